Background: an optimization exercise with open tools, aiming at small area. Do not read the settings as production practice.
In this exercise RTL edits were held to simulation tests only and were not proved equivalent to the original.
The runs stand in the order in which they began. Some may have run side by side, so a run need not build on the results above it, and the first need not be the original design.
Some runs may be left out. An edit can pass the tests and still lose a function that they never use.

$ cat flow/constraint.sdc
create_clock -name core_clock -period 8.0 [get_ports {clk}]
set_input_delay 1.6000 -clock core_clock [delete_from_list [all_inputs] [get_ports {clk}]]
set_output_delay 1.6000 -clock core_clock [all_outputs]
set_load 0.01 [all_outputs]
$ cat flow/design.v
`timescale 1ns / 1ps
module fir(input clk,input rst,input wire signed [15:0] x,output reg signed [31:0] y);
	parameter word_width = 16;
	parameter order = 55;
	reg signed [word_width-1:0] delay_pipeline[order:0];
	wire signed [word_width-1:0]  h[order:0];
	assign h[0] = 0;
	assign h[1] = 0;
	assign h[2] = 0;
	assign h[3] = 0;
	assign h[4] = 0;
	assign h[5] = 0;
	assign h[6] = 2956;  
	assign h[7] = 0;
	assign h[8] = -12358;  
	assign h[9] = 0;
	assign h[10] = 24967;  
	assign h[11] = 0;
	assign h[12] = -32768;  
	assign h[13] = 0;
	assign h[14] = 30525;  
	assign h[15] = 0;
	assign h[16] = -19613;  
	assign h[17] = 0;
	assign h[18] = 5890; 
	assign h[19] = 0;
	assign h[20] = 4820;  
	assign h[21] = 0;
	assign h[22] = -9700;  
	assign h[23] = 0;
	assign h[24] = 9177;  
	assign h[25] = 0;
	assign h[26] = -5513; 
	assign h[27] = 0;
	assign h[28] = 1204;  
	assign h[29] = 0;
	assign h[30] = 2009;  
	assign h[31] = 0;
	assign h[32] = -3421;  
	assign h[33] = 0;
	assign h[34] = 3184;  
	assign h[35] = 0;
	assign h[36] = -1947;  
	assign h[37] = 0;
	assign h[38] = 468;  
	assign h[39] = 0;
	assign h[40] = 665;  
	assign h[41] = 0;
	assign h[42] = -1183;  
	assign h[43] = 0;
	assign h[44] = 1114;  
	assign h[45] = 0;
	assign h[46] = -683;  
	assign h[47] = 0;
	assign h[48] = 163;  
	assign h[49] = 0;
	assign h[50] = 234;  
	assign h[51] = 0;
	assign h[52] = -414;  
	assign h[53] = 0;
	assign h[54] = 389;  
	assign h[55] = 0;
	reg signed [31:0]  product[order:0];
	reg signed [31:0]  sum_buf;	
	reg signed [15:0] data_in_buf;
	always @(posedge clk or negedge rst) begin
		if (!rst) begin
			data_in_buf <= 0;
		end
		else begin
			data_in_buf <= x;
		end
	end
	always @(posedge clk or negedge rst) begin
		if (!rst) begin
			delay_pipeline[0] <= 0 ;
			delay_pipeline[1] <= 0 ;
			delay_pipeline[2] <= 0 ;
			delay_pipeline[3] <= 0 ;
			delay_pipeline[4] <= 0 ;
			delay_pipeline[5] <= 0 ;
			delay_pipeline[6] <= 0 ;
			delay_pipeline[7] <= 0 ;
			delay_pipeline[8] <= 0 ;
			delay_pipeline[9] <= 0 ;
			delay_pipeline[10] <= 0 ;
			delay_pipeline[11] <= 0 ;
			delay_pipeline[12] <= 0 ;
			delay_pipeline[13] <= 0 ;
			delay_pipeline[14] <= 0 ;
			delay_pipeline[15] <= 0 ;
			delay_pipeline[16] <= 0 ;
			delay_pipeline[17] <= 0 ;
			delay_pipeline[18] <= 0 ;
			delay_pipeline[19] <= 0 ;
			delay_pipeline[20] <= 0 ;
			delay_pipeline[21] <= 0 ;
			delay_pipeline[22] <= 0 ;
			delay_pipeline[23] <= 0 ;
			delay_pipeline[24] <= 0 ;
			delay_pipeline[25] <= 0 ;
			delay_pipeline[26] <= 0 ;
			delay_pipeline[27] <= 0 ;
			delay_pipeline[28] <= 0 ;
			delay_pipeline[29] <= 0 ;
			delay_pipeline[30] <= 0 ;
			delay_pipeline[31] <= 0 ;
			delay_pipeline[32] <= 0 ;
			delay_pipeline[33] <= 0 ;
			delay_pipeline[34] <= 0 ;
			delay_pipeline[35] <= 0 ;
			delay_pipeline[36] <= 0 ;
			delay_pipeline[37] <= 0 ;
			delay_pipeline[38] <= 0 ;
			delay_pipeline[39] <= 0 ;
			delay_pipeline[40] <= 0 ;
			delay_pipeline[41] <= 0 ;
			delay_pipeline[42] <= 0 ;
			delay_pipeline[43] <= 0 ;
			delay_pipeline[44] <= 0 ;
			delay_pipeline[45] <= 0 ;
			delay_pipeline[46] <= 0 ;
			delay_pipeline[47] <= 0 ;
			delay_pipeline[48] <= 0 ;
			delay_pipeline[49] <= 0 ;
			delay_pipeline[50] <= 0 ;
			delay_pipeline[51] <= 0 ;
			delay_pipeline[52] <= 0 ;
			delay_pipeline[53] <= 0 ;
			delay_pipeline[54] <= 0 ;
			delay_pipeline[55] <= 0 ;
		end 
		else begin
			delay_pipeline[0] <= data_in_buf ;
			delay_pipeline[1] <= delay_pipeline[0] ;
			delay_pipeline[2] <= delay_pipeline[1] ;
			delay_pipeline[3] <= delay_pipeline[2] ;
			delay_pipeline[4] <= delay_pipeline[3] ;
			delay_pipeline[5] <= delay_pipeline[4] ;
			delay_pipeline[6] <= delay_pipeline[5] ;
			delay_pipeline[7] <= delay_pipeline[6] ;
			delay_pipeline[8] <= delay_pipeline[7] ;
			delay_pipeline[9] <= delay_pipeline[8] ;
			delay_pipeline[10] <= delay_pipeline[9] ;
			delay_pipeline[11] <= delay_pipeline[10] ;
			delay_pipeline[12] <= delay_pipeline[11] ;
			delay_pipeline[13] <= delay_pipeline[12] ;
			delay_pipeline[14] <= delay_pipeline[13] ;
			delay_pipeline[15] <= delay_pipeline[14] ;
			delay_pipeline[16] <= delay_pipeline[15] ;
			delay_pipeline[17] <= delay_pipeline[16] ;
			delay_pipeline[18] <= delay_pipeline[17] ;
			delay_pipeline[19] <= delay_pipeline[18] ;
			delay_pipeline[20] <= delay_pipeline[19] ;
			delay_pipeline[21] <= delay_pipeline[20] ;
			delay_pipeline[22] <= delay_pipeline[21] ;
			delay_pipeline[23] <= delay_pipeline[22] ;
			delay_pipeline[24] <= delay_pipeline[23] ;
			delay_pipeline[25] <= delay_pipeline[24] ;
			delay_pipeline[26] <= delay_pipeline[25] ;
			delay_pipeline[27] <= delay_pipeline[26] ;
			delay_pipeline[28] <= delay_pipeline[27] ;
			delay_pipeline[29] <= delay_pipeline[28] ;
			delay_pipeline[30] <= delay_pipeline[29] ;
			delay_pipeline[31] <= delay_pipeline[30] ;
			delay_pipeline[32] <= delay_pipeline[31] ;
			delay_pipeline[33] <= delay_pipeline[32] ;
			delay_pipeline[34] <= delay_pipeline[33] ;
			delay_pipeline[35] <= delay_pipeline[34] ;
			delay_pipeline[36] <= delay_pipeline[35] ;
			delay_pipeline[37] <= delay_pipeline[36] ;
			delay_pipeline[38] <= delay_pipeline[37] ;
			delay_pipeline[39] <= delay_pipeline[38] ;
			delay_pipeline[40] <= delay_pipeline[39] ;
			delay_pipeline[41] <= delay_pipeline[40] ;
			delay_pipeline[42] <= delay_pipeline[41] ;
			delay_pipeline[43] <= delay_pipeline[42] ;
			delay_pipeline[44] <= delay_pipeline[43] ;
			delay_pipeline[45] <= delay_pipeline[44] ;
			delay_pipeline[46] <= delay_pipeline[45] ;
			delay_pipeline[47] <= delay_pipeline[46] ;
			delay_pipeline[48] <= delay_pipeline[47] ;
			delay_pipeline[49] <= delay_pipeline[48] ;
			delay_pipeline[50] <= delay_pipeline[49] ;
			delay_pipeline[51] <= delay_pipeline[50] ;
			delay_pipeline[52] <= delay_pipeline[51] ;
			delay_pipeline[53] <= delay_pipeline[52] ;
			delay_pipeline[54] <= delay_pipeline[53] ;
			delay_pipeline[55] <= delay_pipeline[54] ;
		end
	end
always @(posedge clk or negedge rst) begin
		if (!rst) begin
			product[0] <= 0;
			product[1] <= 0;
			product[2] <= 0;
			product[3] <= 0;
			product[4] <= 0;
			product[5] <= 0;
			product[6] <= 0;
			product[7] <= 0;
			product[8] <= 0;
			product[9] <= 0;
			product[10] <= 0;
			product[11] <= 0;
			product[12] <= 0;
			product[13] <= 0;
			product[14] <= 0;
			product[15] <= 0;
			product[16] <= 0;
			product[17] <= 0;
			product[18] <= 0;
			product[19] <= 0;
			product[20] <= 0;
			product[21] <= 0;
			product[22] <= 0;
			product[23] <= 0;
			product[24] <= 0;
			product[25] <= 0;
			product[26] <= 0;
			product[27] <= 0;
			product[28] <= 0;
			product[29] <= 0;
			product[30] <= 0;
			product[31] <= 0;
			product[32] <= 0;
			product[33] <= 0;
			product[34] <= 0;
			product[35] <= 0;
			product[36] <= 0;
			product[37] <= 0;
			product[38] <= 0;
			product[39] <= 0;
			product[40] <= 0;
			product[41] <= 0;
			product[42] <= 0;
			product[43] <= 0;
			product[44] <= 0;
			product[45] <= 0;
			product[46] <= 0;
			product[47] <= 0;
			product[48] <= 0;
			product[49] <= 0;
			product[50] <= 0;
			product[51] <= 0;
			product[52] <= 0;
			product[53] <= 0;
			product[54] <= 0;
			product[55] <= 0;
		end
		else begin
			product[0] <= h[0] * delay_pipeline[0];
			product[1] <= h[1] * delay_pipeline[1];
			product[2] <= h[2] * delay_pipeline[2];
			product[3] <= h[3] * delay_pipeline[3];
			product[4] <= h[4] * delay_pipeline[4];
			product[5] <= h[5] * delay_pipeline[5];
			product[6] <= h[6] * delay_pipeline[6];
			product[7] <= h[7] * delay_pipeline[7];
			product[8] <= h[8] * delay_pipeline[8];
			product[9] <= h[9] * delay_pipeline[9];
			product[10] <= h[10] * delay_pipeline[10];
			product[11] <= h[11] * delay_pipeline[11];
			product[12] <= h[12] * delay_pipeline[12];
			product[13] <= h[13] * delay_pipeline[13];
			product[14] <= h[14] * delay_pipeline[14];
			product[15] <= h[15] * delay_pipeline[15];
			product[16] <= h[16] * delay_pipeline[16];
			product[17] <= h[17] * delay_pipeline[17];
			product[18] <= h[18] * delay_pipeline[18];
			product[19] <= h[19] * delay_pipeline[19];
			product[20] <= h[20] * delay_pipeline[20];
			product[21] <= h[21] * delay_pipeline[21];
			product[22] <= h[22] * delay_pipeline[22];
			product[23] <= h[23] * delay_pipeline[23];
			product[24] <= h[24] * delay_pipeline[24];
			product[25] <= h[25] * delay_pipeline[25];
			product[26] <= h[26] * delay_pipeline[26];
			product[27] <= h[27] * delay_pipeline[27];
			product[28] <= h[28] * delay_pipeline[28];
			product[29] <= h[29] * delay_pipeline[29];
			product[30] <= h[30] * delay_pipeline[30];
			product[31] <= h[31] * delay_pipeline[31];
			product[32] <= h[32] * delay_pipeline[32];
			product[33] <= h[33] * delay_pipeline[33];
			product[34] <= h[34] * delay_pipeline[34];
			product[35] <= h[35] * delay_pipeline[35];
			product[36] <= h[36] * delay_pipeline[36];
			product[37] <= h[37] * delay_pipeline[37];
			product[38] <= h[38] * delay_pipeline[38];
			product[39] <= h[39] * delay_pipeline[39];
			product[40] <= h[40] * delay_pipeline[40];
			product[41] <= h[41] * delay_pipeline[41];
			product[42] <= h[42] * delay_pipeline[42];
			product[43] <= h[43] * delay_pipeline[43];
			product[44] <= h[44] * delay_pipeline[44];
			product[45] <= h[45] * delay_pipeline[45];
			product[46] <= h[46] * delay_pipeline[46];
			product[47] <= h[47] * delay_pipeline[47];
			product[48] <= h[48] * delay_pipeline[48];
			product[49] <= h[49] * delay_pipeline[49];
			product[50] <= h[50] * delay_pipeline[50];
			product[51] <= h[51] * delay_pipeline[51];
			product[52] <= h[52] * delay_pipeline[52];
			product[53] <= h[53] * delay_pipeline[53];
			product[54] <= h[54] * delay_pipeline[54];
			product[55] <= h[55] * delay_pipeline[55];
		end
	end
	always @(posedge clk or negedge rst) begin
		if (!rst) begin
			sum_buf <= 0;
		end
		else begin
			sum_buf <= product[0] + product[1]+ product[2]+ product[3]+ product[4]
			+ product[5]+ product[6]+ product[7]+ product[8]+ product[9]+ product[10]
			+ product[11]+ product[12]+ product[13]+ product[14]+ product[15]+ product[16]
			+ product[17]+ product[18]+ product[19]+ product[20]+ product[21]+ product[22]
			+ product[23]+ product[24]+ product[25]+ product[26]+ product[27]+ product[28]
			+ product[29]+ product[30]+ product[31]+ product[32]+ product[33]+ product[34]
			+ product[35]+ product[36]+ product[37]+ product[38]+ product[39]+ product[40]
			+ product[41]+ product[42]+ product[43]+ product[44]+ product[45]+ product[46]
			+ product[47]+ product[48]+ product[49]+ product[50] + product[51] + product[52]
			+ product[53] + product[54]+product[55];
		end
	end
	always @(*) begin
		if (!rst) begin
			y = 0;
		end
		else begin
			y = sum_buf;
		end
	end
endmodule
$ cat flow/run.sh
#!/bin/bash
# synth_recipe.tcl (not shown) runs the flow's synth.tcl, then flattens the netlist and writes it again
# the make line also repeats each setting of config.mk as NAME=value (left out here)
make -C /OpenROAD-flow-scripts/flow DESIGN_CONFIG=/design/flow/config.mk WORK_HOME=/design/flow/orfs CLKGATE_MAP_FILE= SYNTH_SCRIPT=/design/flow/synth_recipe.tcl finish
$ cat flow/config.mk
export PLATFORM = sky130hd
export DESIGN_NAME = fir
export DESIGN_NICKNAME = fir
export VERILOG_FILES = /design/flow/design.v
export SDC_FILE = /design/flow/constraint.sdc
export NUM_CORES = 4
export LEC_CHECK = 0
export CAP_MARGIN = 20
export CORE_MARGIN = 2
export CORE_UTILIZATION = 40
export SLEW_MARGIN = 20
==> results of run 1 <==
-- layer usage --
metal | part of all wire | routed length, um | vias to the layer above
li1 | - | - | 39400
met1 | 0.45 | 152000 | 42600
met2 | 0.47 | 159000 | 1281
met3 | 0.053 | 18100 | 423
met4 | 0.035 | 12100 | 8
met5 | 0.00016 | 53 | -
-- synth_stat cells (19+ instances only) --
cell      number
a31oi_1       36
o21ai_0      201
inv_1       3257
mux2i_1       34
xnor2_1      496
a211oi_1      61
or3_1         49
a21o_1       116
o21bai_1      39
o31ai_1       31
nor2b_1       59
nand3_1      103
and3_1        67
nand2b_1      66
a21oi_1      363
or2_2         38
ha_1        2386
a31o_2        19
nor3_1       148
o21a_1        67
a211o_1       26
dfrtp_1     1562
fa_1        2092
nand4_1       21
nor2_1       358
o211ai_1      42
xor2_1       160
and2_1        72
nand2_1      224
-- kinds of logic after synthesis --
logic type	count (synthesis)	synth area share
muxes	52	0.00379
adders and majority gates	4478	0.500
DFF	1562	0.273
AOI/OAI and AO/OA	1172	0.0540
buffers and inverters	3279	0.0859
and+or+nand+nor	1259	0.0431
xor gates and xnor gates	656	0.0401
-- metrics by stage --
| stage | std cells | utilization |
|---|---|---|
| after floorplan | 12500 | - |
| after global placement | 17300 | 0.421 |
| after detailed placement | 17300 | 0.421 |
| after CTS | 17600 | 0.439 |
| after global routing | 17600 | 0.439 |
| final | 17600 | 0.439 |
-- worst max-delay path by stage --
stage	depth (start not counted)	end	start	slack (ns)
floorplan	22	sum_buf[28]$_DFF_PN0_	delay_pipeline[53][3]$_DFF_PN0_	1.51
global placement	22	sum_buf[28]$_DFF_PN0_	delay_pipeline[53][3]$_DFF_PN0_	0.85
detailed placement	22	sum_buf[28]$_DFF_PN0_	delay_pipeline[53][3]$_DFF_PN0_	0.90
CTS	22	sum_buf[28]$_DFF_PN0_	delay_pipeline[53][3]$_DFF_PN0_	0.84
global route	22	sum_buf[28]$_DFF_PN0_	delay_pipeline[53][3]$_DFF_PN0_	0.46
finish	22	sum_buf[28]$_DFF_PN0_	delay_pipeline[53][3]$_DFF_PN0_	0.80
-- flip-flops by register name, indices dropped and copies added, names as in the netlist --
signal	flops
data_in_buf	16
delay_pipeline	880
product	634
sum_buf	32
-- cell type report --
cell class	instances	area (um^2)	share of cell area
well taps	4751	5940	0.0380
clock inverters	91	1270	0.00811
multi-input cells	7617	91900	0.587
diodes	13	32.5	0.000208
clock buffers	245	5210	0.0333
repair buffers	81	811	0.00518
flip-flops and latches	1562	39100	0.250
inverters	3257	12200	0.0781
-- critical path: cells and delay by family, from the launching register on --
family | cells | cell delay, ns
compound gates | 6 | 1.68
xor+xnor | 1 | 0.16
fa+ha+maj | 9 | 4.29
buf+inv | 4 | 0.21
flops | 1 | 0.41
simple gates | 2 | 0.32
==> flow_summary.json, run 1 <==
{
  "outcome": "timing/DRC/antenna clean",
  "dr_total_vias": 83700,
  "final_hold_viol_count": 0,
  "first_pass_iters": 8,
  "cts_tree": "yes",
  "htreeDepth": 4,
  "timing.rr.end": "sum_buf[28]$_DFF_PN0_",
  "die_area_um2": 363000,
  "viasPerCell": 4.75,
  "final_common_cell": "inv_1",
  "synth_top_area_frac": 0.292,
  "max_stage_delay_ns": 0.55,
  "cp.required_ns": 8.78,
  "skew_ns": 0.0707,
  "wl_per_cell_um": 19.4,
  "antenna_left": 0,
  "track_usage": 0.196,
  "cts_buffers": 185,
  "pre_cts_slack_ns": 0.898,
  "tns_ns": 0,
  "fin_nets": 17200,
  "synth_area_um2": 143000,
  "r2r_start": "delay_pipeline[53][3]$_DFF_PN0_",
  "pin_count": 50,
  "ys_async_sr_fraction": 1.00,
  "place.gp.congestion": 0.924,
  "post_cts_buffers": 0,
  "syn_area_per_cell_um2": 11.5,
  "final_cell_mix": "inv_1 (3257), ha_1 (2386), fa_1 (2092), dfrtp_1 (1562), xnor2_1 (496)",
  "synth_area_leader_cell": "fa_1",
  "grt_pass1_wl_um": 537000,
  "seq_area_frac_synth": 0.273,
  "clock_latency_ns": 0.90,
  "top_usage_layer": "met2",
  "clk_pin_slew_ns": 0.06,
  "die_w_um": 603,
  "worst_slack_ns": 0.803,
  "endpoint_kind": "flip-flop",
  "fin_crit_sh": 0.900,
  "wirelength_um": 342000,
  "drive_above_1_share": 0.0347,
  "syn_to_final_growth_pct": 9.20,
  "holdPathStages": 0,
  "slew_viol_final": 0,
  "fin_crit_ns": 7.20,
  "dpl_cell_area_um2": 150000,
  "worstHoldStart": "delay_pipeline[21][2]$_DFF_PN0_",
  "cp.arrival_ns": 7.98,
  "maxCapViolCount": 0,
  "drc_errors": 0,
  "core_area_um2": 356000,
  "grt_start_max_net_pins": 181,
  "cts_resized": 0,
  "yosysWarnings": 3,
  "portBuffers": 49,
  "r2r_cells": 22,
  "chipHeight_um": 603,
  "grt-ovfl-total": 0,
  "synth_ff_type": "dfrtp_1",
  "crit_chain": "fa_1, inv_1, fa_1, fa_1, fa_1, inv_1, fa_1, fa_1, inv_1, fa_1, inv_1, ha_1, fa_1, a21o_1, a211oi_1, o211ai_1, nand3_1, o211ai_1, a31o_2, a311oi_1, nor2_1, xor2_1",
  "slowest_stage": "fa_1",
  "crit_top_cell": "fa_1",
  "tightest_slew_ns": 1.04,
  "crit_fanout": 3,
  "cts_hold_buf": 0,
  "criticalPathCategory": "reg -> reg",
  "hold_class": "reg -> reg",
  "use_met3": 0.0335,
  "max_freq_mhz": 139,
  "ys_types": 87,
  "fillers": 33500,
  "start_util": 0.402,
  "root_buffer": "clkbuf_16",
  "antenna_found_initial": 41,
  "clk_path_buf_depth": 4,
  "syn-num-nets": 17000,
  "syn_inst": 12500,
  "holdPathEnd": "delay_pipeline[22][2]$_DFF_PN0_",
  "drt-initial-drc-count": 4690,
  "rsz0062_at_grt": "false",
  "grtUsageMet1": 0.268,
  "design_area_um2": 157000,
  "setup_viol": 0,
  "cts_num_sinks": 1562,
  "yosys-top-cells-area": "fa_1 (29%), dfrtp_1 (27%), ha_1 (21%), inv_1 (8.5%), xnor2_1 (3.0%)",
  "synth_edf_count": 0,
  "ff2ff_setup_slack_ns": 0.80,
  "slew_headroom": 0.306,
  "rows": 219,
  "crit_path_start_kind": "flip-flop",
  "dp.final_hpwl_um": 290000,
  "grt_pass1_vias": 89500,
  "holdWs_ns": 0.295,
  "use_met2": 0.317,
  "ys_ff_latch": 1562
}
Power of run 1 is not shown: default switching activity piles up to over one toggle a cycle in this logic, so the estimate is an artifact.
--- run 2: outline of the changes from run 1 ---
flow/design.v: 335 -> 2404 lines; modules unchanged: 0
  fir: edited, 334 -> 2395 lines, shown in part
  fa_cell: new, 4 lines
  ha_cell: new, 4 lines
==> module fir as of run 2, first 88 of 2395 lines <==
module fir(input clk, input rst, input wire signed [15:0] x, output reg signed [31:0] y);
	reg [15:0] d1, d2, d3, d4, d5, d6, d7, d8, d9, d10, d11, d12, d13, d14, d15, d16, d17, d18, d19, d20, d21, d22, d23, d24, d25, d26, d27, d28, d29, d30, d31, d32, d33, d34, d35, d36, d37, d38, d39, d40, d41, d42, d43, d44, d45, d46, d47, d48, d49, d50, d51, d52, d53, d54, d55, d56, d57;
	always @(posedge clk or negedge rst) begin
		if (!rst) begin
			d1 <= 16'd0;
			d2 <= 16'd0;
			d3 <= 16'd0;
			d4 <= 16'd0;
			d5 <= 16'd0;
			d6 <= 16'd0;
			d7 <= 16'd0;
			d8 <= 16'd0;
			d9 <= 16'd0;
			d10 <= 16'd0;
			d11 <= 16'd0;
			d12 <= 16'd0;
			d13 <= 16'd0;
			d14 <= 16'd0;
			d15 <= 16'd0;
			d16 <= 16'd0;
			d17 <= 16'd0;
			d18 <= 16'd0;
			d19 <= 16'd0;
			d20 <= 16'd0;
			d21 <= 16'd0;
			d22 <= 16'd0;
			d23 <= 16'd0;
			d24 <= 16'd0;
			d25 <= 16'd0;
			d26 <= 16'd0;
			d27 <= 16'd0;
			d28 <= 16'd0;
			d29 <= 16'd0;
			d30 <= 16'd0;
			d31 <= 16'd0;
			d32 <= 16'd0;
			d33 <= 16'd0;
			d34 <= 16'd0;
			d35 <= 16'd0;
			d36 <= 16'd0;
			d37 <= 16'd0;
			d38 <= 16'd0;
			d39 <= 16'd0;
			d40 <= 16'd0;
			d41 <= 16'd0;
			d42 <= 16'd0;
			d43 <= 16'd0;
			d44 <= 16'd0;
			d45 <= 16'd0;
			d46 <= 16'd0;
			d47 <= 16'd0;
			d48 <= 16'd0;
			d49 <= 16'd0;
			d50 <= 16'd0;
			d51 <= 16'd0;
			d52 <= 16'd0;
			d53 <= 16'd0;
			d54 <= 16'd0;
			d55 <= 16'd0;
			d56 <= 16'd0;
			d57 <= 16'd0;
		end else begin
			d1 <= x;
			d2 <= d1;
			d3 <= d2;
			d4 <= d3;
			d5 <= d4;
			d6 <= d5;
			d7 <= d6;
			d8 <= d7;
			d9 <= d8;
			d10 <= d9;
			d11 <= d10;
			d12 <= d11;
			d13 <= d12;
			d14 <= d13;
			d15 <= d14;
			d16 <= d15;
			d17 <= d16;
			d18 <= d17;
			d19 <= d18;
			d20 <= d19;
			d21 <= d20;
			d22 <= d21;
			d23 <= d22;
			d24 <= d23;
			d25 <= d24;
			d26 <= d25;
==> module fa_cell as of run 2 <==
module fa_cell(input a, input b, input c, output s, output co);
	assign s = a ^ b ^ c;
	assign co = (a & b) | (a & c) | (b & c);
endmodule
==> module ha_cell as of run 2 <==
module ha_cell(input a, input b, output s, output co);
	assign s = a ^ b;
	assign co = a & b;
endmodule
--- a/flow/config.mk
+++ b/flow/config.mk
@@ -9,3 +9,5 @@
 export CORE_MARGIN = 2
 export CORE_UTILIZATION = 40
 export SLEW_MARGIN = 20
+export SYNTH_HIERARCHICAL = 1
+export SYNTH_MINIMUM_KEEP_SIZE = 0
==> run 2 against run 1 <==
- routed wire length fell by 17%
- global-route usage rose by 17 points
- via count fell by 60%
- final cell count fell by 66%
- utilization rose by 3.8 points
- clock skew fell by 0.0035 ns
- worst setup slack got worse by 0.71 ns
- area after synthesis fell by 56%
- count of clock-buffer cells in the layout fell by 105
- hold slack barely moved
- cell area fell by 52%
- critical path type unchanged
==> flow_summary.json, run 2 <==
{
  "synth_area_um2": 63500,
  "ys_ff_latch": 962,
  "timing.rr.end": "qa[24]$_DFF_PN0_",
  "portBuffers": 49,
  "final_util": 0.478,
  "syn-num-nets": 5090,
  "ff2ff_setup_slack_ns": 0.1,
  "synth_ff_type": "dfrtp_1",
  "syn_area_per_cell_um2": 20.0,
  "final_cell_mix": "fa_1 (1862), dfrtp_1 (953), buf_4 (508), inv_1 (179), clkbuf_16 (107)",
  "max_freq_mhz": 127,
  "final_common_cell": "fa_1",
  "r2r_cells": 18,
  "slew_viol_final": 0,
  "yosysWarnings": 7,
  "ys_async_sr_fraction": 1.00,
  "holdPathEnd": "d23[7]$_DFF_PN0_",
  "core_area_um2": 158000,
  "drc_errors": 0,
  "slowest_stage": "fa_2",
  "worstHoldStart": "d22[7]$_DFF_PN0_",
  "crit_fanout": 4,
  "viasPerCell": 5.51,
  "crit_top_cell": "fa_1",
  "tns_ns": 0,
  "synth_area_leader_cell": "fa_1",
  "hold_class": "reg -> reg",
  "design_area_um2": 75500,
  "start_util": 0.402,
  "crit_chain": "fa_1, fa_2, buf_4, fa_1, fa_1, fa_1, fa_1, fa_1, fa_1, fa_2, buf_12, fa_1, inv_1, fa_1, fa_1, fa_1, fa_1, fa_1",
  "clk_path_buf_depth": 3,
  "grt_pass1_wl_um": 376000,
  "grt-ovfl-total": 0,
  "crit_path_start_kind": "flip-flop",
  "rsz0062_at_grt": "false",
  "maxCapViolCount": 0,
  "cts_num_sinks": 962,
  "max_stage_delay_ns": 0.67,
  "slew_headroom": 0.300,
  "top_regs": "qa x32, qb x18",
  "seq_area_frac_synth": 0.379,
  "fin_crit_sh": 0.988,
  "outcome": "timing/DRC/antenna clean",
  "syn_inst": 3170,
  "dp.final_hpwl_um": 246000,
  "ys_types": 40,
  "dpl_cell_area_um2": 71600,
  "antenna_left": 0,
  "holdWs_ns": 0.294,
  "die_w_um": 402,
  "syn_to_final_growth_pct": 18.9,
  "wirelength_um": 283000,
  "grt_start_max_net_pins": 195,
  "largest_reg_flops": 32,
  "root_buffer": "clkbuf_16",
  "clk_pin_slew_ns": 0.06,
  "criticalPathCategory": "reg -> reg",
  "track_usage": 0.366,
  "wl_per_cell_um": 46.6,
  "setup_viol": 0,
  "fin_nets": 5821,
  "die_area_um2": 162000,
  "tightest_slew_ns": 1.05,
  "final_hold_viol_count": 0,
  "drt-initial-drc-count": 4167,
  "synth_top_area_frac": 0.590,
  "fin_crit_ns": 7.90,
  "pin_count": 50,
  "max_flop_register": "qa",
  "yosysMostFrequentCell": "fa_1",
  "skew_ns": 0.0671,
  "holdPathStages": 0,
  "drive_above_1_share": 0.197,
  "cp.arrival_ns": 8.51,
  "endpoint_kind": "flip-flop",
  "post_cts_buffers": 0,
  "grt_pass1_vias": 38600,
  "r2r_start": "d45[5]$_DFF_PN0_",
  "cts_hold_buf": 0,
  "synth_edf_count": 0,
  "htreeDepth": 3,
  "cp.required_ns": 8.60,
  "place.gp.congestion": 1.08,
  "chipHeight_um": 402,
  "dr_total_vias": 33400,
  "cts_tree": "yes",
  "yosys-top-cells-area": "fa_1 (59%), dfrtp_1 (38%), inv_1 (1.1%), ha_1 (0.65%), xnor2_1 (0.28%)",
  "rows": 146,
  "cts_buffers": 107,
  "clock_latency_ns": 0.79,
  "first_pass_iters": 5,
  "antenna_found_initial": 21,
  "synthTopCellsByCount": "fa_1 (1869), dfrtp_1 (962), inv_1 (179), ha_1 (33), xnor2_1 (20)"
}
run 2: cells by family after synthesis:
group,Yosys count,share of synthesized area
adders and majority gates,1902,0.596
DFF,962,0.379
xor gates and xnor gates,27,0.00373
AOI/OAI and AO/OA,46,0.00554
buffers and inverters,179,0.0106
muxes,1,0.000158
and+or+nand+nor,53,0.00459
run 2: worst max path at each step:
stage                      startpoint                to  slack (ns)
floorplan           d19[10]$_DFF_PN0_  qa[24]$_DFF_PN0_        0.77
global placement      d9[4]$_DFF_PN0_  qa[24]$_DFF_PN0_       -0.20
detailed placement    d9[4]$_DFF_PN0_  qa[24]$_DFF_PN0_       -0.18
CTS                  d11[0]$_DFF_PN0_  qa[24]$_DFF_PN0_        0.03
global route         d45[5]$_DFF_PN0_  qa[24]$_DFF_PN0_       0.002
finish               d45[5]$_DFF_PN0_  qa[24]$_DFF_PN0_         0.1
run 2: per-module statistics from Yosys (local to each module, per instance):
module / cell area (um^2) / copies in the design / flip-flops and latches / cells inside
fa_cell: 20.0 / 1868 / 0 / 1
fir: 26100 / 1 / 962 / 1302
run 2: cell type report:
class,instances,area [um^2]
antenna,7,17.5
clock buffer,140,2990
clock inverter,60,762
fill,13300,82500
inverter,179,672
multi-input combinational,2029,38700
sequential,962,24100
tap,2072,2590
timing repair buffer,622,5610
run 2: layer usage:
metal / vias to the layer above / wire length [um] / GRT usage
met4: 10 / 21800 / 0.221
li1: 11100 / - / -
met5: - / 69 / 0
met1: 19400 / 108000 / 0.492
met2: 2228 / 125000 / 0.537
met3: 662 / 27800 / 0.101
run 2: critical path: cells and delay by family, from the launching register on:
kind                     cells  cell delay [ns]
flip-flops                   1             0.55
buffers and inverters        3             0.36
adder cells (fa/ha/maj)     15             6.82
run 2: stage by stage:
stage	worst slack (ns)	cells
2_1_floorplan	0.767	3170
3_3_place_gp	-0.200	5862
3_5_place_dp	-0.175	5862
4_1_cts	0.0277	6062
5_1_grt	0.00194	6064
6_report	0.0966	6071
run 2: what timing repair did:
action,CTS,global route
resized for setup,5,11
endpoints found under the hold margin,0,0
endpoints found under the setup margin,2,3
Power of run 2 is left out for the same reason.
## Run 3: large edit since run 2, in outline
flow/design.v: 2404 -> 2771 lines; modules unchanged: 2
  fir: edited, 2395 -> 2762 lines, shown in part
==> module fir, changes in run 3, first 66 of 5116 lines <==
@@ -1,2395 +1,2762 @@
 module fir(input clk, input rst, input wire signed [15:0] x, output reg signed [31:0] y);
-	reg [15:0] d1, d2, d3, d4, d5, d6, d7, d8, d9, d10, d11, d12, d13, d14, d15, d16, d17, d18, d19, d20, d21, d22, d23, d24, d25, d26, d27, d28, d29, d30, d31, d32, d33, d34, d35, d36, d37, d38, d39, d40, d41, d42, d43, d44, d45, d46, d47, d48, d49, d50, d51, d52, d53, d54, d55, d56, d57;
+	reg [15:0] d1, d2, d3, d4, d5, d6, d7, d8, d9, d10, d11, d12, d13, d14, d15, d16, d17, d18, d19, d20, d21, d22, d23, d24, d25, d26, d27, d28, d29, d30, d31, d32, d33, d34, d35, d36, d37, d38, d39, d40, d41, d42, d43, d44, d45, d46, d47, d48, d49, d50, d51, d52, d53, d54, d55, d56;
+	reg [31:0] r0, r1;
+	always @(posedge clk) begin
+		d1 <= x;
+		d2 <= d1;
+		d3 <= d2;
+		d4 <= d3;
+		d5 <= d4;
+		d6 <= d5;
+		d7 <= d6;
+		d8 <= d7;
+		d9 <= d8;
+		d10 <= d9;
+		d11 <= d10;
+		d12 <= d11;
+		d13 <= d12;
+		d14 <= d13;
+		d15 <= d14;
+		d16 <= d15;
+		d17 <= d16;
+		d18 <= d17;
+		d19 <= d18;
+		d20 <= d19;
+		d21 <= d20;
+		d22 <= d21;
+		d23 <= d22;
+		d24 <= d23;
+		d25 <= d24;
+		d26 <= d25;
+		d27 <= d26;
+		d28 <= d27;
+		d29 <= d28;
+		d30 <= d29;
+		d31 <= d30;
+		d32 <= d31;
+		d33 <= d32;
+		d34 <= d33;
+		d35 <= d34;
+		d36 <= d35;
+		d37 <= d36;
+		d38 <= d37;
+		d39 <= d38;
+		d40 <= d39;
+		d41 <= d40;
+		d42 <= d41;
+		d43 <= d42;
+		d44 <= d43;
+		d45 <= d44;
+		d46 <= d45;
+		d47 <= d46;
+		d48 <= d47;
+		d49 <= d48;
+		d50 <= d49;
+		d51 <= d50;
+		d52 <= d51;
+		d53 <= d52;
+		d54 <= d53;
+		d55 <= d54;
+		d56 <= d55;
+	end
+	reg [5:0] vc;
+	wire [5:0] vc_n = (vc == 6'd63) ? vc : vc + 6'd1;
+	reg vm8, vm11, vm12, vm15, vm16, vm18, vm21, vm23, vm25, vm27, vm29, vm30, vm33, vm34, vm37, vm38, vm41, vm43, vm45, vm46, vm48, vm50, vm53, vm55, vm56;
==> run 3 against run 2 <==
- register-to-register slack better by 0.28 ns
- count of clock-buffer cells in the layout is 17 lower
- global-route usage is 11 points lower
- still clean
- sequential share of layout area is 1.1 points higher
- final cell count is 1.7% higher
- via count is 9.2% lower
- area after synthesis is 7.6% lower
==> flow_summary.json, run 3 <==
{
  "core_area_um2": 146000,
  "synth_top_family_by_area": "adder cells",
  "grt-ovfl-total": 0,
  "crit_path_start_kind": "flip-flop",
  "wl_per_cell_um": 30.5,
  "post_cts_buffers": 0,
  "cts_buffers": 101,
  "tightest_slew_ns": 1.00,
  "ys_ff_latch": 1043,
  "yosysMostFrequentCell": "fa_1",
  "fin_nets": 5816,
  "synth_fa_ha_area_frac": 0.533,
  "start_util": 0.403,
  "worstHoldStart": "d4[10]$_DFF_P_",
  "drt-initial-drc-count": 2644,
  "fillers": 13000,
  "tns_ns": 0,
  "root_buffer": "clkbuf_16",
  "seq_area_frac_synth": 0.369,
  "antenna_left": 0,
  "final_common_cell": "fa_1",
  "crit_top_cell": "fa_1",
  "endpoint_kind": "flip-flop",
  "yosys-mux-area-fraction": 0.000512,
  "synth-xor-area-share": 0.00478,
  "rows": 140,
  "synthTopCellsByCount": "fa_1 (1452), dfxtp_1 (896), inv_1 (609), nand2_1 (395), ha_1 (175)",
  "top_usage_layer": "met2",
  "pin_count": 50,
  "syn_to_final_growth_pct": 11.8,
  "max_freq_mhz": 131,
  "instances_no_fill": 6174,
  "max_stage_delay_ns": 0.87,
  "skew_ns": 0.0470,
  "yosysWarnings": 7,
  "synth_compound_area_frac": 0.0143,
  "criticalPathCategory": "reg -> reg",
  "use_met2": 0.426,
  "use_met3": 0.0433,
  "r2r_start": "vm29$_DFF_PN0_",
  "slew_viol_final": 0,
  "syn_area_per_cell_um2": 14.7,
  "viasPerCell": 4.92,
  "wirelength_um": 188000,
  "track_usage": 0.260,
  "antenna_found_initial": 4,
  "syn_inst": 3991,
  "multiInputGateArea_um2": 34500,
  "dp.final_hpwl_um": 169000,
  "synth_top_area_frac": 0.496,
  "die_area_um2": 150000,
  "die_w_um": 387,
  "drive_above_1_share": 0.0731,
  "outcome": "timing/DRC/antenna clean",
  "portBuffers": 49,
  "cts_resized": 0,
  "final_cell_mix": "fa_1 (1452), dfxtp_1 (896), inv_1 (609), nand2_1 (395), ha_1 (175)",
  "first_pass_iters": 7,
  "maxCapViolCount": 0,
  "cp.arrival_ns": 8.21,
  "cts_tree": "yes",
  "final_hold_viol_count": 0,
  "chipHeight_um": 387,
  "crit_chain": "nand2_1, inv_1, ha_1, inv_1, fa_1, fa_1, fa_1, fa_1, fa_1, fa_1, fa_1, fa_1, fa_1, fa_1, fa_1, fa_1, fa_1, inv_1",
  "hold_class": "reg -> reg",
  "yosys-top-cells-area": "fa_1 (50%), dfxtp_1 (31%), dfrtp_1 (4.9%), inv_1 (3.9%), ha_1 (3.7%)",
  "ys_types": 63,
  "fin_crit_ns": 7.62,
  "ff_latch_area_um2": 21700,
  "diodes": 0,
  "cp.required_ns": 8.59,
  "synthSimpleGateAreaFrac": 0.0363,
  "synth_edf_count": 0,
  "critPathLaunch": "vm29$_DFF_PN0_",
  "grt_start_max_net_pins": 56,
  "htreeDepth": 3,
  "grt_pass1_vias": 34800,
  "setup_viol": 0,
  "grt_pass1_wl_um": 265000,
  "crit_fanout": 16,
  "top_regs": "q0 x32, r0 x32, q1 x28",
  "place.gp.congestion": 1.01,
  "dp_cells": 5985,
  "clock_latency_ns": 0.74,
  "cpLargestDelayFamily": "adder cells",
  "cts_hold_buf": 0,
  "slew_headroom": 0.334,
  "cts_num_sinks": 1043,
  "synth_area_leader_cell": "fa_1",
  "grtUsageMet1": 0.351,
  "drc_errors": 0,
  "ys_async_sr_fraction": 0.141,
  "fin_crit_sh": 0.952,
  "clk_path_buf_depth": 3,
  "worst-path-buf-inv": 3,
  "dr_total_vias": 30300,
  "syn-num-nets": 5636,
  "slowest_stage": "dfrtp_1",
  "synth_area_um2": 58700,
  "rsz0062_at_grt": "false",
  "synth_ff_type": "dfxtp_1",
  "clk_pin_slew_ns": 0.08
}
## run 3: per-stage QoR
stage | hold WS, ns | utilization | cell area [um^2] | worst slack [ns]
2_1_floorplan | 0.310 | - | 58700 | 1.27
6_report | 0.307 | 0.451 | 65600 | 0.380
4_1_cts | 0.311 | 0.451 | 65600 | 0.358
3_3_place_gp | 0.310 | 0.425 | 61900 | 0.439
5_1_grt | 0.312 | 0.451 | 65600 | 0.215
3_5_place_dp | 0.312 | 0.425 | 61900 | 0.395
## run 3: path summary, 6_finish.rpt
check | end | slack [ns] | cells after the start
hold / removal | d5[10]$_DFF_P_ | 0.31 | 0
min in group asynchronous | q1[27]$_DFF_PN0_ | 0.82 | 1
max in group asynchronous | r0[24]$_DFF_PN0_ | 5.86 | 2
hold reg to reg | d5[10]$_DFF_P_ | 0.31 | 0
setup reg to reg | q0[19]$_DFF_PN0_ | 0.38 | 18
setup / recovery | q0[19]$_DFF_PN0_ | 0.38 | 18
## run 3: Yosys stat by module, one instance, submodules excluded
| module | copies in the design | flip-flops and latches |
|---|---|---|
| fa_cell | 1452 | 0 |
| fir | 1 | 1043 |
| ha_cell | 52 | 0 |
## run 3: logic make-up after synthesis
family | count (synthesis)
muxes | 3
buffers and inverters | 656
adders and majority gates | 1627
AOI/OAI and AO/OA | 120
DFF | 1043
and+or+nand+nor | 510
xor gates and xnor gates | 32
## run 3: worst reg2reg max path: stages, from the launching register on
cell and delay, ns:
dfrtp_1 0.87, nand2_1 0.38, inv_1 0.22, ha_1 0.17, inv_1 0.05, fa_1 0.37, fa_1 0.40, fa_1 0.47
fa_1 0.43, fa_1 0.42, fa_1 0.40, fa_1 0.52, fa_1 0.46, fa_1 0.41, fa_1 0.43, fa_1 0.45
fa_1 0.47, fa_1 0.53, inv_1 0.04
## run 3: final cells by class
cell class | count | share of cell area
inverters | 609 | 0.0348
well taps | 1917 | 0.0366
flip-flops and latches | 1043 | 0.330
multi-input cells | 2292 | 0.526
clock buffers | 123 | 0.0424
repair buffers | 124 | 0.0161
clock inverters | 66 | 0.0137
## run 3: metal layers
metal  vias up  part of all wire
li1      12300                 -
met1     16700              0.42
met2      1074              0.49
met3       264             0.058
met4         2             0.040
met5         -          0.000069
Power of run 3 is left out for the same reason.
==> run 4: changes to the inputs <==
--- a/flow/config.mk
+++ b/flow/config.mk
@@ -8,6 +8,8 @@
 export CAP_MARGIN = 20
 export CORE_MARGIN = 2
 export CORE_UTILIZATION = 40
+export CTS_BUF_LIST = sky130_fd_sc_hd__clkbuf_4 sky130_fd_sc_hd__clkbuf_8
+export GPL_TIMING_DRIVEN = 0
 export SLEW_MARGIN = 20
 export SYNTH_HIERARCHICAL = 1
 export SYNTH_MINIMUM_KEEP_SIZE = 0
==> run 4 against run 3 <==
- still clean on timing, DRC and antenna
- fmax down 3.7%
- via count increased by 0.58%
- first-iteration DRC count is 5.2% lower
- routed wire length down 3.0%
- register-to-register slack worse by 0.29 ns
==> flow_summary.json, run 4 <==
{
  "use_met3": 0.0540,
  "worst_slack_ns": 0.0907,
  "synth_area_um2": 58700,
  "outcome": "timing/DRC/antenna clean",
  "synth_top_area_frac": 0.496,
  "synth_edf_count": 0,
  "setup_viol": 0,
  "drt-initial-drc-count": 2507,
  "grt_pass1_wl_um": 259000,
  "pin_count": 50,
  "yosysMostFrequentCell": "fa_1",
  "dp.final_hpwl_um": 164000,
  "fin_crit_ns": 7.91,
  "cp.required_ns": 8.71,
  "top_usage_layer": "met2",
  "ff_latch_area_um2": 21700,
  "clk_path_buf_depth": 3,
  "slew_headroom": 0.453,
  "maxCapViolCount": 0,
  "rsz0062_at_grt": "false",
  "fin_nets": 5845,
  "fin_crit_sh": 0.989,
  "criticalPathCategory": "reg -> reg",
  "syn_inst": 3991,
  "cp.arrival_ns": 8.61,
  "grt-ovfl-total": 0,
  "viasPerCell": 4.88,
  "grt_start_max_net_pins": 80,
  "antenna_left": 0,
  "place.gp.congestion": 0.997,
  "holdPathStages": 0,
  "slew_viol_final": 0,
  "final_common_cell": "fa_1",
  "worstHoldStart": "d10[8]$_DFF_P_",
  "core_area_um2": 146000,
  "use_met2": 0.408,
  "max_freq_mhz": 126,
  "hold_class": "reg -> reg",
  "crit_path_start_kind": "flip-flop",
  "grtUsageMet1": 0.338,
  "syn-num-nets": 5636,
  "wl_per_cell_um": 29.2,
  "cts_tree": "yes",
  "final_cell_mix": "fa_1 (1452), dfxtp_1 (896), inv_1 (609), nand2_1 (388), clkbuf_8 (206)",
  "portBuffers": 49,
  "ff2ff_setup_slack_ns": 0.09,
  "syn_to_final_growth_pct": 11.3,
  "final_hold_viol_count": 0,
  "dpl_cell_area_um2": 61600,
  "root_buffer": "clkbuf_8",
  "grt_pass1_vias": 35200,
  "yosysWarnings": 7,
  "track_usage": 0.253,
  "skew_ns": 0.0783,
  "drive_above_1_share": 0.0864,
  "cts_num_sinks": 1043,
  "cts_hold_buf": 0,
  "timing.rr.end": "r0[23]$_DFF_PN1_",
  "tns_ns": 0,
  "yosys-top-cells-area": "fa_1 (50%), dfxtp_1 (31%), dfrtp_1 (4.9%), inv_1 (3.9%), ha_1 (3.7%)",
  "crit_fanout": 10,
  "top_regs": "q0 x32, r0 x32, q1 x28",
  "tightest_slew_ns": 0.820,
  "start_util": 0.403,
  "holdPathEnd": "d11[8]$_DFF_P_",
  "ys_ff_latch": 1043,
  "dr_total_vias": 30500,
  "first_pass_iters": 6,
  "endpoint_kind": "flip-flop",
  "clock_latency_ns": 0.88,
  "r2r_start": "vm18$_DFF_PN0_",
  "r2r_cells": 17,
  "seq_area_frac_synth": 0.369,
  "ys_types": 63,
  "ys_async_sr_fraction": 0.141,
  "rows": 140,
  "design_area_um2": 65300,
  "clk_pin_slew_ns": 0.08,
  "htreeDepth": 4,
  "wirelength_um": 182000,
  "chipHeight_um": 387,
  "pre_cts_slack_ns": -0.210,
  "drc_errors": 0,
  "synthTopCellsByCount": "fa_1 (1452), dfxtp_1 (896), inv_1 (609), nand2_1 (395), ha_1 (175)",
  "antenna_found_initial": 6,
  "fillers": 13100,
  "synth_ff_type": "dfxtp_1",
  "syn_area_per_cell_um2": 14.7,
  "cts_buffers": 162,
  "synth_area_leader_cell": "fa_1",
  "die_w_um": 387,
  "multiInputGateArea_um2": 34600,
  "die_area_um2": 150000
}
==> run 4: cell counts after synthesis <==
No cell type changed its count.
==> run 4: logic make-up after synthesis <==
| group | after synthesis | synth area share |
|---|---|---|
| xor gates and xnor gates | 32 | 0.00478 |
| buffers and inverters | 656 | 0.0421 |
| adders and majority gates | 1627 | 0.533 |
| and+or+nand+nor | 510 | 0.0363 |
| muxes | 3 | 0.000512 |
| DFF | 1043 | 0.369 |
| AOI/OAI and AO/OA | 120 | 0.0143 |
==> run 4: how the worst max path moves through the flow <==
stage,from,depth (start not counted),endpoint,slack [ns]
detailed placement,vm46$_DFF_PN0_,18,r1[17]$_DFF_PN1_,-0.21
CTS,vm12$_DFF_PN0_,16,r0[23]$_DFF_PN1_,0.005
global placement,rst,1,r1[25]$_DFF_PN0_,-1.57
floorplan,vm43$_DFF_PN0_,17,q0[19]$_DFF_PN0_,1.27
finish,vm18$_DFF_PN0_,17,r0[23]$_DFF_PN1_,0.09
global route,vm18$_DFF_PN0_,19,r1[17]$_DFF_PN1_,0.001
==> run 4: critical path: stages, from the launching register on <==
cell,delay [ns]
dfrtp_1,0.33
clkbuf_1,0.57
clkbuf_2,0.41
nand2_1,0.39
fa_1,0.55
fa_1,0.38
fa_1,0.52
fa_1,0.52
inv_1,0.04
ha_1,0.42
fa_1,0.49
fa_1,0.53
fa_1,0.43
fa_1,0.40
fa_1,0.44
fa_1,0.46
ha_1,0.22
fa_1,0.66
==> run 4: per-layer routing <==
metal | share of wire | up-vias
met1 | 0.41 | 16800
met4 | 0.041 | 0
li1 | - | 12300
met2 | 0.48 | 1150
met3 | 0.071 | 235
met5 | 0 | -
==> run 4: per-module statistics from Yosys (local to each module, per instance) <==
module,flops+latches,times used
fa_cell,0,1452
fir,1043,1
ha_cell,0,52
==> run 4: timing repair <==
item / 4_1_cts / 5_1_grt
buffers inserted: 0 / 0
endpoints found under the setup margin: 6 / 19
gates resized for setup: 7 / 26
==> run 4: cell type report <==
type / count / area share
flip-flops and latches: 1043 / 0.332
inverters: 609 / 0.0350
diodes: 5 / 0.000192
clock buffers: 250 / 0.0485
clock inverters: 41 / 0.00742
multi-input cells: 2292 / 0.529
repair buffers: 50 / 0.00801
plain buffers: 42 / 0.00284
well taps: 1917 / 0.0368
==> run 4: metrics by stage <==
step / hold WS [ns] / instances / util
final: 0.294 / 6249 / 0.448
after global placement: 0.310 / 5957 / 0.423
after detailed placement: 0.312 / 5958 / 0.423
after floorplan: 0.310 / 3991 / -
after global routing: 0.307 / 6247 / 0.448
after CTS: 0.302 / 6249 / 0.448
Power of run 4 is left out for the same reason.
--- run 5: outline of the changes from run 4 ---
flow/design.v: 2771 -> 2237 lines; modules unchanged: 2
  fir: edited, 2762 -> 2228 lines, shown in part
==> module fir, changes in run 5, first 61 of 4932 lines <==
@@ -1,6 +1,37 @@
 module fir(input clk, input rst, input wire signed [15:0] x, output reg signed [31:0] y);
 	reg [15:0] d1, d2, d3, d4, d5, d6, d7, d8, d9, d10, d11, d12, d13, d14, d15, d16, d17, d18, d19, d20, d21, d22, d23, d24, d25, d26, d27, d28, d29, d30, d31, d32, d33, d34, d35, d36, d37, d38, d39, d40, d41, d42, d43, d44, d45, d46, d47, d48, d49, d50, d51, d52, d53, d54, d55, d56;
-	reg [31:0] r0, r1;
+	reg [5:0] vc;
+	always @(posedge clk or negedge rst) begin
+		if (!rst) vc <= 6'd0;
+		else if (vc != 6'd63) vc <= vc + 6'd1;
+	end
+	wire vz = (vc == 6'd0);
+	wire vnz = ~vz;
+	wire vg9 = (vc >= 6'd8);
+	wire vg11 = (vc >= 6'd10);
+	wire vg12 = (vc >= 6'd11);
+	wire vg15 = (vc >= 6'd14);
+	wire vg17 = (vc >= 6'd16);
+	wire vg19 = (vc >= 6'd18);
+	wire vg21 = (vc >= 6'd20);
+	wire vg23 = (vc >= 6'd22);
+	wire vg24 = (vc >= 6'd23);
+	wire vg27 = (vc >= 6'd26);
+	wire vg28 = (vc >= 6'd27);
+	wire vg30 = (vc >= 6'd29);
+	wire vg33 = (vc >= 6'd32);
+	wire vg34 = (vc >= 6'd33);
+	wire vg37 = (vc >= 6'd36);
+	wire vg38 = (vc >= 6'd37);
+	wire vg41 = (vc >= 6'd40);
+	wire vg42 = (vc >= 6'd41);
+	wire vg45 = (vc >= 6'd44);
+	wire vg46 = (vc >= 6'd45);
+	wire vg48 = (vc >= 6'd47);
+	wire vg50 = (vc >= 6'd49);
+	wire vg53 = (vc >= 6'd52);
+	wire vg55 = (vc >= 6'd54);
+	wire vg56 = (vc >= 6'd55);
 	always @(posedge clk) begin
 		d1 <= x;
 		d2 <= d1;
@@ -10,2753 +41,2188 @@
 		d6 <= d5;
 		d7 <= d6;
 		d8 <= d7;
-		d9 <= d8;
+		d9 <= ~(d8 & {16{vg9}});
 		d10 <= d9;
-		d11 <= d10;
-		d12 <= d11;
+		d11 <= ~(d10 | {16{~vg11}});
+		d12 <= ~(d11 & {16{vg12}});
 		d13 <= d12;
 		d14 <= d13;
-		d15 <= d14;
+		d15 <= ~(d14 | {16{~vg15}});
 		d16 <= d15;
-		d17 <= d16;
+		d17 <= ~(d16 & {16{vg17}});
 		d18 <= d17;
-		d19 <= d18;
+		d19 <= ~(d18 | {16{~vg19}});
 		d20 <= d19;
--- a/flow/config.mk
+++ b/flow/config.mk
@@ -7,8 +7,9 @@
 export LEC_CHECK = 0
 export CAP_MARGIN = 20
 export CORE_MARGIN = 2
-export CORE_UTILIZATION = 40
-export CTS_BUF_LIST = sky130_fd_sc_hd__clkbuf_4 sky130_fd_sc_hd__clkbuf_8
+export CORE_UTILIZATION = 70
+export CTS_CLUSTER_DIAMETER = 120
+export CTS_CLUSTER_SIZE = 24
 export GPL_TIMING_DRIVEN = 0
 export SLEW_MARGIN = 20
 export SYNTH_HIERARCHICAL = 1
==> run 5 against run 4 <==
- highest routed layer unchanged
- sequential share of layout area up 1.6 points
- clock skew down 0.024 ns
- fmax up 11%
- register-to-register slack better by 0.80 ns
- synthesized cell count down 4.5%
- die area down 44%
- hold slack better by 0.024 ns
- non-clock buffer count up 18
- via count up 3.8%
- final cell count down 20%
- utilization up 30 points
- largest cell class unchanged
- global-route usage up 21 points
==> flow_summary.json, run 5 <==
{
  "cts_resized": 0,
  "crit_path_start_kind": "flip-flop",
  "multiInputGateArea_um2": 34600,
  "cp.arrival_ns": 7.60,
  "grtUsageMet1": 0.627,
  "core_area_um2": 80700,
  "syn_inst": 3810,
  "syn_area_per_cell_um2": 15.0,
  "outcome": "timing/DRC/antenna clean",
  "tightest_slew_ns": 1.19,
  "r2r_cells": 15,
  "cp.required_ns": 8.49,
  "holdPathStages": 0,
  "synth-xor-area-share": 0.00490,
  "drc_errors": 0,
  "place.gp.congestion": 1.05,
  "dr_total_vias": 31700,
  "hold_class": "reg -> reg",
  "top_regs": "q0 x32, r0 x32, q1 x27",
  "drt-initial-drc-count": 3753,
  "ys_types": 56,
  "wirelength_um": 185000,
  "viasPerCell": 6.34,
  "cts_hold_buf": 0,
  "max_stage_delay_ns": 0.90,
  "setup_viol": 0,
  "fin_crit_ns": 7.11,
  "yosysMostFrequentCell": "fa_1",
  "chipHeight_um": 290,
  "grt-ovfl-total": 0,
  "die_w_um": 290,
  "rsz0062_at_grt": "false",
  "skew_ns": 0.0541,
  "pin_count": 50,
  "synth_compound_area_frac": 0.0128,
  "syn-num-nets": 5444,
  "crit_top_cell": "fa_1",
  "final_common_cell": "fa_1",
  "tns_ns": 0,
  "maxCapViolCount": 0,
  "seq_area_frac_synth": 0.368,
  "slowest_stage": "dfxtp_1",
  "first_pass_iters": 6,
  "grt_pass1_vias": 36600,
  "grt_pass1_wl_um": 264000,
  "cts_num_sinks": 1017,
  "final_hold_viol_count": 0,
  "final_util": 0.750,
  "root_buffer": "clkbuf_16",
  "antenna_left": 0,
  "clk_pin_slew_ns": 0.09,
  "drive_above_1_share": 0.0389,
  "slew_viol_final": 0,
  "post_cts_buffers": 0,
  "fillers": 4732,
  "cp_num_cells": 15,
  "cpLargestDelayFamily": "adder cells",
  "antenna_found_initial": 4,
  "rows": 104,
  "synthSimpleGateAreaFrac": 0.0420,
  "portBuffers": 49,
  "track_usage": 0.465,
  "start_util": 0.709,
  "synth_top_area_frac": 0.508,
  "htreeDepth": 2,
  "synth_ff_type": "dfxtp_1",
  "use_met3": 0.154,
  "slew_headroom": 0.204,
  "yosysWarnings": 7,
  "syn_to_final_growth_pct": 5.78,
  "top_usage_layer": "met2",
  "worst-path-buf-inv": 2,
  "fin_crit_sh": 0.888,
  "synth_fa_ha_area_frac": 0.544,
  "fin_nets": 5545,
  "criticalPathCategory": "reg -> reg",
  "final_cell_mix": "fa_1 (1451), dfxtp_1 (896), inv_1 (369), nand2_1 (301), nor2_1 (257)",
  "dp.final_hpwl_um": 161000,
  "synth_edf_count": 0,
  "clock_latency_ns": 0.66,
  "crit_fanout": 4,
  "synthTopCellsByCount": "fa_1 (1451), dfxtp_1 (896), inv_1 (369), nand2_1 (301), nor2_1 (257)",
  "cts_buffers": 49,
  "crit_chain": "fa_1, fa_1, fa_1, fa_1, fa_1, fa_1, fa_1, fa_1, inv_1, fa_1, fa_1, fa_1, inv_1, fa_1, nor2_1",
  "yosys-mux-area-fraction": 0.000197,
  "max_freq_mhz": 141,
  "endpoint_kind": "flip-flop",
  "grt_start_max_net_pins": 70,
  "yosys-top-cells-area": "fa_1 (51%), dfxtp_1 (31%), ha_1 (3.6%), dfstp_2 (3.4%), inv_1 (2.4%)",
  "ys_async_sr_fraction": 0.119,
  "synth_area_um2": 57200,
  "synth_top_family_by_area": "adder cells",
  "die_area_um2": 84000,
  "use_met2": 0.693,
  "clk_path_buf_depth": 3,
  "cts_tree": "yes",
  "wl_per_cell_um": 37.1,
  "synth_area_leader_cell": "fa_1",
  "ys_ff_latch": 1017,
  "ff_latch_area_um2": 21100
}
-- run 5: changes by cell type after synthesis, sizes merged, moves of 15 or more --
cell	before	now
inv	609	369
dfstp	31	73
and2	47	2
nand2	395	301
dfrtp	116	48
nor2	26	257
clkbuf	42	57
-- run 5: through the flow --
step                      cells  instance area (um^2)  hold WS, ns  setup WS [ns]
final                      4998                 60500        0.317          0.894
after global routing       4997                 60500        0.320          0.753
after CTS                  4997                 60500        0.313          0.948
after detailed placement   4920                 59100        0.312          0.944
after global placement     4919                 59000        0.310          0.802
after floorplan            3810                 57200        0.310           1.62
-- run 5: worst paths after layout --
kind / from / endpoint / slack [ns]
min: d5[1]$_DFF_P_ / d6[1]$_DFF_P_ / 0.32
max in group asynchronous: rst / r0[28]$_DFF_PN1_ / 6.24
max reg2reg: d24[9]$_DFF_P_ / r0[15]$_DFF_PN0_ / 0.89
min reg2reg: d5[1]$_DFF_P_ / d6[1]$_DFF_P_ / 0.32
max: d24[9]$_DFF_P_ / r0[15]$_DFF_PN0_ / 0.89
min in group asynchronous: rst / q0[10]$_DFF_PN0_ / 0.89
-- run 5: per-module statistics from Yosys, one instance, submodules excluded --
module   copies in the design  cell area, um^2  flip-flops and latches  cells inside
fa_cell                  1450             20.0                       0             1
ha_cell                   135             12.5                       0             1
fir                         1            26500                    1017          2225
-- run 5: final cells by class --
cell class,count,share of cell area
Timing Repair Buffer,50,0.00858
Tap cell,1060,0.0219
Multi-Input combinational cell,2364,0.571
Clock inverter,6,0.00136
Antenna cell,1,0.0000414
Buffer,60,0.00376
Inverter,369,0.0229
Clock buffer,71,0.0220
Sequential cell,1017,0.348
-- run 5: worst register-to-register path, cell delays in order, from the launching register on --
cell and delay (ns):
dfxtp_1 0.90, fa_1 0.56, fa_1 0.54, fa_1 0.45
fa_1 0.55, fa_1 0.46, fa_1 0.41, fa_1 0.42
fa_1 0.50, inv_1 0.05, fa_1 0.41, fa_1 0.42
fa_1 0.50, inv_1 0.07, fa_1 0.63, nor2_1 0.08
-- run 5: cell families (layout without fill, tap and decap cells) --
logic type	after synthesis	count (layout)
fa+ha+maj	1616	1616
flops	1017	1017
simple gates	606	606
buf+inv	429	556
compound gates	109	109
xor+xnor	32	32
mux	1	1
other cells	0	1
-- run 5: routing by layer --
| metal | up-vias | wire length (um) |
|---|---|---|
| li1 | 11700 | - |
| met2 | 2245 | 83200 |
| met1 | 17200 | 66400 |
| met5 | - | 0 |
| met4 | 0 | 12100 |
| met3 | 556 | 23700 |
Power of run 5 is left out for the same reason.
==> run 6: changes to the inputs <==
--- a/flow/config.mk
+++ b/flow/config.mk
@@ -7,10 +7,9 @@
 export LEC_CHECK = 0
 export CAP_MARGIN = 20
 export CORE_MARGIN = 2
-export CORE_UTILIZATION = 70
+export CORE_UTILIZATION = 60
 export CTS_CLUSTER_DIAMETER = 120
 export CTS_CLUSTER_SIZE = 24
-export GPL_TIMING_DRIVEN = 0
 export SLEW_MARGIN = 20
 export SYNTH_HIERARCHICAL = 1
 export SYNTH_MINIMUM_KEEP_SIZE = 0
==> run 6 against run 5 <==
- still clean
- die area rose by 16%
- cell area rose by 0.58%
- register-to-register slack improved by 0.20 ns
- first-iteration DRC count fell by 24%
- synthesized cell count did not move
- global-route usage fell by 6.2 points
- sequential share of layout area fell by 0.20 points
- critical path depth rose by 1
- sequential cell count did not move
- hold slack improved by 0.0061 ns
- routed wire length rose by 1.0%
==> flow_summary.json, run 6 <==
{
  "syn_to_final_growth_pct": 6.40,
  "first_pass_iters": 8,
  "die_area_um2": 97800,
  "grt-ovfl-total": 0,
  "holdPathStages": 0,
  "viasPerCell": 5.84,
  "drt-initial-drc-count": 2855,
  "synth_area_um2": 57200,
  "cts_resized": 0,
  "grt_start_max_net_pins": 53,
  "dp.final_hpwl_um": 164000,
  "wirelength_um": 187000,
  "fin_crit_ns": 6.91,
  "antenna_left": 0,
  "top_regs": "q0 x32, r0 x32, q1 x27",
  "rsz0062_at_grt": "false",
  "cts_hold_buf": 0,
  "clk_pin_slew_ns": 0.11,
  "cts_buffers": 50,
  "tns_ns": 0,
  "use_met3": 0.102,
  "slew_headroom": 0.210,
  "core_area_um2": 94700,
  "setup_viol": 0,
  "wl_per_cell_um": 36.1,
  "die_w_um": 313,
  "criticalPathCategory": "reg -> reg",
  "chipHeight_um": 313,
  "cp.arrival_ns": 7.49,
  "yosysWarnings": 7,
  "track_usage": 0.403,
  "syn_inst": 3810,
  "place.gp.congestion": 1.03,
  "tightest_slew_ns": 1.18,
  "post_cts_buffers": 0,
  "endpoint_kind": "flip-flop",
  "grtUsageMet1": 0.561,
  "crit_fanout": 6,
  "yosys-top-cells-area": "fa_1 (51%), dfxtp_1 (31%), ha_1 (3.6%), dfstp_2 (3.4%), inv_1 (2.4%)",
  "synth_edf_count": 0,
  "crit_path_start_kind": "flip-flop",
  "grt_pass1_vias": 35000,
  "outcome": "timing/DRC/antenna clean",
  "final_cell_mix": "fa_1 (1451), dfxtp_1 (896), inv_1 (369), nand2_1 (301), nor2_1 (255)",
  "root_buffer": "clkbuf_16",
  "drc_errors": 0,
  "dr_total_vias": 30300,
  "seq_area_frac_synth": 0.368,
  "fin_crit_sh": 0.863,
  "max_freq_mhz": 145,
  "slew_viol_final": 0,
  "max_stage_delay_ns": 0.72,
  "cts_num_sinks": 1017,
  "slowest_stage": "dfxtp_1",
  "clock_latency_ns": 0.68,
  "maxCapViolCount": 0,
  "syn-num-nets": 5444,
  "antenna_found_initial": 6,
  "hold_class": "reg -> reg",
  "portBuffers": 49,
  "syn_area_per_cell_um2": 15.0,
  "synthTopCellsByCount": "fa_1 (1451), dfxtp_1 (896), inv_1 (369), nand2_1 (301), nor2_1 (257)",
  "clk_path_buf_depth": 3,
  "grt_pass1_wl_um": 265000,
  "cp.required_ns": 8.58,
  "synth_top_area_frac": 0.508,
  "htreeDepth": 2,
  "start_util": 0.604,
  "use_met2": 0.625,
  "ff2ff_setup_slack_ns": 1.09,
  "r2r_cells": 16,
  "synth_ff_type": "dfxtp_1",
  "yosysMostFrequentCell": "fa_1",
  "final_hold_viol_count": 0,
  "ys_ff_latch": 1017,
  "skew_ns": 0.0326,
  "top_usage_layer": "met2",
  "fin_nets": 5515,
  "cts_tree": "yes",
  "rows": 113,
  "final_common_cell": "fa_1",
  "ys_types": 56,
  "synth_area_leader_cell": "fa_1",
  "drive_above_1_share": 0.0468,
  "pin_count": 50,
  "crit_chain": "fa_1, fa_1, fa_1, fa_1, inv_1, fa_1, fa_1, fa_1, fa_1, fa_1, fa_1, fa_1, inv_1, fa_1, fa_1, nand2_1",
  "ys_async_sr_fraction": 0.119,
  "crit_top_cell": "fa_1"
}
run 6: worst paths after layout:
kind	to	start
max in group asynchronous	r1[25]$_DFF_PN0_	rst
max reg2reg	q0[16]$_DFF_PN1_	d11[6]$_DFF_P_
min	d3[11]$_DFF_P_	d2[11]$_DFF_P_
min reg2reg	d3[11]$_DFF_P_	d2[11]$_DFF_P_
min in group asynchronous	r0[6]$_DFF_PN0_	rst
max	q0[16]$_DFF_PN1_	d11[6]$_DFF_P_
run 6: stage by stage:
stage / std cells / setup slack [ns] / area [um^2] / util / hold slack (ns)
2_1_floorplan: 3810 / 1.62 / 57200 / - / 0.310
3_3_place_gp: 5093 / 1.03 / 59300 / 0.626 / 0.310
3_5_place_dp: 5094 / 1.11 / 59300 / 0.626 / 0.312
4_1_cts: 5179 / 1.08 / 60900 / 0.642 / 0.325
5_1_grt: 5179 / 0.938 / 60900 / 0.642 / 0.320
6_report: 5180 / 1.09 / 60900 / 0.643 / 0.323
run 6: layout make-up:
cell class | instances | area [um^2]
Multi-Input combinational cell | 2364 | 34600
Fill cell | 6790 | 33900
Sequential cell | 1017 | 21100
Tap cell | 1265 | 1580
Inverter | 369 | 1390
Clock buffer | 76 | 1350
Timing Repair Buffer | 79 | 733
Clock inverter | 9 | 174
Antenna cell | 1 | 2.50
run 6: Yosys stat by module, one instance, submodules excluded:
module,times used,flip-flops and latches
fa_cell,1450,0
ha_cell,135,0
fir,1,1017
run 6: cell families (layout without fill, tap and decap cells):
kind of cell / Yosys count / in the layout / share of synthesized area
multiplexers: 1 / 1 / 0.000197
buffers and inverters: 429 / 533 / 0.0282
other: 0 / 1 / 0
adder cells (fa/ha/maj): 1616 / 1616 / 0.544
flip-flops: 1017 / 1017 / 0.368
AO/OA/AOI/OAI: 109 / 109 / 0.0128
AND/OR/NAND/NOR: 606 / 606 / 0.0420
XOR/XNOR: 32 / 32 / 0.00490
run 6: critical path, delay by kind of cell, from the launching register on:
kind / cells / cell delay, ns
and+or+nand+nor: 1 / 0.05
adders and majority gates: 13 / 5.91
buffers and inverters: 2 / 0.11
DFF: 1 / 0.72
run 6: layer usage:
layer | vias to the layer above | wire (um)
met5 | - | 16
met4 | 2 | 8540
met3 | 343 | 17000
met2 | 1469 | 87900
met1 | 16800 | 73800
li1 | 11600 | -
Power of run 6 is left out for the same reason.
## Run 7: large edit since run 6, in outline
flow/design.v: 2237 -> 2232 lines; modules unchanged: 2
  fir: edited, 2228 -> 2223 lines, shown in part
==> module fir, changes in run 7, first 71 of 4336 lines <==
@@ -7,30 +7,30 @@
 	end
 	wire vz = (vc == 6'd0);
 	wire vnz = ~vz;
-	wire vg9 = (vc >= 6'd8);
+	wire vg8 = (vc >= 6'd7);
 	wire vg11 = (vc >= 6'd10);
 	wire vg12 = (vc >= 6'd11);
 	wire vg15 = (vc >= 6'd14);
-	wire vg17 = (vc >= 6'd16);
-	wire vg19 = (vc >= 6'd18);
-	wire vg21 = (vc >= 6'd20);
+	wire vg16 = (vc >= 6'd15);
+	wire vg18 = (vc >= 6'd17);
+	wire vg20 = (vc >= 6'd19);
 	wire vg23 = (vc >= 6'd22);
 	wire vg24 = (vc >= 6'd23);
-	wire vg27 = (vc >= 6'd26);
+	wire vg26 = (vc >= 6'd25);
 	wire vg28 = (vc >= 6'd27);
-	wire vg30 = (vc >= 6'd29);
-	wire vg33 = (vc >= 6'd32);
+	wire vg31 = (vc >= 6'd30);
+	wire vg32 = (vc >= 6'd31);
 	wire vg34 = (vc >= 6'd33);
 	wire vg37 = (vc >= 6'd36);
 	wire vg38 = (vc >= 6'd37);
-	wire vg41 = (vc >= 6'd40);
+	wire vg40 = (vc >= 6'd39);
 	wire vg42 = (vc >= 6'd41);
-	wire vg45 = (vc >= 6'd44);
-	wire vg46 = (vc >= 6'd45);
-	wire vg48 = (vc >= 6'd47);
+	wire vg44 = (vc >= 6'd43);
+	wire vg47 = (vc >= 6'd46);
+	wire vg49 = (vc >= 6'd48);
 	wire vg50 = (vc >= 6'd49);
-	wire vg53 = (vc >= 6'd52);
-	wire vg55 = (vc >= 6'd54);
+	wire vg52 = (vc >= 6'd51);
+	wire vg54 = (vc >= 6'd53);
 	wire vg56 = (vc >= 6'd55);
 	always @(posedge clk) begin
 		d1 <= x;
@@ -40,289 +40,287 @@
 		d5 <= d4;
 		d6 <= d5;
 		d7 <= d6;
-		d8 <= d7;
-		d9 <= ~(d8 & {16{vg9}});
+		d8 <= ~(d7 & {16{vg8}});
+		d9 <= d8;
 		d10 <= d9;
 		d11 <= ~(d10 | {16{~vg11}});
 		d12 <= ~(d11 & {16{vg12}});
 		d13 <= d12;
 		d14 <= d13;
 		d15 <= ~(d14 | {16{~vg15}});
-		d16 <= d15;
-		d17 <= ~(d16 & {16{vg17}});
-		d18 <= d17;
-		d19 <= ~(d18 | {16{~vg19}});
-		d20 <= d19;
-		d21 <= ~(d20 & {16{vg21}});
+		d16 <= ~(d15 & {16{vg16}});
+		d17 <= d16;
+		d18 <= ~(d17 | {16{~vg18}});
+		d19 <= d18;
+		d20 <= ~(d19 & {16{vg20}});
+		d21 <= d20;
 		d22 <= d21;
--- a/flow/config.mk
+++ b/flow/config.mk
@@ -7,7 +7,7 @@
 export LEC_CHECK = 0
 export CAP_MARGIN = 20
 export CORE_MARGIN = 2
-export CORE_UTILIZATION = 60
+export CORE_UTILIZATION = 70
 export CTS_CLUSTER_DIAMETER = 120
 export CTS_CLUSTER_SIZE = 24
 export SLEW_MARGIN = 20
==> run 7 against run 6 <==
- utilization up 11 points
- critical path depth up 5
- worst setup slack worse by 0.85 ns
- cell area down 2.6%
==> flow_summary.json, run 7 <==
{
  "tightest_slew_ns": 1.13,
  "setup_viol": 0,
  "antenna_left": 0,
  "core_area_um2": 78900,
  "grt_start_max_net_pins": 53,
  "ys_types": 48,
  "dp.final_hpwl_um": 168000,
  "place.gp.congestion": 1.17,
  "hold_class": "reg -> reg",
  "syn_inst": 3675,
  "die_w_um": 286,
  "tns_ns": 0,
  "cp.arrival_ns": 8.33,
  "wirelength_um": 196000,
  "max_freq_mhz": 129,
  "endpoint_kind": "flip-flop",
  "final_common_cell": "fa_1",
  "yosysWarnings": 7,
  "cts_resized": 0,
  "htreeDepth": 2,
  "syn_to_final_growth_pct": 6.60,
  "cts_num_sinks": 992,
  "maxCapViolCount": 0,
  "crit_fanout": 5,
  "synth_area_leader_cell": "fa_1",
  "grt_pass1_vias": 36200,
  "wl_per_cell_um": 40.2,
  "dr_total_vias": 31700,
  "yosys-top-cells-area": "fa_1 (52%), dfxtp_1 (32%), ha_1 (3.4%), dfrtp_1 (3.0%), inv_1 (2.5%)",
  "fin_crit_sh": 0.970,
  "drc_errors": 0,
  "final_cell_mix": "fa_1 (1435), dfxtp_1 (896), inv_1 (371), nand2_1 (270), nor2_1 (252)",
  "fin_crit_ns": 7.76,
  "portBuffers": 49,
  "skew_ns": 0.0446,
  "outcome": "timing/DRC/antenna clean",
  "clock_latency_ns": 0.68,
  "cp.required_ns": 8.57,
  "syn-num-nets": 5278,
  "fillers": 4653,
  "drt-initial-drc-count": 4022,
  "ys_ff_latch": 992,
  "clk_pin_slew_ns": 0.11,
  "slew_headroom": 0.244,
  "synth_edf_count": 0,
  "root_buffer": "clkbuf_16",
  "syn_area_per_cell_um2": 15.1,
  "rows": 103,
  "final_hold_viol_count": 0,
  "start_util": 0.705,
  "cts_tree": "yes",
  "first_pass_iters": 5,
  "chipHeight_um": 286,
  "yosysMostFrequentCell": "fa_1",
  "top_regs": "r0 x32, y x32, r1 x26",
  "cts_hold_buf": 0,
  "pin_count": 50,
  "seq_area_frac_synth": 0.366,
  "antenna_found_initial": 12,
  "synth_top_area_frac": 0.517,
  "fin_nets": 5406,
  "cts_buffers": 49,
  "drive_above_1_share": 0.0496,
  "clk_path_buf_depth": 3,
  "post_cts_buffers": 0,
  "synthTopCellsByCount": "fa_1 (1435), dfxtp_1 (896), inv_1 (371), nand2_1 (272), nor2_1 (254)",
  "viasPerCell": 6.49,
  "criticalPathCategory": "reg -> reg",
  "crit_path_start_kind": "flip-flop",
  "track_usage": 0.514,
  "die_area_um2": 81700,
  "rsz0062_at_grt": "false",
  "slew_viol_final": 0,
  "synth_area_um2": 55600,
  "ys_async_sr_fraction": 0.0968,
  "grt_pass1_wl_um": 277000,
  "grt-ovfl-total": 0,
  "synth_ff_type": "dfxtp_1"
}
run 7: final timing paths:
path / startpoint / end / slack (ns) / cells after the start
worst min-delay path: d1[8]$_DFF_P_ / d2[8]$_DFF_P_ / 0.32 / 0
min in group asynchronous: rst / y[9]$_DFF_PN0_ / 0.96 / 1
worst max register to register: d11[8]$_DFF_P_ / y[30]$_DFF_PN0_ / 0.24 / 21
worst min register to register: d1[8]$_DFF_P_ / d2[8]$_DFF_P_ / 0.32 / 0
worst max-delay path: d11[8]$_DFF_P_ / y[30]$_DFF_PN0_ / 0.24 / 21
max in group asynchronous: rst / r0[13]$_DFF_PN0_ / 5.61 / 2
run 7: layer usage:
metal  global-route usage  vias to the layer above  wire length (um)
met1                0.617                    16800             62100
met4                0.416                        6             21700
met2                0.740                     2705             85200
li1                     -                    11300                 -
met3                0.206                      935             27400
met5              0.00756                        -                70
run 7: layout make-up:
class,count,area (um^2),share of cell area
repair buffers,123,1040,0.0176
clock buffers,69,1310,0.0221
inverters,371,1390,0.0235
flip-flops and latches,992,20400,0.344
diodes,7,17.5,0.000296
multi-input cells,2266,33700,0.568
well taps,1050,1310,0.0222
clock inverters,9,131,0.00222
run 7: worst max-delay path: stages (launching register included):
cell and delay [ns]:
dfxtp_1 0.66, inv_1 0.10, ha_1 0.24, fa_1 0.41, fa_1 0.42, fa_1 0.57, fa_1 0.48, fa_1 0.52
fa_1 0.44, fa_1 0.44, fa_1 0.41, inv_1 0.07, fa_1 0.42, fa_1 0.49, inv_1 0.04, ha_1 0.32
a21o_1 0.19, a21o_1 0.22, a21oi_1 0.39, a211oi_2 0.18, o21ai_0 0.31, nor3b_2 0.32
run 7: Yosys stat by module, one instance, submodules excluded:
module,cell area [um^2],copies in the design
ha_cell,12.5,125
fir,25300,1
fa_cell,20.0,1434
run 7: cells by family (layout without fill, tap and decap cells):
| kind of cell | Yosys count | count (layout) | synth area share |
|---|---|---|---|
| AOI/OAI and AO/OA | 78 | 78 | 0.00929 |
| xor gates and xnor gates | 20 | 20 | 0.00315 |
| adders and majority gates | 1585 | 1585 | 0.550 |
| buffers and inverters | 417 | 572 | 0.0286 |
| DFF | 992 | 992 | 0.366 |
| muxes | 2 | 2 | 0.000450 |
| other | 0 | 7 | 0 |
| and+or+nand+nor | 581 | 581 | 0.0417 |
run 7: stage by stage:
step / cell area [um^2] / util / hold WS [ns] / instances / setup slack [ns]
after floorplan: 55600 / - / 0.310 / 3675 / 1.28
after global placement: 57800 / 0.733 / 0.309 / 4802 / 0.487
after detailed placement: 57800 / 0.733 / 0.312 / 4802 / 0.460
after CTS: 59200 / 0.751 / 0.321 / 4880 / 0.361
after global routing: 59300 / 0.751 / 0.321 / 4882 / 0.00947
final: 59300 / 0.752 / 0.317 / 4887 / 0.241
Power of run 7 is left out for the same reason.
==> run 8: too many edits to list; what changed since run 7 <==
flow/design.v: 2232 -> 2192 lines; modules unchanged: 2
  fir: edited, 2223 -> 2183 lines, shown in part
==> module fir, changes in run 8, first 70 of 4301 lines <==
@@ -8,27 +8,27 @@
 	wire vz = (vc == 6'd0);
 	wire vnz = ~vz;
 	wire vg8 = (vc >= 6'd7);
-	wire vg11 = (vc >= 6'd10);
+	wire vg10 = (vc >= 6'd9);
 	wire vg12 = (vc >= 6'd11);
-	wire vg15 = (vc >= 6'd14);
+	wire vg14 = (vc >= 6'd13);
 	wire vg16 = (vc >= 6'd15);
 	wire vg18 = (vc >= 6'd17);
 	wire vg20 = (vc >= 6'd19);
-	wire vg23 = (vc >= 6'd22);
+	wire vg22 = (vc >= 6'd21);
 	wire vg24 = (vc >= 6'd23);
-	wire vg26 = (vc >= 6'd25);
+	wire vg27 = (vc >= 6'd26);
 	wire vg28 = (vc >= 6'd27);
-	wire vg31 = (vc >= 6'd30);
+	wire vg30 = (vc >= 6'd29);
 	wire vg32 = (vc >= 6'd31);
 	wire vg34 = (vc >= 6'd33);
-	wire vg37 = (vc >= 6'd36);
+	wire vg36 = (vc >= 6'd35);
 	wire vg38 = (vc >= 6'd37);
 	wire vg40 = (vc >= 6'd39);
-	wire vg42 = (vc >= 6'd41);
-	wire vg44 = (vc >= 6'd43);
-	wire vg47 = (vc >= 6'd46);
+	wire vg43 = (vc >= 6'd42);
+	wire vg45 = (vc >= 6'd44);
+	wire vg46 = (vc >= 6'd45);
 	wire vg49 = (vc >= 6'd48);
-	wire vg50 = (vc >= 6'd49);
+	wire vg51 = (vc >= 6'd50);
 	wire vg52 = (vc >= 6'd51);
 	wire vg54 = (vc >= 6'd53);
 	wire vg56 = (vc >= 6'd55);
@@ -42,48 +42,48 @@
 		d7 <= d6;
 		d8 <= ~(d7 & {16{vg8}});
 		d9 <= d8;
-		d10 <= d9;
-		d11 <= ~(d10 | {16{~vg11}});
+		d10 <= ~(d9 | {16{~vg10}});
+		d11 <= d10;
 		d12 <= ~(d11 & {16{vg12}});
 		d13 <= d12;
-		d14 <= d13;
-		d15 <= ~(d14 | {16{~vg15}});
+		d14 <= ~(d13 | {16{~vg14}});
+		d15 <= d14;
 		d16 <= ~(d15 & {16{vg16}});
 		d17 <= d16;
 		d18 <= ~(d17 | {16{~vg18}});
 		d19 <= d18;
 		d20 <= ~(d19 & {16{vg20}});
 		d21 <= d20;
-		d22 <= d21;
-		d23 <= ~(d22 | {16{~vg23}});
+		d22 <= ~(d21 | {16{~vg22}});
+		d23 <= d22;
 		d24 <= ~(d23 & {16{vg24}});
 		d25 <= d24;
-		d26 <= ~(d25 | {16{~vg26}});
-		d27 <= d26;
+		d26 <= d25;
+		d27 <= ~(d26 | {16{~vg27}});
 		d28 <= ~(d27 & {16{vg28}});
 		d29 <= d28;
==> run 8 against run 7 <==
- still clean
- routed wire length is 7.9% higher
- fmax shrank 1.4%
- final cell count increased by 1.5%
- critical path depth is 1 lower
- global-route usage is 1.9 points higher
- utilization is 0.24 points higher
- worst setup slack worse by 0.11 ns
- count of clock-buffer cells in the layout decreased by 2
- cell area is 1.8% higher
- die area increased by 1.2%
- sequential cell count did not move
- area after synthesis increased by 1.3%
- critical path type unchanged
==> flow_summary.json, run 8 <==
{
  "antenna_found_initial": 15,
  "endpoint_kind": "flip-flop",
  "clk_pin_slew_ns": 0.12,
  "grt_pass1_vias": 37300,
  "ys_types": 58,
  "antenna_left": 0,
  "fin_crit_sh": 0.984,
  "synth_area_um2": 56300,
  "crit_chain": "inv_1, ha_1, fa_1, fa_1, fa_1, fa_1, fa_1, ha_1, fa_1, fa_1, fa_1, fa_1, fa_1, ha_1, and2_1, nand2_1, nor4_1, o311ai_1, nand3_1, nor3b_1",
  "max_stage_delay_ns": 0.65,
  "timing.rr.end": "y[31]$_DFF_PN0_",
  "yosysMostFrequentCell": "fa_1",
  "dp_cells": 4875,
  "drive_above_1_share": 0.0571,
  "start_util": 0.704,
  "die_area_um2": 82700,
  "syn-num-nets": 5340,
  "top_regs": "r0 x32, y x32, r1 x26",
  "synthTopCellsByCount": "fa_1 (1458), dfxtp_1 (896), inv_1 (299), nor2_1 (267), nand2_1 (263)",
  "ys_async_sr_fraction": 0.0968,
  "wl_per_cell_um": 42.7,
  "drc_errors": 0,
  "syn_area_per_cell_um2": 15.2,
  "core_area_um2": 80000,
  "first_pass_iters": 8,
  "r2r_cells": 20,
  "hold_class": "reg -> reg",
  "maxCapViolCount": 0,
  "grt-ovfl-total": 0,
  "wirelength_um": 212000,
  "setup_viol": 0,
  "syn_inst": 3706,
  "rsz0062_at_grt": "false",
  "chipHeight_um": 288,
  "portBuffers": 49,
  "synth_edf_count": 0,
  "yosysWarnings": 7,
  "synth_area_leader_cell": "fa_1",
  "r2r_start": "d49[1]$_DFF_P_",
  "dp.final_hpwl_um": 177000,
  "worstHoldStart": "d1[13]$_DFF_P_",
  "synth_top_area_frac": 0.518,
  "slew_headroom": 0.184,
  "cpLargestDelayFamily": "adder cells",
  "criticalPathCategory": "reg -> reg",
  "tns_ns": 0,
  "holdPathStages": 0,
  "skew_ns": 0.0404,
  "crit_top_cell": "fa_1",
  "slowest_stage": "fa_1",
  "htreeDepth": 2,
  "tightest_slew_ns": 1.22,
  "holdPathEnd": "d2[13]$_DFF_P_",
  "dr_total_vias": 33200,
  "outcome": "timing/DRC/antenna clean",
  "post_cts_buffers": 0,
  "cts_resized": 0,
  "fin_crit_ns": 7.87,
  "final_common_cell": "fa_1",
  "cts_tree": "yes",
  "fin_nets": 5501,
  "crit_path_start_kind": "flip-flop",
  "drt-initial-drc-count": 4414,
  "syn_to_final_growth_pct": 7.15,
  "final_cell_mix": "fa_1 (1458), dfxtp_1 (896), inv_1 (299), nor2_1 (264), nand2_1 (263)",
  "ff2ff_setup_slack_ns": 0.13,
  "crit_fanout": 6,
  "cts_buffers": 50,
  "clock_latency_ns": 0.68,
  "place.gp.congestion": 1.16,
  "synth_ff_type": "dfxtp_1",
  "slew_viol_final": 0,
  "ys_ff_latch": 992,
  "cp.arrival_ns": 8.45,
  "final_hold_viol_count": 0,
  "cts_num_sinks": 992,
  "pre_cts_slack_ns": 0.278,
  "seq_area_frac_synth": 0.362,
  "grt_pass1_wl_um": 288000,
  "root_buffer": "clkbuf_16",
  "pin_count": 50,
  "track_usage": 0.533,
  "yosys-top-cells-area": "fa_1 (52%), dfxtp_1 (32%), ha_1 (3.5%), dfrtp_1 (3.0%), inv_1 (2.0%)",
  "grt_start_max_net_pins": 67,
  "clk_path_buf_depth": 3,
  "cp.required_ns": 8.58,
  "max_freq_mhz": 127,
  "worst-path-buf-inv": 1,
  "worst_slack_ns": 0.129,
  "viasPerCell": 6.70,
  "cts_hold_buf": 0,
  "die_w_um": 288,
  "cp_num_cells": 20,
  "rows": 104,
  "instances_no_fill": 4960
}
## run 8: cell count changes after synthesis, moves of 6 or more
cell and change:
a21o_1 +12, and2_1 -6, ha_1 +8, nand2_1 -9
clkbuf_1 +21, inv_1 -72, xor2_1 +6, a21oi_1 +20
nor2_1 +13, buf_2 -18, nor3_1 +10, fa_1 +23
## run 8: Yosys stat by module (local to each module, per instance)
module,area (um^2),times used,cells inside
ha_cell,12.5,124,1
fir,25600,1,2125
fa_cell,20.0,1457,1
## run 8: worst max-delay path by stage
stage,slack [ns],endpoint,from
after floorplan,0.91,r0[23]$_DFF_PN0_,d16[5]$_DFF_P_
after global placement,0.33,r0[23]$_DFF_PN0_,d10[13]$_DFF_P_
after detailed placement,0.28,y[31]$_DFF_PN0_,d49[1]$_DFF_P_
after CTS,0.19,y[31]$_DFF_PN0_,d49[1]$_DFF_P_
after global routing,0.06,y[30]$_DFF_PN0_,d49[1]$_DFF_P_
final,0.13,y[31]$_DFF_PN0_,d49[1]$_DFF_P_
## run 8: cell families after synthesis
logic type	synth area share
adder cells (fa/ha/maj)	0.553
flip-flops	0.362
AND/OR/NAND/NOR	0.0441
buffers and inverters	0.0233
AO/OA/AOI/OAI	0.0132
XOR/XNOR	0.00358
multiplexers	0.000556
## run 8: area by class of cell
type | count | area, um^2
clock inverter | 8 | 156
clock buffer | 67 | 1330
fill | 4456 | 19700
antenna | 10 | 25.0
timing repair buffer | 159 | 1310
inverter | 299 | 1120
tap | 1060 | 1330
multi-input combinational | 2365 | 34700
sequential | 992 | 20400
## run 8: layer usage
metal / GRT usage / part of all wire
met5: 0.00581 / 0.00061
met4: 0.378 / 0.095
met3: 0.221 / 0.14
met2: 0.779 / 0.43
met1: 0.647 / 0.33
## run 8: per-stage QoR
step | utilization | cell area (um^2) | hold slack [ns]
after floorplan | - | 56300 | 0.310
after global placement | 0.735 | 58800 | 0.310
after global routing | 0.754 | 60300 | 0.328
after detailed placement | 0.735 | 58800 | 0.312
final | 0.754 | 60300 | 0.323
after CTS | 0.754 | 60300 | 0.324
Power of run 8 is left out for the same reason.
==> run 9: changes to the inputs <==
==> flow/design.v: back to that of run 7 <==
--- a/flow/config.mk
+++ b/flow/config.mk
@@ -7,9 +7,11 @@
 export LEC_CHECK = 0
 export CAP_MARGIN = 20
 export CORE_MARGIN = 2
-export CORE_UTILIZATION = 70
+export CORE_UTILIZATION = 60
 export CTS_CLUSTER_DIAMETER = 120
 export CTS_CLUSTER_SIZE = 24
+export GPL_TIMING_DRIVEN = 0
+export SETUP_SLACK_MARGIN = 0.1
 export SLEW_MARGIN = 20
 export SYNTH_HIERARCHICAL = 1
 export SYNTH_MINIMUM_KEEP_SIZE = 0
==> run 9 against run 8 <==
- count of clock-buffer cells in the layout shrank 1
- via count down 9.5%
- sequential share of layout area rose by 0.66 points
- hold slack lost 0.044 ns
- sequential cell count is the same
- still clean
- worst setup slack better by 0.030 ns
- final cell count up 1.8%
- non-clock buffer count fell by 63
==> flow_summary.json, run 9 <==
{
  "outcome": "timing/DRC/antenna clean",
  "endpoint_kind": "flip-flop",
  "ff_latch_area_um2": 20400,
  "final_hold_viol_count": 0,
  "cp.required_ns": 8.57,
  "grt_start_max_net_pins": 52,
  "syn_inst": 3675,
  "synth_ff_type": "dfxtp_1",
  "die_w_um": 308,
  "multiInputGateArea_um2": 33700,
  "crit_fanout": 7,
  "ys_types": 48,
  "htreeDepth": 2,
  "yosysMostFrequentCell": "fa_1",
  "place.gp.congestion": 1.06,
  "maxCapViolCount": 0,
  "design_area_um2": 59200,
  "synth_top_area_frac": 0.517,
  "clock_latency_ns": 0.71,
  "portBuffers": 49,
  "cts_hold_buf": 0,
  "ys_ff_latch": 992,
  "crit_path_start_kind": "flip-flop",
  "synth_edf_count": 0,
  "dr_total_vias": 30100,
  "fin_crit_sh": 0.980,
  "final_cell_mix": "fa_1 (1428), dfxtp_1 (886), inv_1 (371), nand2_1 (272), nor2_1 (254)",
  "drt-initial-drc-count": 3559,
  "ff2ff_setup_slack_ns": 0.16,
  "antenna_left": 0,
  "r2r_start": "d18[0]$_DFF_P_",
  "timing.rr.end": "r0[15]$_DFF_PN0_",
  "die_area_um2": 95100,
  "slew_viol_final": 0,
  "cts_buffers": 49,
  "setup_viol": 0,
  "fin_crit_ns": 7.84,
  "chipHeight_um": 308,
  "holdWs_ns": 0.279,
  "r2r_cells": 14,
  "final_common_cell": "fa_1",
  "wirelength_um": 193000,
  "criticalPathCategory": "reg -> reg",
  "clk_path_buf_depth": 3,
  "root_buffer": "clkbuf_16",
  "pre_cts_slack_ns": -0.0296,
  "grt-ovfl-total": 0,
  "drive_above_1_share": 0.0379,
  "clk_pin_slew_ns": 0.09,
  "track_usage": 0.434,
  "skew_ns": 0.0828,
  "hold_class": "reg -> reg",
  "syn_to_final_growth_pct": 6.48,
  "viasPerCell": 5.96,
  "fillers": 6404,
  "rows": 111,
  "grt_pass1_vias": 34400,
  "cp.arrival_ns": 8.41,
  "critPathLaunch": "d18[0]$_DFF_P_",
  "drc_errors": 0,
  "cts_num_sinks": 992,
  "slew_headroom": 0.218,
  "post_cts_buffers": 0,
  "dp.final_hpwl_um": 170000,
  "synthTopCellsByCount": "fa_1 (1435), dfxtp_1 (896), inv_1 (371), nand2_1 (272), nor2_1 (254)",
  "yosys-top-cells-area": "fa_1 (52%), dfxtp_1 (32%), ha_1 (3.4%), dfrtp_1 (3.0%), inv_1 (2.5%)",
  "ys_async_sr_fraction": 0.0968,
  "cts_tree": "yes",
  "synth_area_um2": 55600,
  "tightest_slew_ns": 1.17,
  "cp-endpoint": "r0[15]$_DFF_PN0_",
  "pin_count": 50,
  "worst_slack_ns": 0.159,
  "syn_area_per_cell_um2": 15.1,
  "grt_pass1_wl_um": 269000,
  "dpl_cell_area_um2": 57700,
  "rsz0062_at_grt": "false",
  "antenna_found_initial": 13,
  "top_regs": "r0 x32, y x32, r1 x26",
  "synth_area_leader_cell": "fa_1",
  "start_util": 0.606,
  "yosysWarnings": 7,
  "core_area_um2": 91800,
  "syn-num-nets": 5278,
  "wl_per_cell_um": 38.2,
  "max_freq_mhz": 128,
  "fin_nets": 5379,
  "first_pass_iters": 7,
  "seq_area_frac_synth": 0.366
}
==> run 9: modules after synthesis (local to each module, per instance) <==
| module | cells inside | cell area [um^2] | copies in the design |
|---|---|---|---|
| fir | 2116 | 25300 | 1 |
| ha_cell | 1 | 12.5 | 125 |
| fa_cell | 1 | 20.0 | 1434 |
==> run 9: metal layers <==
metal / track usage / wire length [um] / vias to the layer above
li1: - / - / 11200
met1: 0.573 / 71100 / 16600
met2: 0.642 / 86200 / 1858
met3: 0.138 / 21800 / 474
met4: 0.245 / 13800 / 6
met5: 0 / 41 / -
==> run 9: worst min-delay path by stage <==
stage	start	endpoint	slack [ns]	depth (start not counted)
after floorplan	d9[0]$_DFF_P_	d10[0]$_DFF_P_	0.31	0
after global placement	d3[6]$_DFF_P_	d4[6]$_DFF_P_	0.31	0
after detailed placement	d9[5]$_DFF_P_	d10[5]$_DFF_P_	0.31	0
after CTS	d9[1]$_DFF_P_	d10[1]$_DFF_P_	0.27	0
after global routing	d13[1]$_DFF_P_	d14[1]$_DFF_P_	0.29	0
final	d13[1]$_DFF_P_	d14[1]$_DFF_P_	0.28	0
==> run 9: layout make-up <==
cell class                 instances  area share
multi-input combinational       2266       0.569
sequential                       992       0.344
tap                             1243      0.0263
inverter                         371      0.0235
clock buffer                      66      0.0223
timing repair buffer              50     0.00877
buffer                            46     0.00330
clock inverter                     8     0.00254
antenna                            6    0.000254
==> run 9: cell families (layout without fill, tap and decap cells) <==
group,after synthesis,count (layout),synth area share
compound gates,78,78,0.00929
xor+xnor,20,20,0.00315
fa+ha+maj,1585,1585,0.550
buf+inv,417,541,0.0286
flops,992,992,0.366
mux,2,2,0.000450
other cells,0,6,0
simple gates,581,581,0.0417
==> run 9: repair_timing <==
item / 4_1_cts / 5_1_grt
pin swaps: 0 / 0
endpoints found under the setup margin: 2 / 11
resized for setup: 5 / 13
==> run 9: stage by stage <==
stage / utilization / TNS [ns] / instances
after global placement: 0.628 / 0 / 4967
after global routing: 0.645 / 0 / 5042
after detailed placement: 0.628 / -0.0296 / 4968
after floorplan: - / 0 / 3675
final: 0.645 / 0 / 5048
after CTS: 0.645 / 0 / 5042
==> run 9: critical path, cell delays in order (launching register included) <==
cell and delay [ns]:
dfxtp_1 0.81, fa_1 0.57, fa_1 0.40, fa_1 0.47, fa_1 0.55, fa_1 0.45, fa_1 0.56, fa_1 0.60
fa_1 0.56, fa_1 0.58, fa_1 0.45, fa_1 0.42, fa_1 0.44, fa_2 0.73, nor2_1 0.10
Power of run 9 is left out for the same reason.
==> run 10: changes to the inputs <==
--- a/flow/design.v
+++ b/flow/design.v
@@ -94,16 +94,13 @@
 	reg [31:0] r0, r1;
 	wire [31:0] sa = {c3453, ~c3441, c3431, c3416, c3399, ~c3377, ~c3352, ~c3325, ~c3298, c3267, ~c3231, ~c3192, ~c3152, c3107, ~s3104, c3021, c2982, ~c2941, ~s2940, c2864, s2863, s2827, s2795, ~c2747, s2743, ~s2719, s2700, s2682, s2667, s2654, s2645, s2638};
 	wire [31:0] sb = {~s3457, s3452, ~s3440, s3430, s3415, s3398, ~s3376, ~s3351, ~s3324, ~s3297, s3266, ~s3230, ~s3191, ~s3151, s3106, s3065, s3020, s2981, 1'b0, ~s2902, 1'b0, 1'b0, 1'b0, s2770, ~s2746, s2721, 1'b0, 1'b0, 1'b0, 1'b0, 1'b0, 1'b0};
+	always @(posedge clk) begin
+		r0 <= {~(c2421 | vz), ~(c2409 & vnz), ~(c2392 & vnz), ~(c2367 | vz), ~(c2336 | vz), ~(c2296 & vnz), ~(c2242 & vnz), ~(c2188 & vnz), ~(c2126 | vz), ~(c2056 | vz), ~(c1974 | vz), ~(c1888 | vz), ~(c1797 & vnz), ~(c1703 | vz), ~(c1600 | vz), ~(c1500 & vnz), ~(s1499 | vz), ~(c1302 | vz), ~(s1301 | vz), ~(c1121 & vnz), ~(c1036 | vz), ~(s1035 & vnz), ~(s962 | vz), ~(s893 & vnz), ~(c789 & vnz), ~(c745 | vz), ~(s744 & vnz), ~(s703 & vnz), ~(s678 & vnz), ~(s657 | vz), ~(s641 | vz), ~(s629 & vnz)};
+		r1 <= {~(s2423 & vnz), ~(s2420 & vnz), ~(s2408 | vz), ~(s2391 & vnz), ~(s2366 & vnz), ~(s2335 & vnz), ~(s2295 | vz), ~(s2241 & vnz), ~(s2187 | vz), ~(s2125 & vnz), ~(s2055 & vnz), ~(s1973 & vnz), ~(s1887 & vnz), ~(s1796 | vz), ~(s1702 & vnz), ~(s1599 & vnz), 1'b0, ~(s1397 | vz), 1'b0, ~(s1203 | vz), ~(s1120 | vz), 1'b0, 1'b0, 1'b0, ~(s837 & vnz), ~(s788 | vz), 1'b0, ~(s707 | vz), ~(s681 | vz), ~(s659 & vnz), ~(s644 | vz), ~(s632 & vnz)};
+	end
 	always @(posedge clk or negedge rst) begin
-		if (!rst) begin
-			r0 <= 32'h670915b9;
-			r1 <= 32'hdd7b0085;
-			y <= 32'sd0;
-		end else begin
-			r0 <= {~(c2421 | vz), ~(c2409 & vnz), ~(c2392 & vnz), ~(c2367 | vz), ~(c2336 | vz), ~(c2296 & vnz), ~(c2242 & vnz), ~(c2188 & vnz), ~(c2126 | vz), ~(c2056 | vz), ~(c1974 | vz), ~(c1888 | vz), ~(c1797 & vnz), ~(c1703 | vz), ~(c1600 | vz), ~(c1500 & vnz), ~(s1499 | vz), ~(c1302 | vz), ~(s1301 | vz), ~(c1121 & vnz), ~(c1036 | vz), ~(s1035 & vnz), ~(s962 | vz), ~(s893 & vnz), ~(c789 & vnz), ~(c745 | vz), ~(s744 & vnz), ~(s703 & vnz), ~(s678 & vnz), ~(s657 | vz), ~(s641 | vz), ~(s629 & vnz)};
-			r1 <= {~(s2423 & vnz), ~(s2420 & vnz), ~(s2408 | vz), ~(s2391 & vnz), ~(s2366 & vnz), ~(s2335 & vnz), ~(s2295 | vz), ~(s2241 & vnz), ~(s2187 | vz), ~(s2125 & vnz), ~(s2055 & vnz), ~(s1973 & vnz), ~(s1887 & vnz), ~(s1796 | vz), ~(s1702 & vnz), ~(s1599 & vnz), 1'b0, ~(s1397 | vz), 1'b0, ~(s1203 | vz), ~(s1120 | vz), 1'b0, 1'b0, 1'b0, ~(s837 & vnz), ~(s788 | vz), 1'b0, ~(s707 | vz), ~(s681 | vz), ~(s659 & vnz), ~(s644 | vz), ~(s632 & vnz)};
-			y <= (sa + sb) & {32{vnz}};
-		end
+		if (!rst) y <= 32'sd0;
+		else y <= (sa + sb) & {32{vnz}};
 	end
 	wire s1, c2, s3, c4, s5, c6, s7, c8, s9, c10, s11, c12, s13, c14, s15, c16;
 	wire s17, c18, s19, c20, s21, c22, s23, c24, s25, c26, s27, c28, s29, c30, n31, s32;
==> run 10 against run 9 <==
- still clean
- critical path depth grew 3
- clock skew shrank 0.012 ns
- cell area shrank 0.50%
- first-iteration DRC count grew 6.0%
- fmax grew 0.44%
- synthesized cell count grew 0.73%
- final cell count shrank 0.93%
- global-route usage shrank 1.2 points
- non-clock buffer count grew 7
- critical endpoint is now r0[15]$_DFF_P_
- largest cell class unchanged
- highest routed layer unchanged
==> flow_summary.json, run 10 <==
{
  "hold_class": "reg -> reg",
  "cts_buffers": 49,
  "criticalPathCategory": "reg -> reg",
  "core_area_um2": 91700,
  "fin_crit_sh": 0.976,
  "die_area_um2": 94800,
  "synthTopCellsByCount": "fa_1 (1435), dfxtp_1 (954), inv_1 (370), nand2_1 (265), nor2_1 (252)",
  "pin_count": 50,
  "drc_errors": 0,
  "dr_wl_met3_um": 19800,
  "syn_inst": 3702,
  "htreeDepth": 2,
  "track_usage": 0.421,
  "syn_to_final_growth_pct": 6.27,
  "crit_top_cell": "fa_1",
  "design_area_um2": 58900,
  "worst-path-buf-inv": 1,
  "syn-num-nets": 5305,
  "dp.final_hpwl_um": 167000,
  "final_cell_mix": "fa_1 (1431), dfxtp_1 (945), inv_1 (370), nand2_1 (265), nor2_1 (252)",
  "cp.arrival_ns": 8.35,
  "cts_hold_buf": 0,
  "rsz0062_at_grt": "true",
  "slew_viol_final": 0,
  "wl_met2_um": 83200,
  "clk_path_buf_depth": 3,
  "drive_above_1_share": 0.0247,
  "endpoint_kind": "flip-flop",
  "wirelength_um": 187000,
  "setup_viol": 0,
  "cp.required_ns": 8.54,
  "dpl_cell_area_um2": 57500,
  "dr_total_vias": 29800,
  "cts_resized": 5,
  "clk_pin_slew_ns": 0.10,
  "fin_nets": 5405,
  "synth_area_leader_cell": "fa_1",
  "chipHeight_um": 308,
  "max_freq_mhz": 128,
  "post_cts_buffers": 0,
  "grt-ovfl-total": 0,
  "clock_latency_ns": 0.72,
  "grt_start_max_net_pins": 26,
  "cts_tree": "yes",
  "synth_ff_type": "dfxtp_1",
  "max_stage_delay_ns": 0.74,
  "antenna_found_initial": 14,
  "synth_area_um2": 55400,
  "fin_crit_ns": 7.81,
  "grt_pass1_wl_um": 262000,
  "yosysWarnings": 7,
  "ys_types": 55,
  "top_regs": "r0 x32, y x32, r1 x26",
  "yosys-top-cells-area": "fa_1 (52%), dfxtp_1 (34%), ha_1 (3.4%), inv_1 (2.5%), nand2_1 (1.8%)",
  "tns_ns": 0,
  "cts_num_sinks": 992,
  "crit_chain": "ha_1, fa_1, fa_1, fa_1, fa_1, fa_1, fa_1, fa_1, fa_1, fa_1, inv_1, fa_1, fa_1, fa_1, fa_1, fa_2, nor2_1",
  "slew_headroom": 0.230,
  "highest_layer": "met5",
  "final_common_cell": "fa_1",
  "die_w_um": 308,
  "yosysMostFrequentCell": "fa_1",
  "syn_area_per_cell_um2": 15.0,
  "ys_ff_latch": 992,
  "synth_edf_count": 0,
  "outcome": "timing/DRC/antenna clean",
  "grt_pass1_vias": 33300,
  "skew_ns": 0.0711,
  "viasPerCell": 5.96,
  "m1WireLength_um": 70300,
  "crit_path_start_kind": "flip-flop",
  "wl_per_cell_um": 37.4,
  "place.gp.congestion": 1.05,
  "start_util": 0.605,
  "synth_top_area_frac": 0.518,
  "antenna_left": 0,
  "cpLargestDelayFamily": "adder cells",
  "maxCapViolCount": 0,
  "portBuffers": 49,
  "tightest_slew_ns": 1.16,
  "rows": 111,
  "drt-initial-drc-count": 3774,
  "seq_area_frac_synth": 0.362,
  "ys_async_sr_fraction": 0.0383,
  "slowest_stage": "fa_1",
  "root_buffer": "clkbuf_16",
  "first_pass_iters": 7,
  "crit_fanout": 4,
  "fillers": 6565,
  "final_hold_viol_count": 0
}
-- run 10: cell types whose count changed after synthesis, moves of 5 or more --
cell,before,now
nor3_1,6,11
dfrtp_1,66,38
nand3_1,10,15
nand2_1,272,265
buf_2,18,3
dfxtp_1,896,954
clkbuf_1,26,50
dfstp_2,30,0
-- run 10: stage by stage --
| stage | util | setup WS, ns | instances | hold slack (ns) |
|---|---|---|---|---|
| 3_3_place_gp | 0.626 | 0.152 | 4937 | 0.310 |
| 3_5_place_dp | 0.627 | 0.0170 | 4940 | 0.312 |
| 6_report | 0.643 | 0.193 | 5001 | 0.314 |
| 5_1_grt | 0.643 | 0.00140 | 4999 | 0.325 |
| 4_1_cts | 0.642 | 0.124 | 5002 | 0.294 |
| 2_1_floorplan | - | 1.07 | 3702 | 0.310 |
-- run 10: per-module statistics from Yosys, one instance, submodules excluded --
module,flops+latches,times used
ha_cell,0,125
fa_cell,0,1434
fir,992,1
-- run 10: area by class of cell --
type,instances,area (um^2),share of cell area
buffer,50,191,0.00325
timing repair buffer,53,536,0.00909
clock inverter,8,161,0.00274
sequential,992,20100,0.340
inverter,370,1390,0.0236
antenna,2,5.00,0.0000849
clock buffer,54,1250,0.0213
tap,1186,1480,0.0252
multi-input combinational,2286,33800,0.574
-- run 10: path summary, 6_finish.rpt --
path | startpoint | to | slack (ns) | cells after the start
max | d34[4]$_DFF_P_ | r0[15]$_DFF_P_ | 0.19 | 17
min in group asynchronous | rst | y[13]$_DFF_PN0_ | 0.91 | 1
min reg2reg | d35[7]$_DFF_P_ | d36[7]$_DFF_P_ | 0.31 | 0
min | d35[7]$_DFF_P_ | d36[7]$_DFF_P_ | 0.31 | 0
max in group asynchronous | rst | y[5]$_DFF_PN0_ | 6.60 | 2
max reg2reg | d34[4]$_DFF_P_ | r0[15]$_DFF_P_ | 0.19 | 17
-- run 10: routing by layer --
metal	vias to the layer above	global-route usage
met1	16300	0.573
met3	417	0.113
li1	11300	-
met5	-	0
met4	6	0.240
met2	1756	0.622
-- run 10: kinds of logic (layout without fill, tap and decap cells) --
| kind of cell | after synthesis | count (layout) | synth area share |
|---|---|---|---|
| mux | 3 | 3 | 0.000542 |
| buf+inv | 424 | 535 | 0.0288 |
| compound gates | 85 | 85 | 0.0104 |
| fa+ha+maj | 1585 | 1585 | 0.552 |
| xor+xnor | 16 | 16 | 0.00253 |
| flops | 992 | 992 | 0.362 |
| simple gates | 597 | 597 | 0.0441 |
| other cells | 0 | 2 | 0 |
Power of run 10 is left out for the same reason.
==> run 11: changes to the inputs <==
--- a/flow/config.mk
+++ b/flow/config.mk
@@ -8,8 +8,8 @@
 export CAP_MARGIN = 20
 export CORE_MARGIN = 2
 export CORE_UTILIZATION = 60
-export CTS_CLUSTER_DIAMETER = 120
-export CTS_CLUSTER_SIZE = 24
+export CTS_CLUSTER_DIAMETER = 110
+export CTS_CLUSTER_SIZE = 28
 export GPL_TIMING_DRIVEN = 0
 export SETUP_SLACK_MARGIN = 0.1
 export SLEW_MARGIN = 20
==> run 11 against run 10 <==
- sequential cell count stayed put
- die area stayed put
- area after synthesis stayed put
- hold slack better by 0.012 ns
- register-to-register slack barely moved
- via count rose by 0.24%
- cell area hardly changed
- first-iteration DRC count is 16% lower
- worst setup slack better by 0.0023 ns
- sequential share of layout area barely moved
- non-clock buffer count is the same
- largest cell class unchanged
==> flow_summary.json, run 11 <==
{
  "synth_area_um2": 55400,
  "syn_to_final_growth_pct": 6.21,
  "dp_cells": 4940,
  "crit_path_start_kind": "flip-flop",
  "criticalPathCategory": "reg -> reg",
  "synthSimpleGateAreaFrac": 0.0441,
  "final_hold_viol_count": 0,
  "cp.arrival_ns": 8.36,
  "tightest_slew_ns": 1.21,
  "rows": 111,
  "syn-num-nets": 5305,
  "core_area_um2": 91700,
  "track_usage": 0.422,
  "r2r_start": "d18[9]$_DFF_P_",
  "max_freq_mhz": 128,
  "timing.rr.end": "r1[21]$_DFF_P_",
  "die_area_um2": 94800,
  "worstHoldStart": "d35[14]$_DFF_P_",
  "drc_errors": 0,
  "drt-initial-drc-count": 3185,
  "r2r_cells": 15,
  "cts_buffers": 45,
  "portBuffers": 49,
  "ys_async_sr_fraction": 0.0383,
  "clk_path_buf_depth": 3,
  "grt_start_max_net_pins": 30,
  "yosysWarnings": 7,
  "synth_top_family_by_area": "adder cells",
  "fin_nets": 5401,
  "crit_fanout": 5,
  "rsz0062_at_grt": "true",
  "final_common_cell": "fa_1",
  "dp.final_hpwl_um": 167000,
  "hold_class": "reg -> reg",
  "start_util": 0.605,
  "first_pass_iters": 5,
  "antenna_left": 0,
  "clock_latency_ns": 0.70,
  "crit_top_cell": "fa_1",
  "die_w_um": 308,
  "wl_per_cell_um": 37.5,
  "yosysMostFrequentCell": "fa_1",
  "synth_edf_count": 0,
  "dr_total_vias": 29900,
  "cts_tree": "yes",
  "maxCapViolCount": 0,
  "viasPerCell": 5.98,
  "synthTopCellsByCount": "fa_1 (1435), dfxtp_1 (954), inv_1 (370), nand2_1 (265), nor2_1 (252)",
  "slowest_stage": "dfxtp_1",
  "grt-ovfl-total": 0,
  "max_stage_delay_ns": 0.85,
  "cp.required_ns": 8.56,
  "grt_pass1_wl_um": 263000,
  "fin_crit_ns": 7.80,
  "cts_num_sinks": 992,
  "skew_ns": 0.0490,
  "ys_ff_latch": 992,
  "fin_crit_sh": 0.976,
  "syn_area_per_cell_um2": 15.0,
  "seq_area_frac_synth": 0.362,
  "yosys-mux-area-fraction": 0.000542,
  "root_buffer": "clkbuf_16",
  "synth-xor-area-share": 0.00253,
  "wirelength_um": 187000,
  "htreeDepth": 2,
  "synth_compound_area_frac": 0.0104,
  "post_cts_buffers": 0,
  "endpoint_kind": "flip-flop",
  "crit_chain": "fa_1, fa_1, fa_1, fa_1, fa_1, fa_1, fa_1, fa_1, fa_1, fa_1, fa_1, fa_1, inv_1, fa_1, nand2_1",
  "fillers": 6567,
  "tns_ns": 0,
  "syn_inst": 3702,
  "ff2ff_setup_slack_ns": 0.20,
  "critPathLaunch": "d18[9]$_DFF_P_",
  "chipHeight_um": 308,
  "synth_area_leader_cell": "fa_1",
  "top_regs": "r0 x32, y x32, r1 x26",
  "synth_ff_type": "dfxtp_1",
  "ff_latch_area_um2": 20100,
  "setup_viol": 0,
  "pin_count": 50,
  "antenna_found_initial": 15,
  "cts_hold_buf": 0,
  "grt_pass1_vias": 33300,
  "drive_above_1_share": 0.0247,
  "place.gp.congestion": 1.05,
  "ys_types": 55,
  "holdPathStages": 0,
  "clk_pin_slew_ns": 0.11,
  "outcome": "timing/DRC/antenna clean",
  "synth_fa_ha_area_frac": 0.552,
  "slew_headroom": 0.191,
  "yosys-top-cells-area": "fa_1 (52%), dfxtp_1 (34%), ha_1 (3.4%), inv_1 (2.5%), nand2_1 (1.8%)",
  "slew_viol_final": 0,
  "holdPathEnd": "d36[14]$_DFF_P_",
  "instances_no_fill": 4999,
  "final_cell_mix": "fa_1 (1430), dfxtp_1 (944), inv_1 (370), nand2_1 (265), nor2_1 (252)",
  "synth_top_area_frac": 0.518,
  "multiInputGateArea_um2": 33800
}
## run 11: cell counts after synthesis
Identical to the previous run, type by type.
## run 11: repair_timing
item                                    CTS  global route
gates resized for setup                   3            17
cloned                                    0             0
endpoints found under the setup margin    2            14
## run 11: critical path, delay by kind of cell, from the launching register on
family / cells / cell delay, ns
adders and majority gates: 13 / 6.65
buffers and inverters: 1 / 0.05
DFF: 1 / 0.85
and+or+nand+nor: 1 / 0.11
## run 11: final cells by class
cell class	count	share of cell area
diodes	2	0.0000850
clock buffers	48	0.0193
well taps	1186	0.0252
clock inverters	12	0.00410
repair buffers	53	0.00910
flip-flops and latches	992	0.341
plain buffers	50	0.00325
inverters	370	0.0236
multi-input cells	2286	0.575
## run 11: routing by layer
layer / share of wire / vias up / GRT usage
li1: - / 11300 / -
met1: 0.37 / 16300 / 0.574
met2: 0.45 / 1830 / 0.628
met3: 0.11 / 423 / 0.114
met4: 0.072 / 8 / 0.229
met5: 0.00020 / - / 0
## run 11: logic make-up after synthesis
group                    after synthesis
buffers and inverters                424
adder cells (fa/ha/maj)             1585
flip-flops                           992
AND/OR/NAND/NOR                      597
multiplexers                           3
AO/OA/AOI/OAI                         85
XOR/XNOR                              16
## run 11: per-module statistics from Yosys, one instance, submodules excluded
module   copies in the design  flip-flops and latches
fir                         1                     992
fa_cell                  1434                       0
ha_cell                   125                       0
## run 11: how the worst max path moves through the flow
stage | endpoint | slack, ns
3_5_place_dp | y[30]$_DFF_PN0_ | 0.02
2_1_floorplan | y[26]$_DFF_PN0_ | 1.07
5_1_grt | y[31]$_DFF_PN0_ | 0.06
4_1_cts | r0[15]$_DFF_P_ | 0.15
3_3_place_gp | y[30]$_DFF_PN0_ | 0.15
6_report | r1[21]$_DFF_P_ | 0.20
## run 11: stage by stage
stage	worst slack, ns	utilization	instance area (um^2)	hold slack [ns]
final	0.196	0.642	58900	0.327
after global placement	0.152	0.626	57400	0.310
after detailed placement	0.0170	0.627	57500	0.312
after global routing	0.0648	0.642	58900	0.330
after floorplan	1.07	-	55400	0.310
after CTS	0.145	0.642	58800	0.324
Power of run 11 is left out for the same reason.
==> run 12: changes to the inputs <==
--- a/flow/design.v
+++ b/flow/design.v
@@ -92,8 +92,8 @@
 		d56 <= ~(d55 & {16{vg56}});
 	end
 	reg [31:0] r0, r1;
-	wire [31:0] sa = {c3453, ~c3441, c3431, c3416, c3399, ~c3377, ~c3352, ~c3325, ~c3298, c3267, ~c3231, ~c3192, ~c3152, c3107, ~s3104, c3021, c2982, ~c2941, ~s2940, c2864, s2863, s2827, s2795, ~c2747, s2743, ~s2719, s2700, s2682, s2667, s2654, s2645, s2638};
-	wire [31:0] sb = {~s3457, s3452, ~s3440, s3430, s3415, s3398, ~s3376, ~s3351, ~s3324, ~s3297, s3266, ~s3230, ~s3191, ~s3151, s3106, s3065, s3020, s2981, 1'b0, ~s2902, 1'b0, 1'b0, 1'b0, s2770, ~s2746, s2721, 1'b0, 1'b0, 1'b0, 1'b0, 1'b0, 1'b0};
+	wire [31:0] sa = {~s3408, ~c3396, c3386, c3371, s3370, c3335, ~c3313, c3287, ~s3284, c3234, s3233, ~c3161, c3124, ~c3082, c3043, ~c3000, s2997, c2925, ~c2889, s2885, s2851, c2788, s2787, s2759, ~c2715, s2711, s2694, s2678, s2665, s2654, s2645, s2638};
+	wire [31:0] sb = {s3410, s3406, ~s3395, s3385, 1'b0, s3355, s3334, ~s3312, s3286, s3263, 1'b0, s3200, ~s3160, s3123, ~s3081, s3042, ~s2999, ~s2963, s2924, ~s2888, 1'b0, s2818, 1'b0, ~s2762, s2739, ~s2714, 1'b0, 1'b0, 1'b0, 1'b0, 1'b0, 1'b0};
 	always @(posedge clk) begin
 		r0 <= {~(c2421 | vz), ~(c2409 & vnz), ~(c2392 & vnz), ~(c2367 | vz), ~(c2336 | vz), ~(c2296 & vnz), ~(c2242 & vnz), ~(c2188 & vnz), ~(c2126 | vz), ~(c2056 | vz), ~(c1974 | vz), ~(c1888 | vz), ~(c1797 & vnz), ~(c1703 | vz), ~(c1600 | vz), ~(c1500 & vnz), ~(s1499 | vz), ~(c1302 | vz), ~(s1301 | vz), ~(c1121 & vnz), ~(c1036 | vz), ~(s1035 & vnz), ~(s962 | vz), ~(s893 & vnz), ~(c789 & vnz), ~(c745 | vz), ~(s744 & vnz), ~(s703 & vnz), ~(s678 & vnz), ~(s657 | vz), ~(s641 | vz), ~(s629 & vnz)};
 		r1 <= {~(s2423 & vnz), ~(s2420 & vnz), ~(s2408 | vz), ~(s2391 & vnz), ~(s2366 & vnz), ~(s2335 & vnz), ~(s2295 | vz), ~(s2241 & vnz), ~(s2187 | vz), ~(s2125 & vnz), ~(s2055 & vnz), ~(s1973 & vnz), ~(s1887 & vnz), ~(s1796 | vz), ~(s1702 & vnz), ~(s1599 & vnz), 1'b0, ~(s1397 | vz), 1'b0, ~(s1203 | vz), ~(s1120 | vz), 1'b0, 1'b0, 1'b0, ~(s837 & vnz), ~(s788 | vz), 1'b0, ~(s707 | vz), ~(s681 | vz), ~(s659 & vnz), ~(s644 | vz), ~(s632 & vnz)};
@@ -267,58 +267,55 @@
 	wire n2593, s2594, c2595, n2596, s2597, c2598, n2599, s2600, c2601, n2602, s2603, c2604, n2605, s2606, c2607, n2608;
 	wire s2609, c2610, n2611, s2612, c2613, n2614, s2615, c2616, n2617, s2618, c2619, n2620, s2621, c2622, n2623, s2624;
 	wire c2625, n2626, s2627, c2628, n2629, s2630, c2631, s2632, c2633, n2634, s2635, c2636, n2637, s2638, c2639, s2640;
-	wire c2641, s2642, c2643, n2644, s2645, c2646, s2647, c2648, s2649, c2650, s2651, c2652, n2653, s2654, c2655, n2656;
-	wire s2657, c2658, n2659, s2660, c2661, s2662, c2663, s2664, c2665, n2666, s2667, c2668, s2669, c2670, n2671, s2672;
-	wire c2673, n2674, s2675, c2676, s2677, c2678, s2679, c2680, n2681, s2682, c2683, n2684, s2685, c2686, s2687, c2688;
-	wire n2689, s2690, c2691, n2692, s2693, c2694, s2695, c2696, s2697, c2698, n2699, s2700, c2701, n2702, s2703, c2704;
-	wire s2705, c2706, s2707, c2708, s2709, c2710, s2711, c2712, s2713, c2714, n2715, s2716, c2717, n2718, s2719, c2720;
-	wire s2721, c2722, s2723, c2724, s2725, c2726, s2727, c2728, n2729, s2730, c2731, n2732, s2733, c2734, s2735, c2736;
-	wire s2737, c2738, s2739, c2740, s2741, c2742, s2743, c2744, n2745, s2746, c2747, s2748, c2749, s2750, c2751, s2752;
-	wire c2753, s2754, c2755, s2756, c2757, s2758, c2759, n2760, s2761, c2762, s2763, c2764, s2765, c2766, s2767, c2768;
-	wire n2769, s2770, c2771, s2772, c2773, n2774, s2775, c2776, s2777, c2778, s2779, c2780, s2781, c2782, s2783, c2784;
-	wire s2785, c2786, n2787, s2788, c2789, s2790, c2791, s2792, c2793, n2794, s2795, c2796, s2797, c2798, n2799, s2800;
-	wire c2801, s2802, c2803, s2804, c2805, s2806, c2807, s2808, c2809, s2810, c2811, s2812, c2813, s2814, c2815, s2816;
-	wire c2817, s2818, c2819, s2820, c2821, s2822, c2823, s2824, c2825, n2826, s2827, c2828, s2829, c2830, s2831, c2832;
-	wire s2833, c2834, s2835, c2836, n2837, s2838, c2839, s2840, c2841, s2842, c2843, s2844, c2845, s2846, c2847, s2848;
-	wire c2849, s2850, c2851, s2852, c2853, s2854, c2855, n2856, s2857, c2858, n2859, s2860, c2861, n2862, s2863, c2864;
-	wire s2865, c2866, s2867, c2868, s2869, c2870, s2871, c2872, s2873, c2874, s2875, c2876, n2877, s2878, c2879, s2880;
-	wire c2881, s2882, c2883, s2884, c2885, s2886, c2887, s2888, c2889, s2890, c2891, s2892, c2893, s2894, c2895, s2896;
-	wire c2897, n2898, s2899, c2900, n2901, s2902, c2903, s2904, c2905, s2906, c2907, s2908, c2909, s2910, c2911, s2912;
-	wire c2913, s2914, c2915, n2916, s2917, c2918, n2919, s2920, c2921, s2922, c2923, n2924, s2925, c2926, s2927, c2928;
-	wire s2929, c2930, s2931, c2932, s2933, c2934, s2935, c2936, s2937, c2938, n2939, s2940, c2941, s2942, c2943, s2944;
+	wire c2641, s2642, c2643, n2644, s2645, c2646, s2647, c2648, s2649, c2650, s2651, c2652, n2653, s2654, c2655, s2656;
+	wire c2657, s2658, c2659, s2660, c2661, s2662, c2663, n2664, s2665, c2666, s2667, c2668, s2669, c2670, s2671, c2672;
+	wire s2673, c2674, s2675, c2676, n2677, s2678, c2679, n2680, s2681, c2682, s2683, c2684, s2685, c2686, s2687, c2688;
+	wire s2689, c2690, s2691, c2692, n2693, s2694, c2695, n2696, s2697, c2698, s2699, c2700, s2701, c2702, s2703, c2704;
+	wire s2705, c2706, s2707, c2708, s2709, c2710, s2711, c2712, n2713, s2714, c2715, s2716, c2717, s2718, c2719, s2720;
+	wire c2721, n2722, s2723, c2724, n2725, s2726, c2727, s2728, c2729, s2730, c2731, s2732, c2733, s2734, c2735, s2736;
+	wire c2737, n2738, s2739, c2740, s2741, c2742, s2743, c2744, s2745, c2746, s2747, c2748, s2749, c2750, s2751, c2752;
+	wire s2753, c2754, s2755, c2756, s2757, c2758, s2759, c2760, n2761, s2762, c2763, s2764, c2765, s2766, c2767, s2768;
+	wire c2769, s2770, c2771, s2772, c2773, s2774, c2775, s2776, c2777, s2778, c2779, n2780, s2781, c2782, n2783, s2784;
+	wire c2785, n2786, s2787, c2788, s2789, c2790, s2791, c2792, s2793, c2794, s2795, c2796, s2797, c2798, s2799, c2800;
+	wire s2801, c2802, s2803, c2804, s2805, c2806, s2807, c2808, s2809, c2810, s2811, c2812, s2813, c2814, n2815, s2816;
+	wire c2817, s2818, c2819, s2820, c2821, s2822, c2823, s2824, c2825, s2826, c2827, s2828, c2829, s2830, c2831, s2832;
+	wire c2833, s2834, c2835, s2836, c2837, s2838, c2839, s2840, c2841, s2842, c2843, s2844, c2845, s2846, c2847, s2848;
+	wire c2849, n2850, s2851, c2852, s2853, c2854, s2855, c2856, s2857, c2858, s2859, c2860, s2861, c2862, s2863, c2864;
+	wire s2865, c2866, s2867, c2868, s2869, c2870, s2871, c2872, s2873, c2874, s2875, c2876, s2877, c2878, s2879, c2880;
+	wire s2881, c2882, s2883, c2884, s2885, c2886, n2887, s2888, c2889, s2890, c2891, s2892, c2893, s2894, c2895, s2896;
+	wire c2897, s2898, c2899, s2900, c2901, s2902, c2903, s2904, c2905, s2906, c2907, s2908, c2909, s2910, c2911, s2912;
+	wire c2913, s2914, c2915, s2916, c2917, s2918, c2919, n2920, s2921, c2922, n2923, s2924, c2925, s2926, c2927, s2928;
+	wire c2929, s2930, c2931, s2932, c2933, s2934, c2935, s2936, c2937, s2938, c2939, s2940, c2941, s2942, c2943, s2944;
 	wire c2945, s2946, c2947, s2948, c2949, s2950, c2951, s2952, c2953, s2954, c2955, s2956, c2957, s2958, c2959, s2960;
-	wire c2961, s2962, c2963, s2964, c2965, s2966, c2967, s2968, c2969, s2970, c2971, s2972, c2973, n2974, s2975, c2976;
-	wire n2977, s2978, c2979, n2980, s2981, c2982, s2983, c2984, s2985, c2986, s2987, c2988, s2989, c2990, s2991, c2992;
+	wire c2961, n2962, s2963, c2964, s2965, c2966, s2967, c2968, s2969, c2970, s2971, c2972, s2973, c2974, s2975, c2976;
+	wire s2977, c2978, s2979, c2980, s2981, c2982, s2983, c2984, s2985, c2986, s2987, c2988, s2989, c2990, s2991, c2992;
 	wire s2993, c2994, s2995, c2996, s2997, c2998, s2999, c3000, s3001, c3002, s3003, c3004, s3005, c3006, s3007, c3008;
-	wire s3009, c3010, s3011, c3012, n3013, s3014, c3015, n3016, s3017, c3018, n3019, s3020, c3021, s3022, c3023, s3024;
-	wire c3025, s3026, c3027, s3028, c3029, s3030, c3031, n3032, s3033, c3034, s3035, c3036, s3037, c3038, s3039, c3040;
-	wire s3041, c3042, s3043, c3044, s3045, c3046, s3047, c3048, s3049, c3050, s3051, c3052, s3053, c3054, s3055, c3056;
-	wire s3057, c3058, s3059, c3060, n3061, s3062, c3063, n3064, s3065, c3066, s3067, c3068, n3069, s3070, c3071, s3072;
-	wire c3073, s3074, c3075, s3076, c3077, s3078, c3079, s3080, c3081, s3082, c3083, s3084, c3085, s3086, c3087, s3088;
-	wire c3089, s3090, c3091, s3092, c3093, n3094, s3095, c3096, s3097, c3098, n3099, s3100, c3101, s3102, c3103, s3104;
-	wire c3105, s3106, c3107, s3108, c3109, n3110, s3111, c3112, s3113, c3114, n3115, s3116, c3117, s3118, c3119, s3120;
-	wire c3121, s3122, c3123, s3124, c3125, s3126, c3127, s3128, c3129, s3130, c3131, s3132, c3133, s3134, c3135, s3136;
-	wire c3137, n3138, s3139, c3140, s3141, c3142, s3143, c3144, s3145, c3146, n3147, s3148, c3149, n3150, s3151, c3152;
-	wire s3153, c3154, s3155, c3156, s3157, c3158, n3159, s3160, c3161, n3162, s3163, c3164, s3165, c3166, s3167, c3168;
-	wire s3169, c3170, s3171, c3172, s3173, c3174, s3175, c3176, s3177, c3178, s3179, c3180, s3181, c3182, s3183, c3184;
-	wire s3185, c3186, n3187, s3188, c3189, n3190, s3191, c3192, s3193, c3194, s3195, c3196, s3197, c3198, s3199, c3200;
-	wire s3201, c3202, s3203, c3204, s3205, c3206, s3207, c3208, s3209, c3210, s3211, c3212, s3213, c3214, s3215, c3216;
-	wire s3217, c3218, s3219, c3220, s3221, c3222, s3223, c3224, s3225, c3226, s3227, c3228, n3229, s3230, c3231, n3232;
-	wire s3233, c3234, n3235, s3236, c3237, s3238, c3239, s3240, c3241, s3242, c3243, s3244, c3245, s3246, c3247, s3248;
-	wire c3249, s3250, c3251, s3252, c3253, s3254, c3255, s3256, c3257, s3258, c3259, s3260, c3261, n3262, s3263, c3264;
-	wire n3265, s3266, c3267, s3268, c3269, s3270, c3271, s3272, c3273, n3274, s3275, c3276, s3277, c3278, s3279, c3280;
-	wire s3281, c3282, s3283, c3284, s3285, c3286, s3287, c3288, s3289, c3290, s3291, c3292, n3293, s3294, c3295, n3296;
-	wire s3297, c3298, n3299, s3300, c3301, s3302, c3303, s3304, c3305, s3306, c3307, n3308, s3309, c3310, s3311, c3312;
-	wire s3313, c3314, n3315, s3316, c3317, s3318, c3319, n3320, s3321, c3322, n3323, s3324, c3325, s3326, c3327, s3328;
-	wire c3329, s3330, c3331, s3332, c3333, s3334, c3335, s3336, c3337, s3338, c3339, s3340, c3341, n3342, s3343, c3344;
-	wire s3345, c3346, n3347, s3348, c3349, n3350, s3351, c3352, s3353, c3354, s3355, c3356, s3357, c3358, n3359, s3360;
-	wire c3361, s3362, c3363, n3364, s3365, c3366, n3367, s3368, c3369, s3370, c3371, n3372, s3373, c3374, n3375, s3376;
-	wire c3377, s3378, c3379, n3380, s3381, c3382, s3383, c3384, s3385, c3386, n3387, s3388, c3389, s3390, c3391, n3392;
-	wire s3393, c3394, s3395, c3396, n3397, s3398, c3399, s3400, c3401, s3402, c3403, s3404, c3405, n3406, s3407, c3408;
-	wire n3409, s3410, c3411, n3412, s3413, c3414, s3415, c3416, s3417, c3418, s3419, c3420, n3421, s3422, c3423, s3424;
-	wire c3425, n3426, s3427, c3428, n3429, s3430, c3431, n3432, s3433, c3434, s3435, c3436, n3437, s3438, c3439, s3440;
-	wire c3441, n3442, s3443, c3444, s3445, c3446, n3447, s3448, c3449, n3450, n3451, s3452, c3453, n3454, s3455, c3456;
-	wire s3457, c3458;
+	wire s3009, c3010, s3011, c3012, s3013, c3014, s3015, c3016, s3017, c3018, s3019, c3020, s3021, c3022, s3023, c3024;
+	wire s3025, c3026, s3027, c3028, s3029, c3030, s3031, c3032, s3033, c3034, s3035, c3036, s3037, c3038, s3039, c3040;
+	wire n3041, s3042, c3043, s3044, c3045, s3046, c3047, s3048, c3049, s3050, c3051, s3052, c3053, s3054, c3055, s3056;
+	wire c3057, s3058, c3059, s3060, c3061, s3062, c3063, s3064, c3065, s3066, c3067, s3068, c3069, s3070, c3071, s3072;
+	wire c3073, s3074, c3075, s3076, c3077, s3078, c3079, n3080, s3081, c3082, s3083, c3084, s3085, c3086, s3087, c3088;
+	wire s3089, c3090, s3091, c3092, s3093, c3094, s3095, c3096, s3097, c3098, s3099, c3100, s3101, c3102, s3103, c3104;
+	wire s3105, c3106, s3107, c3108, s3109, c3110, s3111, c3112, s3113, c3114, s3115, c3116, s3117, c3118, n3119, s3120;
+	wire c3121, n3122, s3123, c3124, s3125, c3126, s3127, c3128, s3129, c3130, s3131, c3132, s3133, c3134, s3135, c3136;
+	wire s3137, c3138, s3139, c3140, s3141, c3142, s3143, c3144, s3145, c3146, s3147, c3148, s3149, c3150, s3151, c3152;
+	wire s3153, c3154, s3155, c3156, s3157, c3158, n3159, s3160, c3161, s3162, c3163, s3164, c3165, s3166, c3167, s3168;
+	wire c3169, s3170, c3171, s3172, c3173, s3174, c3175, s3176, c3177, s3178, c3179, s3180, c3181, s3182, c3183, s3184;
+	wire c3185, s3186, c3187, s3188, c3189, s3190, c3191, s3192, c3193, s3194, c3195, n3196, s3197, c3198, n3199, s3200;
+	wire c3201, s3202, c3203, s3204, c3205, s3206, c3207, s3208, c3209, s3210, c3211, s3212, c3213, s3214, c3215, s3216;
+	wire c3217, s3218, c3219, s3220, c3221, s3222, c3223, s3224, c3225, s3226, c3227, s3228, c3229, s3230, c3231, n3232;
+	wire s3233, c3234, s3235, c3236, s3237, c3238, s3239, c3240, s3241, c3242, s3243, c3244, s3245, c3246, s3247, c3248;
+	wire s3249, c3250, s3251, c3252, s3253, c3254, s3255, c3256, s3257, c3258, n3259, s3260, c3261, n3262, s3263, c3264;
+	wire s3265, c3266, s3267, c3268, s3269, c3270, s3271, c3272, s3273, c3274, s3275, c3276, s3277, c3278, s3279, c3280;
+	wire s3281, c3282, n3283, s3284, c3285, s3286, c3287, s3288, c3289, s3290, c3291, s3292, c3293, s3294, c3295, s3296;
+	wire c3297, s3298, c3299, s3300, c3301, s3302, c3303, s3304, c3305, n3306, s3307, c3308, s3309, c3310, n3311, s3312;
+	wire c3313, s3314, c3315, s3316, c3317, s3318, c3319, s3320, c3321, s3322, c3323, s3324, c3325, s3326, c3327, s3328;
+	wire c3329, n3330, s3331, c3332, n3333, s3334, c3335, s3336, c3337, s3338, c3339, s3340, c3341, s3342, c3343, s3344;
+	wire c3345, s3346, c3347, n3348, s3349, c3350, n3351, s3352, c3353, n3354, s3355, c3356, s3357, c3358, s3359, c3360;
+	wire s3361, c3362, s3363, c3364, s3365, c3366, s3367, c3368, n3369, s3370, c3371, s3372, c3373, s3374, c3375, n3376;
+	wire s3377, c3378, s3379, c3380, n3381, s3382, c3383, n3384, s3385, c3386, s3387, c3388, n3389, s3390, c3391, s3392;
+	wire c3393, n3394, s3395, c3396, n3397, s3398, c3399, s3400, c3401, n3402, s3403, c3404, n3405, s3406, c3407, s3408;
+	wire c3409, s3410, c3411;
 	ha_cell u_s1 (.a(d34[0]), .b(d50[0]), .s(s1), .co(c2));
 	fa_cell u_s3 (.a(d34[1]), .b(d50[1]), .c(c2), .s(s3), .co(c4));
 	fa_cell u_s5 (.a(d34[2]), .b(d50[2]), .c(c4), .s(s5), .co(c6));
@@ -1770,454 +1767,407 @@
 	fa_cell u_s2651 (.a(s2459), .b(c2641), .c(s2647), .s(s2651), .co(c2652));
 	assign n2653 = ~s2649;
 	fa_cell u_s2654 (.a(n2653), .b(c2646), .c(s2651), .s(s2654), .co(c2655));
-	assign n2656 = ~d23[1];
-	fa_cell u_s2657 (.a(n2656), .b(d47[0]), .c(r0[3]), .s(s2657), .co(c2658));
-	assign n2659 = ~r1[3];
-	fa_cell u_s2660 (.a(n2659), .b(s2591), .c(c2648), .s(s2660), .co(c2661));
-	fa_cell u_s2662 (.a(s2657), .b(s2550), .c(c2650), .s(s2662), .co(c2663));
-	fa_cell u_s2664 (.a(s2461), .b(c2652), .c(s2660), .s(s2664), .co(c2665));
-	assign n2666 = ~s2662;
-	fa_cell u_s2667 (.a(n2666), .b(c2655), .c(s2664), .s(s2667), .co(c2668));
-	fa_cell u_s2669 (.a(d49[0]), .b(r1[4]), .c(d23[2]), .s(s2669), .co(c2670));
-	assign n2671 = ~r0[4];
-	fa_cell u_s2672 (.a(n2671), .b(s2459), .c(c2658), .s(s2672), .co(c2673));
-	assign n2674 = ~s2669;
-	fa_cell u_s2675 (.a(n2674), .b(s2594), .c(c2661), .s(s2675), .co(c2676));
-	fa_cell u_s2677 (.a(s2672), .b(s2553), .c(c2663), .s(s2677), .co(c2678));
-	fa_cell u_s2679 (.a(s2463), .b(c2665), .c(s2675), .s(s2679), .co(c2680));
-	assign n2681 = ~s2677;
-	fa_cell u_s2682 (.a(n2681), .b(c2668), .c(s2679), .s(s2682), .co(c2683));
-	assign n2684 = ~d23[3];
-	fa_cell u_s2685 (.a(n2684), .b(d49[1]), .c(d47[0]), .s(s2685), .co(c2686));
-	fa_cell u_s2687 (.a(r0[5]), .b(c2670), .c(s2685), .s(s2687), .co(c2688));
-	assign n2689 = ~d23[2];
-	fa_cell u_s2690 (.a(n2689), .b(s2461), .c(c2673), .s(s2690), .co(c2691));
-	assign n2692 = ~s2687;
-	fa_cell u_s2693 (.a(n2692), .b(s2597), .c(c2676), .s(s2693), .co(c2694));
-	fa_cell u_s2695 (.a(s2690), .b(s2556), .c(c2678), .s(s2695), .co(c2696));
-	fa_cell u_s2697 (.a(s2465), .b(c2680), .c(s2693), .s(s2697), .co(c2698));
-	assign n2699 = ~s2695;
-	fa_cell u_s2700 (.a(n2699), .b(c2683), .c(s2697), .s(s2700), .co(c2701));
-	assign n2702 = ~d23[4];
-	fa_cell u_s2703 (.a(n2702), .b(d49[2]), .c(d49[0]), .s(s2703), .co(c2704));
-	fa_cell u_s2705 (.a(r0[6]), .b(r1[6]), .c(s2459), .s(s2705), .co(c2706));
-	fa_cell u_s2707 (.a(n2590), .b(c2686), .c(s2703), .s(s2707), .co(c2708));
-	fa_cell u_s2709 (.a(s2705), .b(c2688), .c(s2707), .s(s2709), .co(c2710));
-	fa_cell u_s2711 (.a(s2463), .b(c2691), .c(c2557), .s(s2711), .co(c2712));
-	fa_cell u_s2713 (.a(s2467), .b(c2466), .c(s2558), .s(s2713), .co(c2714));
-	assign n2715 = ~s2709;
-	fa_cell u_s2716 (.a(n2715), .b(s2600), .c(c2694), .s(s2716), .co(c2717));
-	assign n2718 = ~s2713;
-	fa_cell u_s2719 (.a(s2711), .b(n2718), .c(c2696), .s(s2719), .co(c2720));
-	fa_cell u_s2721 (.a(c2698), .b(s2716), .c(c2701), .s(s2721), .co(c2722));
-	fa_cell u_s2723 (.a(d11[1]), .b(d37[0]), .c(d49[3]), .s(s2723), .co(c2724));
-	fa_cell u_s2725 (.a(d23[5]), .b(d47[0]), .c(r1[7]), .s(s2725), .co(c2726));
-	fa_cell u_s2727 (.a(d49[1]), .b(r0[7]), .c(d11[0]), .s(s2727), .co(c2728));
-	assign n2729 = ~s2603;
-	fa_cell u_s2730 (.a(n2729), .b(c2704), .c(s2723), .s(s2730), .co(c2731));
-	assign n2732 = ~s2725;
-	fa_cell u_s2733 (.a(n2732), .b(s2727), .c(c2706), .s(s2733), .co(c2734));
-	fa_cell u_s2735 (.a(s2461), .b(c2708), .c(s2730), .s(s2735), .co(c2736));
-	fa_cell u_s2737 (.a(s2733), .b(c2710), .c(s2735), .s(s2737), .co(c2738));
-	fa_cell u_s2739 (.a(c2601), .b(c2714), .c(c2717), .s(s2739), .co(c2740));
-	fa_cell u_s2741 (.a(s2465), .b(c2712), .c(s2737), .s(s2741), .co(c2742));
-	fa_cell u_s2743 (.a(s2469), .b(s2560), .c(s2739), .s(s2743), .co(c2744));
-	assign n2745 = ~c2722;
-	fa_cell u_s2746 (.a(s2741), .b(c2720), .c(n2745), .s(s2746), .co(c2747));
-	fa_cell u_s2748 (.a(d11[2]), .b(d37[1]), .c(d49[4]), .s(s2748), .co(c2749));
-	fa_cell u_s2750 (.a(d23[6]), .b(r0[8]), .c(s2459), .s(s2750), .co(c2751));
-	fa_cell u_s2752 (.a(s2548), .b(c2724), .c(c2728), .s(s2752), .co(c2753));
-	fa_cell u_s2754 (.a(c2726), .b(s2750), .c(s2606), .s(s2754), .co(c2755));
-	fa_cell u_s2756 (.a(s2748), .b(c2731), .c(s2752), .s(s2756), .co(c2757));
-	fa_cell u_s2758 (.a(c2734), .b(s2463), .c(c2736), .s(s2758), .co(c2759));
-	assign n2760 = ~s2754;
-	fa_cell u_s2761 (.a(n2760), .b(s2756), .c(s2467), .s(s2761), .co(c2762));
-	fa_cell u_s2763 (.a(c2466), .b(c2738), .c(s2758), .s(s2763), .co(c2764));
-	fa_cell u_s2765 (.a(s2761), .b(c2742), .c(s2763), .s(s2765), .co(c2766));
-	fa_cell u_s2767 (.a(s2473), .b(s2564), .c(c2740), .s(s2767), .co(c2768));
-	assign n2769 = ~s2765;
-	fa_cell u_s2770 (.a(n2769), .b(c2744), .c(s2767), .s(s2770), .co(c2771));
-	fa_cell u_s2772 (.a(d11[3]), .b(d37[2]), .c(d49[5]), .s(s2772), .co(c2773));
-	assign n2774 = ~c2749;
-	fa_cell u_s2775 (.a(d23[7]), .b(r0[9]), .c(n2774), .s(s2775), .co(c2776));
-	fa_cell u_s2777 (.a(s2772), .b(s2550), .c(c2753), .s(s2777), .co(c2778));
-	fa_cell u_s2779 (.a(c2751), .b(s2461), .c(s2775), .s(s2779), .co(c2780));
-	fa_cell u_s2781 (.a(s2609), .b(c2755), .c(s2779), .s(s2781), .co(c2782));
-	fa_cell u_s2783 (.a(c2757), .b(s2777), .c(s2465), .s(s2783), .co(c2784));
-	fa_cell u_s2785 (.a(c2759), .b(c2762), .c(s2469), .s(s2785), .co(c2786));
-	assign n2787 = ~s2781;
-	fa_cell u_s2788 (.a(n2787), .b(s2783), .c(c2764), .s(s2788), .co(c2789));
-	fa_cell u_s2790 (.a(s2785), .b(c2766), .c(s2788), .s(s2790), .co(c2791));
-	fa_cell u_s2792 (.a(s2477), .b(s2568), .c(c2768), .s(s2792), .co(c2793));
-	assign n2794 = ~s2790;
-	fa_cell u_s2795 (.a(n2794), .b(c2771), .c(s2792), .s(s2795), .co(c2796));
-	fa_cell u_s2797 (.a(d23[8]), .b(d47[0]), .c(d31[0]), .s(s2797), .co(c2798));
-	assign n2799 = ~d49[0];
-	fa_cell u_s2800 (.a(d37[3]), .b(d49[6]), .c(n2799), .s(s2800), .co(c2801));
-	fa_cell u_s2802 (.a(r0[10]), .b(d11[4]), .c(s2797), .s(s2802), .co(c2803));
-	fa_cell u_s2804 (.a(c2773), .b(s2800), .c(s2553), .s(s2804), .co(c2805));
-	fa_cell u_s2806 (.a(c2776), .b(s2802), .c(s2463), .s(s2806), .co(c2807));
-	fa_cell u_s2808 (.a(c2778), .b(s2467), .c(c2466), .s(s2808), .co(c2809));
-	fa_cell u_s2810 (.a(c2780), .b(s2479), .c(s2570), .s(s2810), .co(c2811));
-	fa_cell u_s2812 (.a(s2612), .b(s2806), .c(c2782), .s(s2812), .co(c2813));
-	fa_cell u_s2814 (.a(s2804), .b(c2784), .c(s2808), .s(s2814), .co(c2815));
-	fa_cell u_s2816 (.a(s2810), .b(c2476), .c(s2812), .s(s2816), .co(c2817));
-	fa_cell u_s2818 (.a(s2473), .b(c2786), .c(s2814), .s(s2818), .co(c2819));
-	fa_cell u_s2820 (.a(c2567), .b(c2478), .c(c2569), .s(s2820), .co(c2821));
-	fa_cell u_s2822 (.a(c2789), .b(s2818), .c(c2791), .s(s2822), .co(c2823));
-	fa_cell u_s2824 (.a(s2816), .b(s2820), .c(c2793), .s(s2824), .co(c2825));
-	assign n2826 = ~s2822;
-	fa_cell u_s2827 (.a(n2826), .b(c2796), .c(s2824), .s(s2827), .co(c2828));
-	fa_cell u_s2829 (.a(d23[9]), .b(d47[1]), .c(d31[1]), .s(s2829), .co(c2830));
-	fa_cell u_s2831 (.a(d37[4]), .b(d49[7]), .c(d11[4]), .s(s2831), .co(c2832));
-	fa_cell u_s2833 (.a(d49[1]), .b(r0[11]), .c(r1[11]), .s(s2833), .co(c2834));
-	fa_cell u_s2835 (.a(d11[5]), .b(s2615), .c(c2798), .s(s2835), .co(c2836));
-	assign n2837 = ~s2829;
-	fa_cell u_s2838 (.a(c2801), .b(n2837), .c(s2831), .s(s2838), .co(c2839));
-	fa_cell u_s2840 (.a(s2833), .b(c2803), .c(s2835), .s(s2840), .co(c2841));
-	fa_cell u_s2842 (.a(s2838), .b(s2556), .c(c2805), .s(s2842), .co(c2843));
-	fa_cell u_s2844 (.a(s2840), .b(c2613), .c(s2465), .s(s2844), .co(c2845));
-	fa_cell u_s2846 (.a(c2807), .b(c2811), .c(s2481), .s(s2846), .co(c2847));
-	fa_cell u_s2848 (.a(c2809), .b(s2469), .c(s2842), .s(s2848), .co(c2849));
-	fa_cell u_s2850 (.a(s2844), .b(s2572), .c(c2813), .s(s2850), .co(c2851));
-	fa_cell u_s2852 (.a(c2815), .b(s2848), .c(s2477), .s(s2852), .co(c2853));
-	fa_cell u_s2854 (.a(s2846), .b(c2817), .c(s2850), .s(s2854), .co(c2855));
-	assign n2856 = ~c2821;
-	fa_cell u_s2857 (.a(c2819), .b(n2856), .c(s2852), .s(s2857), .co(c2858));
-	assign n2859 = ~s2854;
-	fa_cell u_s2860 (.a(n2859), .b(c2823), .c(s2857), .s(s2860), .co(c2861));
-	assign n2862 = ~s2860;
-	fa_cell u_s2863 (.a(c2825), .b(n2862), .c(c2828), .s(s2863), .co(c2864));
-	fa_cell u_s2865 (.a(d23[10]), .b(d47[2]), .c(d11[0]), .s(s2865), .co(c2866));
-	fa_cell u_s2867 (.a(d37[5]), .b(d49[8]), .c(d11[5]), .s(s2867), .co(c2868));
-	fa_cell u_s2869 (.a(r0[12]), .b(r1[12]), .c(d11[6]), .s(s2869), .co(c2870));
-	fa_cell u_s2871 (.a(s2425), .b(c2830), .c(c2834), .s(s2871), .co(c2872));
-	fa_cell u_s2873 (.a(s2503), .b(c2832), .c(s2867), .s(s2873), .co(c2874));
-	fa_cell u_s2875 (.a(s2865), .b(s2869), .c(s2618), .s(s2875), .co(c2876));
-	assign n2877 = ~c2839;
-	fa_cell u_s2878 (.a(c2836), .b(s2871), .c(n2877), .s(s2878), .co(c2879));
-	fa_cell u_s2880 (.a(s2873), .b(s2479), .c(c2557), .s(s2880), .co(c2881));
-	fa_cell u_s2882 (.a(s2875), .b(c2841), .c(s2467), .s(s2882), .co(c2883));
-	fa_cell u_s2884 (.a(c2466), .b(s2878), .c(s2558), .s(s2884), .co(c2885));
-	fa_cell u_s2886 (.a(s2882), .b(c2845), .c(s2884), .s(s2886), .co(c2887));
-	fa_cell u_s2888 (.a(c2843), .b(s2880), .c(s2473), .s(s2888), .co(c2889));
-	fa_cell u_s2890 (.a(s2485), .b(s2576), .c(c2847), .s(s2890), .co(c2891));
-	fa_cell u_s2892 (.a(c2476), .b(c2849), .c(c2478), .s(s2892), .co(c2893));
-	fa_cell u_s2894 (.a(s2886), .b(c2851), .c(s2890), .s(s2894), .co(c2895));
-	fa_cell u_s2896 (.a(s2888), .b(c2853), .c(s2892), .s(s2896), .co(c2897));
-	assign n2898 = ~c2858;
-	fa_cell u_s2899 (.a(c2855), .b(s2894), .c(n2898), .s(s2899), .co(c2900));
-	assign n2901 = ~s2899;
-	fa_cell u_s2902 (.a(s2896), .b(c2861), .c(n2901), .s(s2902), .co(c2903));
-	fa_cell u_s2904 (.a(d11[7]), .b(d37[6]), .c(d49[9]), .s(s2904), .co(c2905));
-	fa_cell u_s2906 (.a(d23[11]), .b(d47[3]), .c(d11[1]), .s(s2906), .co(c2907));
-	fa_cell u_s2908 (.a(r0[13]), .b(d11[6]), .c(c2868), .s(s2908), .co(c2909));
-	fa_cell u_s2910 (.a(c2866), .b(c2870), .c(s2906), .s(s2910), .co(c2911));
-	fa_cell u_s2912 (.a(s2904), .b(s2506), .c(c2874), .s(s2912), .co(c2913));
-	fa_cell u_s2914 (.a(s2427), .b(c2872), .c(s2910), .s(s2914), .co(c2915));
-	assign n2916 = ~s2908;
-	fa_cell u_s2917 (.a(n2916), .b(s2621), .c(c2876), .s(s2917), .co(c2918));
-	assign n2919 = ~s2912;
-	fa_cell u_s2920 (.a(n2919), .b(c2879), .c(s2914), .s(s2920), .co(c2921));
-	fa_cell u_s2922 (.a(s2917), .b(c2883), .c(c2885), .s(s2922), .co(c2923));
-	assign n2924 = ~s2920;
-	fa_cell u_s2925 (.a(c2881), .b(n2924), .c(s2481), .s(s2925), .co(c2926));
-	fa_cell u_s2927 (.a(s2469), .b(s2560), .c(c2887), .s(s2927), .co(c2928));
-	fa_cell u_s2929 (.a(s2922), .b(s2489), .c(s2580), .s(s2929), .co(c2930));
-	fa_cell u_s2931 (.a(s2925), .b(s2477), .c(c2889), .s(s2931), .co(c2932));
-	fa_cell u_s2933 (.a(c2891), .b(s2927), .c(s2929), .s(s2933), .co(c2934));
-	fa_cell u_s2935 (.a(c2893), .b(s2931), .c(c2897), .s(s2935), .co(c2936));
-	fa_cell u_s2937 (.a(c2895), .b(s2933), .c(c2900), .s(s2937), .co(c2938));
-	assign n2939 = ~s2937;
-	fa_cell u_s2940 (.a(s2935), .b(n2939), .c(c2903), .s(s2940), .co(c2941));
-	fa_cell u_s2942 (.a(d23[12]), .b(d47[4]), .c(d11[8]), .s(s2942), .co(c2943));
-	fa_cell u_s2944 (.a(d37[7]), .b(d49[10]), .c(r0[14]), .s(s2944), .co(c2945));
-	fa_cell u_s2946 (.a(r1[14]), .b(c2905), .c(s2944), .s(s2946), .co(c2947));
-	fa_cell u_s2948 (.a(s2591), .b(c2907), .c(s2942), .s(s2948), .co(c2949));
-	fa_cell u_s2950 (.a(c2909), .b(s2946), .c(s2509), .s(s2950), .co(c2951));
-	fa_cell u_s2952 (.a(c2911), .b(s2948), .c(s2429), .s(s2952), .co(c2953));
-	fa_cell u_s2954 (.a(c2913), .b(s2479), .c(s2950), .s(s2954), .co(c2955));
-	fa_cell u_s2956 (.a(c2915), .b(s2491), .c(s2582), .s(s2956), .co(c2957));
-	fa_cell u_s2958 (.a(s2624), .b(c2918), .c(s2952), .s(s2958), .co(c2959));
-	fa_cell u_s2960 (.a(c2921), .b(s2956), .c(s2958), .s(s2960), .co(c2961));
-	fa_cell u_s2962 (.a(s2954), .b(s2485), .c(c2476), .s(s2962), .co(c2963));
-	fa_cell u_s2964 (.a(s2473), .b(c2488), .c(s2564), .s(s2964), .co(c2965));
-	fa_cell u_s2966 (.a(c2923), .b(c2579), .c(s2960), .s(s2966), .co(c2967));
-	fa_cell u_s2968 (.a(c2926), .b(c2478), .c(s2962), .s(s2968), .co(c2969));
-	fa_cell u_s2970 (.a(c2490), .b(c2581), .c(c2928), .s(s2970), .co(c2971));
-	fa_cell u_s2972 (.a(s2964), .b(s2966), .c(c2930), .s(s2972), .co(c2973));
-	assign n2974 = ~s2970;
-	fa_cell u_s2975 (.a(c2932), .b(s2968), .c(n2974), .s(s2975), .co(c2976));
-	assign n2977 = ~s2975;
-	fa_cell u_s2978 (.a(c2934), .b(s2972), .c(n2977), .s(s2978), .co(c2979));
-	assign n2980 = ~c2936;
-	fa_cell u_s2981 (.a(n2980), .b(s2978), .c(c2938), .s(s2981), .co(c2982));
-	fa_cell u_s2983 (.a(d11[9]), .b(d15[0]), .c(d37[8]), .s(s2983), .co(c2984));
-	fa_cell u_s2985 (.a(d23[13]), .b(d47[5]), .c(n2529), .s(s2985), .co(c2986));
-	fa_cell u_s2987 (.a(r0[15]), .b(d11[8]), .c(c2945), .s(s2987), .co(c2988));
-	fa_cell u_s2989 (.a(s2627), .b(c2943), .c(s2985), .s(s2989), .co(c2990));
-	fa_cell u_s2991 (.a(s2983), .b(c2947), .c(s2987), .s(s2991), .co(c2992));
-	fa_cell u_s2993 (.a(s2594), .b(c2949), .c(s2989), .s(s2993), .co(c2994));
-	fa_cell u_s2995 (.a(s2991), .b(s2512), .c(c2951), .s(s2995), .co(c2996));
-	fa_cell u_s2997 (.a(s2993), .b(c2625), .c(s2431), .s(s2997), .co(c2998));
-	fa_cell u_s2999 (.a(c2953), .b(c2957), .c(s2493), .s(s2999), .co(c3000));
-	fa_cell u_s3001 (.a(s2481), .b(c2955), .c(s2995), .s(s3001), .co(c3002));
-	fa_cell u_s3003 (.a(c2959), .b(s2997), .c(s2584), .s(s3003), .co(c3004));
-	fa_cell u_s3005 (.a(c2961), .b(s2999), .c(s3003), .s(s3005), .co(c3006));
-	fa_cell u_s3007 (.a(s3001), .b(s2489), .c(c2963), .s(s3007), .co(c3008));
-	fa_cell u_s3009 (.a(s2477), .b(s2568), .c(c2965), .s(s3009), .co(c3010));
-	fa_cell u_s3011 (.a(c2967), .b(s3005), .c(c2971), .s(s3011), .co(c3012));
-	assign n3013 = ~s3009;
-	fa_cell u_s3014 (.a(c2969), .b(s3007), .c(n3013), .s(s3014), .co(c3015));
-	assign n3016 = ~s3014;
-	fa_cell u_s3017 (.a(c2973), .b(s3011), .c(n3016), .s(s3017), .co(c3018));
-	assign n3019 = ~c2976;
-	fa_cell u_s3020 (.a(n3019), .b(s3017), .c(c2979), .s(s3020), .co(c3021));
-	fa_cell u_s3022 (.a(d15[1]), .b(d37[9]), .c(d49[12]), .s(s3022), .co(c3023));
-	fa_cell u_s3024 (.a(d23[14]), .b(d47[6]), .c(d11[10]), .s(s3024), .co(c3025));
-	fa_cell u_s3026 (.a(r0[16]), .b(r1[16]), .c(s2515), .s(s3026), .co(c3027));
-	fa_cell u_s3028 (.a(s2433), .b(c2986), .c(s3024), .s(s3028), .co(c3029));
-	fa_cell u_s3030 (.a(c2984), .b(s3022), .c(c2988), .s(s3030), .co(c3031));
-	assign n3032 = ~c2990;
-	fa_cell u_s3033 (.a(s3026), .b(s2630), .c(n3032), .s(s3033), .co(c3034));
-	fa_cell u_s3035 (.a(s3028), .b(s2597), .c(c2994), .s(s3035), .co(c3036));
-	fa_cell u_s3037 (.a(c2992), .b(s3030), .c(s2491), .s(s3037), .co(c3038));
-	fa_cell u_s3039 (.a(s2479), .b(c2432), .c(s2570), .s(s3039), .co(c3040));
-	fa_cell u_s3041 (.a(s3033), .b(c2513), .c(s3037), .s(s3041), .co(c3042));
-	fa_cell u_s3043 (.a(s3035), .b(c2998), .c(s3039), .s(s3043), .co(c3044));
-	fa_cell u_s3045 (.a(c2996), .b(s2485), .c(c2488), .s(s3045), .co(c3046));
-	fa_cell u_s3047 (.a(s2498), .b(c2476), .c(c2567), .s(s3047), .co(c3048));
-	fa_cell u_s3049 (.a(s3041), .b(c3002), .c(c2490), .s(s3049), .co(c3050));
-	fa_cell u_s3051 (.a(c3000), .b(s3043), .c(s2586), .s(s3051), .co(c3052));
-	fa_cell u_s3053 (.a(c3004), .b(c2478), .c(c2569), .s(s3053), .co(c3054));
-	fa_cell u_s3055 (.a(s3045), .b(c3008), .c(s3049), .s(s3055), .co(c3056));
-	fa_cell u_s3057 (.a(s3047), .b(c3006), .c(s3051), .s(s3057), .co(c3058));
-	fa_cell u_s3059 (.a(c3010), .b(s3053), .c(s3057), .s(s3059), .co(c3060));
-	assign n3061 = ~c3012;
-	fa_cell u_s3062 (.a(s3055), .b(n3061), .c(c3015), .s(s3062), .co(c3063));
-	assign n3064 = ~s3062;
-	fa_cell u_s3065 (.a(s3059), .b(n3064), .c(c3018), .s(s3065), .co(c3066));
-	fa_cell u_s3067 (.a(d15[2]), .b(d23[15]), .c(d37[10]), .s(s3067), .co(c3068));
-	assign n3069 = ~d47[7];
-	fa_cell u_s3070 (.a(n3069), .b(d49[13]), .c(r0[17]), .s(s3070), .co(c3071));
-	fa_cell u_s3072 (.a(r1[17]), .b(d11[10]), .c(n2623), .s(s3072), .co(c3073));
-	fa_cell u_s3074 (.a(c3023), .b(s3067), .c(s3070), .s(s3074), .co(c3075));
-	fa_cell u_s3076 (.a(c3025), .b(s2435), .c(c3029), .s(s3076), .co(c3077));
-	fa_cell u_s3078 (.a(s3072), .b(c3027), .c(s2518), .s(s3078), .co(c3079));
-	fa_cell u_s3080 (.a(s3074), .b(s2632), .c(c3031), .s(s3080), .co(c3081));
-	fa_cell u_s3082 (.a(s3078), .b(c3034), .c(s3080), .s(s3082), .co(c3083));
-	fa_cell u_s3084 (.a(s3076), .b(s2600), .c(c3036), .s(s3084), .co(c3085));
-	fa_cell u_s3086 (.a(c3038), .b(s2493), .c(s3082), .s(s3086), .co(c3087));
-	fa_cell u_s3088 (.a(c3040), .b(s2481), .c(s2572), .s(s3088), .co(c3089));
-	fa_cell u_s3090 (.a(s3084), .b(c3044), .c(s3088), .s(s3090), .co(c3091));
-	fa_cell u_s3092 (.a(c3042), .b(s2489), .c(s3086), .s(s3092), .co(c3093));
-	assign n3094 = ~c3046;
-	fa_cell u_s3095 (.a(n3094), .b(s2500), .c(s2588), .s(s3095), .co(c3096));
-	fa_cell u_s3097 (.a(c3048), .b(c3052), .c(s3090), .s(s3097), .co(c3098));
-	assign n3099 = ~c3054;
-	fa_cell u_s3100 (.a(c3050), .b(n3099), .c(s3092), .s(s3100), .co(c3101));
-	fa_cell u_s3102 (.a(s3095), .b(c3058), .c(s3097), .s(s3102), .co(c3103));
-	fa_cell u_s3104 (.a(c3056), .b(s3100), .c(c3063), .s(s3104), .co(c3105));
-	fa_cell u_s3106 (.a(c3060), .b(s3102), .c(c3066), .s(s3106), .co(c3107));
-	fa_cell u_s3108 (.a(d15[3]), .b(d37[11]), .c(d49[14]), .s(s3108), .co(c3109));
-	assign n3110 = ~d47[8];
-	fa_cell u_s3111 (.a(n3110), .b(r0[18]), .c(r1[18]), .s(s3111), .co(c3112));
-	fa_cell u_s3113 (.a(d11[11]), .b(c3068), .c(c3071), .s(s3113), .co(c3114));
-	assign n3115 = ~c3073;
-	fa_cell u_s3116 (.a(d11[12]), .b(s2603), .c(n3115), .s(s3116), .co(c3117));
-	fa_cell u_s3118 (.a(s3108), .b(s3111), .c(c3075), .s(s3118), .co(c3119));
-	fa_cell u_s3120 (.a(s3113), .b(s2521), .c(c3079), .s(s3120), .co(c3121));
-	fa_cell u_s3122 (.a(s2454), .b(s3116), .c(s2543), .s(s3122), .co(c3123));
-	fa_cell u_s3124 (.a(s2437), .b(c3077), .c(s2635), .s(s3124), .co(c3125));
-	fa_cell u_s3126 (.a(s3118), .b(s2491), .c(c3081), .s(s3126), .co(c3127));
-	fa_cell u_s3128 (.a(s3122), .b(c2601), .c(s3124), .s(s3128), .co(c3129));
-	fa_cell u_s3130 (.a(s3120), .b(c3083), .c(s3126), .s(s3130), .co(c3131));
-	fa_cell u_s3132 (.a(c3085), .b(s2485), .c(s2576), .s(s3132), .co(c3133));
-	fa_cell u_s3134 (.a(s2498), .b(c2488), .c(c3087), .s(s3134), .co(c3135));
-	fa_cell u_s3136 (.a(s3128), .b(c3089), .c(c2501), .s(s3136), .co(c3137));
-	assign n3138 = ~c2589;
-	fa_cell u_s3139 (.a(s3130), .b(c2490), .c(n3138), .s(s3139), .co(c3140));
-	fa_cell u_s3141 (.a(s3132), .b(c3091), .c(s3136), .s(s3141), .co(c3142));
-	fa_cell u_s3143 (.a(c3093), .b(s3134), .c(s3139), .s(s3143), .co(c3144));
-	fa_cell u_s3145 (.a(c3096), .b(c3098), .c(s3141), .s(s3145), .co(c3146));
-	assign n3147 = ~c3103;
-	fa_cell u_s3148 (.a(c3101), .b(s3143), .c(n3147), .s(s3148), .co(c3149));
-	assign n3150 = ~s3145;
-	fa_cell u_s3151 (.a(n3150), .b(c3105), .c(s3148), .s(s3151), .co(c3152));
-	fa_cell u_s3153 (.a(d11[13]), .b(d15[4]), .c(d37[12]), .s(s3153), .co(c3154));
-	fa_cell u_s3155 (.a(d47[9]), .b(d49[15]), .c(r1[19]), .s(s3155), .co(c3156));
-	fa_cell u_s3157 (.a(r0[19]), .b(d11[12]), .c(c3109), .s(s3157), .co(c3158));
-	assign n3159 = ~s3155;
-	fa_cell u_s3160 (.a(c3112), .b(s3153), .c(n3159), .s(s3160), .co(c3161));
-	assign n3162 = ~s2606;
-	fa_cell u_s3163 (.a(n3162), .b(c3114), .c(s3157), .s(s3163), .co(c3164));
-	fa_cell u_s3165 (.a(c3117), .b(s2457), .c(s2546), .s(s3165), .co(c3166));
-	fa_cell u_s3167 (.a(s3160), .b(c3119), .c(s3163), .s(s3167), .co(c3168));
-	fa_cell u_s3169 (.a(c2636), .b(c3123), .c(s2439), .s(s3169), .co(c3170));
-	fa_cell u_s3171 (.a(s2524), .b(c3121), .c(s3167), .s(s3171), .co(c3172));
-	fa_cell u_s3173 (.a(s3165), .b(c3125), .c(s3169), .s(s3173), .co(c3174));
-	fa_cell u_s3175 (.a(c3127), .b(s2493), .c(s3171), .s(s3175), .co(c3176));
-	fa_cell u_s3177 (.a(c3129), .b(s3173), .c(s2489), .s(s3177), .co(c3178));
-	fa_cell u_s3179 (.a(c3131), .b(s2500), .c(s3175), .s(s3179), .co(c3180));
-	fa_cell u_s3181 (.a(s2580), .b(c3133), .c(c3137), .s(s3181), .co(c3182));
-	fa_cell u_s3183 (.a(c3135), .b(c3140), .c(s3179), .s(s3183), .co(c3184));
-	fa_cell u_s3185 (.a(s3177), .b(c3142), .c(s3181), .s(s3185), .co(c3186));
-	assign n3187 = ~c3146;
-	fa_cell u_s3188 (.a(c3144), .b(s3183), .c(n3187), .s(s3188), .co(c3189));
-	assign n3190 = ~s3185;
-	fa_cell u_s3191 (.a(n3190), .b(c3149), .c(s3188), .s(s3191), .co(c3192));
-	fa_cell u_s3193 (.a(d15[5]), .b(d37[13]), .c(r1[20]), .s(s3193), .co(c3194));
-	fa_cell u_s3195 (.a(d47[10]), .b(r0[20]), .c(d11[14]), .s(s3195), .co(c3196));
-	fa_cell u_s3197 (.a(s2441), .b(c3156), .c(s3195), .s(s3197), .co(c3198));
-	fa_cell u_s3199 (.a(s2527), .b(c3154), .c(s3193), .s(s3199), .co(c3200));
-	fa_cell u_s3201 (.a(c3158), .b(c3161), .c(s2454), .s(s3201), .co(c3202));
-	fa_cell u_s3203 (.a(s3197), .b(c2458), .c(s2609), .s(s3203), .co(c3204));
-	fa_cell u_s3205 (.a(s3199), .b(c3164), .c(s3201), .s(s3205), .co(c3206));
-	fa_cell u_s3207 (.a(c2547), .b(s2491), .c(c2440), .s(s3207), .co(c3208));
-	fa_cell u_s3209 (.a(s2582), .b(c3166), .c(s3203), .s(s3209), .co(c3210));
-	fa_cell u_s3211 (.a(c2525), .b(c3168), .c(s3205), .s(s3211), .co(c3212));
-	fa_cell u_s3213 (.a(c3170), .b(s3207), .c(s3209), .s(s3213), .co(c3214));
-	fa_cell u_s3215 (.a(s2498), .b(c3172), .c(s3211), .s(s3215), .co(c3216));
-	fa_cell u_s3217 (.a(c2488), .b(c2579), .c(c3174), .s(s3217), .co(c3218));
-	fa_cell u_s3219 (.a(c2501), .b(c3176), .c(s3215), .s(s3219), .co(c3220));
-	fa_cell u_s3221 (.a(c2490), .b(s3213), .c(c2581), .s(s3221), .co(c3222));
-	fa_cell u_s3223 (.a(s3217), .b(c3178), .c(s3221), .s(s3223), .co(c3224));
-	fa_cell u_s3225 (.a(c3180), .b(s3219), .c(c3184), .s(s3225), .co(c3226));
-	fa_cell u_s3227 (.a(c3182), .b(s3223), .c(c3186), .s(s3227), .co(c3228));
-	assign n3229 = ~s3227;
-	fa_cell u_s3230 (.a(s3225), .b(n3229), .c(c3189), .s(s3230), .co(c3231));
-	assign n3232 = ~d11[15];
-	fa_cell u_s3233 (.a(n3232), .b(d15[6]), .c(d37[14]), .s(s3233), .co(c3234));
-	assign n3235 = ~d47[11];
-	fa_cell u_s3236 (.a(n3235), .b(r0[21]), .c(r1[21]), .s(s3236), .co(c3237));
-	fa_cell u_s3238 (.a(d11[14]), .b(c3194), .c(s3233), .s(s3238), .co(c3239));
-	fa_cell u_s3240 (.a(c3196), .b(s2443), .c(c3198), .s(s3240), .co(c3241));
-	fa_cell u_s3242 (.a(s3236), .b(s2530), .c(c3200), .s(s3242), .co(c3243));
-	fa_cell u_s3244 (.a(s3238), .b(s2457), .c(c3202), .s(s3244), .co(c3245));
-	fa_cell u_s3246 (.a(s3240), .b(s2612), .c(c3204), .s(s3246), .co(c3247));
-	fa_cell u_s3248 (.a(s3242), .b(c3206), .c(s3244), .s(s3248), .co(c3249));
-	fa_cell u_s3250 (.a(c3208), .b(s2493), .c(s2584), .s(s3250), .co(c3251));
-	fa_cell u_s3252 (.a(c3210), .b(s3246), .c(c3214), .s(s3252), .co(c3253));
-	fa_cell u_s3254 (.a(c3212), .b(s3248), .c(s2500), .s(s3254), .co(c3255));
-	fa_cell u_s3256 (.a(s3250), .b(c3218), .c(s3252), .s(s3256), .co(c3257));
-	fa_cell u_s3258 (.a(c3216), .b(s3254), .c(c3220), .s(s3258), .co(c3259));
-	fa_cell u_s3260 (.a(c3222), .b(s3256), .c(c3224), .s(s3260), .co(c3261));
-	assign n3262 = ~s3260;
-	fa_cell u_s3263 (.a(s3258), .b(n3262), .c(c3226), .s(s3263), .co(c3264));
-	assign n3265 = ~s3263;
-	ha_cell u_s3266 (.a(c3228), .b(n3265), .s(s3266), .co(c3267));
-	fa_cell u_s3268 (.a(d15[7]), .b(r0[22]), .c(r1[22]), .s(s3268), .co(c3269));
-	fa_cell u_s3270 (.a(d37[15]), .b(d47[12]), .c(s2615), .s(s3270), .co(c3271));
-	fa_cell u_s3272 (.a(c3234), .b(c3237), .c(s3268), .s(s3272), .co(c3273));
-	assign n3274 = ~s3270;
-	fa_cell u_s3275 (.a(n3274), .b(c3239), .c(s2454), .s(s3275), .co(c3276));
-	fa_cell u_s3277 (.a(s3272), .b(c2458), .c(s2533), .s(s3277), .co(c3278));
-	fa_cell u_s3279 (.a(s2445), .b(c3241), .c(c2613), .s(s3279), .co(c3280));
-	fa_cell u_s3281 (.a(c3243), .b(s3275), .c(s3277), .s(s3281), .co(c3282));
-	fa_cell u_s3283 (.a(c3245), .b(s3281), .c(c3249), .s(s3283), .co(c3284));
-	fa_cell u_s3285 (.a(c3247), .b(s3279), .c(s2498), .s(s3285), .co(c3286));
-	fa_cell u_s3287 (.a(s2586), .b(c3251), .c(s3285), .s(s3287), .co(c3288));
-	fa_cell u_s3289 (.a(c2501), .b(s3283), .c(c3255), .s(s3289), .co(c3290));
-	fa_cell u_s3291 (.a(c3253), .b(s3287), .c(c3257), .s(s3291), .co(c3292));
-	assign n3293 = ~s3291;
-	fa_cell u_s3294 (.a(s3289), .b(c3259), .c(n3293), .s(s3294), .co(c3295));
-	assign n3296 = ~c3261;
-	fa_cell u_s3297 (.a(n3296), .b(s3294), .c(c3264), .s(s3297), .co(c3298));
-	assign n3299 = ~d47[13];
-	fa_cell u_s3300 (.a(n3299), .b(r0[23]), .c(r1[23]), .s(s3300), .co(c3301));
-	fa_cell u_s3302 (.a(d15[8]), .b(c3271), .c(s2618), .s(s3302), .co(c3303));
-	fa_cell u_s3304 (.a(c3269), .b(s3300), .c(c3273), .s(s3304), .co(c3305));
-	fa_cell u_s3306 (.a(s2457), .b(c3276), .c(s3304), .s(s3306), .co(c3307));
-	assign n3308 = ~s2536;
-	fa_cell u_s3309 (.a(s3302), .b(s2447), .c(n3308), .s(s3309), .co(c3310));
-	fa_cell u_s3311 (.a(c3278), .b(s3306), .c(c3282), .s(s3311), .co(c3312));
-	fa_cell u_s3313 (.a(c3280), .b(s3309), .c(c3286), .s(s3313), .co(c3314));
-	assign n3315 = ~s2500;
-	fa_cell u_s3316 (.a(s3311), .b(c3284), .c(n3315), .s(s3316), .co(c3317));
-	fa_cell u_s3318 (.a(s2588), .b(c3288), .c(s3313), .s(s3318), .co(c3319));
-	assign n3320 = ~s3318;
-	fa_cell u_s3321 (.a(s3316), .b(c3290), .c(n3320), .s(s3321), .co(c3322));
-	assign n3323 = ~c3292;
-	fa_cell u_s3324 (.a(n3323), .b(s3321), .c(c3295), .s(s3324), .co(c3325));
-	fa_cell u_s3326 (.a(d47[14]), .b(d15[9]), .c(s2449), .s(s3326), .co(c3327));
-	fa_cell u_s3328 (.a(r0[24]), .b(r1[24]), .c(d15[8]), .s(s3328), .co(c3329));
-	fa_cell u_s3330 (.a(s2539), .b(c3301), .c(s3328), .s(s3330), .co(c3331));
-	fa_cell u_s3332 (.a(s3326), .b(s2454), .c(s2543), .s(s3332), .co(c3333));
-	fa_cell u_s3334 (.a(s3330), .b(c2458), .c(c3305), .s(s3334), .co(c3335));
-	fa_cell u_s3336 (.a(s2621), .b(c3303), .c(c2448), .s(s3336), .co(c3337));
-	fa_cell u_s3338 (.a(s3332), .b(s3336), .c(c3310), .s(s3338), .co(c3339));
-	fa_cell u_s3340 (.a(c2537), .b(c3307), .c(s3334), .s(s3340), .co(c3341));
-	assign n3342 = ~s3338;
-	fa_cell u_s3343 (.a(s3340), .b(c3312), .c(n3342), .s(s3343), .co(c3344));
-	fa_cell u_s3345 (.a(c2501), .b(c2589), .c(c3314), .s(s3345), .co(c3346));
-	assign n3347 = ~c3319;
-	fa_cell u_s3348 (.a(s3343), .b(c3317), .c(n3347), .s(s3348), .co(c3349));
-	assign n3350 = ~s3345;
-	fa_cell u_s3351 (.a(n3350), .b(s3348), .c(c3322), .s(s3351), .co(c3352));
-	fa_cell u_s3353 (.a(d15[10]), .b(d47[15]), .c(r0[25]), .s(s3353), .co(c3354));
-	fa_cell u_s3355 (.a(r1[25]), .b(d15[9]), .c(c3329), .s(s3355), .co(c3356));
-	fa_cell u_s3357 (.a(s3353), .b(s2541), .c(c3331), .s(s3357), .co(c3358));
-	assign n3359 = ~s3355;
-	fa_cell u_s3360 (.a(c3327), .b(s2452), .c(n3359), .s(s3360), .co(c3361));
-	fa_cell u_s3362 (.a(s2457), .b(s2546), .c(c3333), .s(s3362), .co(c3363));
-	assign n3364 = ~s3357;
-	fa_cell u_s3365 (.a(n3364), .b(s3360), .c(s2624), .s(s3365), .co(c3366));
-	assign n3367 = ~c3335;
-	fa_cell u_s3368 (.a(n3367), .b(c3337), .c(s3362), .s(s3368), .co(c3369));
-	fa_cell u_s3370 (.a(s3365), .b(s3368), .c(c3339), .s(s3370), .co(c3371));
-	assign n3372 = ~s3370;
-	fa_cell u_s3373 (.a(c3341), .b(n3372), .c(c3344), .s(s3373), .co(c3374));
-	assign n3375 = ~c3346;
-	fa_cell u_s3376 (.a(n3375), .b(s3373), .c(c3349), .s(s3376), .co(c3377));
-	fa_cell u_s3378 (.a(d15[11]), .b(r0[26]), .c(r1[26]), .s(s3378), .co(c3379));
-	assign n3380 = ~s2627;
-	fa_cell u_s3381 (.a(n3380), .b(c3354), .c(s3378), .s(s3381), .co(c3382));
-	fa_cell u_s3383 (.a(c3356), .b(s3381), .c(s2543), .s(s3383), .co(c3384));
-	fa_cell u_s3385 (.a(s2454), .b(c2458), .c(c2547), .s(s3385), .co(c3386));
-	assign n3387 = ~c3361;
-	fa_cell u_s3388 (.a(c3358), .b(n3387), .c(s3383), .s(s3388), .co(c3389));
-	fa_cell u_s3390 (.a(c2625), .b(s3385), .c(c3363), .s(s3390), .co(c3391));
-	assign n3392 = ~s3388;
-	fa_cell u_s3393 (.a(n3392), .b(c3366), .c(c3369), .s(s3393), .co(c3394));
-	fa_cell u_s3395 (.a(s3390), .b(s3393), .c(c3371), .s(s3395), .co(c3396));
-	assign n3397 = ~c3374;
-	ha_cell u_s3398 (.a(s3395), .b(n3397), .s(s3398), .co(c3399));
-	fa_cell u_s3400 (.a(d15[12]), .b(r0[27]), .c(r1[27]), .s(s3400), .co(c3401));
-	fa_cell u_s3402 (.a(c3379), .b(s3400), .c(s2630), .s(s3402), .co(c3403));
-	fa_cell u_s3404 (.a(c3382), .b(s2546), .c(s3402), .s(s3404), .co(c3405));
-	assign n3406 = ~c3384;
-	fa_cell u_s3407 (.a(s2457), .b(n3406), .c(c3386), .s(s3407), .co(c3408));
-	assign n3409 = ~s3407;
-	fa_cell u_s3410 (.a(s3404), .b(c3389), .c(n3409), .s(s3410), .co(c3411));
-	assign n3412 = ~s3410;
-	fa_cell u_s3413 (.a(c3391), .b(n3412), .c(c3394), .s(s3413), .co(c3414));
-	ha_cell u_s3415 (.a(s3413), .b(c3396), .s(s3415), .co(c3416));
-	fa_cell u_s3417 (.a(d15[13]), .b(r0[28]), .c(r1[28]), .s(s3417), .co(c3418));
-	fa_cell u_s3419 (.a(c3401), .b(s3417), .c(s2632), .s(s3419), .co(c3420));
-	assign n3421 = ~c2458;
-	fa_cell u_s3422 (.a(n3421), .b(c2547), .c(c3403), .s(s3422), .co(c3423));
-	fa_cell u_s3424 (.a(s3419), .b(c3405), .c(s3422), .s(s3424), .co(c3425));
-	assign n3426 = ~c3408;
-	fa_cell u_s3427 (.a(n3426), .b(s3424), .c(c3411), .s(s3427), .co(c3428));
-	assign n3429 = ~s3427;
-	ha_cell u_s3430 (.a(n3429), .b(c3414), .s(s3430), .co(c3431));
-	assign n3432 = ~d15[14];
-	fa_cell u_s3433 (.a(r0[29]), .b(r1[29]), .c(n3432), .s(s3433), .co(c3434));
-	fa_cell u_s3435 (.a(c3418), .b(s3433), .c(c3420), .s(s3435), .co(c3436));
-	assign n3437 = ~s2635;
-	fa_cell u_s3438 (.a(n3437), .b(c3423), .c(s3435), .s(s3438), .co(c3439));
-	fa_cell u_s3440 (.a(c3425), .b(s3438), .c(c3428), .s(s3440), .co(c3441));
-	assign n3442 = ~d15[15];
-	fa_cell u_s3443 (.a(n3442), .b(r0[30]), .c(r1[30]), .s(s3443), .co(c3444));
-	fa_cell u_s3445 (.a(d15[14]), .b(c3434), .c(s3443), .s(s3445), .co(c3446));
-	assign n3447 = ~c2636;
-	fa_cell u_s3448 (.a(s3445), .b(n3447), .c(c3436), .s(s3448), .co(c3449));
-	assign n3450 = ~c3439;
-	assign n3451 = ~s3448;
-	ha_cell u_s3452 (.a(n3450), .b(n3451), .s(s3452), .co(c3453));
-	assign n3454 = ~r1[31];
-	fa_cell u_s3455 (.a(r0[31]), .b(n3454), .c(c3444), .s(s3455), .co(c3456));
-	fa_cell u_s3457 (.a(c3446), .b(s3455), .c(c3449), .s(s3457), .co(c3458));
+	fa_cell u_s2656 (.a(d23[1]), .b(s2591), .c(c2648), .s(s2656), .co(c2657));
+	fa_cell u_s2658 (.a(d47[0]), .b(r0[3]), .c(r1[3]), .s(s2658), .co(c2659));
+	fa_cell u_s2660 (.a(s2658), .b(s2550), .c(c2650), .s(s2660), .co(c2661));
+	fa_cell u_s2662 (.a(s2461), .b(c2652), .c(s2656), .s(s2662), .co(c2663));
+	assign n2664 = ~s2660;
+	fa_cell u_s2665 (.a(n2664), .b(c2655), .c(s2662), .s(s2665), .co(c2666));
+	fa_cell u_s2667 (.a(d49[0]), .b(r1[4]), .c(d23[2]), .s(s2667), .co(c2668));
+	fa_cell u_s2669 (.a(r0[4]), .b(s2594), .c(c2657), .s(s2669), .co(c2670));
+	fa_cell u_s2671 (.a(s2459), .b(c2659), .c(s2667), .s(s2671), .co(c2672));
+	fa_cell u_s2673 (.a(s2671), .b(s2553), .c(c2661), .s(s2673), .co(c2674));
+	fa_cell u_s2675 (.a(s2463), .b(c2663), .c(s2669), .s(s2675), .co(c2676));
+	assign n2677 = ~s2673;
+	fa_cell u_s2678 (.a(n2677), .b(c2666), .c(s2675), .s(s2678), .co(c2679));
+	assign n2680 = ~d23[3];
+	fa_cell u_s2681 (.a(n2680), .b(d49[1]), .c(d47[0]), .s(s2681), .co(c2682));
+	fa_cell u_s2683 (.a(r0[5]), .b(c2668), .c(s2681), .s(s2683), .co(c2684));
+	fa_cell u_s2685 (.a(d23[2]), .b(s2597), .c(c2670), .s(s2685), .co(c2686));
+	fa_cell u_s2687 (.a(s2461), .b(c2672), .c(s2683), .s(s2687), .co(c2688));
+	fa_cell u_s2689 (.a(s2687), .b(s2556), .c(c2674), .s(s2689), .co(c2690));
+	fa_cell u_s2691 (.a(s2465), .b(c2676), .c(s2685), .s(s2691), .co(c2692));
+	assign n2693 = ~s2689;
+	fa_cell u_s2694 (.a(n2693), .b(c2679), .c(s2691), .s(s2694), .co(c2695));
+	assign n2696 = ~d23[4];
+	fa_cell u_s2697 (.a(n2696), .b(d49[2]), .c(d49[0]), .s(s2697), .co(c2698));
+	fa_cell u_s2699 (.a(r0[6]), .b(r1[6]), .c(s2459), .s(s2699), .co(c2700));
+	fa_cell u_s2701 (.a(d11[0]), .b(s2467), .c(c2466), .s(s2701), .co(c2702));
+	fa_cell u_s2703 (.a(c2682), .b(s2697), .c(s2699), .s(s2703), .co(c2704));
+	fa_cell u_s2705 (.a(c2684), .b(s2463), .c(s2703), .s(s2705), .co(c2706));
+	fa_cell u_s2707 (.a(c2688), .b(c2557), .c(s2705), .s(s2707), .co(c2708));
+	fa_cell u_s2709 (.a(s2558), .b(s2600), .c(c2686), .s(s2709), .co(c2710));
+	fa_cell u_s2711 (.a(s2701), .b(c2692), .c(s2709), .s(s2711), .co(c2712));
+	assign n2713 = ~c2695;
+	fa_cell u_s2714 (.a(c2690), .b(s2707), .c(n2713), .s(s2714), .co(c2715));
+	fa_cell u_s2716 (.a(d11[1]), .b(d37[0]), .c(d49[3]), .s(s2716), .co(c2717));
+	fa_cell u_s2718 (.a(d23[5]), .b(d47[0]), .c(r1[7]), .s(s2718), .co(c2719));
+	fa_cell u_s2720 (.a(d49[1]), .b(r0[7]), .c(d11[0]), .s(s2720), .co(c2721));
+	assign n2722 = ~s2603;
+	fa_cell u_s2723 (.a(n2722), .b(c2698), .c(s2716), .s(s2723), .co(c2724));
+	assign n2725 = ~s2718;
+	fa_cell u_s2726 (.a(n2725), .b(s2720), .c(c2700), .s(s2726), .co(c2727));
+	fa_cell u_s2728 (.a(s2461), .b(s2723), .c(c2704), .s(s2728), .co(c2729));
+	fa_cell u_s2730 (.a(s2726), .b(s2465), .c(c2706), .s(s2730), .co(c2731));
+	fa_cell u_s2732 (.a(c2601), .b(c2702), .c(c2710), .s(s2732), .co(c2733));
+	fa_cell u_s2734 (.a(s2728), .b(c2708), .c(s2730), .s(s2734), .co(c2735));
+	fa_cell u_s2736 (.a(s2469), .b(s2560), .c(c2712), .s(s2736), .co(c2737));
+	assign n2738 = ~s2734;
+	fa_cell u_s2739 (.a(s2732), .b(n2738), .c(s2736), .s(s2739), .co(c2740));
+	fa_cell u_s2741 (.a(d11[2]), .b(d37[1]), .c(d49[4]), .s(s2741), .co(c2742));
+	fa_cell u_s2743 (.a(d23[6]), .b(r0[8]), .c(s2459), .s(s2743), .co(c2744));
+	fa_cell u_s2745 (.a(s2548), .b(c2717), .c(c2721), .s(s2745), .co(c2746));
+	fa_cell u_s2747 (.a(c2719), .b(s2743), .c(s2606), .s(s2747), .co(c2748));
+	fa_cell u_s2749 (.a(s2741), .b(c2724), .c(s2745), .s(s2749), .co(c2750));
+	fa_cell u_s2751 (.a(c2727), .b(s2463), .c(s2749), .s(s2751), .co(c2752));
+	fa_cell u_s2753 (.a(s2747), .b(s2473), .c(s2564), .s(s2753), .co(c2754));
+	fa_cell u_s2755 (.a(s2467), .b(c2466), .c(c2729), .s(s2755), .co(c2756));
+	fa_cell u_s2757 (.a(s2751), .b(c2731), .c(s2755), .s(s2757), .co(c2758));
+	fa_cell u_s2759 (.a(c2733), .b(s2753), .c(c2737), .s(s2759), .co(c2760));
+	assign n2761 = ~c2740;
+	fa_cell u_s2762 (.a(c2735), .b(s2757), .c(n2761), .s(s2762), .co(c2763));
+	fa_cell u_s2764 (.a(d11[3]), .b(d37[2]), .c(d49[5]), .s(s2764), .co(c2765));
+	fa_cell u_s2766 (.a(d23[7]), .b(r0[9]), .c(c2744), .s(s2766), .co(c2767));
+	fa_cell u_s2768 (.a(c2742), .b(s2764), .c(s2550), .s(s2768), .co(c2769));
+	fa_cell u_s2770 (.a(s2461), .b(s2766), .c(s2609), .s(s2770), .co(c2771));
+	fa_cell u_s2772 (.a(c2746), .b(s2768), .c(c2750), .s(s2772), .co(c2773));
+	fa_cell u_s2774 (.a(c2748), .b(s2770), .c(s2477), .s(s2774), .co(c2775));
+	fa_cell u_s2776 (.a(s2465), .b(c2752), .c(s2772), .s(s2776), .co(c2777));
+	fa_cell u_s2778 (.a(c2756), .b(s2469), .c(s2776), .s(s2778), .co(c2779));
+	assign n2780 = ~c2758;
+	fa_cell u_s2781 (.a(n2780), .b(s2568), .c(c2754), .s(s2781), .co(c2782));
+	assign n2783 = ~s2778;
+	fa_cell u_s2784 (.a(n2783), .b(s2774), .c(s2781), .s(s2784), .co(c2785));
+	assign n2786 = ~c2763;
+	fa_cell u_s2787 (.a(c2760), .b(s2784), .c(n2786), .s(s2787), .co(c2788));
+	fa_cell u_s2789 (.a(d23[8]), .b(d47[0]), .c(d31[0]), .s(s2789), .co(c2790));
+	fa_cell u_s2791 (.a(d37[3]), .b(d49[6]), .c(c2765), .s(s2791), .co(c2792));
+	fa_cell u_s2793 (.a(d49[0]), .b(r0[10]), .c(d11[4]), .s(s2793), .co(c2794));
+	fa_cell u_s2795 (.a(s2789), .b(s2793), .c(c2767), .s(s2795), .co(c2796));
+	fa_cell u_s2797 (.a(s2791), .b(s2553), .c(c2769), .s(s2797), .co(c2798));
+	fa_cell u_s2799 (.a(s2463), .b(s2479), .c(s2570), .s(s2799), .co(c2800));
+	fa_cell u_s2801 (.a(s2467), .b(c2466), .c(s2797), .s(s2801), .co(c2802));
+	fa_cell u_s2803 (.a(s2795), .b(s2612), .c(c2771), .s(s2803), .co(c2804));
+	fa_cell u_s2805 (.a(c2773), .b(s2801), .c(c2777), .s(s2805), .co(c2806));
+	fa_cell u_s2807 (.a(s2799), .b(s2803), .c(c2476), .s(s2807), .co(c2808));
+	fa_cell u_s2809 (.a(s2473), .b(c2779), .c(s2805), .s(s2809), .co(c2810));
+	fa_cell u_s2811 (.a(c2567), .b(c2478), .c(c2569), .s(s2811), .co(c2812));
+	fa_cell u_s2813 (.a(s2807), .b(c2775), .c(c2782), .s(s2813), .co(c2814));
+	assign n2815 = ~s2809;
+	fa_cell u_s2816 (.a(n2815), .b(s2811), .c(c2785), .s(s2816), .co(c2817));
+	ha_cell u_s2818 (.a(s2813), .b(s2816), .s(s2818), .co(c2819));
+	fa_cell u_s2820 (.a(d23[9]), .b(d47[1]), .c(d31[1]), .s(s2820), .co(c2821));
+	fa_cell u_s2822 (.a(d37[4]), .b(d49[7]), .c(d11[4]), .s(s2822), .co(c2823));
+	fa_cell u_s2824 (.a(d49[1]), .b(r0[11]), .c(r1[11]), .s(s2824), .co(c2825));
+	fa_cell u_s2826 (.a(d11[5]), .b(s2615), .c(c2790), .s(s2826), .co(c2827));
+	fa_cell u_s2828 (.a(c2794), .b(s2820), .c(s2824), .s(s2828), .co(c2829));
+	fa_cell u_s2830 (.a(s2822), .b(c2792), .c(s2556), .s(s2830), .co(c2831));
+	fa_cell u_s2832 (.a(s2826), .b(s2828), .c(c2796), .s(s2832), .co(c2833));
+	fa_cell u_s2834 (.a(c2613), .b(s2465), .c(c2800), .s(s2834), .co(c2835));
+	fa_cell u_s2836 (.a(c2798), .b(s2469), .c(c2802), .s(s2836), .co(c2837));
+	fa_cell u_s2838 (.a(s2832), .b(c2804), .c(s2481), .s(s2838), .co(c2839));
+	fa_cell u_s2840 (.a(s2830), .b(s2836), .c(c2806), .s(s2840), .co(c2841));
+	fa_cell u_s2842 (.a(s2572), .b(s2834), .c(s2838), .s(s2842), .co(c2843));
+	fa_cell u_s2844 (.a(s2477), .b(c2810), .c(s2840), .s(s2844), .co(c2845));
+	fa_cell u_s2846 (.a(c2808), .b(s2842), .c(c2812), .s(s2846), .co(c2847));
+	fa_cell u_s2848 (.a(c2814), .b(s2846), .c(c2817), .s(s2848), .co(c2849));
+	assign n2850 = ~s2844;
+	fa_cell u_s2851 (.a(n2850), .b(c2819), .c(s2848), .s(s2851), .co(c2852));
+	fa_cell u_s2853 (.a(d23[10]), .b(d47[2]), .c(d11[0]), .s(s2853), .co(c2854));
+	fa_cell u_s2855 (.a(d37[5]), .b(d49[8]), .c(d11[5]), .s(s2855), .co(c2856));
+	fa_cell u_s2857 (.a(r0[12]), .b(r1[12]), .c(d11[6]), .s(s2857), .co(c2858));
+	fa_cell u_s2859 (.a(s2425), .b(c2821), .c(c2825), .s(s2859), .co(c2860));
+	fa_cell u_s2861 (.a(s2503), .b(c2823), .c(s2855), .s(s2861), .co(c2862));
+	fa_cell u_s2863 (.a(s2853), .b(s2857), .c(s2618), .s(s2863), .co(c2864));
+	fa_cell u_s2865 (.a(c2827), .b(c2829), .c(s2859), .s(s2865), .co(c2866));
+	fa_cell u_s2867 (.a(s2861), .b(s2479), .c(c2557), .s(s2867), .co(c2868));
+	fa_cell u_s2869 (.a(s2863), .b(s2865), .c(s2467), .s(s2869), .co(c2870));
+	fa_cell u_s2871 (.a(c2466), .b(s2558), .c(c2833), .s(s2871), .co(c2872));
+	fa_cell u_s2873 (.a(s2869), .b(s2485), .c(s2576), .s(s2873), .co(c2874));
+	fa_cell u_s2875 (.a(c2831), .b(s2867), .c(s2473), .s(s2875), .co(c2876));
+	fa_cell u_s2877 (.a(c2476), .b(c2837), .c(c2478), .s(s2877), .co(c2878));
+	fa_cell u_s2879 (.a(c2835), .b(s2871), .c(c2839), .s(s2879), .co(c2880));
+	fa_cell u_s2881 (.a(s2875), .b(c2841), .c(s2877), .s(s2881), .co(c2882));
+	fa_cell u_s2883 (.a(s2873), .b(c2843), .c(s2879), .s(s2883), .co(c2884));
+	fa_cell u_s2885 (.a(s2883), .b(c2847), .c(c2849), .s(s2885), .co(c2886));
+	assign n2887 = ~c2852;
+	fa_cell u_s2888 (.a(c2845), .b(s2881), .c(n2887), .s(s2888), .co(c2889));
+	fa_cell u_s2890 (.a(d11[7]), .b(d37[6]), .c(d49[9]), .s(s2890), .co(c2891));
+	fa_cell u_s2892 (.a(d23[11]), .b(d47[3]), .c(d11[1]), .s(s2892), .co(c2893));
+	fa_cell u_s2894 (.a(r0[13]), .b(d11[6]), .c(c2856), .s(s2894), .co(c2895));
+	fa_cell u_s2896 (.a(c2854), .b(c2858), .c(s2892), .s(s2896), .co(c2897));
+	fa_cell u_s2898 (.a(s2890), .b(s2506), .c(c2862), .s(s2898), .co(c2899));
+	fa_cell u_s2900 (.a(s2427), .b(c2860), .c(s2896), .s(s2900), .co(c2901));
+	fa_cell u_s2902 (.a(s2894), .b(s2898), .c(c2868), .s(s2902), .co(c2903));
+	fa_cell u_s2904 (.a(s2621), .b(c2864), .c(c2866), .s(s2904), .co(c2905));
+	fa_cell u_s2906 (.a(s2900), .b(s2904), .c(c2870), .s(s2906), .co(c2907));
+	fa_cell u_s2908 (.a(s2481), .b(s2902), .c(s2477), .s(s2908), .co(c2909));
+	fa_cell u_s2910 (.a(s2469), .b(s2560), .c(c2872), .s(s2910), .co(c2911));
+	fa_cell u_s2912 (.a(s2906), .b(s2489), .c(s2580), .s(s2912), .co(c2913));
+	fa_cell u_s2914 (.a(c2876), .b(c2878), .c(s2908), .s(s2914), .co(c2915));
+	fa_cell u_s2916 (.a(c2874), .b(s2910), .c(c2880), .s(s2916), .co(c2917));
+	fa_cell u_s2918 (.a(s2912), .b(c2884), .c(s2916), .s(s2918), .co(c2919));
+	assign n2920 = ~s2918;
+	fa_cell u_s2921 (.a(c2882), .b(s2914), .c(n2920), .s(s2921), .co(c2922));
+	assign n2923 = ~s2921;
+	ha_cell u_s2924 (.a(n2923), .b(c2886), .s(s2924), .co(c2925));
+	fa_cell u_s2926 (.a(d23[12]), .b(d47[4]), .c(d11[8]), .s(s2926), .co(c2927));
+	fa_cell u_s2928 (.a(d37[7]), .b(d49[10]), .c(r0[14]), .s(s2928), .co(c2929));
+	fa_cell u_s2930 (.a(r1[14]), .b(c2891), .c(s2928), .s(s2930), .co(c2931));
+	fa_cell u_s2932 (.a(s2591), .b(c2893), .c(s2926), .s(s2932), .co(c2933));
+	fa_cell u_s2934 (.a(c2895), .b(s2930), .c(s2509), .s(s2934), .co(c2935));
+	fa_cell u_s2936 (.a(c2897), .b(s2932), .c(s2429), .s(s2936), .co(c2937));
+	fa_cell u_s2938 (.a(c2899), .b(s2479), .c(s2934), .s(s2938), .co(c2939));
+	fa_cell u_s2940 (.a(c2901), .b(s2491), .c(s2582), .s(s2940), .co(c2941));
+	fa_cell u_s2942 (.a(s2624), .b(s2936), .c(c2905), .s(s2942), .co(c2943));
+	fa_cell u_s2944 (.a(s2940), .b(s2942), .c(s2473), .s(s2944), .co(c2945));
+	fa_cell u_s2946 (.a(s2938), .b(s2485), .c(c2476), .s(s2946), .co(c2947));
+	fa_cell u_s2948 (.a(c2907), .b(c2488), .c(s2564), .s(s2948), .co(c2949));
+	fa_cell u_s2950 (.a(c2903), .b(c2478), .c(s2946), .s(s2950), .co(c2951));
+	fa_cell u_s2952 (.a(c2579), .b(c2490), .c(c2581), .s(s2952), .co(c2953));
+	fa_cell u_s2954 (.a(c2911), .b(s2944), .c(s2948), .s(s2954), .co(c2955));
+	fa_cell u_s2956 (.a(c2909), .b(s2950), .c(c2915), .s(s2956), .co(c2957));
+	fa_cell u_s2958 (.a(c2913), .b(s2952), .c(c2917), .s(s2958), .co(c2959));
+	fa_cell u_s2960 (.a(s2954), .b(c2919), .c(s2958), .s(s2960), .co(c2961));
+	assign n2962 = ~s2960;
+	fa_cell u_s2963 (.a(s2956), .b(n2962), .c(c2922), .s(s2963), .co(c2964));
+	fa_cell u_s2965 (.a(d11[9]), .b(d15[0]), .c(d37[8]), .s(s2965), .co(c2966));
+	fa_cell u_s2967 (.a(d23[13]), .b(d47[5]), .c(s2627), .s(s2967), .co(c2968));
+	fa_cell u_s2969 (.a(d49[11]), .b(r0[15]), .c(d11[8]), .s(s2969), .co(c2970));
+	fa_cell u_s2971 (.a(c2927), .b(s2594), .c(s2967), .s(s2971), .co(c2972));
+	fa_cell u_s2973 (.a(c2929), .b(s2965), .c(s2969), .s(s2973), .co(c2974));
+	fa_cell u_s2975 (.a(c2931), .b(s2973), .c(s2512), .s(s2975), .co(c2976));
+	fa_cell u_s2977 (.a(c2933), .b(s2971), .c(c2625), .s(s2977), .co(c2978));
+	fa_cell u_s2979 (.a(s2431), .b(c2937), .c(c2941), .s(s2979), .co(c2980));
+	fa_cell u_s2981 (.a(c2935), .b(s2481), .c(c2939), .s(s2981), .co(c2982));
+	fa_cell u_s2983 (.a(s2977), .b(s2493), .c(s2584), .s(s2983), .co(c2984));
+	fa_cell u_s2985 (.a(s2975), .b(s2981), .c(s2489), .s(s2985), .co(c2986));
+	fa_cell u_s2987 (.a(c2943), .b(s2979), .c(s2983), .s(s2987), .co(c2988));
+	fa_cell u_s2989 (.a(s2477), .b(c2945), .c(s2568), .s(s2989), .co(c2990));
+	fa_cell u_s2991 (.a(c2947), .b(s2985), .c(c2951), .s(s2991), .co(c2992));
+	fa_cell u_s2993 (.a(c2949), .b(s2987), .c(c2953), .s(s2993), .co(c2994));
+	fa_cell u_s2995 (.a(c2955), .b(s2989), .c(s2993), .s(s2995), .co(c2996));
+	fa_cell u_s2997 (.a(c2959), .b(s2995), .c(c2961), .s(s2997), .co(c2998));
+	fa_cell u_s2999 (.a(s2991), .b(c2957), .c(c2964), .s(s2999), .co(c3000));
+	fa_cell u_s3001 (.a(d15[1]), .b(d37[9]), .c(d49[12]), .s(s3001), .co(c3002));
+	fa_cell u_s3003 (.a(d23[14]), .b(d47[6]), .c(d11[10]), .s(s3003), .co(c3004));
+	fa_cell u_s3005 (.a(r0[16]), .b(r1[16]), .c(s2515), .s(s3005), .co(c3006));
+	fa_cell u_s3007 (.a(s2433), .b(s3003), .c(c2968), .s(s3007), .co(c3008));
+	fa_cell u_s3009 (.a(c2966), .b(c2970), .c(s3001), .s(s3009), .co(c3010));
+	fa_cell u_s3011 (.a(s3005), .b(s2630), .c(c2974), .s(s3011), .co(c3012));
+	fa_cell u_s3013 (.a(s3009), .b(s3011), .c(s2491), .s(s3013), .co(c3014));
+	fa_cell u_s3015 (.a(s2597), .b(c2972), .c(s3007), .s(s3015), .co(c3016));
+	fa_cell u_s3017 (.a(s2479), .b(c2432), .c(s2570), .s(s3017), .co(c3018));
+	fa_cell u_s3019 (.a(c2513), .b(s3013), .c(c2976), .s(s3019), .co(c3020));
+	fa_cell u_s3021 (.a(s3015), .b(c2978), .c(s3017), .s(s3021), .co(c3022));
+	fa_cell u_s3023 (.a(s2498), .b(c2476), .c(c2980), .s(s3023), .co(c3024));
+	fa_cell u_s3025 (.a(s2485), .b(c2488), .c(c2982), .s(s3025), .co(c3026));
+	fa_cell u_s3027 (.a(c2567), .b(s3021), .c(s2586), .s(s3027), .co(c3028));
+	fa_cell u_s3029 (.a(c2984), .b(c2478), .c(c2569), .s(s3029), .co(c3030));
+	fa_cell u_s3031 (.a(s3019), .b(c2490), .c(s3025), .s(s3031), .co(c3032));
+	fa_cell u_s3033 (.a(s3023), .b(c2988), .c(s3027), .s(s3033), .co(c3034));
+	fa_cell u_s3035 (.a(c2986), .b(s3031), .c(c2992), .s(s3035), .co(c3036));
+	fa_cell u_s3037 (.a(c2990), .b(s3029), .c(s3033), .s(s3037), .co(c3038));
+	fa_cell u_s3039 (.a(c2994), .b(s3037), .c(c2996), .s(s3039), .co(c3040));
+	assign n3041 = ~s3035;
+	fa_cell u_s3042 (.a(n3041), .b(s3039), .c(c2998), .s(s3042), .co(c3043));
+	fa_cell u_s3044 (.a(d15[2]), .b(d23[15]), .c(d37[10]), .s(s3044), .co(c3045));
+	fa_cell u_s3046 (.a(d47[7]), .b(d11[11]), .c(c3004), .s(s3046), .co(c3047));
+	fa_cell u_s3048 (.a(d49[13]), .b(r0[17]), .c(r1[17]), .s(s3048), .co(c3049));
+	fa_cell u_s3050 (.a(d11[10]), .b(c3002), .c(s3044), .s(s3050), .co(c3051));
+	fa_cell u_s3052 (.a(s3048), .b(c3006), .c(s2518), .s(s3052), .co(c3053));
+	fa_cell u_s3054 (.a(s2435), .b(s3046), .c(c3008), .s(s3054), .co(c3055));
+	fa_cell u_s3056 (.a(c3010), .b(s3050), .c(s2632), .s(s3056), .co(c3057));
+	fa_cell u_s3058 (.a(s3052), .b(c3012), .c(s3056), .s(s3058), .co(c3059));
+	fa_cell u_s3060 (.a(s2600), .b(c3016), .c(s3054), .s(s3060), .co(c3061));
+	fa_cell u_s3062 (.a(c3014), .b(s2493), .c(s3058), .s(s3062), .co(c3063));
+	fa_cell u_s3064 (.a(c3018), .b(s2481), .c(s2572), .s(s3064), .co(c3065));
+	fa_cell u_s3066 (.a(s3060), .b(c3022), .c(s3064), .s(s3066), .co(c3067));
+	fa_cell u_s3068 (.a(c3020), .b(s3062), .c(s2489), .s(s3068), .co(c3069));
+	fa_cell u_s3070 (.a(s2500), .b(s2588), .c(c3024), .s(s3070), .co(c3071));
+	fa_cell u_s3072 (.a(c3026), .b(s3068), .c(c3032), .s(s3072), .co(c3073));
+	fa_cell u_s3074 (.a(c3028), .b(s3066), .c(c3030), .s(s3074), .co(c3075));
+	fa_cell u_s3076 (.a(s3070), .b(c3034), .c(s3074), .s(s3076), .co(c3077));
+	fa_cell u_s3078 (.a(c3038), .b(s3076), .c(c3040), .s(s3078), .co(c3079));
+	assign n3080 = ~s3078;
+	fa_cell u_s3081 (.a(s3072), .b(c3036), .c(n3080), .s(s3081), .co(c3082));
+	fa_cell u_s3083 (.a(d15[3]), .b(d37[11]), .c(d49[14]), .s(s3083), .co(c3084));
+	fa_cell u_s3085 (.a(d47[8]), .b(d11[12]), .c(s2603), .s(s3085), .co(c3086));
+	fa_cell u_s3087 (.a(r0[18]), .b(r1[18]), .c(d11[11]), .s(s3087), .co(c3088));
+	fa_cell u_s3089 (.a(c3045), .b(c3049), .c(s3083), .s(s3089), .co(c3090));
+	fa_cell u_s3091 (.a(s3087), .b(c3051), .c(s3089), .s(s3091), .co(c3092));
+	fa_cell u_s3093 (.a(c3047), .b(s3085), .c(s2454), .s(s3093), .co(c3094));
+	fa_cell u_s3095 (.a(s2543), .b(s2437), .c(s2635), .s(s3095), .co(c3096));
+	fa_cell u_s3097 (.a(s2521), .b(c3053), .c(s2491), .s(s3097), .co(c3098));
+	fa_cell u_s3099 (.a(s3093), .b(c2601), .c(c3055), .s(s3099), .co(c3100));
+	fa_cell u_s3101 (.a(s3091), .b(c3057), .c(s3097), .s(s3101), .co(c3102));
+	fa_cell u_s3103 (.a(s3095), .b(c3061), .c(s3099), .s(s3103), .co(c3104));
+	fa_cell u_s3105 (.a(c3059), .b(s2498), .c(c2488), .s(s3105), .co(c3106));
+	fa_cell u_s3107 (.a(s2485), .b(s2576), .c(c3065), .s(s3107), .co(c3108));
+	fa_cell u_s3109 (.a(s3101), .b(c3063), .c(c2490), .s(s3109), .co(c3110));
+	fa_cell u_s3111 (.a(s3103), .b(c2501), .c(c2589), .s(s3111), .co(c3112));
+	fa_cell u_s3113 (.a(s3105), .b(c3069), .c(s3109), .s(s3113), .co(c3114));
+	fa_cell u_s3115 (.a(c3067), .b(s3107), .c(c3071), .s(s3115), .co(c3116));
+	fa_cell u_s3117 (.a(s3111), .b(c3075), .c(s3115), .s(s3117), .co(c3118));
+	assign n3119 = ~c3077;
+	fa_cell u_s3120 (.a(s3113), .b(c3073), .c(n3119), .s(s3120), .co(c3121));
+	assign n3122 = ~s3120;
+	fa_cell u_s3123 (.a(s3117), .b(n3122), .c(c3079), .s(s3123), .co(c3124));
+	fa_cell u_s3125 (.a(d11[13]), .b(d15[4]), .c(d37[12]), .s(s3125), .co(c3126));
+	fa_cell u_s3127 (.a(d47[9]), .b(d49[15]), .c(r1[19]), .s(s3127), .co(c3128));
+	fa_cell u_s3129 (.a(r0[19]), .b(d11[12]), .c(c3084), .s(s3129), .co(c3130));
+	fa_cell u_s3131 (.a(c3088), .b(s3125), .c(c3090), .s(s3131), .co(c3132));
+	fa_cell u_s3133 (.a(s3127), .b(c3086), .c(s2606), .s(s3133), .co(c3134));
+	fa_cell u_s3135 (.a(s3129), .b(c3092), .c(s3131), .s(s3135), .co(c3136));
+	fa_cell u_s3137 (.a(s2457), .b(s2546), .c(s3133), .s(s3137), .co(c3138));
+	fa_cell u_s3139 (.a(c2636), .b(c3094), .c(s2439), .s(s3139), .co(c3140));
+	fa_cell u_s3141 (.a(s2524), .b(c3098), .c(s3135), .s(s3141), .co(c3142));
+	fa_cell u_s3143 (.a(s3137), .b(c3096), .c(c3100), .s(s3143), .co(c3144));
+	fa_cell u_s3145 (.a(s2493), .b(c3102), .c(s3141), .s(s3145), .co(c3146));
+	fa_cell u_s3147 (.a(s3139), .b(c3104), .c(s3143), .s(s3147), .co(c3148));
+	fa_cell u_s3149 (.a(s2489), .b(s2580), .c(c3108), .s(s3149), .co(c3150));
+	fa_cell u_s3151 (.a(c3106), .b(s2500), .c(s3145), .s(s3151), .co(c3152));
+	fa_cell u_s3153 (.a(s3147), .b(c3112), .c(s3149), .s(s3153), .co(c3154));
+	fa_cell u_s3155 (.a(c3110), .b(s3151), .c(c3114), .s(s3155), .co(c3156));
+	fa_cell u_s3157 (.a(c3116), .b(s3153), .c(c3118), .s(s3157), .co(c3158));
+	assign n3159 = ~s3157;
+	fa_cell u_s3160 (.a(s3155), .b(c3121), .c(n3159), .s(s3160), .co(c3161));
+	fa_cell u_s3162 (.a(d15[5]), .b(d37[13]), .c(r1[20]), .s(s3162), .co(c3163));
+	fa_cell u_s3164 (.a(d47[10]), .b(r0[20]), .c(d11[14]), .s(s3164), .co(c3165));
+	fa_cell u_s3166 (.a(s2441), .b(c3128), .c(s3164), .s(s3166), .co(c3167));
+	fa_cell u_s3168 (.a(s2527), .b(c3126), .c(s3162), .s(s3168), .co(c3169));
+	fa_cell u_s3170 (.a(c3130), .b(s2454), .c(s3168), .s(s3170), .co(c3171));
+	fa_cell u_s3172 (.a(s3166), .b(c2458), .c(s2609), .s(s3172), .co(c3173));
+	fa_cell u_s3174 (.a(c3134), .b(c2547), .c(s2491), .s(s3174), .co(c3175));
+	fa_cell u_s3176 (.a(c3132), .b(s3170), .c(c2525), .s(s3176), .co(c3177));
+	fa_cell u_s3178 (.a(c2440), .b(s2582), .c(c3138), .s(s3178), .co(c3179));
+	fa_cell u_s3180 (.a(s3172), .b(s3174), .c(c3140), .s(s3180), .co(c3181));
+	fa_cell u_s3182 (.a(c3136), .b(s3176), .c(s2498), .s(s3182), .co(c3183));
+	fa_cell u_s3184 (.a(s3178), .b(c2488), .c(c2579), .s(s3184), .co(c3185));
+	fa_cell u_s3186 (.a(c3142), .b(c2501), .c(s3182), .s(s3186), .co(c3187));
+	fa_cell u_s3188 (.a(c3144), .b(s3180), .c(c2490), .s(s3188), .co(c3189));
+	fa_cell u_s3190 (.a(c2581), .b(s3184), .c(c3148), .s(s3190), .co(c3191));
+	fa_cell u_s3192 (.a(c3146), .b(s3186), .c(c3152), .s(s3192), .co(c3193));
+	fa_cell u_s3194 (.a(s3188), .b(c3150), .c(s3190), .s(s3194), .co(c3195));
+	assign n3196 = ~s3192;
+	fa_cell u_s3197 (.a(n3196), .b(c3154), .c(s3194), .s(s3197), .co(c3198));
+	assign n3199 = ~c3156;
+	fa_cell u_s3200 (.a(n3199), .b(s3197), .c(c3158), .s(s3200), .co(c3201));
+	fa_cell u_s3202 (.a(d11[15]), .b(d47[11]), .c(c3165), .s(s3202), .co(c3203));
+	fa_cell u_s3204 (.a(d15[6]), .b(d37[14]), .c(r0[21]), .s(s3204), .co(c3205));
+	fa_cell u_s3206 (.a(r1[21]), .b(d11[14]), .c(c3163), .s(s3206), .co(c3207));
+	fa_cell u_s3208 (.a(s3204), .b(s2530), .c(c3169), .s(s3208), .co(c3209));
+	fa_cell u_s3210 (.a(s2443), .b(c3167), .c(s3202), .s(s3210), .co(c3211));
+	fa_cell u_s3212 (.a(s3206), .b(s2457), .c(c3171), .s(s3212), .co(c3213));
+	fa_cell u_s3214 (.a(s3208), .b(s3212), .c(c3177), .s(s3214), .co(c3215));
+	fa_cell u_s3216 (.a(s3210), .b(s2612), .c(c3173), .s(s3216), .co(c3217));
+	fa_cell u_s3218 (.a(c3175), .b(s2493), .c(s2584), .s(s3218), .co(c3219));
+	fa_cell u_s3220 (.a(c3179), .b(s3216), .c(c3181), .s(s3220), .co(c3221));
+	fa_cell u_s3222 (.a(s3214), .b(c3183), .c(s2500), .s(s3222), .co(c3223));
+	fa_cell u_s3224 (.a(s3218), .b(c3185), .c(s3220), .s(s3224), .co(c3225));
+	fa_cell u_s3226 (.a(c3189), .b(c3191), .c(s3224), .s(s3226), .co(c3227));
+	fa_cell u_s3228 (.a(c3187), .b(s3222), .c(c3193), .s(s3228), .co(c3229));
+	fa_cell u_s3230 (.a(c3195), .b(s3226), .c(c3198), .s(s3230), .co(c3231));
+	assign n3232 = ~s3228;
+	fa_cell u_s3233 (.a(n3232), .b(s3230), .c(c3201), .s(s3233), .co(c3234));
+	fa_cell u_s3235 (.a(d15[7]), .b(r0[22]), .c(r1[22]), .s(s3235), .co(c3236));
+	fa_cell u_s3237 (.a(d37[15]), .b(d47[12]), .c(s2615), .s(s3237), .co(c3238));
+	fa_cell u_s3239 (.a(c3205), .b(s3235), .c(c3207), .s(s3239), .co(c3240));
+	fa_cell u_s3241 (.a(c3203), .b(s3237), .c(s2445), .s(s3241), .co(c3242));
+	fa_cell u_s3243 (.a(s2454), .b(c2458), .c(s2533), .s(s3243), .co(c3244));
+	fa_cell u_s3245 (.a(c3209), .b(s3239), .c(s3243), .s(s3245), .co(c3246));
+	fa_cell u_s3247 (.a(c3211), .b(c2613), .c(s3241), .s(s3247), .co(c3248));
+	fa_cell u_s3249 (.a(c3213), .b(s3245), .c(c3215), .s(s3249), .co(c3250));
+	fa_cell u_s3251 (.a(c3217), .b(s3247), .c(s2498), .s(s3251), .co(c3252));
+	fa_cell u_s3253 (.a(s2586), .b(c3219), .c(s3251), .s(s3253), .co(c3254));
+	fa_cell u_s3255 (.a(c2501), .b(s3249), .c(c3223), .s(s3255), .co(c3256));
+	fa_cell u_s3257 (.a(c3221), .b(s3253), .c(c3225), .s(s3257), .co(c3258));
+	assign n3259 = ~s3255;
+	fa_cell u_s3260 (.a(n3259), .b(c3227), .c(s3257), .s(s3260), .co(c3261));
+	assign n3262 = ~c3229;
+	fa_cell u_s3263 (.a(n3262), .b(s3260), .c(c3231), .s(s3263), .co(c3264));
+	fa_cell u_s3265 (.a(d47[13]), .b(d15[8]), .c(c3238), .s(s3265), .co(c3266));
+	fa_cell u_s3267 (.a(r0[23]), .b(r1[23]), .c(c3236), .s(s3267), .co(c3268));
+	fa_cell u_s3269 (.a(s2618), .b(s3265), .c(s2447), .s(s3269), .co(c3270));
+	fa_cell u_s3271 (.a(s3267), .b(s2457), .c(c3240), .s(s3271), .co(c3272));
+	fa_cell u_s3273 (.a(c3242), .b(c3248), .c(s3269), .s(s3273), .co(c3274));
+	fa_cell u_s3275 (.a(s2536), .b(c3244), .c(s3271), .s(s3275), .co(c3276));
+	fa_cell u_s3277 (.a(c3246), .b(s3275), .c(c3250), .s(s3277), .co(c3278));
+	fa_cell u_s3279 (.a(s3273), .b(c3252), .c(s2500), .s(s3279), .co(c3280));
+	fa_cell u_s3281 (.a(s2588), .b(c3254), .c(s3279), .s(s3281), .co(c3282));
+	assign n3283 = ~c3258;
+	fa_cell u_s3284 (.a(s3277), .b(c3256), .c(n3283), .s(s3284), .co(c3285));
+	fa_cell u_s3286 (.a(s3281), .b(c3261), .c(c3264), .s(s3286), .co(c3287));
+	fa_cell u_s3288 (.a(d47[14]), .b(d15[9]), .c(s2449), .s(s3288), .co(c3289));
+	fa_cell u_s3290 (.a(r0[24]), .b(r1[24]), .c(d15[8]), .s(s3290), .co(c3291));
+	fa_cell u_s3292 (.a(s2539), .b(s3290), .c(c3268), .s(s3292), .co(c3293));
+	fa_cell u_s3294 (.a(s3288), .b(s2454), .c(s2543), .s(s3294), .co(c3295));
+	fa_cell u_s3296 (.a(c2458), .b(s3292), .c(c2537), .s(s3296), .co(c3297));
+	fa_cell u_s3298 (.a(c3266), .b(s2621), .c(c2448), .s(s3298), .co(c3299));
+	fa_cell u_s3300 (.a(s3294), .b(c3270), .c(s3298), .s(s3300), .co(c3301));
+	fa_cell u_s3302 (.a(c3272), .b(s3296), .c(c3276), .s(s3302), .co(c3303));
+	fa_cell u_s3304 (.a(c3274), .b(s3300), .c(c2501), .s(s3304), .co(c3305));
+	assign n3306 = ~s3302;
+	fa_cell u_s3307 (.a(n3306), .b(c2589), .c(c3280), .s(s3307), .co(c3308));
+	fa_cell u_s3309 (.a(s3304), .b(s3307), .c(c3282), .s(s3309), .co(c3310));
+	assign n3311 = ~s3309;
+	fa_cell u_s3312 (.a(c3278), .b(n3311), .c(c3285), .s(s3312), .co(c3313));
+	fa_cell u_s3314 (.a(d15[10]), .b(d47[15]), .c(r0[25]), .s(s3314), .co(c3315));
+	fa_cell u_s3316 (.a(r1[25]), .b(d15[9]), .c(c3291), .s(s3316), .co(c3317));
+	fa_cell u_s3318 (.a(s3314), .b(s2541), .c(s3316), .s(s3318), .co(c3319));
+	fa_cell u_s3320 (.a(c3289), .b(s2452), .c(s2457), .s(s3320), .co(c3321));
+	fa_cell u_s3322 (.a(c3293), .b(s3318), .c(c3297), .s(s3322), .co(c3323));
+	fa_cell u_s3324 (.a(s2546), .b(c3295), .c(s2624), .s(s3324), .co(c3325));
+	fa_cell u_s3326 (.a(s3320), .b(c3299), .c(s3324), .s(s3326), .co(c3327));
+	fa_cell u_s3328 (.a(c3301), .b(s3326), .c(c3305), .s(s3328), .co(c3329));
+	assign n3330 = ~c3308;
+	fa_cell u_s3331 (.a(s3322), .b(c3303), .c(n3330), .s(s3331), .co(c3332));
+	assign n3333 = ~s3331;
+	fa_cell u_s3334 (.a(s3328), .b(c3310), .c(n3333), .s(s3334), .co(c3335));
+	fa_cell u_s3336 (.a(d15[11]), .b(r0[26]), .c(r1[26]), .s(s3336), .co(c3337));
+	fa_cell u_s3338 (.a(s2627), .b(s2454), .c(c2458), .s(s3338), .co(c3339));
+	fa_cell u_s3340 (.a(c3315), .b(s3336), .c(c3317), .s(s3340), .co(c3341));
+	fa_cell u_s3342 (.a(s2543), .b(c3319), .c(s3340), .s(s3342), .co(c3343));
+	fa_cell u_s3344 (.a(c2547), .b(c2625), .c(c3321), .s(s3344), .co(c3345));
+	fa_cell u_s3346 (.a(s3338), .b(c3325), .c(s3344), .s(s3346), .co(c3347));
+	assign n3348 = ~c3327;
+	fa_cell u_s3349 (.a(s3342), .b(c3323), .c(n3348), .s(s3349), .co(c3350));
+	assign n3351 = ~s3349;
+	fa_cell u_s3352 (.a(s3346), .b(n3351), .c(c3329), .s(s3352), .co(c3353));
+	assign n3354 = ~c3332;
+	ha_cell u_s3355 (.a(s3352), .b(n3354), .s(s3355), .co(c3356));
+	fa_cell u_s3357 (.a(d15[12]), .b(r0[27]), .c(r1[27]), .s(s3357), .co(c3358));
+	fa_cell u_s3359 (.a(c3337), .b(s3357), .c(s2630), .s(s3359), .co(c3360));
+	fa_cell u_s3361 (.a(s2457), .b(c3339), .c(c3345), .s(s3361), .co(c3362));
+	fa_cell u_s3363 (.a(c3341), .b(s2546), .c(s3359), .s(s3363), .co(c3364));
+	fa_cell u_s3365 (.a(c3343), .b(s3363), .c(c3350), .s(s3365), .co(c3366));
+	fa_cell u_s3367 (.a(c3347), .b(s3361), .c(c3353), .s(s3367), .co(c3368));
+	assign n3369 = ~s3365;
+	fa_cell u_s3370 (.a(n3369), .b(c3356), .c(s3367), .s(s3370), .co(c3371));
+	fa_cell u_s3372 (.a(d15[13]), .b(r0[28]), .c(r1[28]), .s(s3372), .co(c3373));
+	fa_cell u_s3374 (.a(c3358), .b(s3372), .c(s2632), .s(s3374), .co(c3375));
+	assign n3376 = ~c2458;
+	fa_cell u_s3377 (.a(n3376), .b(c2547), .c(c3360), .s(s3377), .co(c3378));
+	fa_cell u_s3379 (.a(s3374), .b(c3364), .c(s3377), .s(s3379), .co(c3380));
+	assign n3381 = ~c3362;
+	fa_cell u_s3382 (.a(s3379), .b(n3381), .c(c3366), .s(s3382), .co(c3383));
+	assign n3384 = ~s3382;
+	ha_cell u_s3385 (.a(n3384), .b(c3368), .s(s3385), .co(c3386));
+	fa_cell u_s3387 (.a(r0[29]), .b(r1[29]), .c(c3373), .s(s3387), .co(c3388));
+	assign n3389 = ~s3387;
+	fa_cell u_s3390 (.a(d15[14]), .b(n3389), .c(s2635), .s(s3390), .co(c3391));
+	fa_cell u_s3392 (.a(c3375), .b(c3378), .c(c3380), .s(s3392), .co(c3393));
+	assign n3394 = ~s3390;
+	fa_cell u_s3395 (.a(n3394), .b(s3392), .c(c3383), .s(s3395), .co(c3396));
+	assign n3397 = ~d15[15];
+	fa_cell u_s3398 (.a(n3397), .b(r0[30]), .c(r1[30]), .s(s3398), .co(c3399));
+	fa_cell u_s3400 (.a(d15[14]), .b(s3398), .c(c3388), .s(s3400), .co(c3401));
+	assign n3402 = ~s3400;
+	fa_cell u_s3403 (.a(n3402), .b(c2636), .c(c3391), .s(s3403), .co(c3404));
+	assign n3405 = ~c3393;
+	ha_cell u_s3406 (.a(s3403), .b(n3405), .s(s3406), .co(c3407));
+	fa_cell u_s3408 (.a(r0[31]), .b(c3399), .c(c3401), .s(s3408), .co(c3409));
+	fa_cell u_s3410 (.a(r1[31]), .b(c3404), .c(c3407), .s(s3410), .co(c3411));
 endmodule
 module fa_cell(input a, input b, input c, output s, output co);
 	assign s = a ^ b ^ c;
==> run 12 against run 11 <==
- still clean on timing, DRC and antenna
- worst setup slack worse by 0.10 ns
- synthesized cell count down 1.5%
- first-iteration DRC count up 0.44%
- fmax down 1.3%
- sequential share of layout area down 0.092 points
- count of clock-buffer cells in the layout unchanged
- hold slack about the same
- non-clock buffer count up 19
- utilization up 0.56 points
- largest cell class unchanged
- highest routed layer unchanged
==> flow_summary.json, run 12 <==
{
  "fin_nets": 5368,
  "cts_tree": "yes",
  "yosysWarnings": 7,
  "place.gp.congestion": 1.07,
  "dp.final_hpwl_um": 167000,
  "synth_top_area_frac": 0.520,
  "track_usage": 0.424,
  "core_area_um2": 91400,
  "chipHeight_um": 307,
  "drc_errors": 0,
  "slowest_stage": "fa_2",
  "rows": 111,
  "final_common_cell": "fa_1",
  "crit_path_start_kind": "flip-flop",
  "cts_num_sinks": 992,
  "antenna_found_initial": 12,
  "slew_viol_final": 0,
  "htreeDepth": 2,
  "rsz0062_at_grt": "true",
  "die_w_um": 307,
  "yosysMostFrequentCell": "fa_1",
  "ys_ff_latch": 992,
  "clock_latency_ns": 0.70,
  "cts_buffers": 46,
  "drt-initial-drc-count": 3199,
  "syn_inst": 3646,
  "cts_hold_buf": 0,
  "synth_area_leader_cell": "fa_1",
  "wirelength_um": 189000,
  "tightest_slew_ns": 1.16,
  "yosys-top-cells-area": "fa_1 (52%), dfxtp_1 (35%), ha_1 (3.4%), inv_1 (2.2%), nand2_1 (1.8%)",
  "start_util": 0.604,
  "antenna_left": 0,
  "endpoint_kind": "flip-flop",
  "viasPerCell": 6.00,
  "die_area_um2": 94500,
  "clk_path_buf_depth": 3,
  "synth_ff_type": "dfxtp_1",
  "portBuffers": 49,
  "first_pass_iters": 5,
  "synth_edf_count": 0,
  "final_hold_viol_count": 0,
  "grt-ovfl-total": 0,
  "outcome": "timing/DRC/antenna clean",
  "fin_crit_ns": 7.91,
  "crit_fanout": 4,
  "grt_pass1_wl_um": 264000,
  "synthTopCellsByCount": "fa_1 (1435), dfxtp_1 (954), inv_1 (318), nand2_1 (264), nor2_1 (258)",
  "tns_ns": 0,
  "criticalPathCategory": "reg -> reg",
  "cp.arrival_ns": 8.45,
  "skew_ns": 0.0585,
  "grt_pass1_vias": 33600,
  "instances_no_fill": 4967,
  "crit_top_cell": "fa_1",
  "slew_headroom": 0.224,
  "maxCapViolCount": 0,
  "drive_above_1_share": 0.0540,
  "setup_viol": 0,
  "final_util": 0.648,
  "design_area_um2": 59200,
  "top_regs": "r0 x32, y x32, r1 x26",
  "syn_to_final_growth_pct": 7.23,
  "ys_async_sr_fraction": 0.0383,
  "cp.required_ns": 8.55,
  "fin_crit_sh": 0.988,
  "root_buffer": "clkbuf_16",
  "ys_types": 53,
  "final_cell_mix": "fa_1 (1397), dfxtp_1 (921), inv_1 (315), nand2_1 (263), nor2_1 (258)",
  "crit_chain": "inv_4, ha_4, fa_2, fa_2, ha_4, fa_1, fa_1, fa_1, fa_1, fa_1, fa_2, fa_1, inv_1, fa_1, inv_2, ha_4, a21o_1, o21bai_4, a222oi_1, a21boi_1, o311ai_2, nand3_1, nor3b_2",
  "hold_class": "reg -> reg",
  "worst-path-buf-inv": 3,
  "seq_area_frac_synth": 0.363,
  "pin_count": 50,
  "syn_area_per_cell_um2": 15.1,
  "clk_pin_slew_ns": 0.10,
  "max_freq_mhz": 127,
  "fillers": 6456,
  "wl_per_cell_um": 38.1,
  "dpl_cell_area_um2": 57300,
  "syn-num-nets": 5249,
  "cpLargestDelayFamily": "adder cells",
  "dr_total_vias": 29800,
  "grt_start_max_net_pins": 30,
  "synth_area_um2": 55200,
  "dp_cells": 4884,
  "max_stage_delay_ns": 0.64
}
[run 12: per-layer routing]
metal	up-vias	wire, um	global-route usage
met1	16300	69900	0.564
li1	11200	-	-
met3	468	19900	0.116
met2	1792	84700	0.631
met5	-	27	0
met4	4	14800	0.251
[run 12: logic make-up (layout without fill, tap and decap cells)]
kind of cell,Yosys count,after routing,synth area share
multiplexers,1,1,0.000181
AO/OA/AOI/OAI,89,89,0.0112
other,0,2,0
adder cells (fa/ha/maj),1585,1585,0.554
flip-flops,992,992,0.363
buffers and inverters,369,502,0.0253
AND/OR/NAND/NOR,592,592,0.0431
XOR/XNOR,18,18,0.00286
[run 12: per-module statistics from Yosys (local to each module, per instance)]
module / flops+latches / cells inside / area (um^2)
fa_cell: 0 / 1 / 20.0
fir: 992 / 2087 / 24900
ha_cell: 0 / 1 / 12.5
[run 12: cell type report]
| type | instances | area [um^2] | area share |
|---|---|---|---|
| Timing Repair Buffer | 71 | 671 | 0.0113 |
| Inverter | 318 | 1200 | 0.0202 |
| Antenna cell | 2 | 5.00 | 0.0000845 |
| Buffer | 51 | 204 | 0.00344 |
| Tap cell | 1186 | 1480 | 0.0251 |
| Multi-Input combinational cell | 2285 | 34100 | 0.576 |
| Sequential cell | 992 | 20100 | 0.340 |
| Clock buffer | 48 | 1160 | 0.0196 |
| Clock inverter | 14 | 279 | 0.00471 |
[run 12: final timing paths]
kind / cells past startpoint / slack (ns) / end / from
hold / removal: 0 / 0.33 / d36[1]$_DFF_P_ / d35[1]$_DFF_P_
min in group asynchronous: 1 / 0.86 / y[10]$_DFF_PN0_ / rst
setup / recovery: 23 / 0.09 / y[31]$_DFF_PN0_ / d49[6]$_DFF_P_
setup reg to reg: 23 / 0.09 / y[31]$_DFF_PN0_ / d49[6]$_DFF_P_
max in group asynchronous: 2 / 6.66 / y[28]$_DFF_PN0_ / rst
hold reg to reg: 0 / 0.33 / d36[1]$_DFF_P_ / d35[1]$_DFF_P_
[run 12: what timing repair did]
| item | 4_1_cts | 5_1_grt |
|---|---|---|
| setup endpoints to repair | 9 | 17 |
| pin swaps | 5 | 32 |
| setup buffers | 3 | 15 |
| gates resized for setup | 31 | 95 |
[run 12: per-stage QoR]
stage | worst slack [ns] | hold WS (ns)
2_1_floorplan | 0.597 | 0.310
3_3_place_gp | -0.267 | 0.310
3_5_place_dp | -0.372 | 0.312
4_1_cts | 0.0485 | 0.327
5_1_grt | -0.0315 | 0.323
6_report | 0.0949 | 0.327
[run 12: worst register-to-register path: stages (launching register included)]
cell,delay [ns]
dfxtp_4,0.38
inv_4,0.04
ha_4,0.15
fa_2,0.39
fa_2,0.64
ha_4,0.23
fa_1,0.50
fa_1,0.57
fa_1,0.46
fa_1,0.55
fa_1,0.44
fa_2,0.35
fa_1,0.49
inv_1,0.05
fa_1,0.51
inv_2,0.04
ha_4,0.16
a21o_1,0.20
o21bai_4,0.19
a222oi_1,0.54
a21boi_1,0.23
o311ai_2,0.38
nand3_1,0.10
nor3b_2,0.17
Power of run 12 is left out for the same reason.

afterwards: timing with drivers on the ports:
No port has a modelled driver above. Below, the same layouts with a new extraction and two added sets of constraints.
Step 1 (the two cells are an assumption about what drives the block):
set clk [get_ports {clk}]
set_driving_cell -lib_cell sky130_fd_sc_hd__clkbuf_16 $clk
set_driving_cell -lib_cell sky130_fd_sc_hd__buf_2 [delete_from_list [all_inputs] $clk]
Step 2 also shifts input and output timing later by t, the mid clock arrival at the registers, as if the neighbouring blocks saw the same clock.
Slacks: ideal / step 1 / step 2; pairs: ideal / step 1.
run | t, ns | setup WS [ns] | worst hold slack (ns) | worst setup path at the end | latest minus earliest clock arrival (ns)
run 1 | 0.969 | 0.803 / 0.803 / 0.803 | 0.295 / 0.295 / 0.295 | register to register | 0.076 / 0.076
run 2 | 0.840 | 0.097 / 0.097 / 0.097 | 0.294 / 0.294 / 0.294 | register to register | 0.070 / 0.070
run 3 | 0.786 | 0.380 / 0.380 / 0.380 | 0.307 / 0.307 / 0.307 | register to register | 0.047 / 0.047
run 4 | 0.914 | 0.091 / 0.091 / 0.091 | 0.294 / 0.294 / 0.294 | register to register | 0.082 / 0.081
run 5 | 0.705 | 0.894 / 0.894 / 0.894 | 0.317 / 0.317 / 0.317 | register to register | 0.057 / 0.058
run 6 | 0.736 | 1.095 / 1.095 / 1.095 | 0.323 / 0.323 / 0.323 | register to register | 0.040 / 0.039
run 7 | 0.732 | 0.241 / 0.241 / 0.241 | 0.317 / 0.317 / 0.317 | register to register | 0.044 / 0.045
run 8 | 0.726 | 0.129 / 0.129 / 0.129 | 0.323 / 0.323 / 0.323 | register to register | 0.041 / 0.041
run 9 | 0.738 | 0.159 / 0.159 / 0.159 | 0.279 / 0.279 / 0.279 | register to register | 0.096 / 0.095
run 10 | 0.752 | 0.193 / 0.193 / 0.193 | 0.314 / 0.314 / 0.314 | register to register | 0.079 / 0.079
run 11 | 0.752 | 0.196 / 0.196 / 0.196 | 0.327 / 0.327 / 0.327 | register to register | 0.054 / 0.055
run 12 | 0.744 | 0.095 / 0.095 / 0.095 | 0.327 / 0.327 / 0.327 | register to register | 0.064 / 0.064
After both steps every run listed still meets setup and hold.
